Background: an optimization exercise with open tools, aiming at small area. Do not read the settings as production practice.
The RTL was checked by simulation tests, not by an equivalence proof against the original design.
Runs are listed by start time; runs that overlapped did not see each other's results, and the first one shown may already differ from the original design.
The series may have gaps, and a smaller design here may also do less where the tests do not look.
Power figures rest on the tool's default switching activity, not on a simulated workload.

<file path="design.v">
module qcpu_spi(
    input [7:0] divisor,
    input [7:0] din,
    output reg [7:0] dout,
    output reg SCLK,
    output reg DO,
    input DI,
    input start,
    output reg busy,
    input clk,
    input rst
);
reg [7:0] data_out_buff;
reg [7:0] data_in_buff;
reg [7:0] div_counter;
reg [4:0] counter;
always @(posedge clk) begin
    if(rst) begin
        counter <= 5'b11111;
        dout <= 0;
        div_counter <= 0;
        data_in_buff <= 0;
        data_out_buff <= 0;
    end else begin
        if(start) begin
            counter <= 5'b10000;
            div_counter <= 0;
            data_out_buff <= din;
            data_in_buff <= 1;
            SCLK <= 0;
        end
        if(counter != 5'b11111) begin
            busy <= 1;
            div_counter <= div_counter + 1;
            if(div_counter == divisor) begin
                div_counter <= 0;
                counter <= counter - 1;
                if(!counter[0]) begin
                    DO <= data_out_buff[7];
                    data_out_buff <= {data_out_buff[6:0], 1'b0};
                    SCLK <= 0;
                end else begin
                    SCLK <= 1;
                    data_in_buff <= {data_in_buff[6:0], DI};
                end
            end
        end else begin
            SCLK <= 0;
            DO <= 0;
            busy <= 0;
            dout <= data_in_buff;
        end
    end
end
endmodule
module qcpu_uart(
    input [15:0] divisor,
    input [7:0] din,
    output reg [7:0] dout,
    output reg TX,
    input RX,
    input start,
    output reg busy,
    output reg has_byte,
    input clr_hb,
    input clk,
    input rst
);
reg [9:0] data_buff;
reg [15:0] div_counter;
reg [3:0] counter;
reg receiving;
reg [7:0] receive_buff;
reg [3:0] receive_counter;
reg [15:0] receive_div_counter;
always @(posedge clk) begin
    if(rst) begin
        TX <= 1;
        busy <= 0;
        counter <= 0;
        div_counter <= 0;
        receive_div_counter <= 0;
        receiving <= 0;
        dout <= 0;
        has_byte <= 0;
        receive_buff <= 0;
        receive_counter <= 0;
        receive_div_counter <= 0;
        data_buff <= 0;
    end else begin
        if(clr_hb) begin
            has_byte <= 0;
        end
        if(start) begin
            counter <= 4'b1010;
            div_counter <= 0;
            data_buff <= {1'b1, din, 1'b0};
        end
        if(counter != 0) begin
            busy <= 1;
            div_counter <= div_counter + 1;
            if(div_counter == divisor) begin
                div_counter <= 0;
                counter <= counter - 1;
                TX <= data_buff[0];
                data_buff <= {1'b0, data_buff[9:1]};
            end
        end else begin
            TX <= 1;
            busy <= 0;
        end
        if(!receiving && !RX) begin
            receiving <= 1;
            receive_counter <= 4'b1000;
            receive_buff <= 0;
            receive_div_counter <= 0;
        end
        if(receiving) begin
            receive_div_counter <= receive_div_counter + 1;
            if(receive_div_counter == divisor) begin
                receive_div_counter <= 0;
                receive_counter <= receive_counter - 1;
                if(receive_counter == 0) begin
                    receiving <= 0;
                    dout <= receive_buff;
                    has_byte <= 1;
                end else begin
                    receive_buff <= {RX, receive_buff[7:1]};
                end
            end
        end
    end
end
endmodule
module mul_step(
    input [31:0] a,
    input sa,
    input [10:0] c,
    input cneg,
    input [33:0] H,
    output [44:0] T
);
localparam [44:0] K = 45'h0 - (45'h7FF << 32) - (45'h1 << 33);
wire [32:0] x10 = {sa, a} ^ {33{cneg}};
wire [44:0] r0  = {12'h0, ~(c[0] & sa), a & {32{c[0]}}};
wire [44:0] r1  = {11'h0, ~(c[1] & sa), a & {32{c[1]}}, 1'h0};
wire [44:0] r2  = {10'h0, ~(c[2] & sa), a & {32{c[2]}}, 2'h0};
wire [44:0] r3  = {9'h0, ~(c[3] & sa), a & {32{c[3]}}, 3'h0};
wire [44:0] r4  = {8'h0, ~(c[4] & sa), a & {32{c[4]}}, 4'h0};
wire [44:0] r5  = {7'h0, ~(c[5] & sa), a & {32{c[5]}}, 5'h0};
wire [44:0] r6  = {6'h0, ~(c[6] & sa), a & {32{c[6]}}, 6'h0};
wire [44:0] r7  = {5'h0, ~(c[7] & sa), a & {32{c[7]}}, 7'h0};
wire [44:0] r8  = {4'h0, ~(c[8] & sa), a & {32{c[8]}}, 8'h0};
wire [44:0] r9  = {3'h0, ~(c[9] & sa), a & {32{c[9]}}, 9'h0};
wire [44:0] r10 = {2'h0, ~(c[10] & x10[32]), x10[31:0] & {32{c[10]}}, 10'h0};
wire [44:0] rh  = {11'h0, ~H[33], H[32:0]};
wire [44:0] rc  = {34'h0, c[10] & cneg, 10'h0};
assign T = r0 + r1 + r2 + r3 + r4 + r5 + r6 + r7 + r8 + r9 + r10 + rh + rc + K;
endmodule
`default_nettype none
module tholin_riscv(
    output [15:0] bus_out,
    input [15:0] bus_in,
    output le_lo,
    output le_hi,
    output OEb,
    output WEb_lo,
    output WEb_hi,
    output bus_dir,
    output SCLK,
    output SDO,
    input SDI,
    output TXD,
    input RXD,
    output reg [5:0] PORT_dir,
    output reg [5:0] PORT_out,
    input [5:0] PORT_in,
    input clk,
    input rst_n
);
reg [2:0] irqs;
reg io_int_enable;
reg uart_int_enable;
reg timer_int_enable;
reg last_io_state;
wire [1:0] highest_irq = irqs[2] ? 3 : (irqs[1] ? 2 : (irqs[0] ? 1 : 0));
reg [1:0] current_irq;
reg [31:0] PC;
reg [31:0] PCE;
reg [31:0] tmr0;
reg [31:0] tmr1;
reg [31:0] tmr0_pre;
reg [31:0] tmr1_pre;
reg [31:0] tmr0_top;
reg [31:0] tmr1_top;
reg [31:0] tmr0_pre_ctr;
reg [31:0] tmr1_pre_ctr;
reg [29:0] intr_vec;
reg [31:0] requested_addr;
reg is_write;
reg [31:0] mem_io;
reg [1:0] io_size;
reg [2:0] ret_cycle;
reg int_enabled;
reg [3:0] cycle;
localparam FETCH = 0;
localparam MEM1 = 1;
localparam MEM2 = 2;
localparam MEM3 = 3;
localparam MEM4 = 4;
localparam MEM5 = 5;
localparam EXEC1 = 6;
localparam LOAD = 7;
localparam MUL = 8;
localparam DIV1 = 9;
localparam DIV2 = 10;
wire le_lo_pre = cycle == MEM1 || cycle == MEM4;
assign le_lo = le_lo_pre;
wire le_hi_pre = cycle == MEM2;
assign le_hi = le_hi_pre;
wire WEb = !((cycle == MEM3 || cycle == MEM5) && is_write);
assign bus_dir = !(le_lo_pre || le_hi_pre || (!WEb));
assign OEb = !((cycle == MEM3 || cycle == MEM5) && !is_write);
assign WEb_lo = !(io_size != 0 || requested_addr[0] == 0) || WEb;
assign WEb_hi = !(io_size != 0 || requested_addr[0] == 1) || WEb;
reg [15:0] bus_out_c;
always @(*) begin
    case(cycle)
        default: bus_out_c = 0;
        MEM1: bus_out_c = requested_addr[16:1];
        MEM2: bus_out_c = {1'b0, requested_addr[31:17]};
        MEM3: begin
            if(io_size == 0) begin
                if(requested_addr[0]) bus_out_c = {mem_io[7:0], 8'h00};
                else bus_out_c = {8'h00, mem_io[7:0]};
            end else begin
                bus_out_c = mem_io[15:0];
            end
        end
        MEM4: bus_out_c = requested_addr[16:1] | 1;
        MEM5: bus_out_c = mem_io[31:16];
    endcase
end
assign bus_out = bus_out_c;
wire [31:0] instr = mem_io;
wire isALUreg = instr[6:0] == 7'b0110011;
wire isALUimm = instr[6:0] == 7'b0010011;
wire isBranch = instr[6:0] == 7'b1100011;
wire isJALR   = instr[6:0] == 7'b1100111;
wire isJAL    = instr[6:0] == 7'b1101111;
wire isAUIPC  = instr[6:0] == 7'b0010111;
wire isLUI    = instr[6:0] == 7'b0110111;
wire isLoad   = instr[6:0] == 7'b0000011;
wire isStore  = instr[6:0] == 7'b0100011;
wire isSYSTEM = instr[6:0] == 7'b1110011;
wire [4:0] rdId   = instr[11:7];
wire [2:0] funct3 = instr[14:12];
wire [6:0] funct7 = instr[31:25];
wire [11:0] func12 = instr[31:20];
wire [31:0] Uimm = {instr[31], instr[30:12], 12'h000};
wire [31:0] Iimm = {{21{instr[31]}}, instr[30:20]};
wire [31:0] Simm = {{21{instr[31]}}, instr[30:25], instr[11:7]};
wire [31:0] Bimm = {{20{instr[31]}}, instr[7], instr[30:25], instr[11:8], 1'b0};
wire [31:0] Jimm = {{12{instr[31]}}, instr[19:12], instr[20], instr[30:21], 1'b0};
reg load_funct;
reg [4:0] load_dest;
wire LOAD_sign = load_funct & (io_size == 0 ? mem_io[7] : mem_io[15]);
wire mmio = requested_addr >= 32'hFFFFFF00;
reg [7:0] spi_div;
wire [7:0] spi_dout;
wire spi_busy;
reg [15:0] uart_div;
wire [7:0] uart_dout;
wire uart_busy;
wire uart_hb;
reg mmio_rd;
reg [31:0] mmio_rdata;
always @(*) begin
    mmio_rd = 1'b1;
    mmio_rdata = 32'h0;
    case(requested_addr[7:2])
        0: mmio_rdata = {24'h0, spi_div};
        1: mmio_rdata = {24'h0, spi_dout};
        2: mmio_rdata = {16'h0, uart_div};
        3: mmio_rdata = {24'h0, uart_dout};
        4: mmio_rdata = {29'h0, uart_hb, uart_busy, spi_busy};
        5: mmio_rdata = {26'h0, PORT_dir};
        6: mmio_rdata = {26'h0, PORT_out};
        7: mmio_rdata = {26'h0, PORT_in};
        8: mmio_rdata = {intr_vec, 2'b00};
        9: mmio_rdata = {30'h0, current_irq};
        10: mmio_rdata = {29'h0, uart_int_enable, timer_int_enable, io_int_enable};
        11: mmio_rdata = tmr0_pre;
        12: mmio_rdata = tmr1_pre;
        13: mmio_rdata = tmr0_top;
        14: mmio_rdata = tmr1_top;
        15: mmio_rdata = tmr0;
        16: mmio_rdata = tmr1;
        18: mmio_rdata = PCE;
        19: mmio_rdata = {8'h52, 8'h49, 8'h48, 8'h43};
        20: mmio_rdata = {8'h00, 8'h00, 8'h21, 8'h50};
        default: mmio_rd = 1'b0;
    endcase
end
wire [31:0] rs2 = requested_addr;
reg [31:0] mem_io_nxt;
always @(*) begin
    mem_io_nxt = mem_io;
    if(cycle == MEM1) begin
        if(mmio && !is_write && mmio_rd) mem_io_nxt = mmio_rdata;
    end else if(cycle == MEM3) begin
        if(io_size == 0) mem_io_nxt[7:0] = requested_addr[0] ? bus_in[15:8] : bus_in[7:0];
        else mem_io_nxt[15:0] = bus_in;
    end else if(cycle == MEM5) begin
        mem_io_nxt[31:16] = bus_in;
    end else if(cycle == EXEC1 && isStore) begin
        mem_io_nxt = rs2;
    end
end
wire [4:0] raddr = (cycle == MEM1 || cycle == MEM5) ? mem_io_nxt[24:20] : instr[19:15];
wire [32*32-1:0] rf_flat;
assign rf_flat[31:0] = 32'h0;
wire [31:0] rdata = rf_flat[raddr*32 +: 32];
wire [31:0] rs1 = rdata;
reg rf_we;
reg [4:0] rf_waddr;
reg [31:0] rf_wdata;
genvar gi;
generate for(gi = 1; gi < 32; gi = gi + 1) begin : rf
    reg [31:0] q;
    always @(posedge clk) begin
        if(gi == 1 && !rst_n) q <= 0;
        else if(rst_n && rf_we && rf_waddr == gi) q <= rf_wdata;
    end
    assign rf_flat[gi*32 +: 32] = q;
end endgenerate
reg should_branch;
always @(*) begin
    case(funct3)
        0: should_branch = EQ;
        1: should_branch = !EQ;
        4: should_branch = LTS;
        5: should_branch = !LTS;
        6: should_branch = LT;
        7: should_branch = !LT;
        default: should_branch = 1'b0;
    endcase
end
wire is_muldiv = funct7 == 1 && isALUreg;
wire is_mul = funct3 < 4;
wire is_div = !is_mul;
wire signed_div = funct3 == 3'b100 || funct3 == 3'b110;
wire res_sign = signed_div & (rs1[31] ^ rs2[31]);
wire [31:0] aluIn1 = rs1;
wire [31:0] aluIn2 = isStore ? Simm : (isALUreg || isBranch ? rs2 : Iimm);
wire [31:0] XOR = aluIn1 ^ aluIn2;
wire EQ = XOR == 0;
reg mul_delay;
reg [63:0] div_shifter;
reg [4:0] div_counter;
reg [31:0] add_a;
reg [31:0] add_b;
reg add_sub;
always @(*) begin
    add_a = aluIn1;
    add_b = aluIn2;
    add_sub = isBranch || ((isALUreg || isALUimm) && ((funct3 == 0 && funct7[5] && instr[5]) || funct3 == 2 || funct3 == 3));
    if(cycle == DIV1) begin
        add_a = div_shifter[62:31];
        add_b = rs2;
        add_sub = !(signed_div && rs2[31]);
    end else if(cycle == DIV2) begin
        add_a = 0;
        add_b = funct3[1] ? div_shifter[63:32] : div_shifter[31:0];
        add_sub = funct3 == 3'b100 ? res_sign : (funct3 == 3'b110 ? rs1[31] : 1'b0);
    end else if(is_muldiv) begin
        add_a = 0;
        add_b = rs1;
        add_sub = signed_div && rs1[31];
    end
end
wire [32:0] add_res = {1'b0, add_a} + {1'b0, add_b ^ {32{add_sub}}} + {32'h0, add_sub};
wire [31:0] addsub = add_res[31:0];
wire LT = !add_res[32];
wire LTS = (aluIn1[31] ^ aluIn2[31]) ? aluIn1[31] : LT;
wire [4:0] shift_amount = isALUreg ? rs2[4:0] : instr[24:20];
wire [31:0] shifter_in = (funct3 == 3'b001) ?
{aluIn1[0], aluIn1[1], aluIn1[2], aluIn1[3], aluIn1[4], aluIn1[5],
aluIn1[6], aluIn1[7], aluIn1[8], aluIn1[9], aluIn1[10], aluIn1[11], aluIn1[12],
aluIn1[13], aluIn1[14], aluIn1[15], aluIn1[16], aluIn1[17], aluIn1[18], aluIn1[19],
aluIn1[20], aluIn1[21], aluIn1[22], aluIn1[23], aluIn1[24], aluIn1[25],
aluIn1[26], aluIn1[27], aluIn1[28], aluIn1[29], aluIn1[30], aluIn1[31]}
 : aluIn1;
wire [31:0] shifter = $signed({funct7[5] & aluIn1[31], shifter_in}) >>> shift_amount;
reg [31:0] ALUout;
always @(*) begin
    case(funct3)
        0: ALUout = addsub;
        1: ALUout = {shifter[0], shifter[1], shifter[2], shifter[3], shifter[4], shifter[5], shifter[6],
        shifter[7], shifter[8], shifter[9], shifter[10], shifter[11], shifter[12], shifter[13], shifter[14], shifter[15],
        shifter[16], shifter[17], shifter[18], shifter[19], shifter[20], shifter[21], shifter[22],
        shifter[23], shifter[24], shifter[25], shifter[26], shifter[27], shifter[28], shifter[29],
        shifter[30], shifter[31]};
        2: ALUout = {31'h0, LTS};
        3: ALUout = {31'h0, LT};
        4: ALUout = XOR;
        5: ALUout = shifter;
        6: ALUout = aluIn1 | aluIn2;
        7: ALUout = aluIn1 & aluIn2;
    endcase
end
wire mul_first = cycle == EXEC1;
wire mul_last = cycle == MUL && mul_delay;
wire m_sa = rs1[31] && (funct3 == 3'b001 || funct3 == 3'b010);
wire m_sb = rs2[31] && funct3 == 3'b001;
wire [10:0] m_c = mul_first ? rs2[10:0] : (mul_last ? {m_sb, rs2[31:22]} : rs2[21:11]);
wire [33:0] m_H = mul_first ? 34'h0 : div_shifter[63:30];
wire [44:0] m_T;
mul_step mstep(
    .a(rs1),
    .sa(m_sa),
    .c(m_c),
    .cneg(mul_last),
    .H(m_H),
    .T(m_T)
);
wire [63:0] mul_next = {m_T[44:11], 8'h0, m_T[10:0], div_shifter[21:11]};
wire [31:0] mul_res = funct3 == 0 ? {m_T[9:0], div_shifter[21:0]} : m_T[41:10];
wire [31:0] PC_next = PC + 4;
wire [31:0] PC_imm = isJAL ? Jimm : (isBranch ? Bimm : Uimm);
wire [31:0] PC_jmp = PC + PC_imm;
always @(*) begin
    rf_we = 1'b0;
    rf_waddr = rdId;
    rf_wdata = ALUout;
    if(cycle == EXEC1) begin
        if(isJAL || isJALR) begin
            rf_we = 1'b1;
            rf_wdata = PC_next;
        end else if(isLUI) begin
            rf_we = 1'b1;
            rf_wdata = Uimm;
        end else if(isAUIPC) begin
            rf_we = 1'b1;
            rf_wdata = PC_jmp;
        end else if((isALUreg || isALUimm) && !is_muldiv) begin
            rf_we = 1'b1;
        end
    end else if(cycle == LOAD) begin
        rf_we = 1'b1;
        rf_waddr = load_dest;
        if(io_size == 0) rf_wdata = {{24{LOAD_sign}}, mem_io[7:0]};
        else if(io_size == 1) rf_wdata = {{16{LOAD_sign}}, mem_io[15:0]};
        else rf_wdata = mem_io;
    end else if(cycle == MUL) begin
        rf_we = mul_delay;
        rf_wdata = mul_res;
    end else if(cycle == DIV2) begin
        rf_we = 1'b1;
        rf_wdata = addsub;
    end
end
always @(posedge clk) begin
    if(!rst_n) begin
        PC <= 0;
        cycle <= FETCH;
        PORT_dir <= 0;
        PORT_out <= 0;
        spi_div <= 8'h80;
        uart_div <= 16'h0101;
        int_enabled <= 0;
        irqs <= 0;
        io_int_enable <= 0;
        last_io_state <= 0;
        current_irq <= 0;
        uart_int_enable <= 0;
        timer_int_enable <= 0;
        tmr0 <= 0;
        tmr1 <= 0;
        tmr0_pre <= 32'h00008000;
        tmr1_pre <= 32'h00001000;
        tmr0_top <= 32'hFFFFFFFF;
        tmr1_top <= 32'hFFFFFFFF;
        tmr0_pre_ctr <= 0;
        tmr1_pre_ctr <= 0;
        intr_vec <= 0;
        mem_io <= 0;
    end else begin
        mem_io <= mem_io_nxt;
        last_io_state <= PORT_in[5];
        if(!last_io_state && PORT_in[5] && io_int_enable) irqs[0] <= 1;
        else irqs[0] <= irqs[0] & io_int_enable;
        irqs[2] <= uart_hb & uart_int_enable;
        tmr0_pre_ctr <= tmr0_pre_ctr + 1;
        tmr1_pre_ctr <= tmr1_pre_ctr + 1;
        if((tmr0_pre_ctr+1) >= tmr0_pre) begin
            tmr0_pre_ctr <= 0;
            tmr0 <= tmr0 + 1;
            if(tmr0 >= tmr0_top) begin
                tmr0 <= 0;
            end
        end
        irqs[1] <= (irqs[1] || tmr1 >= tmr1_top) && timer_int_enable;
        if((tmr1_pre_ctr+1) >= tmr1_pre) begin
            tmr1_pre_ctr <= 0;
            tmr1 <= tmr1 + 1;
            if(tmr1 >= tmr1_top) begin
                tmr1 <= 0;
            end
        end
        if(cycle == MEM1) begin
            if(mmio) begin
                if(is_write) case(requested_addr[7:2])
                    0: spi_div <= mem_io[7:0];
                    2: uart_div <= mem_io[15:0];
                    5: PORT_dir <= mem_io[5:0];
                    6: PORT_out <= mem_io[5:0];
                    7: irqs[0] <= 0;
                    8: intr_vec <= mem_io[31:2];
                    10: begin
                        io_int_enable <= mem_io[0];
                        timer_int_enable <= mem_io[1];
                        uart_int_enable <= mem_io[2];
                    end
                    11: tmr0_pre <= mem_io;
                    12: tmr1_pre <= mem_io;
                    13: tmr0_top <= mem_io;
                    14: tmr1_top <= mem_io;
                    15: tmr0 <= mem_io;
                    16: tmr1 <= mem_io;
                    17: irqs[1] <= 0;
                endcase
                cycle <= {1'b0, ret_cycle};
                if(ret_cycle == EXEC1) requested_addr <= rdata;
            end else cycle <= MEM2;
        end else if(cycle == MEM2) begin
            cycle <= MEM3;
        end else if(cycle == MEM3) begin
            if(io_size == 0) begin
                cycle <= {1'b0, ret_cycle};
            end else begin
                cycle <= io_size == 1 ? {1'b0, ret_cycle} : MEM4;
            end
        end else if(cycle == MEM4) begin
            cycle <= MEM5;
        end else if(cycle == MEM5) begin
            cycle <= {1'b0, ret_cycle};
            if(ret_cycle == EXEC1) requested_addr <= rdata;
        end
        else if(cycle == FETCH && irqs != 0 && int_enabled) begin
            PCE <= PC;
            PC <= {2'b00, intr_vec};
            int_enabled <= 0;
            current_irq <= highest_irq;
        end else if(cycle == FETCH) begin
            requested_addr <= PC;
            ret_cycle <= EXEC1;
            cycle <= MEM1;
            is_write <= 0;
            io_size <= 2;
        end else if(cycle == EXEC1) begin
            PC <= PC_next;
            if(isSYSTEM) begin
                if(func12 == 12'h26D) begin
                    int_enabled <= !int_enabled;
                    PC <= PCE;
                end else if(func12 == 12'h007) begin
                    int_enabled <= 1;
                end else if(func12 == 12'h008) begin
                    int_enabled <= 0;
                end
                cycle <= FETCH;
            end else if(is_muldiv) begin
                mul_delay <= 1'b0;
                cycle <= is_mul ? MUL : DIV1;
                div_counter <= 0;
                div_shifter <= is_div ? {32'h0, addsub} : mul_next;
            end else if(isJAL || isJALR) begin
                PC <= isJALR ? addsub : PC_jmp;
                cycle <= FETCH;
            end else if(isBranch) begin
                if(should_branch) PC <= PC_jmp;
                cycle <= FETCH;
            end else if(isLoad) begin
                load_funct <= !funct3[2];
                load_dest <= rdId;
                io_size <= funct3[1:0];
                requested_addr <= addsub;
                is_write <= 0;
                ret_cycle <= LOAD;
                cycle <= MEM1;
            end else if(isStore) begin
                io_size <= funct3[1:0];
                requested_addr <= addsub;
                is_write <= 1;
                ret_cycle <= FETCH;
                cycle <= MEM1;
            end else if(isLUI || isAUIPC || isALUreg || isALUimm) begin
                cycle <= FETCH;
            end
        end else if(cycle == LOAD) begin
            cycle <= FETCH;
        end else if(cycle == MUL) begin
            mul_delay <= !mul_delay;
            div_shifter <= mul_next;
            if(mul_delay) begin
                cycle <= FETCH;
            end
        end else if(cycle == DIV1) begin
            div_shifter <= add_res[32] ? {addsub, div_shifter[30:0], 1'b1} : {div_shifter[62:0], 1'b0};
            div_counter <= div_counter + 1;
            if(div_counter == 31) begin
                cycle <= DIV2;
            end
        end else if(cycle == DIV2) begin
            cycle <= FETCH;
        end
    end
end
qcpu_spi spi(
    .divisor(spi_div),
    .din(mem_io[7:0]),
    .dout(spi_dout),
    .SCLK(SCLK),
    .DO(SDO),
    .DI(SDI),
    .start(cycle == MEM1 && requested_addr == 32'hFFFFFF04 && is_write),
    .busy(spi_busy),
    .clk(clk),
    .rst(!rst_n)
);
qcpu_uart uart(
    .divisor(uart_div),
    .din(mem_io[7:0]),
    .dout(uart_dout),
    .TX(TXD),
    .RX(RXD),
    .start(cycle == MEM1 && requested_addr == 32'hFFFFFF0C && is_write),
    .busy(uart_busy),
    .has_byte(uart_hb),
    .clr_hb(cycle == MEM1 && requested_addr == 32'hFFFFFF10 && is_write),
    .clk(clk),
    .rst(!rst_n)
);
endmodule
</file>
<file path="constraint.sdc">
create_clock -name core_clock -period 15.0 [get_ports {clk}]
set_input_delay 3.0000 -clock core_clock [delete_from_list [all_inputs] [get_ports {clk}]]
set_output_delay 3.0000 -clock core_clock [all_outputs]
set_load 0.01 [all_outputs]
</file>
<file path="config.mk">
export PLATFORM = sky130hd
export DESIGN_NAME = tholin_riscv
export DESIGN_NICKNAME = tholin_riscv
export VERILOG_FILES = /design/flow/design.v
export SDC_FILE = /design/flow/constraint.sdc
export NUM_CORES = 4
export LEC_CHECK = 0
export CAP_MARGIN = 20
export CORE_MARGIN = 2
export CORE_UTILIZATION = 30
export PLACE_DENSITY = 0.42
export SLEW_MARGIN = 20
</file>
<file path="run.sh">
#!/bin/bash
# synth_recipe.tcl (not shown) runs the flow's synth.tcl, then flattens the netlist and writes it again
# the make line also repeats each setting of config.mk as NAME=value (left out here)
make -C /OpenROAD-flow-scripts/flow DESIGN_CONFIG=/design/flow/config.mk WORK_HOME=/design/flow/orfs CLKGATE_MAP_FILE= SYNTH_SCRIPT=/design/flow/synth_recipe.tcl finish
</file>
==> summary.txt, run 1 <==
Worst setup path
The number of cells on the worst reg-to-reg path is 65. The data required time at the worst endpoint is 15740 ps. The worst setup path is captured at a register. The delay contributed by the slowest stage of the critical path is 510 ps. The number of gates on the worst path with buffers counted is 63. In this run the critical register-to-register path is captured at rf[27].q[28]. The critical path is of the input port to register type. The kind of cell adding the most delay to the critical path is compound AO/OA/AOI/OAI gates.

The peak fanout along the critical path is 15. The most frequent cell on the critical path is sky130_fd_sc_hd__buf_4. The startpoint class of the critical path is an input port.

The setup check on the worst reg-to-reg path leaves a slack of 730 ps. The arrival time reported for the critical path endpoint is 15360 ps. The worst register-to-register path begins at requested_addr[6]. Among all stages on the critical path, the largest delay is contributed by sky130_fd_sc_hd__fa_1. The number of buffers and inverters on the critical path is 17.

Synth
The unique cell type count in the Yosys netlist is 101. After synthesis, the cell types taking the most area are sky130_fd_sc_hd__edfxtp_1 (33%), sky130_fd_sc_hd__dfxtp_1 (11%), sky130_fd_sc_hd__nand2_1 (7.0%). Counting every instance in the synthesized netlist gives 11100. The commonest cells after synthesis are sky130_fd_sc_hd__nand2_1 (1904), sky130_fd_sc_hd__edfxtp_1 (1108), sky130_fd_sc_hd__nor2_1 (832), sky130_fd_sc_hd__a21oi_1 (690), sky130_fd_sc_hd__nand3_1 (640). The number of warning messages in the yosys log is 3. In this run, synthesis produced a sequential element count of 1647. The most common cell in the synthesized netlist is sky130_fd_sc_hd__nand2_1.

Of the post-synthesis cell area, the dominant cell type holds 0.328. The average instance area after synthesis is 9.17 sq um. For this run, the register share of the synthesized area comes to 0.434. The primary flip-flop cell chosen by synthesis mapping is sky130_fd_sc_hd__edfxtp_1.

sky130_fd_sc_hd__edfxtp_1 takes more of the synthesized area than any other cell. The number of enable flip-flop cells after synthesis is 1108. The mapped netlist covers 0.101 sq mm. The proportion of synthesized flip-flops having asynchronous set or reset is 0.

Power
The cell area power density is 225 mW/mm^2. The peak supply drop is 0.531 mV. Summing internal, switching and leakage power gives 27000 uW. In this run the static leakage power is 0.0451 uW.

STA
The least setup slack across all paths after layout is 375 ps. After layout, the minimum clock period comes to 14630 ps. Between clock sinks in the finished design, the worst skew comes to 79.2 ps.

The worst pin sits at a relative slew slack of 0.0965. Setup violations remaining at the end of the flow were counted as 0. For the pin with the worst max-slew slack, the measured transition is 1350 ps. The hold violation total from the final report is 0. Dividing the final minimum period by the clock period gives 0.975. Timing would allow up to 68.4 MHz. The worst hold margin is 466 ps.

The number of pins with negative max-slew slack in the final report came to 0.

Floorplanning
The x dimension of the die is 586 microns. The number of I/O pins is 63. The area of the die is 0.343 sq mm. The floorplan step defined a core boundary enclosing 0.337 sq mm.

In this run the core area contains 213 standard-cell rows. The initial core utilization is 0.301. Measured along the y axis, the die boundary spans 586 microns.

Drt
Once detail routing completed, the nets flagged for antenna violations numbered 0. The vias per cell is 5.79. The first detailed-routing pass took 11 iterations. The total wire length after detailed routing is 520000 microns. The detailed router finished its first iteration with 11600 violations.

Summing over every cut layer, the via total after detailed routing is 93300. The detailed-route wire length per cell is 32.3 microns. In the routed design, unresolved DRC markers number 0.

Flow run
The tool flagged a number of max-cap violations equal to 0.

Clock network
The clock root buffer master is sky130_fd_sc_hd__clkbuf_16. The total clock sinks is 1647. TritonCTS built the clock tree.

The source-to-sink clock delay at the later pin of the worst-skew pair is 920 ps. Buffers inserted during clock tree synthesis total 195. The clock tree synthesis step divided the H-tree into 4 levels. The clock-pin slew of the registers on the worst-case setup and hold paths is 60 ps.

After clock tree synthesis, the flow added hold-fix buffers numbering 0. The maximum buffer depth of the clock tree is 4.

Final layout
The count of non-filler cells in the finished layout is 16100. The top register by number of flip-flops is rf.q. The largest registers in the layout are rf.q (992), div_shifter (64). The register with the most flip-flops in the layout has 992 of them. Fill cells in the final layout number 34200. The ratio of cells with drive above 1 in the final layout is 0.126. The post-layout net count is 12100. Relative to the synthesized area, the layout overhead comes to 18.3%.

Placed design
Port buffering added 62 buffers. Routability-driven placement finished with a final weighted congestion of 1.04. The number of cells in the design after placement is 15700.

The HPWL after detailed placement is 366000 microns. At the placement stage, the worst setup path has a slack of -1570 ps.

Global routing
The via count of the first global-routing pass is 88300. For this run, the total global-route usage over all layers was measured as 0.294. The first global-routing pass estimated 715000 microns of wire. The initial antenna violation count was 43. The pin count of the biggest net entering global routing is 134. The remaining global-route overflow is 0.

Min path
The worst min-delay path category is register to register. Counting instances, the worst hold path has a depth of 2. The worst hold path begins at spi.data_out_buff[0]. The worst hold path terminates at spi.data_out_buff[0].

Run status
The run finished with no timing, DRC or antenna violations.
routing by layer:
metal,vias to the layer above,routed length (microns),track usage
met5,-,293,0
met4,32,24600,0.117
met3,1036,49500,0.0642
met2,4917,218000,0.432
met1,47000,227000,0.417
li1,40300,-,-
report_power, final:
part           internal [uW]  switching, uW
sequential              5430           62.3
clock                   2920           2070
combinational           6300          10300
repair_timing:
item | in CTS | in global routing
pin swaps | 4 | 24
resized for setup | 26 | 80
setup buffers | 3 | 14
gates cloned | 1 | 4
setup endpoints to repair | 310 | 338
cells by family (layout without fill, tap and decap cells):
group	count (synthesis)	in the layout	synth area share
compound gates	2612	2612	0.170
xor+xnor	346	346	0.0299
fa+ha+maj	700	700	0.107
buf+inv	1398	1898	0.0538
flops	1647	1647	0.434
mux	266	266	0.0273
other cells	0	20	0
simple gates	4097	4097	0.177
through the flow:
| step | setup TNS, ps | util | area, sq um |
|---|---|---|---|
| after detailed placement | -491680 | 0.335 | 113000 |
| after global routing | -585 | 0.356 | 120000 |
| after floorplan | 0 | - | 101000 |
| final | 0 | 0.356 | 120000 |
| after CTS | 0 | 0.354 | 119000 |
| after global placement | -585110 | 0.334 | 113000 |
layout make-up:
cell class | count | area [sq um] | share of cell area
clock inverter | 99 | 1190 | 0.00994
tap | 4515 | 5650 | 0.0471
multi-input combinational | 8021 | 53400 | 0.445
antenna | 20 | 50.0 | 0.000417
sequential | 1647 | 44100 | 0.367
clock buffer | 260 | 5350 | 0.0446
timing repair buffer | 922 | 7920 | 0.0660
inverter | 617 | 2320 | 0.0194
cell usage in the layout, fill, tap and decap left out, types with 40 or more instances in the layout:
cell                              count
sky130_fd_sc_hd__nand2b_1            63
sky130_fd_sc_hd__a21o_1             104
sky130_fd_sc_hd__inv_1              608
sky130_fd_sc_hd__nor2_1             769
sky130_fd_sc_hd__o22ai_1             54
sky130_fd_sc_hd__and3_1             146
sky130_fd_sc_hd__nand4_1             84
sky130_fd_sc_hd__nor3_1             125
sky130_fd_sc_hd__ha_1               413
sky130_fd_sc_hd__nand3_1            636
sky130_fd_sc_hd__a221oi_1            68
sky130_fd_sc_hd__a311oi_1           172
sky130_fd_sc_hd__a31oi_1             73
sky130_fd_sc_hd__o211ai_1           181
sky130_fd_sc_hd__fa_1               285
sky130_fd_sc_hd__nand2_1           1902
sky130_fd_sc_hd__dfxtp_1            532
sky130_fd_sc_hd__clkbuf_1            47
sky130_fd_sc_hd__edfxtp_1          1108
sky130_fd_sc_hd__a22oi_1            125
sky130_fd_sc_hd__clkdlybuf4s50_1     58
sky130_fd_sc_hd__buf_12              51
sky130_fd_sc_hd__nor2_4              40
sky130_fd_sc_hd__mux2i_1            230
sky130_fd_sc_hd__buf_4              784
sky130_fd_sc_hd__clkbuf_16          204
sky130_fd_sc_hd__xor2_1             100
sky130_fd_sc_hd__o21ai_0            530
sky130_fd_sc_hd__xnor2_1            234
sky130_fd_sc_hd__nor2b_1             55
sky130_fd_sc_hd__a211oi_1           142
sky130_fd_sc_hd__a21oi_1            665
sky130_fd_sc_hd__and2_1              67
worst max path at each step:
stage / slack (ps) / from / endpoint
2_1_floorplan: 3 / bus_in[4] / rf[10].q[28]
3_3_place_gp: -1790 / bus_in[4] / rf[19].q[27]
3_5_place_dp: -1570 / bus_in[4] / rf[19].q[27]
4_1_cts: 4 / bus_in[4] / rf[1].q[28]
5_1_grt: -40 / bus_in[5] / rf[11].q[31]
6_report: 370 / bus_in[6] / rf[27].q[28]
worst min-delay path, delay by kind of cell (launching register included):
| family | cells | cell delay (ps) |
|---|---|---|
| compound gates | 1 | 60 |
| flops | 1 | 310 |
| simple gates | 1 | 50 |
==> run 2: changes to the inputs <==
--- a/design.v
+++ b/design.v
@@ -15,4 +15,6 @@
 reg [7:0] div_counter;
 reg [4:0] counter;
+wire [7:0] div_counter_inc;
+inc_rc #(8) dinc(.a(div_counter), .s(div_counter_inc));
 always @(posedge clk) begin
     if(rst) begin
@@ -32,5 +34,5 @@
         if(counter != 5'b11111) begin
             busy <= 1;
-            div_counter <= div_counter + 1;
+            div_counter <= div_counter_inc;
             if(div_counter == divisor) begin
                 div_counter <= 0;
@@ -74,4 +76,7 @@
 reg [3:0] receive_counter;
 reg [15:0] receive_div_counter;
+wire [15:0] div_counter_inc, receive_div_counter_inc;
+inc_rc #(16) tinc(.a(div_counter), .s(div_counter_inc));
+inc_rc #(16) rinc(.a(receive_div_counter), .s(receive_div_counter_inc));
 always @(posedge clk) begin
     if(rst) begin
@@ -99,5 +104,5 @@
         if(counter != 0) begin
             busy <= 1;
-            div_counter <= div_counter + 1;
+            div_counter <= div_counter_inc;
             if(div_counter == divisor) begin
                 div_counter <= 0;
@@ -117,5 +122,5 @@
         end
         if(receiving) begin
-            receive_div_counter <= receive_div_counter + 1;
+            receive_div_counter <= receive_div_counter_inc;
             if(receive_div_counter == divisor) begin
                 receive_div_counter <= 0;
@@ -136,25 +141,430 @@
     input [31:0] a,
     input sa,
-    input [10:0] c,
-    input cneg,
+    input [12:0] w,
     input [33:0] H,
-    output [44:0] T
+    output [45:0] T
 );
-localparam [44:0] K = 45'h0 - (45'h7FF << 32) - (45'h1 << 33);
-wire [32:0] x10 = {sa, a} ^ {33{cneg}};
-wire [44:0] r0  = {12'h0, ~(c[0] & sa), a & {32{c[0]}}};
-wire [44:0] r1  = {11'h0, ~(c[1] & sa), a & {32{c[1]}}, 1'h0};
-wire [44:0] r2  = {10'h0, ~(c[2] & sa), a & {32{c[2]}}, 2'h0};
-wire [44:0] r3  = {9'h0, ~(c[3] & sa), a & {32{c[3]}}, 3'h0};
-wire [44:0] r4  = {8'h0, ~(c[4] & sa), a & {32{c[4]}}, 4'h0};
-wire [44:0] r5  = {7'h0, ~(c[5] & sa), a & {32{c[5]}}, 5'h0};
-wire [44:0] r6  = {6'h0, ~(c[6] & sa), a & {32{c[6]}}, 6'h0};
-wire [44:0] r7  = {5'h0, ~(c[7] & sa), a & {32{c[7]}}, 7'h0};
-wire [44:0] r8  = {4'h0, ~(c[8] & sa), a & {32{c[8]}}, 8'h0};
-wire [44:0] r9  = {3'h0, ~(c[9] & sa), a & {32{c[9]}}, 9'h0};
-wire [44:0] r10 = {2'h0, ~(c[10] & x10[32]), x10[31:0] & {32{c[10]}}, 10'h0};
-wire [44:0] rh  = {11'h0, ~H[33], H[32:0]};
-wire [44:0] rc  = {34'h0, c[10] & cneg, 10'h0};
-assign T = r0 + r1 + r2 + r3 + r4 + r5 + r6 + r7 + r8 + r9 + r10 + rh + rc + K;
+wire [34:0] A = {sa, sa, a, 1'b0};
+wire [5:0] neg;
+genvar k, i;
+generate for(k = 0; k < 6; k = k + 1) begin : dig
+    wire w0 = w[2*k];
+    wire w1 = w[2*k+1];
+    wire w2 = w[2*k+2];
+    wire one = w1 ^ w0;
+    wire two = (w2 & !w1 & !w0) | (!w2 & w1 & w0);
+    assign neg[k] = w2 & !(w1 & w0);
+    wire [33:0] p;
+    for(i = 0; i < 34; i = i + 1) begin : pb
+        assign p[i] = ((one & A[i+1]) | (two & A[i])) ^ neg[k];
+    end
+end endgenerate
+wire [33:0] p0 = dig[0].p;
+wire [33:0] p1 = dig[1].p;
+wire [33:0] p2 = dig[2].p;
+wire [33:0] p3 = dig[3].p;
+wire [33:0] p4 = dig[4].p;
+wire [33:0] p5 = dig[5].p;
+wire t1 = p0[8] ^ p1[6];
+wire t2 = p0[8] & p1[6];
+wire t3 = p0[9] ^ p1[7];
+wire t4 = p0[9] & p1[7];
+wire t5 = p0[10] ^ p1[8] ^ p2[6];
+wire t6 = (p0[10] & p1[8]) | (p2[6] & (p0[10] ^ p1[8]));
+wire t7 = p3[4] ^ p4[2];
+wire t8 = p3[4] & p4[2];
+wire t9 = p0[11] ^ p1[9] ^ p2[7];
+wire t10 = (p0[11] & p1[9]) | (p2[7] & (p0[11] ^ p1[9]));
+wire t11 = p3[5] ^ p4[3];
+wire t12 = p3[5] & p4[3];
+wire t13 = p0[12] ^ p1[10] ^ p2[8];
+wire t14 = (p0[12] & p1[10]) | (p2[8] & (p0[12] ^ p1[10]));
+wire t15 = p3[6] ^ p4[4];
+wire t16 = p3[6] & p4[4];
+wire t17 = p0[13] ^ p1[11] ^ p2[9];
+wire t18 = (p0[13] & p1[11]) | (p2[9] & (p0[13] ^ p1[11]));
+wire t19 = p3[7] ^ p4[5];
+wire t20 = p3[7] & p4[5];
+wire t21 = p0[14] ^ p1[12] ^ p2[10];
+wire t22 = (p0[14] & p1[12]) | (p2[10] & (p0[14] ^ p1[12]));
+wire t23 = p3[8] ^ p4[6];
+wire t24 = p3[8] & p4[6];
+wire t25 = p0[15] ^ p1[13] ^ p2[11];
+wire t26 = (p0[15] & p1[13]) | (p2[11] & (p0[15] ^ p1[13]));
+wire t27 = p3[9] ^ p4[7];
+wire t28 = p3[9] & p4[7];
+wire t29 = p0[16] ^ p1[14] ^ p2[12];
+wire t30 = (p0[16] & p1[14]) | (p2[12] & (p0[16] ^ p1[14]));
+wire t31 = p3[10] ^ p4[8];
+wire t32 = p3[10] & p4[8];
+wire t33 = p0[17] ^ p1[15] ^ p2[13];
+wire t34 = (p0[17] & p1[15]) | (p2[13] & (p0[17] ^ p1[15]));
+wire t35 = p3[11] ^ p4[9];
+wire t36 = p3[11] & p4[9];
+wire t37 = p0[18] ^ p1[16] ^ p2[14];
+wire t38 = (p0[18] & p1[16]) | (p2[14] & (p0[18] ^ p1[16]));
+wire t39 = p3[12] ^ p4[10];
+wire t40 = p3[12] & p4[10];
+wire t41 = p0[19] ^ p1[17] ^ p2[15];
+wire t42 = (p0[19] & p1[17]) | (p2[15] & (p0[19] ^ p1[17]));
+wire t43 = p3[13] ^ p4[11];
+wire t44 = p3[13] & p4[11];
+wire t45 = p0[20] ^ p1[18] ^ p2[16];
+wire t46 = (p0[20] & p1[18]) | (p2[16] & (p0[20] ^ p1[18]));
+wire t47 = p3[14] ^ p4[12];
+wire t48 = p3[14] & p4[12];
+wire t49 = p0[21] ^ p1[19] ^ p2[17];
+wire t50 = (p0[21] & p1[19]) | (p2[17] & (p0[21] ^ p1[19]));
+wire t51 = p3[15] ^ p4[13];
+wire t52 = p3[15] & p4[13];
+wire t53 = p0[22] ^ p1[20] ^ p2[18];
+wire t54 = (p0[22] & p1[20]) | (p2[18] & (p0[22] ^ p1[20]));
+wire t55 = p3[16] ^ p4[14];
+wire t56 = p3[16] & p4[14];
+wire t57 = p0[23] ^ p1[21] ^ p2[19];
+wire t58 = (p0[23] & p1[21]) | (p2[19] & (p0[23] ^ p1[21]));
+wire t59 = p3[17] ^ p4[15];
+wire t60 = p3[17] & p4[15];
+wire t61 = p0[24] ^ p1[22] ^ p2[20];
+wire t62 = (p0[24] & p1[22]) | (p2[20] & (p0[24] ^ p1[22]));
+wire t63 = p3[18] ^ p4[16];
+wire t64 = p3[18] & p4[16];
+wire t65 = p0[25] ^ p1[23] ^ p2[21];
+wire t66 = (p0[25] & p1[23]) | (p2[21] & (p0[25] ^ p1[23]));
+wire t67 = p3[19] ^ p4[17];
+wire t68 = p3[19] & p4[17];
+wire t69 = p0[26] ^ p1[24] ^ p2[22];
+wire t70 = (p0[26] & p1[24]) | (p2[22] & (p0[26] ^ p1[24]));
+wire t71 = p3[20] ^ p4[18];
+wire t72 = p3[20] & p4[18];
+wire t73 = p0[27] ^ p1[25] ^ p2[23];
+wire t74 = (p0[27] & p1[25]) | (p2[23] & (p0[27] ^ p1[25]));
+wire t75 = p3[21] ^ p4[19];
+wire t76 = p3[21] & p4[19];
+wire t77 = p0[28] ^ p1[26] ^ p2[24];
+wire t78 = (p0[28] & p1[26]) | (p2[24] & (p0[28] ^ p1[26]));
+wire t79 = p3[22] ^ p4[20];
+wire t80 = p3[22] & p4[20];
+wire t81 = p0[29] ^ p1[27] ^ p2[25];
+wire t82 = (p0[29] & p1[27]) | (p2[25] & (p0[29] ^ p1[27]));
+wire t83 = p3[23] ^ p4[21];
+wire t84 = p3[23] & p4[21];
+wire t85 = p0[30] ^ p1[28] ^ p2[26];
+wire t86 = (p0[30] & p1[28]) | (p2[26] & (p0[30] ^ p1[28]));
+wire t87 = p3[24] ^ p4[22];
+wire t88 = p3[24] & p4[22];
+wire t89 = p0[31] ^ p1[29] ^ p2[27];
+wire t90 = (p0[31] & p1[29]) | (p2[27] & (p0[31] ^ p1[29]));
+wire t91 = p3[25] ^ p4[23];
+wire t92 = p3[25] & p4[23];
+wire t93 = p0[32] ^ p1[30] ^ p2[28];
+wire t94 = (p0[32] & p1[30]) | (p2[28] & (p0[32] ^ p1[30]));
+wire t95 = p3[26] ^ p4[24];
+wire t96 = p3[26] & p4[24];
+wire t97 = ~p0[33] ^ p1[31] ^ p2[29];
+wire t98 = (~p0[33] & p1[31]) | (p2[29] & (~p0[33] ^ p1[31]));
+wire t99 = p3[27] ^ p4[25];
+wire t100 = p3[27] & p4[25];
+wire t101 = p1[32] ^ p2[30] ^ p3[28];
+wire t102 = (p1[32] & p2[30]) | (p3[28] & (p1[32] ^ p2[30]));
+wire t103 = p0[4] ^ p1[2];
+wire t104 = p0[4] & p1[2];
+wire t105 = p0[5] ^ p1[3];
+wire t106 = p0[5] & p1[3];
+wire t107 = p0[6] ^ p1[4] ^ p2[2];
+wire t108 = (p0[6] & p1[4]) | (p2[2] & (p0[6] ^ p1[4]));
+wire t109 = p3[0] ^ neg[3];
+wire t110 = p3[0] & neg[3];
+wire t111 = p0[7] ^ p1[5] ^ p2[3];
+wire t112 = (p0[7] & p1[5]) | (p2[3] & (p0[7] ^ p1[5]));
+wire t113 = p3[1] ^ H[7];
+wire t114 = p3[1] & H[7];
+wire t115 = t1 ^ p2[4] ^ p3[2];
+wire t116 = (t1 & p2[4]) | (p3[2] & (t1 ^ p2[4]));
+wire t117 = p4[0] ^ neg[4] ^ H[8];
+wire t118 = (p4[0] & neg[4]) | (H[8] & (p4[0] ^ neg[4]));
+wire t119 = t3 ^ p2[5] ^ p3[3];
+wire t120 = (t3 & p2[5]) | (p3[3] & (t3 ^ p2[5]));
+wire t121 = p4[1] ^ H[9] ^ t2;
+wire t122 = (p4[1] & H[9]) | (t2 & (p4[1] ^ H[9]));
+wire t123 = t5 ^ t7 ^ p5[0];
+wire t124 = (t5 & t7) | (p5[0] & (t5 ^ t7));
+wire t125 = neg[5] ^ H[10] ^ t4;
+wire t126 = (neg[5] & H[10]) | (t4 & (neg[5] ^ H[10]));
+wire t127 = t9 ^ t11 ^ p5[1];
+wire t128 = (t9 & t11) | (p5[1] & (t9 ^ t11));
+wire t129 = H[11] ^ t6 ^ t8;
+wire t130 = (H[11] & t6) | (t8 & (H[11] ^ t6));
+wire t131 = t13 ^ t15 ^ p5[2];
+wire t132 = (t13 & t15) | (p5[2] & (t13 ^ t15));
+wire t133 = H[12] ^ t10 ^ t12;
+wire t134 = (H[12] & t10) | (t12 & (H[12] ^ t10));
+wire t135 = t17 ^ t19 ^ p5[3];
+wire t136 = (t17 & t19) | (p5[3] & (t17 ^ t19));
+wire t137 = H[13] ^ t14 ^ t16;
+wire t138 = (H[13] & t14) | (t16 & (H[13] ^ t14));
+wire t139 = t21 ^ t23 ^ p5[4];
+wire t140 = (t21 & t23) | (p5[4] & (t21 ^ t23));
+wire t141 = H[14] ^ t18 ^ t20;
+wire t142 = (H[14] & t18) | (t20 & (H[14] ^ t18));
+wire t143 = t25 ^ t27 ^ p5[5];
+wire t144 = (t25 & t27) | (p5[5] & (t25 ^ t27));
+wire t145 = H[15] ^ t22 ^ t24;
+wire t146 = (H[15] & t22) | (t24 & (H[15] ^ t22));
+wire t147 = t29 ^ t31 ^ p5[6];
+wire t148 = (t29 & t31) | (p5[6] & (t29 ^ t31));
+wire t149 = H[16] ^ t26 ^ t28;
+wire t150 = (H[16] & t26) | (t28 & (H[16] ^ t26));
+wire t151 = t33 ^ t35 ^ p5[7];
+wire t152 = (t33 & t35) | (p5[7] & (t33 ^ t35));
+wire t153 = H[17] ^ t30 ^ t32;
+wire t154 = (H[17] & t30) | (t32 & (H[17] ^ t30));
+wire t155 = t37 ^ t39 ^ p5[8];
+wire t156 = (t37 & t39) | (p5[8] & (t37 ^ t39));
+wire t157 = H[18] ^ t34 ^ t36;
+wire t158 = (H[18] & t34) | (t36 & (H[18] ^ t34));
+wire t159 = t41 ^ t43 ^ p5[9];
+wire t160 = (t41 & t43) | (p5[9] & (t41 ^ t43));
+wire t161 = H[19] ^ t38 ^ t40;
+wire t162 = (H[19] & t38) | (t40 & (H[19] ^ t38));
+wire t163 = t45 ^ t47 ^ p5[10];
+wire t164 = (t45 & t47) | (p5[10] & (t45 ^ t47));
+wire t165 = H[20] ^ t42 ^ t44;
+wire t166 = (H[20] & t42) | (t44 & (H[20] ^ t42));
+wire t167 = t49 ^ t51 ^ p5[11];
+wire t168 = (t49 & t51) | (p5[11] & (t49 ^ t51));
+wire t169 = H[21] ^ t46 ^ t48;
+wire t170 = (H[21] & t46) | (t48 & (H[21] ^ t46));
+wire t171 = t53 ^ t55 ^ p5[12];
+wire t172 = (t53 & t55) | (p5[12] & (t53 ^ t55));
+wire t173 = H[22] ^ t50 ^ t52;
+wire t174 = (H[22] & t50) | (t52 & (H[22] ^ t50));
+wire t175 = t57 ^ t59 ^ p5[13];
+wire t176 = (t57 & t59) | (p5[13] & (t57 ^ t59));
+wire t177 = H[23] ^ t54 ^ t56;
+wire t178 = (H[23] & t54) | (t56 & (H[23] ^ t54));
+wire t179 = t61 ^ t63 ^ p5[14];
+wire t180 = (t61 & t63) | (p5[14] & (t61 ^ t63));
+wire t181 = H[24] ^ t58 ^ t60;
+wire t182 = (H[24] & t58) | (t60 & (H[24] ^ t58));
+wire t183 = t65 ^ t67 ^ p5[15];
+wire t184 = (t65 & t67) | (p5[15] & (t65 ^ t67));
+wire t185 = H[25] ^ t62 ^ t64;
+wire t186 = (H[25] & t62) | (t64 & (H[25] ^ t62));
+wire t187 = t69 ^ t71 ^ p5[16];
+wire t188 = (t69 & t71) | (p5[16] & (t69 ^ t71));
+wire t189 = H[26] ^ t66 ^ t68;
+wire t190 = (H[26] & t66) | (t68 & (H[26] ^ t66));
+wire t191 = t73 ^ t75 ^ p5[17];
+wire t192 = (t73 & t75) | (p5[17] & (t73 ^ t75));
+wire t193 = H[27] ^ t70 ^ t72;
+wire t194 = (H[27] & t70) | (t72 & (H[27] ^ t70));
+wire t195 = t77 ^ t79 ^ p5[18];
+wire t196 = (t77 & t79) | (p5[18] & (t77 ^ t79));
+wire t197 = H[28] ^ t74 ^ t76;
+wire t198 = (H[28] & t74) | (t76 & (H[28] ^ t74));
+wire t199 = t81 ^ t83 ^ p5[19];
+wire t200 = (t81 & t83) | (p5[19] & (t81 ^ t83));
+wire t201 = H[29] ^ t78 ^ t80;
+wire t202 = (H[29] & t78) | (t80 & (H[29] ^ t78));
+wire t203 = t85 ^ t87 ^ p5[20];
+wire t204 = (t85 & t87) | (p5[20] & (t85 ^ t87));
+wire t205 = H[30] ^ t82 ^ t84;
+wire t206 = (H[30] & t82) | (t84 & (H[30] ^ t82));
+wire t207 = t89 ^ t91 ^ p5[21];
+wire t208 = (t89 & t91) | (p5[21] & (t89 ^ t91));
+wire t209 = H[31] ^ t86 ^ t88;
+wire t210 = (H[31] & t86) | (t88 & (H[31] ^ t86));
+wire t211 = t93 ^ t95 ^ p5[22];
+wire t212 = (t93 & t95) | (p5[22] & (t93 ^ t95));
+wire t213 = H[32] ^ t90 ^ t92;
+wire t214 = (H[32] & t90) | (t92 & (H[32] ^ t90));
+wire t215 = t97 ^ t99 ^ p5[23];
+wire t216 = (t97 & t99) | (p5[23] & (t97 ^ t99));
+wire t217 = ~H[33] ^ t94 ^ t96;
+wire t218 = (~H[33] & t94) | (t96 & (~H[33] ^ t94));
+wire t219 = t101 ^ p4[26] ^ p5[24];
+wire t220 = (t101 & p4[26]) | (p5[24] & (t101 ^ p4[26]));
+wire t221 = 1'b1 ^ t98 ^ t100;
+wire t222 = (1'b1 & t98) | (t100 & (1'b1 ^ t98));
+wire t223 = ~p1[33] ^ p2[31] ^ p3[29];
+wire t224 = (~p1[33] & p2[31]) | (p3[29] & (~p1[33] ^ p2[31]));
+wire t225 = p4[27] ^ p5[25] ^ t102;
+wire t226 = (p4[27] & p5[25]) | (t102 & (p4[27] ^ p5[25]));
+wire t227 = p2[32] ^ p3[30] ^ p4[28];
+wire t228 = (p2[32] & p3[30]) | (p4[28] & (p2[32] ^ p3[30]));
+wire t229 = p5[26] ^ 1'b1;
+wire t230 = p5[26] & 1'b1;
+wire t231 = ~p2[33] ^ p3[31] ^ p4[29];
+wire t232 = (~p2[33] & p3[31]) | (p4[29] & (~p2[33] ^ p3[31]));
+wire t233 = p3[32] ^ p4[30];
+wire t234 = p3[32] & p4[30];
+wire t235 = p0[2] ^ p1[0];
+wire t236 = p0[2] & p1[0];
+wire t237 = p0[3] ^ p1[1];
+wire t238 = p0[3] & p1[1];
+wire t239 = t103 ^ p2[0] ^ neg[2];
+wire t240 = (t103 & p2[0]) | (neg[2] & (t103 ^ p2[0]));
+wire t241 = t105 ^ p2[1] ^ H[5];
+wire t242 = (t105 & p2[1]) | (H[5] & (t105 ^ p2[1]));
+wire t243 = t107 ^ t109 ^ H[6];
+wire t244 = (t107 & t109) | (H[6] & (t107 ^ t109));
+wire t245 = t111 ^ t113 ^ t108;
+wire t246 = (t111 & t113) | (t108 & (t111 ^ t113));
+wire t247 = t115 ^ t117 ^ t112;
+wire t248 = (t115 & t117) | (t112 & (t115 ^ t117));
+wire t249 = t119 ^ t121 ^ t116;
+wire t250 = (t119 & t121) | (t116 & (t119 ^ t121));
+wire t251 = t123 ^ t125 ^ t120;
+wire t252 = (t123 & t125) | (t120 & (t123 ^ t125));
+wire t253 = t127 ^ t129 ^ t124;
+wire t254 = (t127 & t129) | (t124 & (t127 ^ t129));
+wire t255 = t131 ^ t133 ^ t128;
+wire t256 = (t131 & t133) | (t128 & (t131 ^ t133));
+wire t257 = t135 ^ t137 ^ t132;
+wire t258 = (t135 & t137) | (t132 & (t135 ^ t137));
+wire t259 = t139 ^ t141 ^ t136;
+wire t260 = (t139 & t141) | (t136 & (t139 ^ t141));
+wire t261 = t143 ^ t145 ^ t140;
+wire t262 = (t143 & t145) | (t140 & (t143 ^ t145));
+wire t263 = t147 ^ t149 ^ t144;
+wire t264 = (t147 & t149) | (t144 & (t147 ^ t149));
+wire t265 = t151 ^ t153 ^ t148;
+wire t266 = (t151 & t153) | (t148 & (t151 ^ t153));
+wire t267 = t155 ^ t157 ^ t152;
+wire t268 = (t155 & t157) | (t152 & (t155 ^ t157));
+wire t269 = t159 ^ t161 ^ t156;
+wire t270 = (t159 & t161) | (t156 & (t159 ^ t161));
+wire t271 = t163 ^ t165 ^ t160;
+wire t272 = (t163 & t165) | (t160 & (t163 ^ t165));
+wire t273 = t167 ^ t169 ^ t164;
+wire t274 = (t167 & t169) | (t164 & (t167 ^ t169));
+wire t275 = t171 ^ t173 ^ t168;
+wire t276 = (t171 & t173) | (t168 & (t171 ^ t173));
+wire t277 = t175 ^ t177 ^ t172;
+wire t278 = (t175 & t177) | (t172 & (t175 ^ t177));
+wire t279 = t179 ^ t181 ^ t176;
+wire t280 = (t179 & t181) | (t176 & (t179 ^ t181));
+wire t281 = t183 ^ t185 ^ t180;
+wire t282 = (t183 & t185) | (t180 & (t183 ^ t185));
+wire t283 = t187 ^ t189 ^ t184;
+wire t284 = (t187 & t189) | (t184 & (t187 ^ t189));
+wire t285 = t191 ^ t193 ^ t188;
+wire t286 = (t191 & t193) | (t188 & (t191 ^ t193));
+wire t287 = t195 ^ t197 ^ t192;
+wire t288 = (t195 & t197) | (t192 & (t195 ^ t197));
+wire t289 = t199 ^ t201 ^ t196;
+wire t290 = (t199 & t201) | (t196 & (t199 ^ t201));
+wire t291 = t203 ^ t205 ^ t200;
+wire t292 = (t203 & t205) | (t200 & (t203 ^ t205));
+wire t293 = t207 ^ t209 ^ t204;
+wire t294 = (t207 & t209) | (t204 & (t207 ^ t209));
+wire t295 = t211 ^ t213 ^ t208;
+wire t296 = (t211 & t213) | (t208 & (t211 ^ t213));
+wire t297 = t215 ^ t217 ^ t212;
+wire t298 = (t215 & t217) | (t212 & (t215 ^ t217));
+wire t299 = t219 ^ t221 ^ t216;
+wire t300 = (t219 & t221) | (t216 & (t219 ^ t221));
+wire t301 = t223 ^ t225 ^ t220;
+wire t302 = (t223 & t225) | (t220 & (t223 ^ t225));
+wire t303 = t227 ^ t229 ^ t224;
+wire t304 = (t227 & t229) | (t224 & (t227 ^ t229));
+wire t305 = t231 ^ p5[27] ^ t228;
+wire t306 = (t231 & p5[27]) | (t228 & (t231 ^ p5[27]));
+wire t307 = t233 ^ p5[28] ^ 1'b1;
+wire t308 = (t233 & p5[28]) | (1'b1 & (t233 ^ p5[28]));
+wire t309 = ~p3[33] ^ p4[31] ^ p5[29];
+wire t310 = (~p3[33] & p4[31]) | (p5[29] & (~p3[33] ^ p4[31]));
+wire t311 = p4[32] ^ p5[30];
+wire t312 = p4[32] & p5[30];
+wire t313 = p0[0] ^ neg[0];
+wire t314 = p0[0] & neg[0];
+wire t315 = p0[1] ^ H[1];
+wire t316 = p0[1] & H[1];
+wire t317 = t235 ^ neg[1] ^ H[2];
+wire t318 = (t235 & neg[1]) | (H[2] & (t235 ^ neg[1]));
+wire t319 = t237 ^ H[3] ^ t236;
+wire t320 = (t237 & H[3]) | (t236 & (t237 ^ H[3]));
+wire t321 = t239 ^ H[4] ^ t238;
+wire t322 = (t239 & H[4]) | (t238 & (t239 ^ H[4]));
+wire t323 = t241 ^ t104 ^ t240;
+wire t324 = (t241 & t104) | (t240 & (t241 ^ t104));
+wire t325 = t243 ^ t106 ^ t242;
+wire t326 = (t243 & t106) | (t242 & (t243 ^ t106));
+wire t327 = t245 ^ t110 ^ t244;
+wire t328 = (t245 & t110) | (t244 & (t245 ^ t110));
+wire t329 = t247 ^ t114 ^ t246;
+wire t330 = (t247 & t114) | (t246 & (t247 ^ t114));
+wire t331 = t249 ^ t118 ^ t248;
+wire t332 = (t249 & t118) | (t248 & (t249 ^ t118));
+wire t333 = t251 ^ t122 ^ t250;
+wire t334 = (t251 & t122) | (t250 & (t251 ^ t122));
+wire t335 = t253 ^ t126 ^ t252;
+wire t336 = (t253 & t126) | (t252 & (t253 ^ t126));
+wire t337 = t255 ^ t130 ^ t254;
+wire t338 = (t255 & t130) | (t254 & (t255 ^ t130));
+wire t339 = t257 ^ t134 ^ t256;
+wire t340 = (t257 & t134) | (t256 & (t257 ^ t134));
+wire t341 = t259 ^ t138 ^ t258;
+wire t342 = (t259 & t138) | (t258 & (t259 ^ t138));
+wire t343 = t261 ^ t142 ^ t260;
+wire t344 = (t261 & t142) | (t260 & (t261 ^ t142));
+wire t345 = t263 ^ t146 ^ t262;
+wire t346 = (t263 & t146) | (t262 & (t263 ^ t146));
+wire t347 = t265 ^ t150 ^ t264;
+wire t348 = (t265 & t150) | (t264 & (t265 ^ t150));
+wire t349 = t267 ^ t154 ^ t266;
+wire t350 = (t267 & t154) | (t266 & (t267 ^ t154));
+wire t351 = t269 ^ t158 ^ t268;
+wire t352 = (t269 & t158) | (t268 & (t269 ^ t158));
+wire t353 = t271 ^ t162 ^ t270;
+wire t354 = (t271 & t162) | (t270 & (t271 ^ t162));
+wire t355 = t273 ^ t166 ^ t272;
+wire t356 = (t273 & t166) | (t272 & (t273 ^ t166));
+wire t357 = t275 ^ t170 ^ t274;
+wire t358 = (t275 & t170) | (t274 & (t275 ^ t170));
+wire t359 = t277 ^ t174 ^ t276;
+wire t360 = (t277 & t174) | (t276 & (t277 ^ t174));
+wire t361 = t279 ^ t178 ^ t278;
+wire t362 = (t279 & t178) | (t278 & (t279 ^ t178));
+wire t363 = t281 ^ t182 ^ t280;
+wire t364 = (t281 & t182) | (t280 & (t281 ^ t182));
+wire t365 = t283 ^ t186 ^ t282;
+wire t366 = (t283 & t186) | (t282 & (t283 ^ t186));
+wire t367 = t285 ^ t190 ^ t284;
+wire t368 = (t285 & t190) | (t284 & (t285 ^ t190));
+wire t369 = t287 ^ t194 ^ t286;
+wire t370 = (t287 & t194) | (t286 & (t287 ^ t194));
+wire t371 = t289 ^ t198 ^ t288;
+wire t372 = (t289 & t198) | (t288 & (t289 ^ t198));
+wire t373 = t291 ^ t202 ^ t290;
+wire t374 = (t291 & t202) | (t290 & (t291 ^ t202));
+wire t375 = t293 ^ t206 ^ t292;
+wire t376 = (t293 & t206) | (t292 & (t293 ^ t206));
+wire t377 = t295 ^ t210 ^ t294;
+wire t378 = (t295 & t210) | (t294 & (t295 ^ t210));
+wire t379 = t297 ^ t214 ^ t296;
+wire t380 = (t297 & t214) | (t296 & (t297 ^ t214));
+wire t381 = t299 ^ t218 ^ t298;
+wire t382 = (t299 & t218) | (t298 & (t299 ^ t218));
+wire t383 = t301 ^ t222 ^ t300;
+wire t384 = (t301 & t222) | (t300 & (t301 ^ t222));
+wire t385 = t303 ^ t226 ^ t302;
+wire t386 = (t303 & t226) | (t302 & (t303 ^ t226));
+wire t387 = t305 ^ t230 ^ t304;
+wire t388 = (t305 & t230) | (t304 & (t305 ^ t230));
+wire t389 = t307 ^ t232 ^ t306;
+wire t390 = (t307 & t232) | (t306 & (t307 ^ t232));
+wire t391 = t309 ^ t234 ^ t308;
+wire t392 = (t309 & t234) | (t308 & (t309 ^ t234));
+wire t393 = t311 ^ 1'b1 ^ t310;
+wire t394 = (t311 & 1'b1) | (t310 & (t311 ^ 1'b1));
+wire t395 = ~p4[33] ^ p5[31] ^ t312;
+wire t396 = (~p4[33] & p5[31]) | (t312 & (~p4[33] ^ p5[31]));
+wire t397 = p5[32] ^ 1'b1;
+wire t398 = p5[32] & 1'b1;
+wire [45:0] ra = {1'b1, 1'b1, ~p5[33], t397, t395, t393, t391, t389, t387, t385, t383, t381, t379, t377, t375, t373, t371, t369, t367, t365, t363, t361, t359, t357, t355, t353, t351, t349, t347, t345, t343, t341, t339, t337, t335, t333, t331, t329, t327, t325, t323, t321, t319, t317, t315, t313};
+wire [45:0] rb = {1'b0, 1'b0, t398, t396, t394, t392, t390, t388, t386, t384, t382, t380, t378, t376, t374, t372, t370, t368, t366, t364, t362, t360, t358, t356, t354, t352, t350, t348, t346, t344, t342, t340, t338, t336, t334, t332, t330, t328, t326, t324, t322, t320, t318, t316, t314, H[0]};
+assign T = ra + rb;
 endmodule
 `default_nettype none
@@ -201,5 +611,6 @@
 reg [31:0] mem_io;
 reg [1:0] io_size;
-reg [2:0] ret_cycle;
+reg [1:0] ret_state;
+wire [2:0] ret_cycle = {ret_state[1], ret_state};
 reg int_enabled;
 reg [3:0] cycle;
@@ -318,21 +729,26 @@
     end
 end
-wire [4:0] raddr = (cycle == MEM1 || cycle == MEM5) ? mem_io_nxt[24:20] : instr[19:15];
-wire [32*32-1:0] rf_flat;
-assign rf_flat[31:0] = 32'h0;
-wire [31:0] rdata = rf_flat[raddr*32 +: 32];
-wire [31:0] rs1 = rdata;
-reg rf_we;
-reg [4:0] rf_waddr;
-reg [31:0] rf_wdata;
+wire rf_we = cycle == FETCH;
+wire [4:0] raddr = (cycle == MEM1 || cycle == MEM5) ? mem_io_nxt[24:20] : (rf_we ? load_dest : instr[19:15]);
+wire [31:1] rsel;
 genvar gi;
 generate for(gi = 1; gi < 32; gi = gi + 1) begin : rf
+    assign rsel[gi] = raddr == gi;
     reg [31:0] q;
     always @(posedge clk) begin
         if(gi == 1 && !rst_n) q <= 0;
-        else if(rst_n && rf_we && rf_waddr == gi) q <= rf_wdata;
+        else if(rst_n && rf_we && rsel[gi]) q <= requested_addr;
     end
-    assign rf_flat[gi*32 +: 32] = q;
 end endgenerate
+wire [31:0] rdata;
+rf_read rport(
+    .q({rf[31].q, rf[30].q, rf[29].q, rf[28].q, rf[27].q, rf[26].q, rf[25].q, rf[24].q,
+        rf[23].q, rf[22].q, rf[21].q, rf[20].q, rf[19].q, rf[18].q, rf[17].q, rf[16].q,
+        rf[15].q, rf[14].q, rf[13].q, rf[12].q, rf[11].q, rf[10].q, rf[9].q, rf[8].q,
+        rf[7].q, rf[6].q, rf[5].q, rf[4].q, rf[3].q, rf[2].q, rf[1].q}),
+    .sel(rsel),
+    .d(rdata)
+);
+wire [31:0] rs1 = rdata;
 reg should_branch;
 always @(*) begin
@@ -356,5 +772,5 @@
 wire [31:0] XOR = aluIn1 ^ aluIn2;
 wire EQ = XOR == 0;
-reg mul_delay;
+wire mul_delay = div_counter[0];
 reg [63:0] div_shifter;
 reg [4:0] div_counter;
@@ -394,12 +810,13 @@
 wire [31:0] shifter = $signed({funct7[5] & aluIn1[31], shifter_in}) >>> shift_amount;
 reg [31:0] ALUout;
-always @(*) begin
-    case(funct3)
-        0: ALUout = addsub;
-        1: ALUout = {shifter[0], shifter[1], shifter[2], shifter[3], shifter[4], shifter[5], shifter[6],
+wire [31:0] sll_res = {shifter[0], shifter[1], shifter[2], shifter[3], shifter[4], shifter[5], shifter[6],
         shifter[7], shifter[8], shifter[9], shifter[10], shifter[11], shifter[12], shifter[13], shifter[14], shifter[15],
         shifter[16], shifter[17], shifter[18], shifter[19], shifter[20], shifter[21], shifter[22],
         shifter[23], shifter[24], shifter[25], shifter[26], shifter[27], shifter[28], shifter[29],
         shifter[30], shifter[31]};
+always @(*) begin
+    case(funct3)
+        0: ALUout = addsub;
+        1: ALUout = sll_res;
         2: ALUout = {31'h0, LTS};
         3: ALUout = {31'h0, LT};
@@ -414,51 +831,69 @@
 wire m_sa = rs1[31] && (funct3 == 3'b001 || funct3 == 3'b010);
 wire m_sb = rs2[31] && funct3 == 3'b001;
-wire [10:0] m_c = mul_first ? rs2[10:0] : (mul_last ? {m_sb, rs2[31:22]} : rs2[21:11]);
+wire [12:0] m_w = mul_first ? {rs2[11:0], 1'b0} : (mul_last ? {{4{m_sb}}, rs2[31:23]} : rs2[23:11]);
 wire [33:0] m_H = mul_first ? 34'h0 : div_shifter[63:30];
-wire [44:0] m_T;
+wire [45:0] m_T;
 mul_step mstep(
     .a(rs1),
     .sa(m_sa),
-    .c(m_c),
-    .cneg(mul_last),
+    .w(m_w),
     .H(m_H),
     .T(m_T)
 );
-wire [63:0] mul_next = {m_T[44:11], 8'h0, m_T[10:0], div_shifter[21:11]};
-wire [31:0] mul_res = funct3 == 0 ? {m_T[9:0], div_shifter[21:0]} : m_T[41:10];
-wire [31:0] PC_next = PC + 4;
+wire [63:0] mul_next = {m_T[45:12], 6'h0, m_T[11:0], div_shifter[23:12]};
+wire [31:0] mul_res = funct3 == 0 ? {m_T[7:0], div_shifter[23:0]} : m_T[39:8];
+wire [31:0] PC_next;
+assign PC_next[1:0] = PC[1:0];
+inc_rc #(30) pcinc(.a(PC[31:2]), .s(PC_next[31:2]));
+wire [31:0] t0_ctr_inc, t1_ctr_inc, t0_inc, t1_inc;
+wire t0_fire, t1_fire, t0_hit, t1_hit;
+inc_rc #(32) t0ci(.a(tmr0_pre_ctr), .s(t0_ctr_inc));
+inc_rc #(32) t1ci(.a(tmr1_pre_ctr), .s(t1_ctr_inc));
+inc_rc #(32) t0i(.a(tmr0), .s(t0_inc));
+inc_rc #(32) t1i(.a(tmr1), .s(t1_inc));
+ge_rc #(32) t0f(.a(t0_ctr_inc), .b(tmr0_pre), .ge(t0_fire));
+ge_rc #(32) t1f(.a(t1_ctr_inc), .b(tmr1_pre), .ge(t1_fire));
+ge_rc #(32) t0h(.a(tmr0), .b(tmr0_top), .ge(t0_hit));
+ge_rc #(32) t1h(.a(tmr1), .b(tmr1_top), .ge(t1_hit));
 wire [31:0] PC_imm = isJAL ? Jimm : (isBranch ? Bimm : Uimm);
-wire [31:0] PC_jmp = PC + PC_imm;
+wire [31:0] PC_jmp;
+add_cs32 pcadd(.a(PC), .b(PC_imm), .s(PC_jmp));
+wire writes_rd = isJAL || isJALR || isLUI || isAUIPC || isLoad || isALUreg || isALUimm;
+reg [31:0] exec_res;
 always @(*) begin
-    rf_we = 1'b0;
-    rf_waddr = rdId;
-    rf_wdata = ALUout;
-    if(cycle == EXEC1) begin
-        if(isJAL || isJALR) begin
-            rf_we = 1'b1;
-            rf_wdata = PC_next;
-        end else if(isLUI) begin
-            rf_we = 1'b1;
-            rf_wdata = Uimm;
-        end else if(isAUIPC) begin
-            rf_we = 1'b1;
-            rf_wdata = PC_jmp;
-        end else if((isALUreg || isALUimm) && !is_muldiv) begin
-            rf_we = 1'b1;
-        end
-    end else if(cycle == LOAD) begin
-        rf_we = 1'b1;
-        rf_waddr = load_dest;
-        if(io_size == 0) rf_wdata = {{24{LOAD_sign}}, mem_io[7:0]};
-        else if(io_size == 1) rf_wdata = {{16{LOAD_sign}}, mem_io[15:0]};
-        else rf_wdata = mem_io;
-    end else if(cycle == MUL) begin
-        rf_we = mul_delay;
-        rf_wdata = mul_res;
-    end else if(cycle == DIV2) begin
-        rf_we = 1'b1;
-        rf_wdata = addsub;
-    end
+    if(isJAL || isJALR) exec_res = PC_next;
+    else if(isLUI) exec_res = Uimm;
+    else if(isAUIPC) exec_res = PC_jmp;
+    else if(isLoad || isStore) exec_res = addsub;
+    else exec_res = ALUout;
 end
+wire [31:0] load_res = io_size == 0 ? {{24{LOAD_sign}}, mem_io[7:0]} :
+                       (io_size == 1 ? {{16{LOAD_sign}}, mem_io[15:0]} : mem_io);
+wire ex = cycle == EXEC1 && !is_muldiv;
+wire aluop = isALUreg || isALUimm;
+wire [16:0] ra_sel = {
+    cycle == FETCH && !(irqs != 0 && int_enabled),
+    (cycle == MEM5 || (cycle == MEM1 && mmio)) && ret_cycle == EXEC1,
+    ex && (isJAL || isJALR),
+    ex && isLUI,
+    ex && isAUIPC,
+    (ex && (isLoad || isStore || (aluop && funct3 == 0))) || cycle == DIV2,
+    ex && aluop && funct3 == 1,
+    ex && aluop && (funct3 == 2 || funct3 == 3),
+    ex && aluop && funct3 == 4,
+    ex && aluop && funct3 == 5,
+    ex && aluop && funct3 == 6,
+    ex && aluop && funct3 == 7,
+    cycle == LOAD && io_size == 0,
+    cycle == LOAD && io_size == 1,
+    cycle == LOAD && io_size[1],
+    cycle == MUL && mul_delay && funct3 == 0,
+    cycle == MUL && mul_delay && funct3 != 0};
+wire [31:0] ra_next;
+aomux #(17) ramux(.sel(ra_sel), .d({PC, rdata, PC_next, Uimm, PC_jmp, addsub, sll_res, {31'h0, funct3[0] ? LT : LTS},
+    XOR, shifter, aluIn1 | aluIn2, aluIn1 & aluIn2,
+    {{24{LOAD_sign}}, mem_io[7:0]}, {{16{LOAD_sign}}, mem_io[15:0]}, mem_io,
+    {m_T[7:0], div_shifter[23:0]}, m_T[39:8]}), .y(ra_next));
+always @(posedge clk) if(rst_n && ra_sel != 0) requested_addr <= ra_next;
 always @(posedge clk) begin
     if(!rst_n) begin
@@ -486,4 +921,5 @@
         intr_vec <= 0;
         mem_io <= 0;
+        load_dest <= 0;
     end else begin
         mem_io <= mem_io_nxt;
@@ -492,21 +928,9 @@
         else irqs[0] <= irqs[0] & io_int_enable;
         irqs[2] <= uart_hb & uart_int_enable;
-        tmr0_pre_ctr <= tmr0_pre_ctr + 1;
-        tmr1_pre_ctr <= tmr1_pre_ctr + 1;
-        if((tmr0_pre_ctr+1) >= tmr0_pre) begin
-            tmr0_pre_ctr <= 0;
-            tmr0 <= tmr0 + 1;
-            if(tmr0 >= tmr0_top) begin
-                tmr0 <= 0;
-            end
-        end
-        irqs[1] <= (irqs[1] || tmr1 >= tmr1_top) && timer_int_enable;
-        if((tmr1_pre_ctr+1) >= tmr1_pre) begin
-            tmr1_pre_ctr <= 0;
-            tmr1 <= tmr1 + 1;
-            if(tmr1 >= tmr1_top) begin
-                tmr1 <= 0;
-            end
-        end
+        tmr0_pre_ctr <= t0_fire ? 32'h0 : t0_ctr_inc;
+        tmr1_pre_ctr <= t1_fire ? 32'h0 : t1_ctr_inc;
+        if(t0_fire) tmr0 <= t0_hit ? 32'h0 : t0_inc;
+        irqs[1] <= (irqs[1] || t1_hit) && timer_int_enable;
+        if(t1_fire) tmr1 <= t1_hit ? 32'h0 : t1_inc;
         if(cycle == MEM1) begin
             if(mmio) begin
@@ -532,5 +956,4 @@
                 endcase
                 cycle <= {1'b0, ret_cycle};
-                if(ret_cycle == EXEC1) requested_addr <= rdata;
             end else cycle <= MEM2;
         end else if(cycle == MEM2) begin
@@ -546,5 +969,4 @@
         end else if(cycle == MEM5) begin
             cycle <= {1'b0, ret_cycle};
-            if(ret_cycle == EXEC1) requested_addr <= rdata;
         end
         else if(cycle == FETCH && irqs != 0 && int_enabled) begin
@@ -554,6 +976,5 @@
             current_irq <= highest_irq;
         end else if(cycle == FETCH) begin
-            requested_addr <= PC;
-            ret_cycle <= EXEC1;
+            ret_state <= 2'b10;
             cycle <= MEM1;
             is_write <= 0;
@@ -561,4 +982,5 @@
         end else if(cycle == EXEC1) begin
             PC <= PC_next;
+            load_dest <= writes_rd ? rdId : 5'd0;
             if(isSYSTEM) begin
                 if(func12 == 12'h26D) begin
@@ -572,5 +994,4 @@
                 cycle <= FETCH;
             end else if(is_muldiv) begin
-                mul_delay <= 1'b0;
                 cycle <= is_mul ? MUL : DIV1;
                 div_counter <= 0;
@@ -584,15 +1005,12 @@
             end else if(isLoad) begin
                 load_funct <= !funct3[2];
-                load_dest <= rdId;
                 io_size <= funct3[1:0];
-                requested_addr <= addsub;
                 is_write <= 0;
-                ret_cycle <= LOAD;
+                ret_state <= 2'b11;
                 cycle <= MEM1;
             end else if(isStore) begin
                 io_size <= funct3[1:0];
-                requested_addr <= addsub;
                 is_write <= 1;
-                ret_cycle <= FETCH;
+                ret_state <= 2'b00;
                 cycle <= MEM1;
             end else if(isLUI || isAUIPC || isALUreg || isALUimm) begin
@@ -602,5 +1020,5 @@
             cycle <= FETCH;
         end else if(cycle == MUL) begin
-            mul_delay <= !mul_delay;
+            div_counter[0] <= !mul_delay;
             div_shifter <= mul_next;
             if(mul_delay) begin
@@ -644,2 +1062,77 @@
 );
 endmodule
+module rf_read(
+    input [991:0] q,
+    input [30:0] sel,
+    output reg [31:0] d
+);
+integer i;
+always @(*) begin
+    d = 32'h0;
+    for(i = 0; i < 31; i = i + 1) d = d | (q[i*32 +: 32] & {32{sel[i]}});
+end
+endmodule
+module inc_rc #(parameter W = 32) (
+    input [W-1:0] a,
+    output [W-1:0] s
+);
+wire [W:0] c;
+assign c[0] = 1'b1;
+genvar i;
+generate for(i = 0; i < W; i = i + 1) begin : g
+    assign s[i] = a[i] ^ c[i];
+    assign c[i+1] = a[i] & c[i];
+end endgenerate
+endmodule
+module ge_rc #(parameter W = 32) (
+    input [W-1:0] a,
+    input [W-1:0] b,
+    output ge
+);
+wire [W:0] c;
+assign c[0] = 1'b1;
+genvar i;
+generate for(i = 0; i < W; i = i + 1) begin : g
+    assign c[i+1] = (a[i] & ~b[i]) | (c[i] & (a[i] | ~b[i]));
+end endgenerate
+assign ge = c[W];
+endmodule
+module add_rc #(parameter W = 16) (
+    input [W-1:0] a,
+    input [W-1:0] b,
+    input ci,
+    output [W-1:0] s,
+    output co
+);
+wire [W:0] c;
+assign c[0] = ci;
+genvar i;
+generate for(i = 0; i < W; i = i + 1) begin : g
+    assign s[i] = a[i] ^ b[i] ^ c[i];
+    assign c[i+1] = (a[i] & b[i]) | (c[i] & (a[i] ^ b[i]));
+end endgenerate
+assign co = c[W];
+endmodule
+module add_cs32(
+    input [31:0] a,
+    input [31:0] b,
+    output [31:0] s
+);
+wire c16, co0, co1;
+wire [15:0] h0, h1;
+add_rc #(16) lo(.a(a[15:0]), .b(b[15:0]), .ci(1'b0), .s(s[15:0]), .co(c16));
+add_rc #(16) hi0(.a(a[31:16]), .b(b[31:16]), .ci(1'b0), .s(h0), .co(co0));
+add_rc #(16) hi1(.a(a[31:16]), .b(b[31:16]), .ci(1'b1), .s(h1), .co(co1));
+assign s[31:16] = c16 ? h1 : h0;
+endmodule
+module aomux #(parameter N = 2, parameter W = 32) (
+    input [N-1:0] sel,
+    input [N*W-1:0] d,
+    output reg [W-1:0] y
+);
+integer i;
+always @(*) begin
+    y = {W{1'b0}};
+    for(i = 0; i < N; i = i + 1) y = y | (d[i*W +: W] & {W{sel[i]}});
+end
+endmodule
--- a/config.mk
+++ b/config.mk
@@ -8,5 +8,9 @@
 export CAP_MARGIN = 20
 export CORE_MARGIN = 2
-export CORE_UTILIZATION = 30
-export PLACE_DENSITY = 0.42
+export CORE_UTILIZATION = 50
+export CTS_BUF_LIST = sky130_fd_sc_hd__clkbuf_16
+export CTS_CLUSTER_DIAMETER = 50
+export CTS_CLUSTER_SIZE = 20
+export PLACE_DENSITY = 0.6
 export SLEW_MARGIN = 20
+export SYNTH_HIERARCHICAL = 1
==> run 2 against run 1 <==
  * Still clean on timing, DRC and antenna
  * Clock power is 11% lower
  * Routed wire length is 19% lower
  * Utilization is 20 points higher
  * Die area is 44% lower
  * Cell count is 28% lower
  * Worst setup slack better by 780 ps
  * Register-to-register slack better by 940 ps
  * Via count is 13% lower
  * Largest cell class unchanged
  * Highest routed layer unchanged
==> summary.txt, run 2 <==
Clock network
The number of buffers added to fix hold violations after cts is 0. The total clock sinks is 1646. The number of clock buffers inserted by TritonCTS is 161. Gates resized during post-CTS repair numbered 0. The longest clock path from root to sink contains 3 buffers. Buffers added to address setup during post-CTS repair amount to 0.

The clock tree from TritonCTS is built. The tree is rooted in a sky130_fd_sc_hd__clkbuf_16. The source-to-sink clock delay at the later pin of the worst-skew pair is 880 ps. After clock tree synthesis, the clock-pin slew on the worst setup and hold paths is 80 ps. The number of H-tree levels is 4.

Power
The analysis attributes to net switching a power of 6730 uW. The internal power of the cells totals 8960 uW. The sequential power share is 0.312. Across the VDD grid, the largest voltage drop is 0.379 mV. The power after layout is 15700 uW. For this design the static power due to leakage is 0.0398 uW.

The share of power burned in combinational logic is 0.403. The cell area power density is 149 mW/mm^2. The switching share of total power is 0.429. The share of total power dissipated in the clock network is 0.284.

Drt
The count of nets left with antenna violations once routing finished came out at 0. The vias per cell is 6.97. For this block, the initial DRC count from the detailed router was 13100. The DRC violation count after routing is 0.

The detailed-route wire length per cell is 36.3 microns. The first-pass iteration count of the detailed router is 11. After detailed routing, the total wire length is 420000 microns. The routed layout has 80800 vias.

Final layout
Counting flops per register, the top entry is rf.q. The library cell used most frequently in the layout, excluding fill and tap cells, is sky130_fd_sc_hd__edfxtp_1. The library cells used most frequently in the layout, excluding fill and tap cells, are sky130_fd_sc_hd__edfxtp_1 (1102), sky130_fd_sc_hd__nand2_1 (896), sky130_fd_sc_hd__a22oi_1 (774), sky130_fd_sc_hd__dfxtp_1 (540), sky130_fd_sc_hd__inv_1 (520). The largest registers in the layout are rf.q (992), div_shifter (64).

The register with the most flip-flops in the layout has 992 of them. Once layout is done, the placed cells without fillers occupy 0.105 sq mm. For this run, the post-layout net count is 9499. The growth of design area from synthesis to finish is 11.8%. In the final layout, the share of cells above drive strength 1 is 0.115. Once layout is complete, the utilization of the core stands at 0.561.

Worst setup path
The worst register-to-register path has a setup slack of 1670 ps. The kind of cell adding the most delay to the critical path is simple AND/OR/NAND/NOR gates. The worst setup path startpoint is bus_in[5].

The peak fanout along the critical path is 13. The end point of the critical path is requested_addr[23]. The kind of end point of the critical path is a register. At the worst endpoint, the arrival time is 14370 ps. The startpoint class of the critical path is an input port. Counting buffers and inverters, the worst setup path is 33 cells deep. The critical path buffer and inverter count is 5. The largest single stage delay on the critical path is 950 ps. The critical path is of the input port to register type.

The critical register-to-register path startpoint is requested_addr[3]. The endpoint of the worst-slack reg-to-reg timing path is requested_addr[23]. For the worst flop-to-flop path, the logic depth is 35. The largest individual stage delay along the critical path comes from the cell sky130_fd_sc_hd__or4_1. The data required time at the worst endpoint is 15520 ps.

STA
Setup slack closes at 1150 ps. The share of the clock period used by the worst path after layout is 0.923. The worst pin sits at a relative slew slack of 0.0703.

For the pin with the worst max-slew slack, the measured transition is 1390 ps. The peak clock frequency supported by timing is 72.2 MHz. Setup violations remaining at the end of the flow were counted as 0.

Setup repair after global routing left no endpoint under its margin. For the finished layout, the period the worst path requires is 13850 ps. The hold violation total from the final report is 0. The sum of negative setup slack is 0 ps. The clock tree skew after final layout is 75.6 ps. The number of pins with negative max-slew slack in the final report is 0.

Floorplanning
After floorplanning, the core was sized to cover 0.187 sq mm. The number of I/O pins is 63. After floorplanning, the core was divided into 159 placement rows. The die covers 0.191 sq mm. The initial utilization of the core area, before any placement, comes to 0.502.

The x dimension of the die is 438 microns. The die is 438 microns tall.

Synth
The number of warning messages in the yosys log is 11. The cell count after synthesis is 8956. The synthesized area is 0.0940 sq mm.

Averaged over all synthesized cells, the footprint is 10.5 sq um.

Global routing
The pin count of the biggest net entering global routing is 98. The initial antenna violation count is 61. The first global-routing pass estimated 586000 microns of wire. The global-route total usage across every layer is 0.430. The remaining global-route overflow is 0. The via count of the first global-routing pass came to 75900.

Placed design
The placed cell area is 0.0988 sq mm. The count of buffers added on input and output ports is 62. The wire-length estimate of the detail-placed layout is 295000 microns. Routability-driven placement finished with a final weighted congestion of 1.10. At the placement stage, the worst setup path has a slack of 843 ps.

Min path
The depth of the worst hold-timing path is 2. The worst min-delay path category is register to register.

Run status
The flow ran to the end and the layout has no timing, DRC or antenna violations.

Flow run
Across the run, the number of max-cap violations was 0.
[run 2: how the worst min path moves through the flow]
| stage | from | endpoint | slack [ps] |
|---|---|---|---|
| detailed placement | mem_io[26] | mem_io[26] | 440 |
| global placement | rf[1].q[4] | rf[1].q[4] | 440 |
| CTS | mem_io[26] | mem_io[26] | 450 |
| finish | rf[1].q[3] | rf[1].q[3] | 460 |
| floorplan | spi.data_in_buff[7] | spi.dout[7] | 430 |
| global route | rf[1].q[4] | rf[1].q[4] | 480 |
[run 2: power by group through the flow]
stage	Combinational, uW	Sequential [uW]	Clock (uW)
2_1_floorplan	3090	5010	0
3_3_place_gp	5740	5000	0
3_5_place_dp	5710	5000	0
4_1_cts	5750	4900	4490
5_1_grt	6430	4900	4650
6_report	6330	4900	4460
[run 2: worst min-delay path, cell delays in order, from the launching register on]
cell                      delay, ps
sky130_fd_sc_hd__dfxtp_1        320
sky130_fd_sc_hd__nand2_1         50
sky130_fd_sc_hd__o21ai_1         50
[run 2: per-stage QoR]
| stage | cells | hold slack, ps |
|---|---|---|
| final | 11600 | 457 |
| after global routing | 11600 | 481 |
| after floorplan | 9000 | 427 |
| after CTS | 11500 | 453 |
| after detailed placement | 11200 | 444 |
| after global placement | 11200 | 436 |
[run 2: layout make-up]
cell class	instances	area [sq um]
Multi-Input combinational cell	6101	46100
Sequential cell	1646	44000
Clock inverter	136	1780
Antenna cell	55	138
Clock buffer	164	4100
Inverter	546	2060
Timing Repair Buffer	440	3760
Fill cell	16200	82200
Tap cell	2495	3120
[run 2: layer usage]
| layer | vias to the layer above | part of all wire | track usage |
|---|---|---|---|
| met5 | - | 0.0010 | 0.00504 |
| li1 | 33700 | - | - |
| met3 | 1442 | 0.12 | 0.134 |
| met2 | 5636 | 0.43 | 0.631 |
| met4 | 48 | 0.085 | 0.301 |
| met1 | 39900 | 0.37 | 0.539 |
==> run 3: changes to the inputs <==
--- a/config.mk
+++ b/config.mk
@@ -8,9 +8,7 @@
 export CAP_MARGIN = 20
 export CORE_MARGIN = 2
-export CORE_UTILIZATION = 50
-export CTS_BUF_LIST = sky130_fd_sc_hd__clkbuf_16
-export CTS_CLUSTER_DIAMETER = 50
-export CTS_CLUSTER_SIZE = 20
-export PLACE_DENSITY = 0.6
+export CORE_UTILIZATION = 45
+export CTS_BUF_LIST = sky130_fd_sc_hd__clkbuf_8
+export PLACE_DENSITY = 0.55
 export SLEW_MARGIN = 20
 export SYNTH_HIERARCHICAL = 1
==> run 3 against run 2 <==
  * Routed wire length grew 3.3%
  * Critical path depth is the same
  * Count of clock-buffer cells in the layout grew 179
  * Still clean
  * Clock skew grew 42 ps
  * Non-clock buffer count shrank 8
  * Final area is essentially flat
  * Global-route usage shrank 3.0 points
  * Die area grew 11%
  * Register-to-register slack lost 140 ps
  * First-iteration DRC count grew 0.11%
  * Sequential share of layout area is essentially flat
==> summary.txt, run 3 <==
Run status
The flow ran to the end and the layout has no timing, DRC or antenna violations.

Drt
The first-pass iteration count of the detailed router is 15. For this block, the via count after detailed routing is 81100. After detailed routing, the number of vias per cell comes to 6.68.

Dividing the detail-routed wire length by the instance count gives 35.8 microns. The amount of wire on met3 after detailed routing is 51900 microns. In the detailed route, the total length drawn on met2 is 185000 microns. The DRC violation count after routing is 0.

The final antenna-violating net count is 0. Wires add up to 434000 microns. For this block, wires on met1 add up to 164000 microns.

The iteration-0 DRC count of the detailed router is 13100. The detailed router used layers up to and including met5.

Final layout
In the final layout, the registers with the most flip-flops are rf.q (992), div_shifter (64). Leaving out fill and tap cells, the most frequent cell in the layout is sky130_fd_sc_hd__edfxtp_1. For this run, the post-layout net count is 9641. The top cell types in the final layout, fill and taps aside, are sky130_fd_sc_hd__edfxtp_1 (1102), sky130_fd_sc_hd__nand2_1 (895), sky130_fd_sc_hd__a22oi_1 (774), sky130_fd_sc_hd__inv_1 (593), sky130_fd_sc_hd__dfxtp_1 (539). The area growth from synthesis to layout is 11.7%. The ratio of cells with drive above 1 in the final layout is 0.123. The register with the most flip-flops in the layout has 992 of them.

Ranked by flip-flop count, first place goes to rf.q. The final design utilization is 0.507. The layout has 19000 filler cells.

Power
The cell area power density is 150 mW/mm^2. The worst-case IR drop observed on VDD is 0.424 mV. Summed over all cells, the static leakage comes to 0.0401 uW.

Worst setup path
The worst setup path is captured at a register. In this design, the stage delay of the slowest critical-path cell is 990 ps. By startpoint and endpoint, the worst setup path is classified as input port to register. Among all stages on the critical path, the largest delay is contributed by sky130_fd_sc_hd__or4_1. The worst register-to-register path ends at requested_addr[20]. The critical register-to-register path startpoint is requested_addr[3]. Data on the critical path arrives at its endpoint at 14290 ps. The startpoint class of the critical path is an input port.

In this run the worst path has a maximum fanout of 17. The setup slack of the most critical reg-to-reg path is 1530 ps. The number of cells on the worst reg-to-reg path is 33. The most frequent cell on the critical path is sky130_fd_sc_hd__a22oi_1.

The data required time at the worst endpoint is 15710 ps.

Synth
The average instance area after synthesis is 10.5 sq um. During synthesis, Yosys emitted a total of 11 warnings. The cell count after synthesis is 8956. After synthesis the cells add up to 0.0940 sq mm.

Floorplanning
The die covers 0.213 sq mm. Measured along the y axis, the die boundary spans 461 microns. The placeable core region is 0.207 sq mm. The number of core rows is 167. The initial utilization of the core area, before any placement, comes to 0.453. 63 I/O pins were placed.

Measured along the x axis, the die boundary spans 461 microns.

Placed design
Once detailed placement completed, the half-perimeter wirelength came to 303000 microns. The weighted congestion at the end of routability-driven global placement is 1.09. The count of port buffers added during placement is 62.

Global routing
The global-route total usage across every layer is 0.400. The pin count of the biggest net entering global routing is 103. For this run the aggregate overflow at the end of global routing stands at 0. The via count of the first global-routing pass is 76400. The wire length of the first global-routing pass is 602000 microns.

The initial antenna violation count is 63.

STA
Setup repair after global routing left no endpoint under its margin. Headroom to the max-slew limit came out at 0.0827. Across the routed clock network, the largest skew measured is 118 ps. The hold violation total from the final report came to 0. The worst hold margin is 448 ps. Setup violations remaining at the end of the flow were counted as 0. The number of pins with negative max-slew slack in the final report is 0.

The transition at the pin with the smallest max-transition slack is 1360 ps. The sum of negative setup slack is 0 ps. The worst path needs 13580 ps of the cycle, external delays included.

The peak clock frequency supported by timing is 73.7 MHz. The share of the clock period used by the worst path after layout is 0.905.

Clock network
The number of H-tree levels is 5. Clock-pin slew was measured on the worst setup and hold paths at 50 ps. The post-cts repair resize count is 0.

The number of hold buffers added after CTS was 0. The clock tree from TritonCTS is built. The total clock sinks is 1646. For the worst-skew pair, the clock arrives at the later sink with an insertion delay of 1090 ps.

In this run the clock root is driven by a sky130_fd_sc_hd__clkbuf_8. The number of setup buffers added after CTS is 0. No sink is reached through more buffers than the 4 on the longest clock path. Buffers inserted during clock tree synthesis total 311.

Flow run
Across the run, the number of max-cap violations was 0.

Min path
Along the worst hold path, the cell count comes to 2. The worst min-delay path category is register to register. The worst hold path begins at spi.data_out_buff[0]. The worst min-delay path endpoint is spi.data_out_buff[1].
-- run 3: cell type report --
type	instances	area (sq um)	share of cell area
Antenna cell	86	215	0.00205
Clock buffer	343	4720	0.0450
Clock inverter	187	862	0.00821
Inverter	546	2060	0.0196
Multi-Input combinational cell	6101	46100	0.439
Sequential cell	1646	44000	0.419
Tap cell	2788	3490	0.0332
Timing Repair Buffer	432	3580	0.0341
-- run 3: worst max path at each step --
stage               from                  to  slack, ps  depth (start not counted)
3_3_place_gp   bus_in[6]  requested_addr[20]       1200                         33
3_5_place_dp   bus_in[6]  requested_addr[20]        980                         33
5_1_grt        bus_in[8]  requested_addr[20]       1330                         30
4_1_cts        bus_in[6]  requested_addr[20]       2040                         33
6_report       bus_in[6]  requested_addr[20]       1420                         33
2_1_floorplan  bus_in[8]  requested_addr[29]       3610                         34
-- run 3: metal layers --
metal  GRT usage  up-vias
met3       0.130     1252
met1       0.506    40200
met5           0        -
li1            -    34100
met2       0.583     5489
met4       0.268       28
-- run 3: power breakdown --
part           switching [uW]  internal (uW)  total (uW)
clock network            1960           2140        4090
logic                    4880           1830        6710
registers                39.6           4870        4910
-- run 3: worst max-delay path, delay by kind of cell --
| family | cells | cell delay [ps] |
|---|---|---|
| AO/OA/AOI/OAI | 10 | 3450 |
| XOR/XNOR | 2 | 510 |
| adder cells (fa/ha/maj) | 5 | 2520 |
| buffers and inverters | 6 | 1070 |
| AND/OR/NAND/NOR | 10 | 3680 |
-- run 3: per-stage QoR --
stage	cells	worst slack [ps]	power (uW)	area [sq um]
floorplan	9000	3610	8110	94200
global placement	11500	1200	11200	98900
detailed placement	11500	981	11200	99100
CTS	12000	2040	15200	105000
global route	12100	1330	16200	105000
finish	12100	1420	15700	105000
==> run 4: changes to the inputs <==
--- a/design.v
+++ b/design.v
@@ -166,406 +166,414 @@
 wire [33:0] p4 = dig[4].p;
 wire [33:0] p5 = dig[5].p;
-wire t1 = p0[8] ^ p1[6];
-wire t2 = p0[8] & p1[6];
-wire t3 = p0[9] ^ p1[7];
-wire t4 = p0[9] & p1[7];
-wire t5 = p0[10] ^ p1[8] ^ p2[6];
-wire t6 = (p0[10] & p1[8]) | (p2[6] & (p0[10] ^ p1[8]));
-wire t7 = p3[4] ^ p4[2];
-wire t8 = p3[4] & p4[2];
-wire t9 = p0[11] ^ p1[9] ^ p2[7];
-wire t10 = (p0[11] & p1[9]) | (p2[7] & (p0[11] ^ p1[9]));
-wire t11 = p3[5] ^ p4[3];
-wire t12 = p3[5] & p4[3];
-wire t13 = p0[12] ^ p1[10] ^ p2[8];
-wire t14 = (p0[12] & p1[10]) | (p2[8] & (p0[12] ^ p1[10]));
-wire t15 = p3[6] ^ p4[4];
-wire t16 = p3[6] & p4[4];
-wire t17 = p0[13] ^ p1[11] ^ p2[9];
-wire t18 = (p0[13] & p1[11]) | (p2[9] & (p0[13] ^ p1[11]));
-wire t19 = p3[7] ^ p4[5];
-wire t20 = p3[7] & p4[5];
-wire t21 = p0[14] ^ p1[12] ^ p2[10];
-wire t22 = (p0[14] & p1[12]) | (p2[10] & (p0[14] ^ p1[12]));
-wire t23 = p3[8] ^ p4[6];
-wire t24 = p3[8] & p4[6];
-wire t25 = p0[15] ^ p1[13] ^ p2[11];
-wire t26 = (p0[15] & p1[13]) | (p2[11] & (p0[15] ^ p1[13]));
-wire t27 = p3[9] ^ p4[7];
-wire t28 = p3[9] & p4[7];
-wire t29 = p0[16] ^ p1[14] ^ p2[12];
-wire t30 = (p0[16] & p1[14]) | (p2[12] & (p0[16] ^ p1[14]));
-wire t31 = p3[10] ^ p4[8];
-wire t32 = p3[10] & p4[8];
-wire t33 = p0[17] ^ p1[15] ^ p2[13];
-wire t34 = (p0[17] & p1[15]) | (p2[13] & (p0[17] ^ p1[15]));
-wire t35 = p3[11] ^ p4[9];
-wire t36 = p3[11] & p4[9];
-wire t37 = p0[18] ^ p1[16] ^ p2[14];
-wire t38 = (p0[18] & p1[16]) | (p2[14] & (p0[18] ^ p1[16]));
-wire t39 = p3[12] ^ p4[10];
-wire t40 = p3[12] & p4[10];
-wire t41 = p0[19] ^ p1[17] ^ p2[15];
-wire t42 = (p0[19] & p1[17]) | (p2[15] & (p0[19] ^ p1[17]));
-wire t43 = p3[13] ^ p4[11];
-wire t44 = p3[13] & p4[11];
-wire t45 = p0[20] ^ p1[18] ^ p2[16];
-wire t46 = (p0[20] & p1[18]) | (p2[16] & (p0[20] ^ p1[18]));
-wire t47 = p3[14] ^ p4[12];
-wire t48 = p3[14] & p4[12];
-wire t49 = p0[21] ^ p1[19] ^ p2[17];
-wire t50 = (p0[21] & p1[19]) | (p2[17] & (p0[21] ^ p1[19]));
-wire t51 = p3[15] ^ p4[13];
-wire t52 = p3[15] & p4[13];
-wire t53 = p0[22] ^ p1[20] ^ p2[18];
-wire t54 = (p0[22] & p1[20]) | (p2[18] & (p0[22] ^ p1[20]));
-wire t55 = p3[16] ^ p4[14];
-wire t56 = p3[16] & p4[14];
-wire t57 = p0[23] ^ p1[21] ^ p2[19];
-wire t58 = (p0[23] & p1[21]) | (p2[19] & (p0[23] ^ p1[21]));
-wire t59 = p3[17] ^ p4[15];
-wire t60 = p3[17] & p4[15];
-wire t61 = p0[24] ^ p1[22] ^ p2[20];
-wire t62 = (p0[24] & p1[22]) | (p2[20] & (p0[24] ^ p1[22]));
-wire t63 = p3[18] ^ p4[16];
-wire t64 = p3[18] & p4[16];
-wire t65 = p0[25] ^ p1[23] ^ p2[21];
-wire t66 = (p0[25] & p1[23]) | (p2[21] & (p0[25] ^ p1[23]));
-wire t67 = p3[19] ^ p4[17];
-wire t68 = p3[19] & p4[17];
-wire t69 = p0[26] ^ p1[24] ^ p2[22];
-wire t70 = (p0[26] & p1[24]) | (p2[22] & (p0[26] ^ p1[24]));
-wire t71 = p3[20] ^ p4[18];
-wire t72 = p3[20] & p4[18];
-wire t73 = p0[27] ^ p1[25] ^ p2[23];
-wire t74 = (p0[27] & p1[25]) | (p2[23] & (p0[27] ^ p1[25]));
-wire t75 = p3[21] ^ p4[19];
-wire t76 = p3[21] & p4[19];
-wire t77 = p0[28] ^ p1[26] ^ p2[24];
-wire t78 = (p0[28] & p1[26]) | (p2[24] & (p0[28] ^ p1[26]));
-wire t79 = p3[22] ^ p4[20];
-wire t80 = p3[22] & p4[20];
-wire t81 = p0[29] ^ p1[27] ^ p2[25];
-wire t82 = (p0[29] & p1[27]) | (p2[25] & (p0[29] ^ p1[27]));
-wire t83 = p3[23] ^ p4[21];
-wire t84 = p3[23] & p4[21];
-wire t85 = p0[30] ^ p1[28] ^ p2[26];
-wire t86 = (p0[30] & p1[28]) | (p2[26] & (p0[30] ^ p1[28]));
-wire t87 = p3[24] ^ p4[22];
-wire t88 = p3[24] & p4[22];
-wire t89 = p0[31] ^ p1[29] ^ p2[27];
-wire t90 = (p0[31] & p1[29]) | (p2[27] & (p0[31] ^ p1[29]));
-wire t91 = p3[25] ^ p4[23];
-wire t92 = p3[25] & p4[23];
-wire t93 = p0[32] ^ p1[30] ^ p2[28];
-wire t94 = (p0[32] & p1[30]) | (p2[28] & (p0[32] ^ p1[30]));
-wire t95 = p3[26] ^ p4[24];
-wire t96 = p3[26] & p4[24];
-wire t97 = ~p0[33] ^ p1[31] ^ p2[29];
-wire t98 = (~p0[33] & p1[31]) | (p2[29] & (~p0[33] ^ p1[31]));
-wire t99 = p3[27] ^ p4[25];
-wire t100 = p3[27] & p4[25];
-wire t101 = p1[32] ^ p2[30] ^ p3[28];
-wire t102 = (p1[32] & p2[30]) | (p3[28] & (p1[32] ^ p2[30]));
-wire t103 = p0[4] ^ p1[2];
-wire t104 = p0[4] & p1[2];
-wire t105 = p0[5] ^ p1[3];
-wire t106 = p0[5] & p1[3];
-wire t107 = p0[6] ^ p1[4] ^ p2[2];
-wire t108 = (p0[6] & p1[4]) | (p2[2] & (p0[6] ^ p1[4]));
-wire t109 = p3[0] ^ neg[3];
-wire t110 = p3[0] & neg[3];
-wire t111 = p0[7] ^ p1[5] ^ p2[3];
-wire t112 = (p0[7] & p1[5]) | (p2[3] & (p0[7] ^ p1[5]));
-wire t113 = p3[1] ^ H[7];
-wire t114 = p3[1] & H[7];
-wire t115 = t1 ^ p2[4] ^ p3[2];
-wire t116 = (t1 & p2[4]) | (p3[2] & (t1 ^ p2[4]));
-wire t117 = p4[0] ^ neg[4] ^ H[8];
-wire t118 = (p4[0] & neg[4]) | (H[8] & (p4[0] ^ neg[4]));
-wire t119 = t3 ^ p2[5] ^ p3[3];
-wire t120 = (t3 & p2[5]) | (p3[3] & (t3 ^ p2[5]));
-wire t121 = p4[1] ^ H[9] ^ t2;
-wire t122 = (p4[1] & H[9]) | (t2 & (p4[1] ^ H[9]));
-wire t123 = t5 ^ t7 ^ p5[0];
-wire t124 = (t5 & t7) | (p5[0] & (t5 ^ t7));
-wire t125 = neg[5] ^ H[10] ^ t4;
-wire t126 = (neg[5] & H[10]) | (t4 & (neg[5] ^ H[10]));
-wire t127 = t9 ^ t11 ^ p5[1];
-wire t128 = (t9 & t11) | (p5[1] & (t9 ^ t11));
-wire t129 = H[11] ^ t6 ^ t8;
-wire t130 = (H[11] & t6) | (t8 & (H[11] ^ t6));
-wire t131 = t13 ^ t15 ^ p5[2];
-wire t132 = (t13 & t15) | (p5[2] & (t13 ^ t15));
-wire t133 = H[12] ^ t10 ^ t12;
-wire t134 = (H[12] & t10) | (t12 & (H[12] ^ t10));
-wire t135 = t17 ^ t19 ^ p5[3];
-wire t136 = (t17 & t19) | (p5[3] & (t17 ^ t19));
-wire t137 = H[13] ^ t14 ^ t16;
-wire t138 = (H[13] & t14) | (t16 & (H[13] ^ t14));
-wire t139 = t21 ^ t23 ^ p5[4];
-wire t140 = (t21 & t23) | (p5[4] & (t21 ^ t23));
-wire t141 = H[14] ^ t18 ^ t20;
-wire t142 = (H[14] & t18) | (t20 & (H[14] ^ t18));
-wire t143 = t25 ^ t27 ^ p5[5];
-wire t144 = (t25 & t27) | (p5[5] & (t25 ^ t27));
-wire t145 = H[15] ^ t22 ^ t24;
-wire t146 = (H[15] & t22) | (t24 & (H[15] ^ t22));
-wire t147 = t29 ^ t31 ^ p5[6];
-wire t148 = (t29 & t31) | (p5[6] & (t29 ^ t31));
-wire t149 = H[16] ^ t26 ^ t28;
-wire t150 = (H[16] & t26) | (t28 & (H[16] ^ t26));
-wire t151 = t33 ^ t35 ^ p5[7];
-wire t152 = (t33 & t35) | (p5[7] & (t33 ^ t35));
-wire t153 = H[17] ^ t30 ^ t32;
-wire t154 = (H[17] & t30) | (t32 & (H[17] ^ t30));
-wire t155 = t37 ^ t39 ^ p5[8];
-wire t156 = (t37 & t39) | (p5[8] & (t37 ^ t39));
-wire t157 = H[18] ^ t34 ^ t36;
-wire t158 = (H[18] & t34) | (t36 & (H[18] ^ t34));
-wire t159 = t41 ^ t43 ^ p5[9];
-wire t160 = (t41 & t43) | (p5[9] & (t41 ^ t43));
-wire t161 = H[19] ^ t38 ^ t40;
-wire t162 = (H[19] & t38) | (t40 & (H[19] ^ t38));
-wire t163 = t45 ^ t47 ^ p5[10];
-wire t164 = (t45 & t47) | (p5[10] & (t45 ^ t47));
-wire t165 = H[20] ^ t42 ^ t44;
-wire t166 = (H[20] & t42) | (t44 & (H[20] ^ t42));
-wire t167 = t49 ^ t51 ^ p5[11];
-wire t168 = (t49 & t51) | (p5[11] & (t49 ^ t51));
-wire t169 = H[21] ^ t46 ^ t48;
-wire t170 = (H[21] & t46) | (t48 & (H[21] ^ t46));
-wire t171 = t53 ^ t55 ^ p5[12];
-wire t172 = (t53 & t55) | (p5[12] & (t53 ^ t55));
-wire t173 = H[22] ^ t50 ^ t52;
-wire t174 = (H[22] & t50) | (t52 & (H[22] ^ t50));
-wire t175 = t57 ^ t59 ^ p5[13];
-wire t176 = (t57 & t59) | (p5[13] & (t57 ^ t59));
-wire t177 = H[23] ^ t54 ^ t56;
-wire t178 = (H[23] & t54) | (t56 & (H[23] ^ t54));
-wire t179 = t61 ^ t63 ^ p5[14];
-wire t180 = (t61 & t63) | (p5[14] & (t61 ^ t63));
-wire t181 = H[24] ^ t58 ^ t60;
-wire t182 = (H[24] & t58) | (t60 & (H[24] ^ t58));
-wire t183 = t65 ^ t67 ^ p5[15];
-wire t184 = (t65 & t67) | (p5[15] & (t65 ^ t67));
-wire t185 = H[25] ^ t62 ^ t64;
-wire t186 = (H[25] & t62) | (t64 & (H[25] ^ t62));
-wire t187 = t69 ^ t71 ^ p5[16];
-wire t188 = (t69 & t71) | (p5[16] & (t69 ^ t71));
-wire t189 = H[26] ^ t66 ^ t68;
-wire t190 = (H[26] & t66) | (t68 & (H[26] ^ t66));
-wire t191 = t73 ^ t75 ^ p5[17];
-wire t192 = (t73 & t75) | (p5[17] & (t73 ^ t75));
-wire t193 = H[27] ^ t70 ^ t72;
-wire t194 = (H[27] & t70) | (t72 & (H[27] ^ t70));
-wire t195 = t77 ^ t79 ^ p5[18];
-wire t196 = (t77 & t79) | (p5[18] & (t77 ^ t79));
-wire t197 = H[28] ^ t74 ^ t76;
-wire t198 = (H[28] & t74) | (t76 & (H[28] ^ t74));
-wire t199 = t81 ^ t83 ^ p5[19];
-wire t200 = (t81 & t83) | (p5[19] & (t81 ^ t83));
-wire t201 = H[29] ^ t78 ^ t80;
-wire t202 = (H[29] & t78) | (t80 & (H[29] ^ t78));
-wire t203 = t85 ^ t87 ^ p5[20];
-wire t204 = (t85 & t87) | (p5[20] & (t85 ^ t87));
-wire t205 = H[30] ^ t82 ^ t84;
-wire t206 = (H[30] & t82) | (t84 & (H[30] ^ t82));
-wire t207 = t89 ^ t91 ^ p5[21];
-wire t208 = (t89 & t91) | (p5[21] & (t89 ^ t91));
-wire t209 = H[31] ^ t86 ^ t88;
-wire t210 = (H[31] & t86) | (t88 & (H[31] ^ t86));
-wire t211 = t93 ^ t95 ^ p5[22];
-wire t212 = (t93 & t95) | (p5[22] & (t93 ^ t95));
-wire t213 = H[32] ^ t90 ^ t92;
-wire t214 = (H[32] & t90) | (t92 & (H[32] ^ t90));
-wire t215 = t97 ^ t99 ^ p5[23];
-wire t216 = (t97 & t99) | (p5[23] & (t97 ^ t99));
-wire t217 = ~H[33] ^ t94 ^ t96;
-wire t218 = (~H[33] & t94) | (t96 & (~H[33] ^ t94));
-wire t219 = t101 ^ p4[26] ^ p5[24];
-wire t220 = (t101 & p4[26]) | (p5[24] & (t101 ^ p4[26]));
-wire t221 = 1'b1 ^ t98 ^ t100;
-wire t222 = (1'b1 & t98) | (t100 & (1'b1 ^ t98));
-wire t223 = ~p1[33] ^ p2[31] ^ p3[29];
-wire t224 = (~p1[33] & p2[31]) | (p3[29] & (~p1[33] ^ p2[31]));
-wire t225 = p4[27] ^ p5[25] ^ t102;
-wire t226 = (p4[27] & p5[25]) | (t102 & (p4[27] ^ p5[25]));
-wire t227 = p2[32] ^ p3[30] ^ p4[28];
-wire t228 = (p2[32] & p3[30]) | (p4[28] & (p2[32] ^ p3[30]));
-wire t229 = p5[26] ^ 1'b1;
-wire t230 = p5[26] & 1'b1;
-wire t231 = ~p2[33] ^ p3[31] ^ p4[29];
-wire t232 = (~p2[33] & p3[31]) | (p4[29] & (~p2[33] ^ p3[31]));
-wire t233 = p3[32] ^ p4[30];
-wire t234 = p3[32] & p4[30];
-wire t235 = p0[2] ^ p1[0];
-wire t236 = p0[2] & p1[0];
-wire t237 = p0[3] ^ p1[1];
-wire t238 = p0[3] & p1[1];
-wire t239 = t103 ^ p2[0] ^ neg[2];
-wire t240 = (t103 & p2[0]) | (neg[2] & (t103 ^ p2[0]));
-wire t241 = t105 ^ p2[1] ^ H[5];
-wire t242 = (t105 & p2[1]) | (H[5] & (t105 ^ p2[1]));
-wire t243 = t107 ^ t109 ^ H[6];
-wire t244 = (t107 & t109) | (H[6] & (t107 ^ t109));
-wire t245 = t111 ^ t113 ^ t108;
-wire t246 = (t111 & t113) | (t108 & (t111 ^ t113));
-wire t247 = t115 ^ t117 ^ t112;
-wire t248 = (t115 & t117) | (t112 & (t115 ^ t117));
-wire t249 = t119 ^ t121 ^ t116;
-wire t250 = (t119 & t121) | (t116 & (t119 ^ t121));
-wire t251 = t123 ^ t125 ^ t120;
-wire t252 = (t123 & t125) | (t120 & (t123 ^ t125));
-wire t253 = t127 ^ t129 ^ t124;
-wire t254 = (t127 & t129) | (t124 & (t127 ^ t129));
-wire t255 = t131 ^ t133 ^ t128;
-wire t256 = (t131 & t133) | (t128 & (t131 ^ t133));
-wire t257 = t135 ^ t137 ^ t132;
-wire t258 = (t135 & t137) | (t132 & (t135 ^ t137));
-wire t259 = t139 ^ t141 ^ t136;
-wire t260 = (t139 & t141) | (t136 & (t139 ^ t141));
-wire t261 = t143 ^ t145 ^ t140;
-wire t262 = (t143 & t145) | (t140 & (t143 ^ t145));
-wire t263 = t147 ^ t149 ^ t144;
-wire t264 = (t147 & t149) | (t144 & (t147 ^ t149));
-wire t265 = t151 ^ t153 ^ t148;
-wire t266 = (t151 & t153) | (t148 & (t151 ^ t153));
-wire t267 = t155 ^ t157 ^ t152;
-wire t268 = (t155 & t157) | (t152 & (t155 ^ t157));
-wire t269 = t159 ^ t161 ^ t156;
-wire t270 = (t159 & t161) | (t156 & (t159 ^ t161));
-wire t271 = t163 ^ t165 ^ t160;
-wire t272 = (t163 & t165) | (t160 & (t163 ^ t165));
-wire t273 = t167 ^ t169 ^ t164;
-wire t274 = (t167 & t169) | (t164 & (t167 ^ t169));
-wire t275 = t171 ^ t173 ^ t168;
-wire t276 = (t171 & t173) | (t168 & (t171 ^ t173));
-wire t277 = t175 ^ t177 ^ t172;
-wire t278 = (t175 & t177) | (t172 & (t175 ^ t177));
-wire t279 = t179 ^ t181 ^ t176;
-wire t280 = (t179 & t181) | (t176 & (t179 ^ t181));
-wire t281 = t183 ^ t185 ^ t180;
-wire t282 = (t183 & t185) | (t180 & (t183 ^ t185));
-wire t283 = t187 ^ t189 ^ t184;
-wire t284 = (t187 & t189) | (t184 & (t187 ^ t189));
-wire t285 = t191 ^ t193 ^ t188;
-wire t286 = (t191 & t193) | (t188 & (t191 ^ t193));
-wire t287 = t195 ^ t197 ^ t192;
-wire t288 = (t195 & t197) | (t192 & (t195 ^ t197));
-wire t289 = t199 ^ t201 ^ t196;
-wire t290 = (t199 & t201) | (t196 & (t199 ^ t201));
-wire t291 = t203 ^ t205 ^ t200;
-wire t292 = (t203 & t205) | (t200 & (t203 ^ t205));
-wire t293 = t207 ^ t209 ^ t204;
-wire t294 = (t207 & t209) | (t204 & (t207 ^ t209));
-wire t295 = t211 ^ t213 ^ t208;
-wire t296 = (t211 & t213) | (t208 & (t211 ^ t213));
-wire t297 = t215 ^ t217 ^ t212;
-wire t298 = (t215 & t217) | (t212 & (t215 ^ t217));
-wire t299 = t219 ^ t221 ^ t216;
-wire t300 = (t219 & t221) | (t216 & (t219 ^ t221));
-wire t301 = t223 ^ t225 ^ t220;
-wire t302 = (t223 & t225) | (t220 & (t223 ^ t225));
-wire t303 = t227 ^ t229 ^ t224;
-wire t304 = (t227 & t229) | (t224 & (t227 ^ t229));
-wire t305 = t231 ^ p5[27] ^ t228;
-wire t306 = (t231 & p5[27]) | (t228 & (t231 ^ p5[27]));
-wire t307 = t233 ^ p5[28] ^ 1'b1;
-wire t308 = (t233 & p5[28]) | (1'b1 & (t233 ^ p5[28]));
-wire t309 = ~p3[33] ^ p4[31] ^ p5[29];
-wire t310 = (~p3[33] & p4[31]) | (p5[29] & (~p3[33] ^ p4[31]));
-wire t311 = p4[32] ^ p5[30];
-wire t312 = p4[32] & p5[30];
-wire t313 = p0[0] ^ neg[0];
-wire t314 = p0[0] & neg[0];
-wire t315 = p0[1] ^ H[1];
-wire t316 = p0[1] & H[1];
-wire t317 = t235 ^ neg[1] ^ H[2];
-wire t318 = (t235 & neg[1]) | (H[2] & (t235 ^ neg[1]));
-wire t319 = t237 ^ H[3] ^ t236;
-wire t320 = (t237 & H[3]) | (t236 & (t237 ^ H[3]));
-wire t321 = t239 ^ H[4] ^ t238;
-wire t322 = (t239 & H[4]) | (t238 & (t239 ^ H[4]));
-wire t323 = t241 ^ t104 ^ t240;
-wire t324 = (t241 & t104) | (t240 & (t241 ^ t104));
-wire t325 = t243 ^ t106 ^ t242;
-wire t326 = (t243 & t106) | (t242 & (t243 ^ t106));
-wire t327 = t245 ^ t110 ^ t244;
-wire t328 = (t245 & t110) | (t244 & (t245 ^ t110));
-wire t329 = t247 ^ t114 ^ t246;
-wire t330 = (t247 & t114) | (t246 & (t247 ^ t114));
-wire t331 = t249 ^ t118 ^ t248;
-wire t332 = (t249 & t118) | (t248 & (t249 ^ t118));
-wire t333 = t251 ^ t122 ^ t250;
-wire t334 = (t251 & t122) | (t250 & (t251 ^ t122));
-wire t335 = t253 ^ t126 ^ t252;
-wire t336 = (t253 & t126) | (t252 & (t253 ^ t126));
-wire t337 = t255 ^ t130 ^ t254;
-wire t338 = (t255 & t130) | (t254 & (t255 ^ t130));
-wire t339 = t257 ^ t134 ^ t256;
-wire t340 = (t257 & t134) | (t256 & (t257 ^ t134));
-wire t341 = t259 ^ t138 ^ t258;
-wire t342 = (t259 & t138) | (t258 & (t259 ^ t138));
-wire t343 = t261 ^ t142 ^ t260;
-wire t344 = (t261 & t142) | (t260 & (t261 ^ t142));
-wire t345 = t263 ^ t146 ^ t262;
-wire t346 = (t263 & t146) | (t262 & (t263 ^ t146));
-wire t347 = t265 ^ t150 ^ t264;
-wire t348 = (t265 & t150) | (t264 & (t265 ^ t150));
-wire t349 = t267 ^ t154 ^ t266;
-wire t350 = (t267 & t154) | (t266 & (t267 ^ t154));
-wire t351 = t269 ^ t158 ^ t268;
-wire t352 = (t269 & t158) | (t268 & (t269 ^ t158));
-wire t353 = t271 ^ t162 ^ t270;
-wire t354 = (t271 & t162) | (t270 & (t271 ^ t162));
-wire t355 = t273 ^ t166 ^ t272;
-wire t356 = (t273 & t166) | (t272 & (t273 ^ t166));
-wire t357 = t275 ^ t170 ^ t274;
-wire t358 = (t275 & t170) | (t274 & (t275 ^ t170));
-wire t359 = t277 ^ t174 ^ t276;
-wire t360 = (t277 & t174) | (t276 & (t277 ^ t174));
-wire t361 = t279 ^ t178 ^ t278;
-wire t362 = (t279 & t178) | (t278 & (t279 ^ t178));
-wire t363 = t281 ^ t182 ^ t280;
-wire t364 = (t281 & t182) | (t280 & (t281 ^ t182));
-wire t365 = t283 ^ t186 ^ t282;
-wire t366 = (t283 & t186) | (t282 & (t283 ^ t186));
-wire t367 = t285 ^ t190 ^ t284;
-wire t368 = (t285 & t190) | (t284 & (t285 ^ t190));
-wire t369 = t287 ^ t194 ^ t286;
-wire t370 = (t287 & t194) | (t286 & (t287 ^ t194));
-wire t371 = t289 ^ t198 ^ t288;
-wire t372 = (t289 & t198) | (t288 & (t289 ^ t198));
-wire t373 = t291 ^ t202 ^ t290;
-wire t374 = (t291 & t202) | (t290 & (t291 ^ t202));
-wire t375 = t293 ^ t206 ^ t292;
-wire t376 = (t293 & t206) | (t292 & (t293 ^ t206));
-wire t377 = t295 ^ t210 ^ t294;
-wire t378 = (t295 & t210) | (t294 & (t295 ^ t210));
-wire t379 = t297 ^ t214 ^ t296;
-wire t380 = (t297 & t214) | (t296 & (t297 ^ t214));
-wire t381 = t299 ^ t218 ^ t298;
-wire t382 = (t299 & t218) | (t298 & (t299 ^ t218));
-wire t383 = t301 ^ t222 ^ t300;
-wire t384 = (t301 & t222) | (t300 & (t301 ^ t222));
-wire t385 = t303 ^ t226 ^ t302;
-wire t386 = (t303 & t226) | (t302 & (t303 ^ t226));
-wire t387 = t305 ^ t230 ^ t304;
-wire t388 = (t305 & t230) | (t304 & (t305 ^ t230));
-wire t389 = t307 ^ t232 ^ t306;
-wire t390 = (t307 & t232) | (t306 & (t307 ^ t232));
-wire t391 = t309 ^ t234 ^ t308;
-wire t392 = (t309 & t234) | (t308 & (t309 ^ t234));
-wire t393 = t311 ^ 1'b1 ^ t310;
-wire t394 = (t311 & 1'b1) | (t310 & (t311 ^ 1'b1));
-wire t395 = ~p4[33] ^ p5[31] ^ t312;
-wire t396 = (~p4[33] & p5[31]) | (t312 & (~p4[33] ^ p5[31]));
-wire t397 = p5[32] ^ 1'b1;
-wire t398 = p5[32] & 1'b1;
+wire t1, t2;
+ha_cell ut1(.a(p0[8]), .b(p1[6]), .s(t1), .co(t2));
+wire t3, t4;
+ha_cell ut3(.a(p0[9]), .b(p1[7]), .s(t3), .co(t4));
+wire t5, t6;
+fa_cell ut5(.a(p0[10]), .b(p1[8]), .c(p2[6]), .s(t5), .co(t6));
+wire t7, t8;
+ha_cell ut7(.a(p3[4]), .b(p4[2]), .s(t7), .co(t8));
+wire t9, t10;
+fa_cell ut9(.a(p0[11]), .b(p1[9]), .c(p2[7]), .s(t9), .co(t10));
+wire t11, t12;
+ha_cell ut11(.a(p3[5]), .b(p4[3]), .s(t11), .co(t12));
+wire t13, t14;
+fa_cell ut13(.a(p0[12]), .b(p1[10]), .c(p2[8]), .s(t13), .co(t14));
+wire t15, t16;
+ha_cell ut15(.a(p3[6]), .b(p4[4]), .s(t15), .co(t16));
+wire t17, t18;
+fa_cell ut17(.a(p0[13]), .b(p1[11]), .c(p2[9]), .s(t17), .co(t18));
+wire t19, t20;
+ha_cell ut19(.a(p3[7]), .b(p4[5]), .s(t19), .co(t20));
+wire t21, t22;
+fa_cell ut21(.a(p0[14]), .b(p1[12]), .c(p2[10]), .s(t21), .co(t22));
+wire t23, t24;
+ha_cell ut23(.a(p3[8]), .b(p4[6]), .s(t23), .co(t24));
+wire t25, t26;
+fa_cell ut25(.a(p0[15]), .b(p1[13]), .c(p2[11]), .s(t25), .co(t26));
+wire t27, t28;
+ha_cell ut27(.a(p3[9]), .b(p4[7]), .s(t27), .co(t28));
+wire t29, t30;
+fa_cell ut29(.a(p0[16]), .b(p1[14]), .c(p2[12]), .s(t29), .co(t30));
+wire t31, t32;
+ha_cell ut31(.a(p3[10]), .b(p4[8]), .s(t31), .co(t32));
+wire t33, t34;
+fa_cell ut33(.a(p0[17]), .b(p1[15]), .c(p2[13]), .s(t33), .co(t34));
+wire t35, t36;
+ha_cell ut35(.a(p3[11]), .b(p4[9]), .s(t35), .co(t36));
+wire t37, t38;
+fa_cell ut37(.a(p0[18]), .b(p1[16]), .c(p2[14]), .s(t37), .co(t38));
+wire t39, t40;
+ha_cell ut39(.a(p3[12]), .b(p4[10]), .s(t39), .co(t40));
+wire t41, t42;
+fa_cell ut41(.a(p0[19]), .b(p1[17]), .c(p2[15]), .s(t41), .co(t42));
+wire t43, t44;
+ha_cell ut43(.a(p3[13]), .b(p4[11]), .s(t43), .co(t44));
+wire t45, t46;
+fa_cell ut45(.a(p0[20]), .b(p1[18]), .c(p2[16]), .s(t45), .co(t46));
+wire t47, t48;
+ha_cell ut47(.a(p3[14]), .b(p4[12]), .s(t47), .co(t48));
+wire t49, t50;
+fa_cell ut49(.a(p0[21]), .b(p1[19]), .c(p2[17]), .s(t49), .co(t50));
+wire t51, t52;
+ha_cell ut51(.a(p3[15]), .b(p4[13]), .s(t51), .co(t52));
+wire t53, t54;
+fa_cell ut53(.a(p0[22]), .b(p1[20]), .c(p2[18]), .s(t53), .co(t54));
+wire t55, t56;
+ha_cell ut55(.a(p3[16]), .b(p4[14]), .s(t55), .co(t56));
+wire t57, t58;
+fa_cell ut57(.a(p0[23]), .b(p1[21]), .c(p2[19]), .s(t57), .co(t58));
+wire t59, t60;
+ha_cell ut59(.a(p3[17]), .b(p4[15]), .s(t59), .co(t60));
+wire t61, t62;
+fa_cell ut61(.a(p0[24]), .b(p1[22]), .c(p2[20]), .s(t61), .co(t62));
+wire t63, t64;
+ha_cell ut63(.a(p3[18]), .b(p4[16]), .s(t63), .co(t64));
+wire t65, t66;
+fa_cell ut65(.a(p0[25]), .b(p1[23]), .c(p2[21]), .s(t65), .co(t66));
+wire t67, t68;
+ha_cell ut67(.a(p3[19]), .b(p4[17]), .s(t67), .co(t68));
+wire t69, t70;
+fa_cell ut69(.a(p0[26]), .b(p1[24]), .c(p2[22]), .s(t69), .co(t70));
+wire t71, t72;
+ha_cell ut71(.a(p3[20]), .b(p4[18]), .s(t71), .co(t72));
+wire t73, t74;
+fa_cell ut73(.a(p0[27]), .b(p1[25]), .c(p2[23]), .s(t73), .co(t74));
+wire t75, t76;
+ha_cell ut75(.a(p3[21]), .b(p4[19]), .s(t75), .co(t76));
+wire t77, t78;
+fa_cell ut77(.a(p0[28]), .b(p1[26]), .c(p2[24]), .s(t77), .co(t78));
+wire t79, t80;
+ha_cell ut79(.a(p3[22]), .b(p4[20]), .s(t79), .co(t80));
+wire t81, t82;
+fa_cell ut81(.a(p0[29]), .b(p1[27]), .c(p2[25]), .s(t81), .co(t82));
+wire t83, t84;
+ha_cell ut83(.a(p3[23]), .b(p4[21]), .s(t83), .co(t84));
+wire t85, t86;
+fa_cell ut85(.a(p0[30]), .b(p1[28]), .c(p2[26]), .s(t85), .co(t86));
+wire t87, t88;
+ha_cell ut87(.a(p3[24]), .b(p4[22]), .s(t87), .co(t88));
+wire t89, t90;
+fa_cell ut89(.a(p0[31]), .b(p1[29]), .c(p2[27]), .s(t89), .co(t90));
+wire t91, t92;
+ha_cell ut91(.a(p3[25]), .b(p4[23]), .s(t91), .co(t92));
+wire t93, t94;
+fa_cell ut93(.a(p0[32]), .b(p1[30]), .c(p2[28]), .s(t93), .co(t94));
+wire t95, t96;
+ha_cell ut95(.a(p3[26]), .b(p4[24]), .s(t95), .co(t96));
+wire t97, t98;
+fa_cell ut97(.a(~p0[33]), .b(p1[31]), .c(p2[29]), .s(t97), .co(t98));
+wire t99, t100;
+ha_cell ut99(.a(p3[27]), .b(p4[25]), .s(t99), .co(t100));
+wire t101, t102;
+fa_cell ut101(.a(p1[32]), .b(p2[30]), .c(p3[28]), .s(t101), .co(t102));
+wire t103, t104;
+ha_cell ut103(.a(p0[4]), .b(p1[2]), .s(t103), .co(t104));
+wire t105, t106;
+ha_cell ut105(.a(p0[5]), .b(p1[3]), .s(t105), .co(t106));
+wire t107, t108;
+fa_cell ut107(.a(p0[6]), .b(p1[4]), .c(p2[2]), .s(t107), .co(t108));
+wire t109, t110;
+ha_cell ut109(.a(p3[0]), .b(neg[3]), .s(t109), .co(t110));
+wire t111, t112;
+fa_cell ut111(.a(p0[7]), .b(p1[5]), .c(p2[3]), .s(t111), .co(t112));
+wire t113, t114;
+ha_cell ut113(.a(p3[1]), .b(H[7]), .s(t113), .co(t114));
+wire t115, t116;
+fa_cell ut115(.a(t1), .b(p2[4]), .c(p3[2]), .s(t115), .co(t116));
+wire t117, t118;
+fa_cell ut117(.a(p4[0]), .b(neg[4]), .c(H[8]), .s(t117), .co(t118));
+wire t119, t120;
+fa_cell ut119(.a(t3), .b(p2[5]), .c(p3[3]), .s(t119), .co(t120));
+wire t121, t122;
+fa_cell ut121(.a(p4[1]), .b(H[9]), .c(t2), .s(t121), .co(t122));
+wire t123, t124;
+fa_cell ut123(.a(t5), .b(t7), .c(p5[0]), .s(t123), .co(t124));
+wire t125, t126;
+fa_cell ut125(.a(neg[5]), .b(H[10]), .c(t4), .s(t125), .co(t126));
+wire t127, t128;
+fa_cell ut127(.a(t9), .b(t11), .c(p5[1]), .s(t127), .co(t128));
+wire t129, t130;
+fa_cell ut129(.a(H[11]), .b(t6), .c(t8), .s(t129), .co(t130));
+wire t131, t132;
+fa_cell ut131(.a(t13), .b(t15), .c(p5[2]), .s(t131), .co(t132));
+wire t133, t134;
+fa_cell ut133(.a(H[12]), .b(t10), .c(t12), .s(t133), .co(t134));
+wire t135, t136;
+fa_cell ut135(.a(t17), .b(t19), .c(p5[3]), .s(t135), .co(t136));
+wire t137, t138;
+fa_cell ut137(.a(H[13]), .b(t14), .c(t16), .s(t137), .co(t138));
+wire t139, t140;
+fa_cell ut139(.a(t21), .b(t23), .c(p5[4]), .s(t139), .co(t140));
+wire t141, t142;
+fa_cell ut141(.a(H[14]), .b(t18), .c(t20), .s(t141), .co(t142));
+wire t143, t144;
+fa_cell ut143(.a(t25), .b(t27), .c(p5[5]), .s(t143), .co(t144));
+wire t145, t146;
+fa_cell ut145(.a(H[15]), .b(t22), .c(t24), .s(t145), .co(t146));
+wire t147, t148;
+fa_cell ut147(.a(t29), .b(t31), .c(p5[6]), .s(t147), .co(t148));
+wire t149, t150;
+fa_cell ut149(.a(H[16]), .b(t26), .c(t28), .s(t149), .co(t150));
+wire t151, t152;
+fa_cell ut151(.a(t33), .b(t35), .c(p5[7]), .s(t151), .co(t152));
+wire t153, t154;
+fa_cell ut153(.a(H[17]), .b(t30), .c(t32), .s(t153), .co(t154));
+wire t155, t156;
+fa_cell ut155(.a(t37), .b(t39), .c(p5[8]), .s(t155), .co(t156));
+wire t157, t158;
+fa_cell ut157(.a(H[18]), .b(t34), .c(t36), .s(t157), .co(t158));
+wire t159, t160;
+fa_cell ut159(.a(t41), .b(t43), .c(p5[9]), .s(t159), .co(t160));
+wire t161, t162;
+fa_cell ut161(.a(H[19]), .b(t38), .c(t40), .s(t161), .co(t162));
+wire t163, t164;
+fa_cell ut163(.a(t45), .b(t47), .c(p5[10]), .s(t163), .co(t164));
+wire t165, t166;
+fa_cell ut165(.a(H[20]), .b(t42), .c(t44), .s(t165), .co(t166));
+wire t167, t168;
+fa_cell ut167(.a(t49), .b(t51), .c(p5[11]), .s(t167), .co(t168));
+wire t169, t170;
+fa_cell ut169(.a(H[21]), .b(t46), .c(t48), .s(t169), .co(t170));
+wire t171, t172;
+fa_cell ut171(.a(t53), .b(t55), .c(p5[12]), .s(t171), .co(t172));
+wire t173, t174;
+fa_cell ut173(.a(H[22]), .b(t50), .c(t52), .s(t173), .co(t174));
+wire t175, t176;
+fa_cell ut175(.a(t57), .b(t59), .c(p5[13]), .s(t175), .co(t176));
+wire t177, t178;
+fa_cell ut177(.a(H[23]), .b(t54), .c(t56), .s(t177), .co(t178));
+wire t179, t180;
+fa_cell ut179(.a(t61), .b(t63), .c(p5[14]), .s(t179), .co(t180));
+wire t181, t182;
+fa_cell ut181(.a(H[24]), .b(t58), .c(t60), .s(t181), .co(t182));
+wire t183, t184;
+fa_cell ut183(.a(t65), .b(t67), .c(p5[15]), .s(t183), .co(t184));
+wire t185, t186;
+fa_cell ut185(.a(H[25]), .b(t62), .c(t64), .s(t185), .co(t186));
+wire t187, t188;
+fa_cell ut187(.a(t69), .b(t71), .c(p5[16]), .s(t187), .co(t188));
+wire t189, t190;
+fa_cell ut189(.a(H[26]), .b(t66), .c(t68), .s(t189), .co(t190));
+wire t191, t192;
+fa_cell ut191(.a(t73), .b(t75), .c(p5[17]), .s(t191), .co(t192));
+wire t193, t194;
+fa_cell ut193(.a(H[27]), .b(t70), .c(t72), .s(t193), .co(t194));
+wire t195, t196;
+fa_cell ut195(.a(t77), .b(t79), .c(p5[18]), .s(t195), .co(t196));
+wire t197, t198;
+fa_cell ut197(.a(H[28]), .b(t74), .c(t76), .s(t197), .co(t198));
+wire t199, t200;
+fa_cell ut199(.a(t81), .b(t83), .c(p5[19]), .s(t199), .co(t200));
+wire t201, t202;
+fa_cell ut201(.a(H[29]), .b(t78), .c(t80), .s(t201), .co(t202));
+wire t203, t204;
+fa_cell ut203(.a(t85), .b(t87), .c(p5[20]), .s(t203), .co(t204));
+wire t205, t206;
+fa_cell ut205(.a(H[30]), .b(t82), .c(t84), .s(t205), .co(t206));
+wire t207, t208;
+fa_cell ut207(.a(t89), .b(t91), .c(p5[21]), .s(t207), .co(t208));
+wire t209, t210;
+fa_cell ut209(.a(H[31]), .b(t86), .c(t88), .s(t209), .co(t210));
+wire t211, t212;
+fa_cell ut211(.a(t93), .b(t95), .c(p5[22]), .s(t211), .co(t212));
+wire t213, t214;
+fa_cell ut213(.a(H[32]), .b(t90), .c(t92), .s(t213), .co(t214));
+wire t215, t216;
+fa_cell ut215(.a(t97), .b(t99), .c(p5[23]), .s(t215), .co(t216));
+wire t217, t218;
+fa_cell ut217(.a(~H[33]), .b(t94), .c(t96), .s(t217), .co(t218));
+wire t219, t220;
+fa_cell ut219(.a(t101), .b(p4[26]), .c(p5[24]), .s(t219), .co(t220));
+wire t221, t222;
+fa_cell ut221(.a(1'b1), .b(t98), .c(t100), .s(t221), .co(t222));
+wire t223, t224;
+fa_cell ut223(.a(~p1[33]), .b(p2[31]), .c(p3[29]), .s(t223), .co(t224));
+wire t225, t226;
+fa_cell ut225(.a(p4[27]), .b(p5[25]), .c(t102), .s(t225), .co(t226));
+wire t227, t228;
+fa_cell ut227(.a(p2[32]), .b(p3[30]), .c(p4[28]), .s(t227), .co(t228));
+wire t229, t230;
+ha_cell ut229(.a(p5[26]), .b(1'b1), .s(t229), .co(t230));
+wire t231, t232;
+fa_cell ut231(.a(~p2[33]), .b(p3[31]), .c(p4[29]), .s(t231), .co(t232));
+wire t233, t234;
+ha_cell ut233(.a(p3[32]), .b(p4[30]), .s(t233), .co(t234));
+wire t235, t236;
+ha_cell ut235(.a(p0[2]), .b(p1[0]), .s(t235), .co(t236));
+wire t237, t238;
+ha_cell ut237(.a(p0[3]), .b(p1[1]), .s(t237), .co(t238));
+wire t239, t240;
+fa_cell ut239(.a(t103), .b(p2[0]), .c(neg[2]), .s(t239), .co(t240));
+wire t241, t242;
+fa_cell ut241(.a(t105), .b(p2[1]), .c(H[5]), .s(t241), .co(t242));
+wire t243, t244;
+fa_cell ut243(.a(t107), .b(t109), .c(H[6]), .s(t243), .co(t244));
+wire t245, t246;
+fa_cell ut245(.a(t111), .b(t113), .c(t108), .s(t245), .co(t246));
+wire t247, t248;
+fa_cell ut247(.a(t115), .b(t117), .c(t112), .s(t247), .co(t248));
+wire t249, t250;
+fa_cell ut249(.a(t119), .b(t121), .c(t116), .s(t249), .co(t250));
+wire t251, t252;
+fa_cell ut251(.a(t123), .b(t125), .c(t120), .s(t251), .co(t252));
+wire t253, t254;
+fa_cell ut253(.a(t127), .b(t129), .c(t124), .s(t253), .co(t254));
+wire t255, t256;
+fa_cell ut255(.a(t131), .b(t133), .c(t128), .s(t255), .co(t256));
+wire t257, t258;
+fa_cell ut257(.a(t135), .b(t137), .c(t132), .s(t257), .co(t258));
+wire t259, t260;
+fa_cell ut259(.a(t139), .b(t141), .c(t136), .s(t259), .co(t260));
+wire t261, t262;
+fa_cell ut261(.a(t143), .b(t145), .c(t140), .s(t261), .co(t262));
+wire t263, t264;
+fa_cell ut263(.a(t147), .b(t149), .c(t144), .s(t263), .co(t264));
+wire t265, t266;
+fa_cell ut265(.a(t151), .b(t153), .c(t148), .s(t265), .co(t266));
+wire t267, t268;
+fa_cell ut267(.a(t155), .b(t157), .c(t152), .s(t267), .co(t268));
+wire t269, t270;
+fa_cell ut269(.a(t159), .b(t161), .c(t156), .s(t269), .co(t270));
+wire t271, t272;
+fa_cell ut271(.a(t163), .b(t165), .c(t160), .s(t271), .co(t272));
+wire t273, t274;
+fa_cell ut273(.a(t167), .b(t169), .c(t164), .s(t273), .co(t274));
+wire t275, t276;
+fa_cell ut275(.a(t171), .b(t173), .c(t168), .s(t275), .co(t276));
+wire t277, t278;
+fa_cell ut277(.a(t175), .b(t177), .c(t172), .s(t277), .co(t278));
+wire t279, t280;
+fa_cell ut279(.a(t179), .b(t181), .c(t176), .s(t279), .co(t280));
+wire t281, t282;
+fa_cell ut281(.a(t183), .b(t185), .c(t180), .s(t281), .co(t282));
+wire t283, t284;
+fa_cell ut283(.a(t187), .b(t189), .c(t184), .s(t283), .co(t284));
+wire t285, t286;
+fa_cell ut285(.a(t191), .b(t193), .c(t188), .s(t285), .co(t286));
+wire t287, t288;
+fa_cell ut287(.a(t195), .b(t197), .c(t192), .s(t287), .co(t288));
+wire t289, t290;
+fa_cell ut289(.a(t199), .b(t201), .c(t196), .s(t289), .co(t290));
+wire t291, t292;
+fa_cell ut291(.a(t203), .b(t205), .c(t200), .s(t291), .co(t292));
+wire t293, t294;
+fa_cell ut293(.a(t207), .b(t209), .c(t204), .s(t293), .co(t294));
+wire t295, t296;
+fa_cell ut295(.a(t211), .b(t213), .c(t208), .s(t295), .co(t296));
+wire t297, t298;
+fa_cell ut297(.a(t215), .b(t217), .c(t212), .s(t297), .co(t298));
+wire t299, t300;
+fa_cell ut299(.a(t219), .b(t221), .c(t216), .s(t299), .co(t300));
+wire t301, t302;
+fa_cell ut301(.a(t223), .b(t225), .c(t220), .s(t301), .co(t302));
+wire t303, t304;
+fa_cell ut303(.a(t227), .b(t229), .c(t224), .s(t303), .co(t304));
+wire t305, t306;
+fa_cell ut305(.a(t231), .b(p5[27]), .c(t228), .s(t305), .co(t306));
+wire t307, t308;
+fa_cell ut307(.a(t233), .b(p5[28]), .c(1'b1), .s(t307), .co(t308));
+wire t309, t310;
+fa_cell ut309(.a(~p3[33]), .b(p4[31]), .c(p5[29]), .s(t309), .co(t310));
+wire t311, t312;
+ha_cell ut311(.a(p4[32]), .b(p5[30]), .s(t311), .co(t312));
+wire t313, t314;
+ha_cell ut313(.a(p0[0]), .b(neg[0]), .s(t313), .co(t314));
+wire t315, t316;
+ha_cell ut315(.a(p0[1]), .b(H[1]), .s(t315), .co(t316));
+wire t317, t318;
+fa_cell ut317(.a(t235), .b(neg[1]), .c(H[2]), .s(t317), .co(t318));
+wire t319, t320;
+fa_cell ut319(.a(t237), .b(H[3]), .c(t236), .s(t319), .co(t320));
+wire t321, t322;
+fa_cell ut321(.a(t239), .b(H[4]), .c(t238), .s(t321), .co(t322));
+wire t323, t324;
+fa_cell ut323(.a(t241), .b(t104), .c(t240), .s(t323), .co(t324));
+wire t325, t326;
+fa_cell ut325(.a(t243), .b(t106), .c(t242), .s(t325), .co(t326));
+wire t327, t328;
+fa_cell ut327(.a(t245), .b(t110), .c(t244), .s(t327), .co(t328));
+wire t329, t330;
+fa_cell ut329(.a(t247), .b(t114), .c(t246), .s(t329), .co(t330));
+wire t331, t332;
+fa_cell ut331(.a(t249), .b(t118), .c(t248), .s(t331), .co(t332));
+wire t333, t334;
+fa_cell ut333(.a(t251), .b(t122), .c(t250), .s(t333), .co(t334));
+wire t335, t336;
+fa_cell ut335(.a(t253), .b(t126), .c(t252), .s(t335), .co(t336));
+wire t337, t338;
+fa_cell ut337(.a(t255), .b(t130), .c(t254), .s(t337), .co(t338));
+wire t339, t340;
+fa_cell ut339(.a(t257), .b(t134), .c(t256), .s(t339), .co(t340));
+wire t341, t342;
+fa_cell ut341(.a(t259), .b(t138), .c(t258), .s(t341), .co(t342));
+wire t343, t344;
+fa_cell ut343(.a(t261), .b(t142), .c(t260), .s(t343), .co(t344));
+wire t345, t346;
+fa_cell ut345(.a(t263), .b(t146), .c(t262), .s(t345), .co(t346));
+wire t347, t348;
+fa_cell ut347(.a(t265), .b(t150), .c(t264), .s(t347), .co(t348));
+wire t349, t350;
+fa_cell ut349(.a(t267), .b(t154), .c(t266), .s(t349), .co(t350));
+wire t351, t352;
+fa_cell ut351(.a(t269), .b(t158), .c(t268), .s(t351), .co(t352));
+wire t353, t354;
+fa_cell ut353(.a(t271), .b(t162), .c(t270), .s(t353), .co(t354));
+wire t355, t356;
+fa_cell ut355(.a(t273), .b(t166), .c(t272), .s(t355), .co(t356));
+wire t357, t358;
+fa_cell ut357(.a(t275), .b(t170), .c(t274), .s(t357), .co(t358));
+wire t359, t360;
+fa_cell ut359(.a(t277), .b(t174), .c(t276), .s(t359), .co(t360));
+wire t361, t362;
+fa_cell ut361(.a(t279), .b(t178), .c(t278), .s(t361), .co(t362));
+wire t363, t364;
+fa_cell ut363(.a(t281), .b(t182), .c(t280), .s(t363), .co(t364));
+wire t365, t366;
+fa_cell ut365(.a(t283), .b(t186), .c(t282), .s(t365), .co(t366));
+wire t367, t368;
+fa_cell ut367(.a(t285), .b(t190), .c(t284), .s(t367), .co(t368));
+wire t369, t370;
+fa_cell ut369(.a(t287), .b(t194), .c(t286), .s(t369), .co(t370));
+wire t371, t372;
+fa_cell ut371(.a(t289), .b(t198), .c(t288), .s(t371), .co(t372));
+wire t373, t374;
+fa_cell ut373(.a(t291), .b(t202), .c(t290), .s(t373), .co(t374));
+wire t375, t376;
+fa_cell ut375(.a(t293), .b(t206), .c(t292), .s(t375), .co(t376));
+wire t377, t378;
+fa_cell ut377(.a(t295), .b(t210), .c(t294), .s(t377), .co(t378));
+wire t379, t380;
+fa_cell ut379(.a(t297), .b(t214), .c(t296), .s(t379), .co(t380));
+wire t381, t382;
+fa_cell ut381(.a(t299), .b(t218), .c(t298), .s(t381), .co(t382));
+wire t383, t384;
+fa_cell ut383(.a(t301), .b(t222), .c(t300), .s(t383), .co(t384));
+wire t385, t386;
+fa_cell ut385(.a(t303), .b(t226), .c(t302), .s(t385), .co(t386));
+wire t387, t388;
+fa_cell ut387(.a(t305), .b(t230), .c(t304), .s(t387), .co(t388));
+wire t389, t390;
+fa_cell ut389(.a(t307), .b(t232), .c(t306), .s(t389), .co(t390));
+wire t391, t392;
+fa_cell ut391(.a(t309), .b(t234), .c(t308), .s(t391), .co(t392));
+wire t393, t394;
+fa_cell ut393(.a(t311), .b(1'b1), .c(t310), .s(t393), .co(t394));
+wire t395, t396;
+fa_cell ut395(.a(~p4[33]), .b(p5[31]), .c(t312), .s(t395), .co(t396));
+wire t397, t398;
+ha_cell ut397(.a(p5[32]), .b(1'b1), .s(t397), .co(t398));
 wire [45:0] ra = {1'b1, 1'b1, ~p5[33], t397, t395, t393, t391, t389, t387, t385, t383, t381, t379, t377, t375, t373, t371, t369, t367, t365, t363, t361, t359, t357, t355, t353, t351, t349, t347, t345, t343, t341, t339, t337, t335, t333, t331, t329, t327, t325, t323, t321, t319, t317, t315, t313};
 wire [45:0] rb = {1'b0, 1'b0, t398, t396, t394, t392, t390, t388, t386, t384, t382, t380, t378, t376, t374, t372, t370, t368, t366, t364, t362, t360, t358, t356, t354, t352, t350, t348, t346, t344, t342, t340, t338, t336, t334, t332, t330, t328, t326, t324, t322, t320, t318, t316, t314, H[0]};
 assign T = ra + rb;
 endmodule
+module fa_cell(input a, input b, input c, output s, output co);
+assign s = a ^ b ^ c;
+assign co = (a & b) | (c & (a ^ b));
+endmodule
+module ha_cell(input a, input b, output s, output co);
+assign s = a ^ b;
+assign co = a & b;
+endmodule
 `default_nettype none
 module tholin_riscv(
@@ -1094,5 +1102,5 @@
 genvar i;
 generate for(i = 0; i < W; i = i + 1) begin : g
-    assign c[i+1] = (a[i] & ~b[i]) | (c[i] & (a[i] | ~b[i]));
+    ge_cell u(.a(a[i]), .b(b[i]), .c(c[i]), .co(c[i+1]));
 end endgenerate
 assign ge = c[W];
@@ -1137,2 +1145,5 @@
 end
 endmodule
+module ge_cell(input a, input b, input c, output co);
+assign co = (a & ~b) | (c & (a | ~b));
+endmodule
==> run 4 against run 3 <==
  * Maximum frequency hardly changed
  * Synthesized cell count decreased by 3.9%
  * Via count down 0.87%
  * First-iteration DRC count is 6.3% lower
  * Worst setup slack worse by 12 ps
  * Area after synthesis down 1.1%
  * Largest cell class unchanged
==> summary.txt, run 4 <==
STA
The minimum period implied by the final worst setup slack is 13590 ps. The clock tree skew after final layout is 111 ps. After routing, the total negative slack on setup checks comes to 0 ps. The share of the clock period used by the worst path after layout is 0.906. The transition at the pin with the smallest max-transition slack is 1290 ps. Setup repair after global routing left no endpoint under its margin. In this run the tightest slew margin relative to its limit is 0.134. The hold violation total from the final report is 0. The number of pins with negative max-slew slack in the final report is 0. The final count of negative-setup-slack endpoints is 0. The peak clock frequency supported by timing is 73.6 MHz. The least setup slack across all paths after layout is 1410 ps.

Floorplanning
The initial utilization of the core area, before any placement, comes to 0.454. From bottom edge to top edge, the die measures 459 microns. Pin placement for this block handled 63 I/O pins.

The die covers 0.210 sq mm. The x dimension of the die is 459 microns. In this run the core area contains 166 standard-cell rows. The core region is 0.205 sq mm.

Min path
Counting instances, the worst hold path has a depth of 2. The path class of the tightest hold or removal check is register to register.

Clock network
After clock tree synthesis, the clock-pin slew on the worst setup and hold paths is 60 ps. TritonCTS built the clock tree. The tree is rooted in a sky130_fd_sc_hd__clkbuf_8. The number of clock buffers inserted by TritonCTS is 305.

Post-CTS timing repair inserted 0 buffers for setup. In this run, post-CTS repair resized a total of 0 instances. The source-to-sink clock delay at the later pin of the worst-skew pair is 1100 ps.

The total clock sinks is 1646. Hold repair after CTS inserted 0 buffers. The maximum buffer depth of the clock tree is 4. The H-tree generated during clock tree synthesis spans 5 levels.

Synth
The average instance area after synthesis is 10.8 sq um. The mapped netlist covers 0.0930 sq mm. The cell count after synthesis is 8606. The number of warning messages in the yosys log is 11.

Final layout
The top register by number of flip-flops is rf.q. Leaving out fill and tap cells, the most frequent cell in the layout is sky130_fd_sc_hd__edfxtp_1. The final design utilization is 0.509. In the final layout, the registers with the most flip-flops are rf.q (992), div_shifter (64). The number of flip-flops under the largest register name is 992. The ratio of cells with drive above 1 in the final layout is 0.142.

The growth of design area from synthesis to finish is 12.3%. At the end of the flow, the number of nets in the layout was 9382. Leaving out fill and tap cells, the most frequent cells in the layout are sky130_fd_sc_hd__edfxtp_1 (1102), sky130_fd_sc_hd__nand2_1 (809), sky130_fd_sc_hd__a22oi_1 (777), sky130_fd_sc_hd__dfxtp_1 (541), sky130_fd_sc_hd__inv_1 (477).

The number of filler instances in the final layout is 18600.

Global routing
The wire length of the first global-routing pass is 631000 microns. The via count of the first global-routing pass is 76300. Summed over all layers, the global routing overflow is 0. Entering global routing, the biggest net connects 94 pins. The initial antenna violation count is 59. Across every metal layer, demand over resource in global routing totals 0.429.

Placed design
The weighted congestion at the end of routability-driven global placement is 1.06. The HPWL after detailed placement is 329000 microns. Input and output buffers added on the ports amount to 62.

The worst slack at placement is 752 ps.

Worst setup path
The arrival time reported for the critical path endpoint is 14300 ps. In this design, the stage delay of the slowest critical-path cell is 1110 ps. Counting buffers and inverters, the worst setup path is 27 cells deep. The startpoint class of the critical path is an input port. The largest individual stage delay along the critical path comes from the cell sky130_fd_sc_hd__or4_1. The worst setup path is of the input port to register kind. Counting both buffers and inverters, the worst setup path holds a total of 2. The kind of end point of the critical path is a register. The number of cells on the worst reg-to-reg path is 30. The peak fanout along the critical path is 21. Among cell families on the critical path, the largest total delay comes from compound AO/OA/AOI/OAI gates. The most frequent cell on the critical path is sky130_fd_sc_hd__fa_1.

At the worst endpoint, the required time is 15710 ps.

Run status
The run finished with no timing, DRC or antenna violations.

Power
For this design the ratio of total power to cell area is 177 mW/mm^2. The worst-case IR drop observed on VDD is 0.456 mV. The leakage power is 0.0406 uW.

Drt
The vias per cell is 6.84. For this run, the detailed router's first-pass iteration total came to 14. Detailed routing inserted a total of 80400 vias. The detailed-route wire length per cell is 39.3 microns. The final antenna-violating net count is 0. The first routing iteration left 12300 violations. In the routed design, unresolved DRC markers number 0. The total wire length after detailed routing is 462000 microns.

Flow run
Max-cap violations in this run came to 0.
[run 4: final cells by class]
cell class              count  area, sq um  share of cell area
multi-input cells        5934        45700               0.437
clock buffers             340         4680              0.0448
diodes                     82          205             0.00197
flip-flops and latches   1646        44000               0.421
repair buffers            502         4160              0.0399
inverters                 385         1450              0.0139
well taps                2688         3360              0.0322
clock inverters           177          863             0.00827
[run 4: worst paths after layout]
kind                             from                 end  slack, ps
setup / recovery            bus_in[8]  requested_addr[20]       1410
hold / removal    spi.data_in_buff[7]         spi.dout[7]        460
setup reg to reg    requested_addr[3]  requested_addr[20]       1580
hold reg to reg   spi.data_in_buff[7]         spi.dout[7]        460
[run 4: power by group]
part	total, uW	switching, uW	internal, uW	leakage (uW)
Combinational	9380	6670	2710	0.0230
Clock	4110	1960	2150	0.00322
Sequential	4990	53.1	4940	0.0144
[run 4: worst reg2reg max path, delay by kind of cell (launching register included)]
kind / cells / cell delay [ps]
AND/OR/NAND/NOR: 9 / 3880
AO/OA/AOI/OAI: 11 / 4580
buffers and inverters: 3 / 1000
adder cells (fa/ha/maj): 5 / 2530
flip-flops: 1 / 680
XOR/XNOR: 2 / 430
[run 4: per-layer routing]
metal / part of all wire / vias to the layer above / global-route usage
met2: 0.43 / 5439 / 0.633
li1: - / 33100 / -
met4: 0.093 / 24 / 0.333
met3: 0.11 / 1462 / 0.125
met5: 0.00032 / - / 0
met1: 0.37 / 40300 / 0.529
[run 4: through the flow]
step / std cells / power, uW / instance area [sq um] / hold slack, ps
after CTS: 11700 / 17900 / 104000 / 457
after global routing: 11700 / 18900 / 104000 / 483
final: 11800 / 18500 / 104000 / 455
after detailed placement: 11100 / 13800 / 98500 / 444
after floorplan: 8654 / 9670 / 93200 / 427
after global placement: 11100 / 13800 / 98300 / 445
==> run 5: changes to the inputs <==
--- a/config.mk
+++ b/config.mk
@@ -9,5 +9,5 @@
 export CORE_MARGIN = 2
 export CORE_UTILIZATION = 45
-export CTS_BUF_LIST = sky130_fd_sc_hd__clkbuf_8
+export CTS_BUF_LIST = sky130_fd_sc_hd__clkbuf_4 sky130_fd_sc_hd__clkbuf_8
 export PLACE_DENSITY = 0.55
 export SLEW_MARGIN = 20
==> run 5 against run 4 <==
  * Via count is 0.13% lower
  * Die area stayed put
  * Critical path depth is 2 higher
  * Routed wire length hardly changed
  * Final area is 0.36% higher
  * Count of clock-buffer cells in the layout is 106 higher
  * Utilization is 0.18 points higher
  * Synthesized cell count stayed put
  * Flip-flop and latch count stayed put
  * Global-route usage hardly changed
  * Highest routed layer unchanged
==> summary.txt, run 5 <==
Drt
Before antenna repair, the detailed router went through 13 iterations. The detailed-route wire length per cell is 39.3 microns. The DRC violation count after routing is 0. The iteration-0 DRC count of the detailed router is 12600. After detailed routing, the number of vias per cell comes to 6.83. Wires add up to 461000 microns.

In this run the remaining antenna-violating nets after routing total 0. The routed layout has 80300 vias.

STA
Setup violations remaining at the end of the flow were counted as 0. The peak clock frequency supported by timing is 73.8 MHz. Adding up every negative setup slack in the final design gives 0 ps.

Hold timing on the final database bottoms out at a slack of 455 ps. The transition at the pin with the smallest max-transition slack is 1270 ps. Setup repair after global routing left no endpoint under its margin.

The clock arrives with 105 ps of skew. The number of pins with negative max-slew slack in the final report was 0. In the finished design, the share of the clock period the worst path needs comes to 0.904. The minimum period implied by the final worst setup slack is 13560 ps. The hold violation total from the final report came to 0.

The headroom to the max-slew limit is 0.152.

Worst setup path
The arrival time reported for the critical path endpoint is 14260 ps. The data required time at the worst endpoint is 15700 ps. The most frequent cell on the critical path is sky130_fd_sc_hd__fa_1.

The end point of the critical path is requested_addr[20]. The number of cells on the worst reg-to-reg path is 32. The delay contributed by the slowest stage of the critical path is 990 ps. The worst setup path startpoint is bus_in[8].

The slowest library cell on the worst path is sky130_fd_sc_hd__or4_1. The peak fanout along the critical path is 21. The setup slack of the most critical reg-to-reg path is 1580 ps. The kind of end point of the critical path is a register.

The worst setup path is launched from an input port. The critical path class is input port to register. The endpoint of the worst-slack reg-to-reg timing path is requested_addr[20]. The critical register-to-register path startpoint is requested_addr[3].

Synth
The number of warning messages in the yosys log is 11. The cell count after synthesis is 8606. The average instance area after synthesis is 10.8 sq um. The synthesized area is 0.0930 sq mm.

Floorplanning
The floorplan step defined a die boundary enclosing 0.210 sq mm. The number of I/O pins is 63. The number of core rows is 166. The initial core utilization is 0.454. The floorplan step set the die width to 459 microns. The die span in y is 459 microns. The placeable core region is 0.205 sq mm.

Clock network
The number of clock buffers added by TritonCTS is 305. The number of buffers added to fix hold violations after cts is 0. The tree is rooted in a sky130_fd_sc_hd__clkbuf_8.

The number of H-tree levels is 5. The clock-pin slew of the registers on the worst-case setup and hold paths is 60 ps. The clock tree from TritonCTS is built. The number of setup buffers added after CTS is 0.

The source-to-sink clock delay at the later pin of the worst-skew pair is 1090 ps. The post-cts repair resize count is 0. In this run the deepest clock path goes through 4 buffers. The total clock sinks is 1646.

Final layout
The number of flip-flops under the largest register name is 992. The register with the most flip-flops in the final layout is rf.q. The count of non-filler cells in the finished layout is 11700. The most common library cell in the layout ignoring fill and taps is sky130_fd_sc_hd__edfxtp_1. Of the cells placed in the final design, the portion with a size suffix greater than 1 is 0.154.

The largest registers in the layout are rf.q (992), div_shifter (64). The final layout contains 9383 nets. In the layout the commonest cells are sky130_fd_sc_hd__edfxtp_1 (1102), sky130_fd_sc_hd__nand2_1 (809), sky130_fd_sc_hd__a22oi_1 (777), sky130_fd_sc_hd__dfxtp_1 (541), sky130_fd_sc_hd__buf_4 (419).

The growth of design area from synthesis to finish is 12.7%.

Power
Summed over all cells, the static leakage comes to 0.0405 uW. Across the VDD grid, the largest voltage drop is 0.454 mV. The cell area power density is 179 mW/mm^2.

Global routing
Across every metal layer, demand over resource in global routing totals 0.430. The met2 demand-to-capacity share in global routing is 0.637. The initial antenna violation count was 62. The busiest layer in global routing is met2. The routing usage on met3 is 0.121.

Entering global routing, the biggest net connects 94 pins. The wire length of the first global-routing pass is 632000 microns. The via count of the first global-routing pass is 76300. The remaining global-route overflow is 0.

For this run, global-route usage on met1 was measured as 0.531.

Placed design
The number of cells in the design after placement is 11100. Input and output buffers added on the ports amount to 62. Routability-driven placement finished with a final weighted congestion of 1.06. Detailed placement ended at an HPWL of 329000 microns.

Flow run
Max-cap violations in this run came to 0.

Min path
The worst min-delay path category is register to register.

Run status
The flow ran to the end and the layout has no timing, DRC or antenna violations.
run 5: final cells by class:
type                            count  area (sq um)
Inverter                          385          1450
Antenna cell                       71           178
Fill cell                       18500        100000
Clock inverter                     71           465
Multi-Input combinational cell   5934         45700
Timing Repair Buffer              503          4170
Tap cell                         2688          3360
Sequential cell                  1646         44000
Clock buffer                      446          5480
run 5: critical path, delay by kind of cell:
family / cells / cell delay, ps
adder cells (fa/ha/maj): 5 / 2500
buffers and inverters: 3 / 1390
AND/OR/NAND/NOR: 8 / 2740
XOR/XNOR: 2 / 370
AO/OA/AOI/OAI: 11 / 4190
run 5: worst min path at each step:
stage                             start          end  slack, ps  cells past startpoint
finish              spi.data_in_buff[7]  spi.dout[7]        450                      2
global placement             rf[1].q[5]   rf[1].q[5]        440                      2
CTS                 spi.data_in_buff[7]  spi.dout[7]        460                      2
detailed placement  spi.data_in_buff[7]  spi.dout[7]        440                      2
global route                rf[1].q[19]  rf[1].q[19]        480                      2
floorplan           spi.data_in_buff[7]  spi.dout[7]        430                      2
run 5: power by group:
group / switching, uW / leakage (uW) / total, uW / internal [uW]
combinational: 6650 / 0.0230 / 9360 / 2720
sequential: 52.9 / 0.0144 / 4990 / 4940
clock: 1960 / 0.00314 / 4370 / 2410
run 5: metrics by stage:
step                setup WS [ps]  utilization  total power [uW]  area, sq um
floorplan                    3930            -              9670        93200
detailed placement            752        0.481             13800        98500
global route                 1320        0.511             19200       105000
finish                       1440        0.511             18700       105000
CTS                          1790        0.509             18200       104000
global placement              777        0.480             13800        98300
run 5: per-layer routing:
layer | vias up | share of wire
met1 | 40300 | 0.37
met4 | 26 | 0.091
met3 | 1430 | 0.11
li1 | 33100 | -
met2 | 5393 | 0.43
met5 | - | 0.00037

port drivers added, routing unchanged:
No port has a modelled driver above. Below, the same layouts with a new extraction and two added sets of constraints. Step 1: set_driving_cell puts a clkbuf_16 on clk and a buf_2 on each other input, an assumption about the parent block. Step 2 times the ports against the registers' clock, not the clock port: input delays grow and output delays shrink by t, the midpoint of the rising clock arrivals with the driver on. Slacks: no drivers / after step 1 / after step 2; pairs: no drivers / after step 1.
run	t, ns	setup slack, ns	slew at the worst register clock pin (ns)	worst slew at a driven data input, ns
run 1	0.976	0.375 / 0.451 / -0.525	0.07 / 0.07	0.10
run 2	0.940	1.154 / 1.230 / 0.290	0.08 / 0.08	0.35
run 3	1.123	1.423 / 1.462 / 0.339	0.07 / 0.07	0.36
run 4	1.145	1.411 / 1.486 / 0.341	0.08 / 0.08	0.06
run 5	1.135	1.441 / 1.518 / 0.382	0.08 / 0.08	0.06
With both steps, setup timing fails in run 1, where it was met with ideal ports. For run 3, which loses most, drivers alone change the setup slack by +0.039 ns; drivers and shift together by -1.084 ns.
